Context: an optimization exercise on an open-source flow, tuned for small area. The choices shown serve that exercise and are no tape-out recipe.
At most, simulation tests tie the RTL to the original design; equivalence was not proved.
Order is by start time. A run may have started before the one above it ended, and the first run may already hold edits.
Not every run is shown, and edits may drop behaviour that the tests do not exercise.
The RTL of runs 3 to 5 was laid out without a check of its function.
Power is estimated from default activity; no workload was simulated.

==> design/flow/config.mk <==
export PLATFORM = sky130hd
export DESIGN_NAME = Config
export DESIGN_NICKNAME = Config
export VERILOG_FILES = /design/flow/design.v
export SDC_FILE = /design/flow/constraint.sdc
export NUM_CORES = 4
export LEC_CHECK = 0
export CAP_MARGIN = 20
export CORE_MARGIN = 2
export CORE_UTILIZATION = 40
export SLEW_MARGIN = 20
==> design/flow/constraint.sdc <==
create_clock -name core_clock -period 10.0 [get_ports {CLK}]
set_input_delay 2.0000 -clock core_clock [delete_from_list [all_inputs] [get_ports {CLK}]]
set_output_delay 2.0000 -clock core_clock [all_outputs]
set_load 0.01 [all_outputs]
==> design/flow/design.v <==
module config_UART #(
	parameter Mode = 0,  
	parameter ComRate = 25  
) (
	input CLK,
	input RST,  
	input Rx,
	output reg [31:0] WriteData,
	output ComActive,
	output reg WriteStrobe,
	output [7:0] Command,
	output reg ReceiveLED
);
	localparam TimeToSendValue = 16777-1;  
	localparam TestFileChecksum = 20'h4FB00;
	function [4:0] ASCII2HEX;
	input [7:0] ASCII;
	begin
	case (ASCII)
		8'h30: ASCII2HEX = 5'b00000; 
		8'h31: ASCII2HEX = 5'b00001;
		8'h32: ASCII2HEX = 5'b00010;
		8'h33: ASCII2HEX = 5'b00011;
		8'h34: ASCII2HEX = 5'b00100;
		8'h35: ASCII2HEX = 5'b00101;
		8'h36: ASCII2HEX = 5'b00110;
		8'h37: ASCII2HEX = 5'b00111;
		8'h38: ASCII2HEX = 5'b01000;
		8'h39: ASCII2HEX = 5'b01001;
		8'h41: ASCII2HEX = 5'b01010;   
		8'h61: ASCII2HEX = 5'b01010;   
		8'h42: ASCII2HEX = 5'b01011;   
		8'h62: ASCII2HEX = 5'b01011;   
		8'h43: ASCII2HEX = 5'b01100;   
		8'h63: ASCII2HEX = 5'b01100;   
		8'h44: ASCII2HEX = 5'b01101;   
		8'h64: ASCII2HEX = 5'b01101;   
		8'h45: ASCII2HEX = 5'b01110;   
		8'h65: ASCII2HEX = 5'b01110;   
		8'h46: ASCII2HEX = 5'b01111;   
		8'h66: ASCII2HEX = 5'b01111;   
		default: ASCII2HEX = 5'b10000;    
	endcase
	end
	endfunction
	localparam HighNibble = 1, LowNibble = 0;
	reg ReceiveState;
	reg [3:0] HighReg;
	wire [4:0] HexValue;  
	reg [7:0] HexData;  
	reg HexWriteStrobe;  
	reg [11:0] ComCount;
	reg ComTick;
	localparam WaitForStartBit=0, DelayAfterStartBit=1, GetBit0=2, GetBit1=3, GetBit2=4, GetBit3=5, GetBit4=6, GetBit5=7, GetBit6=8, GetBit7=9, GetStopBit=10;
	reg [3:0] ComState;
	reg [7:0] ReceivedWord;
	reg RxLocal;
	reg [23:0] ID_Reg;
	reg [31:0] Start_Reg;
	reg [15:0] Size_Reg;
	reg [15:0] CRC_Reg;
	reg [7:0] Command_Reg;
	reg [7:0] Data_Reg;
	wire [7:0] ReceivedByte;
	reg TimeToSend;
	reg [14:0] TimeToSendCounter;
	localparam Idle=0, GetID_00=1, GetID_AA=2, GetID_FF=3, GetCommand=4, EvalCommand=5, GetData=6;
	reg [2:0] PresentState;
	localparam Word0=0, Word1=1, Word2=2, Word3=3;
	reg [1:0] GetWordState;
	reg LocalWriteStrobe;
	reg ByteWriteStrobe;
	reg [19:0] CRCReg,b_counter;
	reg [22:0] blink;
	always @ (posedge CLK)
	begin : P_sync
		if (RST) RxLocal <= 1'b1;
		else RxLocal <= Rx;
	end 
	always @ (posedge CLK)
	begin : P_com_en
		if (RST) begin
			ComCount <= 0;
			ComTick <= 1'b0;
		end else if (ComState == WaitForStartBit) begin
			ComCount <= ComRate/2; 
			ComTick <= 1'b0;
		end else if (ComCount==0) begin
			ComCount <= ComRate;
			ComTick <= 1'b1;
		end else begin
			ComCount <= ComCount - 1;
			ComTick <= 1'b0;
		end
	end
	always @ (posedge CLK)
	begin : P_COM
		if (RST) begin
			ComState <= WaitForStartBit;
			ReceivedWord <= 0;
			ID_Reg <= 0;
			Command_Reg <= 0;
			Data_Reg <= 0;
		end else begin
		case(ComState)
		WaitForStartBit: begin
			if (RxLocal==1'b0) begin
				ComState <= DelayAfterStartBit;
				ReceivedWord <= 0;
			end
		end
		DelayAfterStartBit: begin
			if (ComTick==1'b1) begin
				ComState <= GetBit0;
			end
		end
		GetBit0: begin
			if (ComTick==1'b1) begin
				ComState <= GetBit1;
				ReceivedWord[0] <= RxLocal;
			end
		end
		GetBit1: begin
			if (ComTick==1'b1) begin
				ComState <= GetBit2;
				ReceivedWord[1] <= RxLocal;
			end
		end
		GetBit2: begin
			if (ComTick==1'b1) begin
				ComState <= GetBit3;
				ReceivedWord[2] <= RxLocal;
			end
		end
		GetBit3: begin
			if (ComTick==1'b1) begin
				ComState <= GetBit4;
				ReceivedWord[3] <= RxLocal;
			end
		end
		GetBit4: begin
			if (ComTick==1'b1) begin
				ComState <= GetBit5;
				ReceivedWord[4] <= RxLocal;
			end
		end
		GetBit5: begin
			if (ComTick==1'b1) begin
				ComState <= GetBit6;
				ReceivedWord[5] <= RxLocal;
			end
		end
		GetBit6: begin
			if (ComTick==1'b1) begin
				ComState <= GetBit7;
				ReceivedWord[6] <= RxLocal;
			end
		end
		GetBit7: begin
			if (ComTick==1'b1) begin
				ComState <= GetStopBit;
				ReceivedWord[7] <= RxLocal;
			end
		end
		GetStopBit: begin
			if (ComTick==1'b1) begin
				ComState <= WaitForStartBit;
			end
		end
		endcase
		if (ComState==GetStopBit && ComTick==1'b1) begin
			case (PresentState)
				GetID_00: ID_Reg[23:16] <= ReceivedWord;
				GetID_AA: ID_Reg[15:8] <= ReceivedWord;
				GetID_FF: ID_Reg[7:0] <= ReceivedWord;
				GetCommand: Command_Reg <= ReceivedWord;
				GetData: Data_Reg <= ReceivedWord;
			endcase
		end
		end
	end 
	always @(posedge CLK)
	begin : P_FSM
		if (RST) begin
			PresentState <= Idle;
		end else begin
		case(PresentState)
		Idle: begin
			if (ComState==WaitForStartBit && RxLocal==1'b0) begin 
				PresentState <= GetID_00;
			end
		end
		GetID_00: begin
			if (TimeToSend==1'b1) begin 
				PresentState<=Idle;
			end else if (ComState==GetStopBit && ComTick==1'b1) begin
				PresentState <= GetID_AA;
			end
		end
		GetID_AA: begin
			if (TimeToSend==1'b1) begin
				PresentState<=Idle;
			end else if (ComState==GetStopBit && ComTick==1'b1) begin
				PresentState <= GetID_FF;
			end
		end
		GetID_FF: begin
			if (TimeToSend==1'b1) begin
				PresentState<=Idle;
			end else if (ComState==GetStopBit && ComTick==1'b1) begin 
				PresentState <= GetCommand;
			end
		end
		GetCommand: begin
			if (TimeToSend==1'b1) begin
				PresentState<=Idle;
			end else if (ComState==GetStopBit && ComTick==1'b1) begin 
				PresentState <= EvalCommand;
			end
		end
		EvalCommand: begin
			if (ID_Reg==24'h00AAFF && (Command_Reg[6:0]=={3'b000,4'h1} || Command_Reg[6:0]=={3'b000,4'h2})) begin
				PresentState <= GetData;
			end else begin
				PresentState <= Idle;
			end
		end
		GetData: begin
			if (TimeToSend==1'b1) begin 
				PresentState<=Idle; 
			end
		end
		endcase
		end
	end 
	assign Command = Command_Reg;
	if (Mode==0 || Mode==1) begin : L_hexmode 
		assign HexValue = ASCII2HEX(ReceivedWord);
		always @ (posedge CLK)
		begin
			if (RST) begin
				ReceiveState <= HighNibble;
				HighReg <= 0;
				HexData <= 0;
				HexWriteStrobe <= 1'b0;
			end else begin
			if (PresentState!=GetData) begin
				ReceiveState <= HighNibble;
			end else if (ComState==GetStopBit && ComTick==1'b1 && HexValue[4]==1'b0) begin
				if(ReceiveState==HighNibble) begin
					ReceiveState <= LowNibble;
				end
			end else begin
			  ReceiveState <= HighNibble;
			end
			if (ComState==GetStopBit && ComTick==1'b1 && HexValue[4]==1'b0) begin
				if(ReceiveState==HighNibble) begin
					HighReg <= HexValue[3:0];
					HexWriteStrobe <= 1'b0;
				end else begin 
					HexData <= {HighReg,HexValue[3:0]};
					HexWriteStrobe <= 1'b1;
				end
			end else begin
				HexWriteStrobe <= 1'b0;
			end
			end
		end 
	end
	always @(posedge CLK)
	begin : P_checksum
		if (RST) begin
			CRCReg <= TestFileChecksum;
			b_counter <= TestFileChecksum;
			ReceiveLED <= 1'b0;
			blink <= 0;
		end else begin
		if (PresentState==GetCommand) begin  
			CRCReg <= 0;
			b_counter <= 0;
		end else if (Mode==1 || (Mode==0 && Command_Reg[7]==1'b1)) begin  
			if (ComState==GetStopBit && ComTick==1'b1 && HexValue[4]==1'b0 && PresentState==GetData && ReceiveState==LowNibble) begin
				CRCReg <= CRCReg + {HighReg,HexValue[3:0]};
				b_counter <= b_counter+1;
			end
		end else begin 
			if (ComState==GetStopBit && ComTick==1'b1 && (PresentState==GetData)) begin
				CRCReg <= CRCReg + ReceivedWord;
				b_counter <= b_counter +1;
			end
		end 
		if (PresentState==GetData) begin
			ReceiveLED <= 1'b1;  
		end else if ((PresentState==Idle) && (CRCReg!=TestFileChecksum)) begin
			ReceiveLED <= blink[22];
		end else begin
			ReceiveLED <= 1'b0;  
		end
		blink <= blink-1;
		end
	end  
	always @(posedge CLK)
	begin : P_bus
		if (RST) begin
			LocalWriteStrobe <= 1'b0;
			ByteWriteStrobe <= 1'b0;
		end else begin
		if (PresentState==EvalCommand) begin
			LocalWriteStrobe <= 1'b0;
		end else if (PresentState==GetData && ComState==GetStopBit && ComTick==1'b1) begin
			LocalWriteStrobe <= 1'b1;
		end else begin
			LocalWriteStrobe <= 1'b0;
		end
		if (Mode==2 || (Mode==0 && Command_Reg[7]==1'b0)) begin  
			ByteWriteStrobe <= LocalWriteStrobe;  
		end else begin
			ByteWriteStrobe <= HexWriteStrobe;
		end
		end
	end 
	always @(posedge CLK)
	begin : P_WordMode
		if (RST) begin
			GetWordState <= Word0;
			WriteData <= 0;
			WriteStrobe <= 1'b0;
		end else begin
		if (PresentState==EvalCommand) begin
			GetWordState <= Word0;
			WriteData <= 0;
		end else begin
			case(GetWordState)
			Word0: begin
				if (ByteWriteStrobe==1'b1) begin
					WriteData[31:24] <= ReceivedByte;
					GetWordState <= Word1;
				end
			end
			Word1: begin
				if (ByteWriteStrobe==1'b1) begin
					WriteData[23:16] <= ReceivedByte;
					GetWordState <= Word2;
				end
			end
			Word2: begin
				if (ByteWriteStrobe==1'b1) begin
					WriteData[15:8] <= ReceivedByte;
					GetWordState <= Word3;
				end
			end
			Word3: begin
				if (ByteWriteStrobe==1'b1) begin
					WriteData[7:0] <= ReceivedByte;
					GetWordState <= Word0;
				end
			end
			endcase
		end
		if (ByteWriteStrobe==1'b1 && GetWordState==Word3) begin
			WriteStrobe <= 1'b1;
		end else begin
			WriteStrobe <= 1'b0;
		end
		end
	end 
	assign ReceivedByte = (Mode==2 || (Mode==0 && Command_Reg[7]==1'b0)) ? Data_Reg : HexData;  
	assign ComActive = (PresentState==GetData) ? 1'b1 : 1'b0;
	always @(posedge CLK)
	begin : P_TimeOut
		if (RST) begin
			TimeToSendCounter <= TimeToSendValue;
			TimeToSend <= 1'b0;
		end else if (PresentState==Idle || ComState==GetStopBit) begin
			TimeToSendCounter <= TimeToSendValue;
			TimeToSend <= 1'b0;
		end else if (TimeToSendCounter>0) begin
			TimeToSendCounter <= TimeToSendCounter - 1;
			TimeToSend <= 1'b0;
		end else begin
			TimeToSendCounter <= TimeToSendCounter;
			TimeToSend <= 1'b1;  
		end
	end 
endmodule
module bitbang (s_clk, s_data, strobe, data, active, clk, rst);
	localparam on_pattern = 16'hFAB1; 
	localparam off_pattern = 16'hFAB0; 
	input s_clk;
	input s_data;
	output reg strobe;
	output reg [31:0] data;
	output reg active;
	input clk; 
	input rst;
	reg [3:0] s_data_sample;
	reg [3:0] s_clk_sample;
	reg [31:0] serial_data;
	reg [15:0] serial_control;
	reg local_strobe;
	reg old_local_strobe;
	always @ (posedge clk)
	begin : p_input_sync
		if (rst) begin
			s_data_sample <= 4'b0;
			s_clk_sample  <= 4'b0;
		end else begin
		s_data_sample <= {s_data_sample[3-1:0],s_data};
		s_clk_sample  <= {s_clk_sample[3-1:0],s_clk};
		end
	end
	always @ (posedge clk)
	begin : p_in_shift
		if (rst) begin
			serial_data <= 32'b0;
			serial_control <= 16'b0;
		end else begin
		if ((s_clk_sample[3] == 1'b0) && (s_clk_sample[3-1] == 1'b1)) begin
			serial_data <= {serial_data[31-1:0],s_data_sample[3]};
		end
		if ((s_clk_sample[3] == 1'b1) && (s_clk_sample[3-1] == 1'b0)) begin
			serial_control <= {serial_control[15-1:0],s_data_sample[3]};  
		end
		end
	end
	always @ (posedge clk)
	begin : p_parallel_load
		if (rst) begin
			data <= 32'b0;
			local_strobe <= 1'b0;
			old_local_strobe <= 1'b0;
			strobe <= 1'b0;
		end else begin
		local_strobe <= 1'b0;  
		if (serial_control == on_pattern) begin 
			data <= serial_data;
			local_strobe <= 1'b1;
		end  
		old_local_strobe <= local_strobe;
		strobe <= local_strobe & ~old_local_strobe;  
		end
	end
	always @ (posedge clk)
	begin : active_FSM
		if (rst) begin
			active <= 1'b0;
		end else begin
		if (serial_control == on_pattern) begin 
			active <= 1'b1;
		end
		if (serial_control == off_pattern) begin 
			active <= 1'b0;
		end
		end
	end
endmodule
module ConfigFSM (CLK, RST, WriteData, WriteStrobe, Reset, FrameAddressRegister, LongFrameStrobe, RowSelect);
	parameter NumberOfRows = 12;
	parameter RowSelectWidth = 5;
	parameter FrameBitsPerRow = 32;
	parameter desync_flag = 20;
	input CLK; 
	input RST;
	input [31:0] WriteData;
	input WriteStrobe;
	input Reset;
	output reg [FrameBitsPerRow-1:0] FrameAddressRegister;
	output reg LongFrameStrobe;
	output reg [RowSelectWidth-1:0] RowSelect;
	reg FrameStrobe;
	reg [4:0] FrameShiftState;
	reg [1:0] state;
	reg old_reset;
	always @ (posedge CLK) begin : P_FSM
		if (RST) begin
		old_reset <= 1'b0;
		FrameStrobe <= 1'b0;
		state <= 0;
		FrameShiftState <= 0;
		FrameAddressRegister <= 0;
		end else begin
		old_reset <= Reset;
		FrameStrobe <= 1'b0;
		if ((old_reset == 1'b0) && (Reset == 1'b1)) begin  
			state <= 0;
			FrameShiftState <= 0;
		end else begin
			case(state)
				0: begin  
					if(WriteStrobe == 1'b1) begin  
						if (WriteData == 32'hFAB0_FAB1) begin  
							state <= 1;  
						end
					end
				end
				1: begin  
					if(WriteStrobe == 1'b1) begin 
						if(WriteData[desync_flag] == 1'b1) begin  
							state <= 0;  
						end else begin
							FrameAddressRegister <= WriteData;
							FrameShiftState <= NumberOfRows  ;
							state <= 2;  
						end
					end
				end
				2: begin
					if(WriteStrobe == 1'b1) begin 
						FrameShiftState <= FrameShiftState -1 ;
						if(FrameShiftState == 1) begin  
							FrameStrobe <= 1'b1;  
							state <= 1;  
						end
					end
				end
			endcase
		end
		end
	end
	always @ (*) begin
		if(WriteStrobe) begin  
			RowSelect = FrameShiftState;  
		end else begin
			RowSelect = {RowSelectWidth{1'b1}};  
		end
	end
	reg oldFrameStrobe;
	always @ (posedge CLK) begin : P_StrobeREG
		if (RST) begin
		oldFrameStrobe <= 1'b0;
		LongFrameStrobe <= 1'b0;
		end else begin
		oldFrameStrobe <= FrameStrobe;
		LongFrameStrobe <= (FrameStrobe || oldFrameStrobe);
		end
	end 
endmodule
module Config (CLK, RST, Rx, ComActive, ReceiveLED, s_clk, s_data, SelfWriteData, SelfWriteStrobe, ConfigWriteData, ConfigWriteStrobe, FrameAddressRegister, LongFrameStrobe, RowSelect);
	parameter RowSelectWidth = 5;
	parameter FrameBitsPerRow = 32;
	input CLK;
	input RST;  
	input Rx;
	output ComActive;
	output ReceiveLED;
	input s_clk;
	input s_data;
	input [32-1:0] SelfWriteData;  
	input SelfWriteStrobe;  
	output [32-1:0] ConfigWriteData;
	output ConfigWriteStrobe;
	output [FrameBitsPerRow-1:0] FrameAddressRegister;
	output LongFrameStrobe;
	output [RowSelectWidth-1:0] RowSelect;
	wire [7:0] Command;
	wire [31:0] UART_WriteData;
	wire UART_WriteStrobe;
	wire [31:0] UART_WriteData_Mux;
	wire UART_WriteStrobe_Mux;
	wire UART_ComActive;
	wire UART_LED;
	wire [31:0] BitBangWriteData;
	wire BitBangWriteStrobe;
	wire [31:0] BitBangWriteData_Mux;
	wire BitBangWriteStrobe_Mux;
	wire BitBangActive;
	wire Reset;
	config_UART INST_config_UART (
	.CLK(CLK),
	.RST(RST),
	.Rx(Rx),
	.WriteData(UART_WriteData),
	.ComActive(UART_ComActive),
	.WriteStrobe(UART_WriteStrobe),
	.Command(Command),
	.ReceiveLED(UART_LED)
	);
	bitbang Inst_bitbang (
	.s_clk(s_clk),
	.s_data(s_data),
	.strobe(BitBangWriteStrobe),
	.data(BitBangWriteData),
	.active(BitBangActive),
	.clk(CLK),
	.rst(RST)
	);
	assign BitBangWriteData_Mux = BitBangActive ? BitBangWriteData : SelfWriteData;
	assign BitBangWriteStrobe_Mux = BitBangActive ? BitBangWriteStrobe : SelfWriteStrobe;	
	assign UART_WriteData_Mux = UART_ComActive ? UART_WriteData : BitBangWriteData_Mux;
	assign UART_WriteStrobe_Mux = UART_ComActive ? UART_WriteStrobe : BitBangWriteStrobe_Mux;	
	assign ConfigWriteData = UART_WriteData_Mux;
	assign ConfigWriteStrobe = UART_WriteStrobe_Mux;
	assign Reset = UART_ComActive || BitBangActive;
	assign ComActive = UART_ComActive;
	assign ReceiveLED = UART_LED^BitBangWriteStrobe;   
	ConfigFSM ConfigFSM_inst (
	.CLK(CLK),
	.RST(RST),
	.WriteData(UART_WriteData_Mux),
	.WriteStrobe(UART_WriteStrobe_Mux),
	.Reset(Reset),
	.FrameAddressRegister(FrameAddressRegister),
	.LongFrameStrobe(LongFrameStrobe),
	.RowSelect(RowSelect)
	);
endmodule
==> design/flow/run.sh <==
#!/bin/bash
# synth_recipe.tcl (not shown) runs the flow's synth.tcl, then flattens the netlist and writes it again
# the make line also repeats each setting of config.mk as NAME=value (left out here)
make -C /OpenROAD-flow-scripts/flow DESIGN_CONFIG=/design/flow/config.mk WORK_HOME=/design/flow/orfs CLKGATE_MAP_FILE= SYNTH_SCRIPT=/design/flow/synth_recipe.tcl finish
==> flow_metrics.env, run 1 <==
export IMPL_postCtsHoldBufs=0
export IMPL_hold_violations=0
export IMPL_cts_sink_count=314
export IMPL_synth_area_leaders="dfxtp_1, mux2i_1, nand2_1"
export IMPL_area_delta_synth_final_pct=19.00
export IMPL_final_area_um2=16310
export IMPL_dp_slack_ns=4.065
export IMPL_fin_crit_ns=5.984
export IMPL_avgSynthCellArea_um2=8.556
export IMPL_yosysTopAreaCell="dfxtp_1"
export IMPL_top_layer="met4"
export IMPL_path_cells="clkdlybuf4s50_1 -> mux2_2 -> mux2i_1 -> inv_1 -> nand2_1 -> clkdlybuf4s50_1"
export IMPL_seq_area_frac_synth=0.4586
export IMPL_grt_pass1_vias=10700
export IMPL_clk_pin_slew_worst_paths_ns=0.06
export IMPL_fin_crit_sh=0.5984
export IMPL_io_pins=111
export IMPL_clock_path_buffers=3
export IMPL_holdWs_ns=0.3851
export IMPL_port_buffers=109
export IMPL_numCtsBuffers=37
export IMPL_cts_repair_resized=0
export IMPL_slew_limit_headroom=0.2779
export IMPL_synth_xor_area_frac=0.02939
export IMPL_detail_route_vias_per_cell=5.336
export IMPL_dp_hpwl_um=24420
export IMPL_wl_per_cell_um=16.58
export IMPL_grt_pass1_wl_um=57300
export IMPL_synth_main_ff_cell="dfxtp_1"
export IMPL_crit_slowest_cell="clkdlybuf4s50_1"
export IMPL_ff_latch_area_um2=6287
export IMPL_synthMuxAreaShare=0.09986
export IMPL_nNetsFinal=1711
export IMPL_worst_setup_path_end_kind="primary output"
export IMPL_antenna_found_initial=0
export IMPL_tns_ns=0
export IMPL_layout_commonest_cell="dfxtp_1"
export IMPL_setup_viol=0
export IMPL_synth_compound_area_share=0.1220
export IMPL_cpMostUsedCell="clkdlybuf4s50_1"
export IMPL_multiInputGateArea_um2=6939
export IMPL_ant_nets=0
export IMPL_start_util=0.4077
export IMPL_synth_edf_count=0
export IMPL_layout_common_cells="dfxtp_1, nand2_1, nor2_1, a21oi_1, mux2i_1"
export IMPL_synth_cells=1602
export IMPL_post_route_util=0.4852
export IMPL_synth_top_family_by_area="simple AND/OR/NAND/NOR gates"
export IMPL_place_area_um2=15020
export IMPL_grt_usage=0.1957
export IMPL_cap_violations=0
export IMPL_std_cell_rows=67
export IMPL_num_antenna_cells=0
export IMPL_die_w_um=189.1
export IMPL_cp_max_fo=7
export IMPL_vias=11360
export IMPL_ir_drop_mv=0.1101
export IMPL_htree_levels=2
export IMPL_timing_fmax_mhz=167.1
export IMPL_syn_area_um2=13710
export IMPL_drt_met1_wl_um=16230
export IMPL_drt_iter0_markers=635
export IMPL_synth_simple_area_share=0.2364
export IMPL_crit_buf_inv=3
export IMPL_critPathMaxStageDelay_ns=0.53
export IMPL_synth_seq_cells=314
export IMPL_wl_met2_um=16000
export IMPL_tightest_slew_ns=1.083
export IMPL_die_h_um=189.1
export IMPL_gp_congestion=0.8915
export IMPL_rsz0062_at_grt="no"
export IMPL_crit_arrival_ns=3.98
export IMPL_crit_family="buffers and inverters"
export IMPL_finClkSkew_ns=0.02347
export IMPL_ys_warn_count=3
export IMPL_grt_start_max_net_pins=108
export IMPL_cp_start_kind="primary input"
export IMPL_yosysTopAreaCellShare=0.4586
export IMPL_synthAdderAreaFrac=0.01771
export IMPL_clock_root_buffer="clkbuf_16"
export IMPL_hp_class="flop to flop"
export IMPL_critPathKind="primary input to primary output"
export IMPL_fillers=3268
export IMPL_synth_nets=1658
export IMPL_clk_latency_ns=0.53
export IMPL_wirelength_um=35310
export IMPL_cts_tree="built"
export IMPL_powerDensity_nw_per_um2=180.1
export IMPL_globalRouteOverflowTotal=0
export IMPL_die_area_um2=35760
export IMPL_drtPass1Iterations=7
export IMPL_status="timing/DRC/antenna clean"
export IMPL_synth_cell_types=71
export IMPL_slew_viol_final=0
export IMPL_final_layout_size_suffix_gt1_frac=0.06365
export IMPL_core_um2=33620
export IMPL_post_cts_setup_buffers=0
export IMPL_leakage_nw=6.110
export IMPL_drc=0
export IMPL_async_flop_share=0
export IMPL_critPathRequiredTime_ns=8.00
export IMPL_route_met3_wl_um=2089
export IMPL_fin_ws_ns=4.016
[logic make-up (layout without fill, tap and decap cells)]
logic type      Yosys count  in the layout
fa+ha+maj                19             19
other cells               1              1
simple gates            677            677
mux                     136            136
compound gates          283            283
buf+inv                 126            205
xor+xnor                 46             46
flops                   314            314
[worst reg2reg max path, stage by stage (launching register included)]
cell      delay, ns
dfxtp_1        0.65
or3b_4         0.47
nor3_1         0.15
a21oi_1        0.05
nand2b_1       0.23
a21oi_1        0.18
ha_1           0.22
fa_1           0.23
a21o_1         0.15
a31o_2         0.17
a21boi_0       0.22
or3_4          0.46
and3b_1        0.17
or3_1          0.33
[layer usage]
metal / up-vias / GRT usage
met1: 5308 / 0.2635
met2: 314 / 0.3185
met3: 58 / 0.03522
met5: - / 0
li1: 5681 / -
met4: 0 / 0.06070
[state kept, by name, indices dropped and copies added, names as in the netlist, 5 cells and up]
register                             count
INST_config_UART.WriteData              32
Inst_bitbang.data                       32
Inst_bitbang.serial_data                32
ConfigFSM_inst.FrameAddressRegister     31
INST_config_UART.ID_Reg                 24
INST_config_UART.blink                  23
INST_config_UART.CRCReg                 20
Inst_bitbang.serial_control             16
INST_config_UART.TimeToSendCounter      15
INST_config_UART.ComCount               12
INST_config_UART.Command_Reg             8
INST_config_UART.Data_Reg                8
INST_config_UART.HexData                 8
INST_config_UART.ReceivedWord            8
ConfigFSM_inst.FrameShiftState           5
[power breakdown]
part | switching [mW] | total, mW | internal (mW)
clock network | 0.519 | 1.41 | 0.888
registers | 0.0318 | 1.31 | 1.28
logic | 0.112 | 0.217 | 0.105
total | 0.662 | 2.94 | 2.27
[layout make-up]
class	instances	area share
multi-input combinational	1162	0.4254
tap	448	0.03437
clock inverter	9	0.009129
timing repair buffer	116	0.07019
sequential	314	0.3855
inverter	24	0.005523
clock buffer	56	0.06988
[path summary, 6_finish.rpt]
| check | startpoint | end | slack, ns | cells after the start |
|---|---|---|---|---|
| setup / recovery | SelfWriteStrobe | RowSelect[1] | 4.02 | 6 |
| hold / removal | Inst_bitbang.old_local_strobe$_SDFF_PP0_ | Inst_bitbang.strobe$_SDFF_PP0_ | 0.39 | 1 |
| setup reg to reg | INST_config_UART.ReceivedWord[6]$_SDFFE_PP0P_ | INST_config_UART.CRCReg[8]$_SDFFE_PP1P_ | 6.20 | 13 |
| hold reg to reg | Inst_bitbang.old_local_strobe$_SDFF_PP0_ | Inst_bitbang.strobe$_SDFF_PP0_ | 0.39 | 1 |
[cells in the mapped netlist (all sizes together), types with 18 or more instances]
library cell,number
inv,24
nor4,23
xor2,18
nor2,222
a211oi,42
nand2,231
dfxtp,314
buf,25
or3,20
nor3,37
xnor2,28
clkbuf,77
nor2b,18
a21oi,133
mux2i,130
o21ai,63
[metrics by stage]
stage | std cells | total power, mW
finish | 2129 | 2.937
global route | 2129 | 3.047
CTS | 2129 | 2.969
detailed placement | 2064 | 1.559
global placement | 2064 | 1.552
floorplan | 1602 | 1.492
==> inputs of run 2 (changes only) <==
==> design/flow/design.v (replaced) <==
module config_UART (
	input CLK,
	input RST,  
	input Rx,
	output reg [31:0] WriteData,  
	output ComActive,
	output WriteStrobe,
	output reg ReceiveLED
);
	localparam ComRate = 25;
	localparam TimeOutValue = 16777;
	localparam TestFileChecksum = 20'h4FB00;
	localparam WaitForStartBit=0, DelayAfterStartBit=1, GetBit0=2, GetBit7=9, GetStopBit=10;
	localparam Idle=0, GetID_00=1, GetID_AA=2, GetID_FF=3, GetCommand=4, EvalCommand=5, GetData=6;
	reg RxLocal;
	reg [4:0] ComCount;
	reg [3:0] ComState;
	reg [7:0] ReceivedWord;    
	reg [2:0] PresentState;
	reg HeaderOK;              
	reg HexMode;               
	reg [14:0] TimeOutCounter;
	reg [1:0] ByteStage;       
	reg [1:0] GetWordState;
	reg [19:0] CRCReg;
	reg [22:0] blink;
	wire ComTick = (ComCount == ComRate);    
	wire InWait = (ComState == WaitForStartBit);
	wire StopTick = (ComState == GetStopBit) & ComTick;
	wire TimeToSend = (TimeOutCounter == 15'd0);
	wire InData = (PresentState == GetData);
	wire ByteDone = StopTick & InData & ~HexMode;
	wire AddByte = ByteStage[0] & ~ByteStage[1];
	wire WriteByte = ByteStage[0] & ByteStage[1];
	assign ComActive = InData;
	assign WriteStrobe = ~ByteStage[0] & ByteStage[1] & (GetWordState == 2'd0);
	always @ (posedge CLK) begin
		RxLocal <= Rx | RST;
		if (InWait)
			ComCount <= ComRate / 2;
		else if (ComCount == 5'd0)
			ComCount <= ComRate;
		else
			ComCount <= ComCount - 5'd1;
		if (RST)
			ComState <= WaitForStartBit;
		else if (InWait) begin
			if (!RxLocal)
				ComState <= DelayAfterStartBit;
		end else if (ComTick) begin
			if (ComState == GetStopBit)
				ComState <= WaitForStartBit;
			else
				ComState <= ComState + 4'd1;
		end
		if (ComTick && ComState >= GetBit0 && ComState <= GetBit7)
			ReceivedWord <= {RxLocal, ReceivedWord[7:1]};
		if (StopTick) begin
			case (PresentState)
			GetID_00: HeaderOK <= (ReceivedWord == 8'h00);
			GetID_AA: HeaderOK <= HeaderOK & (ReceivedWord == 8'hAA);
			GetID_FF: HeaderOK <= HeaderOK & (ReceivedWord == 8'hFF);
			GetCommand: begin
				HeaderOK <= HeaderOK & (ReceivedWord[6:0] == 7'h01 || ReceivedWord[6:0] == 7'h02);
				HexMode <= ReceivedWord[7];
			end
			default: ;
			endcase
		end
		if (RST)
			PresentState <= Idle;
		else case (PresentState)
			Idle: if (InWait && !RxLocal) PresentState <= GetID_00;
			GetID_00, GetID_AA, GetID_FF, GetCommand:
				if (TimeToSend) PresentState <= Idle;
				else if (StopTick) PresentState <= PresentState + 3'd1;
			EvalCommand: PresentState <= HeaderOK ? GetData : Idle;
			GetData: if (TimeToSend) PresentState <= Idle;
			default: PresentState <= Idle;
		endcase
		if (PresentState == Idle || ComState == GetStopBit)
			TimeOutCounter <= TimeOutValue;
		else if (!TimeToSend)
			TimeOutCounter <= TimeOutCounter - 15'd1;
		if (RST)
			ByteStage <= 2'b00;
		else begin
			ByteStage[1] <= ByteStage[0];
			ByteStage[0] <= ByteDone | AddByte;
		end
		if (!InData)
			GetWordState <= 2'd0;
		else if (WriteByte)
			GetWordState <= GetWordState + 2'd1;
		if (RST || !InData || TimeToSend)
			WriteData <= 32'd0;
		else if (WriteByte) begin
			case (GetWordState)
			2'd0: WriteData[31:24] <= ReceivedWord;
			2'd1: WriteData[23:16] <= ReceivedWord;
			2'd2: WriteData[15:8] <= ReceivedWord;
			2'd3: WriteData[7:0] <= ReceivedWord;
			endcase
		end
		if (RST)
			CRCReg <= TestFileChecksum;
		else if (PresentState == GetCommand)
			CRCReg <= 20'd0;
		else if (AddByte)
			CRCReg <= CRCReg + {12'd0, ReceivedWord};
		if (RST)
			ReceiveLED <= 1'b0;
		else if (InData)
			ReceiveLED <= 1'b1;
		else if (PresentState == Idle && CRCReg != TestFileChecksum)
			ReceiveLED <= blink[22];
		else
			ReceiveLED <= 1'b0;
		if (RST)
			blink <= 23'd0;
		else
			blink <= blink - 23'd1;
	end
endmodule
module bitbang (s_clk, s_data, strobe, data, active, clk, rst);
	input s_clk;
	input s_data;
	output reg strobe;
	output reg [31:0] data;
	output reg active;
	input clk;
	input rst;
	reg [3:0] s_clk_sample;
	reg s_data_sample0;
	reg [2:0] s_data_delay;  
	reg [31:0] serial_data;
	reg [4:0] ctrl_state;
	reg local_strobe;
	reg old_local_strobe;
	function [4:0] kmp_next;
	input [4:0] s;
	input b;
	begin
		case (s)
		5'd0: kmp_next = b ? 5'd1 : 5'd0;
		5'd1: kmp_next = b ? 5'd2 : 5'd0;
		5'd2: kmp_next = b ? 5'd3 : 5'd0;
		5'd3: kmp_next = b ? 5'd4 : 5'd0;
		5'd4: kmp_next = b ? 5'd5 : 5'd0;
		5'd5: kmp_next = b ? 5'd5 : 5'd6;
		5'd6: kmp_next = b ? 5'd7 : 5'd0;
		5'd7: kmp_next = b ? 5'd2 : 5'd8;
		5'd8: kmp_next = b ? 5'd9 : 5'd0;
		5'd9: kmp_next = b ? 5'd2 : 5'd10;
		5'd10: kmp_next = b ? 5'd11 : 5'd0;
		5'd11: kmp_next = b ? 5'd12 : 5'd0;
		5'd12: kmp_next = b ? 5'd3 : 5'd13;
		5'd13: kmp_next = b ? 5'd1 : 5'd14;
		5'd14: kmp_next = b ? 5'd1 : 5'd15;
		5'd15: kmp_next = b ? 5'd17 : 5'd16;
		5'd16: kmp_next = b ? 5'd1 : 5'd0;
		5'd17: kmp_next = b ? 5'd2 : 5'd0;
		default: kmp_next = 5'd0;
		endcase
	end
	endfunction
	wire s_data3 = s_data_delay[2];
	wire rise = ~s_clk_sample[3] & s_clk_sample[2];
	wire fall = s_clk_sample[3] & ~s_clk_sample[2];
	wire on_match = (ctrl_state == 5'd17);
	wire off_match = (ctrl_state == 5'd16);
	always @ (posedge clk) begin
		s_data_delay <= {s_data_delay[1:0], s_data_sample0};
		if (rise)
			serial_data[31:16] <= serial_data[30:15];
		if (on_match)
			data <= serial_data;
		if (rst) begin
			s_clk_sample <= 4'b0;
			s_data_sample0 <= 1'b0;
			serial_data[15:0] <= 16'b0;
			ctrl_state <= 5'd0;
			local_strobe <= 1'b0;
			old_local_strobe <= 1'b0;
			strobe <= 1'b0;
			active <= 1'b0;
		end else begin
			s_clk_sample <= {s_clk_sample[2:0], s_clk};
			s_data_sample0 <= s_data;
			if (rise)
				serial_data[15:0] <= {serial_data[14:0], s_data3};
			if (fall)
				ctrl_state <= kmp_next(ctrl_state, s_data3);
			local_strobe <= on_match;
			old_local_strobe <= local_strobe;
			strobe <= local_strobe & ~old_local_strobe;
			if (on_match)
				active <= 1'b1;
			else if (off_match)
				active <= 1'b0;
		end
	end
endmodule
module ConfigFSM (CLK, RST, WriteData, WriteStrobe, Reset, FrameAddressRegister, LongFrameStrobe, RowSelect);
	input CLK;
	input RST;
	input [31:0] WriteData;
	input WriteStrobe;
	input Reset;
	output reg [31:0] FrameAddressRegister;
	output LongFrameStrobe;
	output [4:0] RowSelect;
	reg [3:0] FrameShiftState;
	reg synced;
	reg old_reset;
	reg [1:0] fs;
	wire restart = ~old_reset & Reset;
	wire last = WriteStrobe & (FrameShiftState == 4'd1);
	always @ (posedge CLK) begin
		old_reset <= Reset;
		if (RST) begin
			synced <= 1'b0;
			FrameShiftState <= 4'd0;
			FrameAddressRegister <= 32'd0;
			fs <= 2'b00;
		end else begin
			fs[1] <= fs[0];
			fs[0] <= (last & ~restart) | (fs[0] & ~fs[1]);
			if (restart) begin
				synced <= 1'b0;
				FrameShiftState <= 4'd0;
			end else if (WriteStrobe) begin
				if (FrameShiftState != 4'd0) begin
					FrameShiftState <= FrameShiftState - 4'd1;
				end else if (!synced) begin
					if (WriteData == 32'hFAB0_FAB1)
						synced <= 1'b1;
				end else if (WriteData[20]) begin
					synced <= 1'b0;
				end else begin
					FrameAddressRegister <= WriteData;
					FrameShiftState <= 4'd12;
				end
			end
		end
	end
	assign LongFrameStrobe = fs[1];
	assign RowSelect = WriteStrobe ? {1'b0, FrameShiftState} : 5'b11111;
endmodule
module Config (CLK, RST, Rx, ComActive, ReceiveLED, s_clk, s_data, SelfWriteData, SelfWriteStrobe, ConfigWriteData, ConfigWriteStrobe, FrameAddressRegister, LongFrameStrobe, RowSelect);
	parameter RowSelectWidth = 5;
	parameter FrameBitsPerRow = 32;
	input CLK;
	input RST;  
	input Rx;
	output ComActive;
	output ReceiveLED;
	input s_clk;
	input s_data;
	input [32-1:0] SelfWriteData;
	input SelfWriteStrobe;
	output [32-1:0] ConfigWriteData;
	output ConfigWriteStrobe;
	output [FrameBitsPerRow-1:0] FrameAddressRegister;
	output LongFrameStrobe;
	output [RowSelectWidth-1:0] RowSelect;
	wire [31:0] UART_WriteData;    
	wire UART_WriteStrobe;         
	wire UART_ComActive;
	wire UART_LED;
	wire [31:0] BitBangWriteData;
	wire BitBangWriteStrobe;
	wire BitBangActive;
	config_UART INST_config_UART (
	.CLK(CLK),
	.RST(RST),
	.Rx(Rx),
	.WriteData(UART_WriteData),
	.ComActive(UART_ComActive),
	.WriteStrobe(UART_WriteStrobe),
	.ReceiveLED(UART_LED)
	);
	bitbang Inst_bitbang (
	.s_clk(s_clk),
	.s_data(s_data),
	.strobe(BitBangWriteStrobe),
	.data(BitBangWriteData),
	.active(BitBangActive),
	.clk(CLK),
	.rst(RST)
	);
	wire [31:0] BitBangWriteData_Mux = BitBangActive ? BitBangWriteData : SelfWriteData;
	wire BitBangWriteStrobe_Mux = BitBangActive ? BitBangWriteStrobe : SelfWriteStrobe;
	assign ConfigWriteData = UART_WriteData | ({32{~UART_ComActive}} & BitBangWriteData_Mux);
	assign ConfigWriteStrobe = UART_WriteStrobe | (~UART_ComActive & BitBangWriteStrobe_Mux);
	assign ComActive = UART_ComActive;
	assign ReceiveLED = UART_LED ^ BitBangWriteStrobe;
	ConfigFSM ConfigFSM_inst (
	.CLK(CLK),
	.RST(RST),
	.WriteData(ConfigWriteData),
	.WriteStrobe(ConfigWriteStrobe),
	.Reset(UART_ComActive | BitBangActive),
	.FrameAddressRegister(FrameAddressRegister),
	.LongFrameStrobe(LongFrameStrobe),
	.RowSelect(RowSelect)
	);
endmodule
==> run 2 against run 1 <==
Effect of this change:
- total power fell by 22%
- setup slack improved by 0.30 ns
- wire length fell by 32%
- sequential power fell by 19%
- clock power fell by 31%
- first-iteration DRC count fell by 4.9%
- core utilization rose by 0.88 points
- largest cell class is now registers
- global-route usage fell by 1.9 points
==> flow_metrics.env, run 2 <==
export IMPL_status="timing/DRC/antenna clean"
export IMPL_powerDensity_nw_per_um2=183.5
export IMPL_yosysTopAreaCellShare=0.3518
export IMPL_start_util=0.4067
export IMPL_top_usage_layer="met1"
export IMPL_ant_nets=0
export IMPL_num_antenna_cells=0
export IMPL_fin_crit_ns=5.688
export IMPL_die_h_um=164.0
export IMPL_reg2reg_setup_slack_ns=6.44
export IMPL_hold_violations=0
export IMPL_drt_iter0_markers=604
export IMPL_hp_class="flop to flop"
export IMPL_clock_path_buffers=3
export IMPL_drc=0
export IMPL_postCtsHoldBufs=0
export IMPL_synth_seq_cells=238
export IMPL_clk_latency_ns=0.52
export IMPL_drtPass1Iterations=7
export IMPL_leakage_nw=4.518
export IMPL_nNetsFinal=1207
export IMPL_wirelength_um=24100
export IMPL_tns_ns=0
export IMPL_slew_limit_headroom=0.3269
export IMPL_final_layout_size_suffix_gt1_frac=0.06180
export IMPL_place_area_um2=11520
export IMPL_fin_crit_sh=0.5688
export IMPL_yosysTopAreaCell="dfxtp_1"
export IMPL_die_w_um=164.0
export IMPL_r2r_start="INST_config_UART.PresentState[0]$_SDFFE_PP0P_"
export IMPL_async_flop_share=0
export IMPL_finClkSkew_ns=0.01447
export IMPL_dp_hpwl_um=16840
export IMPL_detail_route_vias_per_cell=5.103
export IMPL_r2r_end="ConfigFSM_inst.FrameAddressRegister[16]$_SDFFE_PP0P_"
export IMPL_gr_usage_met1=0.2687
export IMPL_reg2reg_depth=10
export IMPL_rsz0062_at_grt="no"
export IMPL_syn_area_um2=10240
export IMPL_port_buffers=109
export IMPL_final_area_um2=12440
export IMPL_globalRouteOverflowTotal=0
export IMPL_hold_path_end="Inst_bitbang.s_data_delay[0]$_DFF_P_"
export IMPL_hold_start="Inst_bitbang.s_data_sample0$_SDFF_PP0_"
export IMPL_use_met3=0.02525
export IMPL_cp_start_kind="primary input"
export IMPL_tightest_slew_ns=1.010
export IMPL_layout_commonest_cell="dfxtp_1"
export IMPL_top_regs="INST_config_UART.WriteData (32), Inst_bitbang.data (32), Inst_bitbang.serial_data (32)"
export IMPL_setup_viol=0
export IMPL_antenna_found_initial=0
export IMPL_synth_cells=1059
export IMPL_htree_levels=1
export IMPL_core_um2=25180
export IMPL_std_cell_rows=58
export IMPL_synth_area_leaders="dfxtp_1, edfxtp_1, nor2_1"
export IMPL_slew_viol_final=0
export IMPL_grt_usage=0.1763
export IMPL_grt_pass1_vias=7146
export IMPL_post_synth_top_count_cell="dfxtp_1"
export IMPL_cp_max_fo=3
export IMPL_met2_usage=0.2641
export IMPL_worst_setup_path_end_kind="primary output"
export IMPL_ys_warn_count=3
export IMPL_clk_pin_slew_worst_paths_ns=0.05
export IMPL_synth_nets=1120
export IMPL_avgSynthCellArea_um2=9.672
export IMPL_cts_sink_count=238
export IMPL_crit_arrival_ns=3.69
export IMPL_layout_common_cells="dfxtp_1, nor2_1, clkdlybuf4s50_1, nand2_1, a21oi_1"
export IMPL_cts_tree="built"
export IMPL_ir_drop_mv=0.1411
export IMPL_wl_per_cell_um=16.12
export IMPL_seq_area_frac_synth=0.5219
export IMPL_area_delta_synth_final_pct=21.45
export IMPL_critPathKind="primary input to primary output"
export IMPL_synthTopCellsByCount="dfxtp_1, nor2_1, nand2_1, a21oi_1, edfxtp_1"
export IMPL_grt_pass1_wl_um=38050
export IMPL_timing_fmax_mhz=175.8
export IMPL_grt_start_max_net_pins=64
export IMPL_critPathRequiredTime_ns=8.00
export IMPL_post_cts_setup_buffers=0
export IMPL_cap_violations=0
export IMPL_io_pins=111
export IMPL_synth_main_ff_cell="dfxtp_1"
export IMPL_synth_edf_count=58
export IMPL_die_area_um2=26900
export IMPL_synth_cell_types=66
export IMPL_clock_root_buffer="clkbuf_16"
export IMPL_cts_repair_resized=0
export IMPL_vias=7629
export IMPL_holdPathStages=0
export IMPL_gp_congestion=0.8073
export IMPL_numCtsBuffers=26
-- run 2: cell types whose count changed after synthesis, moves of 33 or more --
cell,change
a21oi_1,-69
clkbuf_1,-41
dfxtp_1,-134
edfxtp_1,+58
mux2i_1,-79
nand2_1,-154
nor2_1,-66
o21ai_0,-33
-- run 2: through the flow --
stage	util	hold slack (ns)	power (mW)	instances	setup WS (ns)
2_1_floorplan	-	0.3096	1.252	1059	5.456
3_3_place_gp	0.4577	0.3130	1.327	1447	4.324
3_5_place_dp	0.4577	0.3121	1.330	1447	4.320
4_1_cts	0.4929	0.3347	2.308	1494	4.310
5_1_grt	0.4940	0.3534	2.387	1495	4.237
6_report	0.4940	0.3341	2.282	1495	4.312
-- run 2: critical path, stage by stage --
cell and delay [ns]:
clkdlybuf4s50_1 0.40, mux2_2 0.29, a21oi_1 0.41, inv_1 0.09
clkdlybuf4s50_1 0.49
-- run 2: worst max-delay path by stage --
stage / startpoint / to / cells past startpoint
final: SelfWriteData[20] / ConfigWriteData[20] / 5
after global routing: SelfWriteData[5] / ConfigWriteData[5] / 5
after CTS: SelfWriteData[20] / ConfigWriteData[20] / 5
after detailed placement: SelfWriteData[20] / ConfigWriteData[20] / 5
after global placement: SelfWriteData[0] / ConfigWriteData[0] / 5
after floorplan: SelfWriteData[23] / ConfigWriteData[23] / 3
-- run 2: cell families (layout without fill, tap and decap cells) --
logic type,count (synthesis),in the layout,synth area share
and+or+nand+nor,415,415,0.1962
AOI/OAI and AO/OA,184,184,0.1157
muxes,64,64,0.06413
other,1,1,0.0003661
adders and majority gates,23,23,0.02883
DFF,238,238,0.5219
buffers and inverters,94,200,0.03872
xor gates and xnor gates,40,40,0.03421
-- run 2: layout make-up --
| type | instances | area (um2) |
|---|---|---|
| flip-flops and latches | 238 | 5346 |
| inverters | 39 | 146.4 |
| well taps | 330 | 412.9 |
| repair buffers | 114 | 1144 |
| fillers | 2356 | 12740 |
| clock inverters | 6 | 90.09 |
| clock buffers | 41 | 798.3 |
| multi-input cells | 727 | 4502 |
-- run 2: per-layer routing --
layer / routed length (um) / part of all wire
met1: 12330 / 0.51
met2: 10370 / 0.43
met3: 1096 / 0.045
met4: 300 / 0.012
met5: 0 / 0
-- run 2: where the power goes --
group	internal [mW]	switching [mW]	total, mW
clock	0.597	0.374	0.971
combinational	0.116	0.136	0.252
sequential	1.02	0.0366	1.06
==> inputs of run 3 (changes only) <==
--- a/design/flow/design.v
+++ b/design/flow/design.v
@@ -8,7 +8,8 @@
 	output reg ReceiveLED
 );
 	localparam ComRate = 25;
-	localparam TimeOutValue = 16777;
+	localparam TimeOutLoad = 15'h7FFF;
+	localparam TimeOutEnd = 15'h5922;  
 	localparam TestFileChecksum = 20'h4FB00;
 	localparam WaitForStartBit=0, DelayAfterStartBit=1, GetBit0=2, GetBit7=9, GetStopBit=10;
 	localparam Idle=0, GetID_00=1, GetID_AA=2, GetID_FF=3, GetCommand=4, EvalCommand=5, GetData=6;
@@ -19,19 +20,23 @@
 	reg [2:0] PresentState;
 	reg HeaderOK;              
 	reg HexMode;               
-	reg [14:0] TimeOutCounter;
+	reg [14:0] TimeOutCounter;   
 	reg [1:0] ByteStage;       
 	reg [1:0] GetWordState;
 	reg [19:0] CRCReg;
-	reg [22:0] blink;
+	reg [21:0] blink;            
+	reg blink_bit;               
 	wire ComTick = (ComCount == ComRate);    
 	wire InWait = (ComState == WaitForStartBit);
 	wire StopTick = (ComState == GetStopBit) & ComTick;
-	wire TimeToSend = (TimeOutCounter == 15'd0);
+	wire TimeToSend = (TimeOutCounter == TimeOutEnd);
+	wire blink_zero = (blink[20:0] == 21'd0);
 	wire InData = (PresentState == GetData);
 	wire ByteDone = StopTick & InData & ~HexMode;
 	wire AddByte = ByteStage[0] & ~ByteStage[1];
 	wire WriteByte = ByteStage[0] & ByteStage[1];
+	wire ClearData = RST | ~InData | TimeToSend;
+	wire [7:0] LaneData = ReceivedWord & {8{~ClearData}};
 	assign ComActive = InData;
 	assign WriteStrobe = ~ByteStage[0] & ByteStage[1] & (GetWordState == 2'd0);
 	always @ (posedge CLK) begin
@@ -79,9 +84,9 @@
 			default: PresentState <= Idle;
 		endcase
 		if (PresentState == Idle || ComState == GetStopBit)
-			TimeOutCounter <= TimeOutValue;
-		else if (!TimeToSend)
-			TimeOutCounter <= TimeOutCounter - 15'd1;
+			TimeOutCounter <= TimeOutLoad;
+		else
+			TimeOutCounter <= {TimeOutCounter[13:0], TimeOutCounter[14] ^ TimeOutCounter[13]};
 		if (RST)
 			ByteStage <= 2'b00;
 		else begin
@@ -92,34 +97,31 @@
 			GetWordState <= 2'd0;
 		else if (WriteByte)
 			GetWordState <= GetWordState + 2'd1;
-		if (RST || !InData || TimeToSend)
-			WriteData <= 32'd0;
-		else if (WriteByte) begin
-			case (GetWordState)
-			2'd0: WriteData[31:24] <= ReceivedWord;
-			2'd1: WriteData[23:16] <= ReceivedWord;
-			2'd2: WriteData[15:8] <= ReceivedWord;
-			2'd3: WriteData[7:0] <= ReceivedWord;
-			endcase
-		end
+		if (ClearData || (WriteByte && GetWordState == 2'd0)) WriteData[31:24] <= LaneData;
+		if (ClearData || (WriteByte && GetWordState == 2'd1)) WriteData[23:16] <= LaneData;
+		if (ClearData || (WriteByte && GetWordState == 2'd2)) WriteData[15:8] <= LaneData;
+		if (ClearData || (WriteByte && GetWordState == 2'd3)) WriteData[7:0] <= LaneData;
 		if (RST)
 			CRCReg <= TestFileChecksum;
 		else if (PresentState == GetCommand)
 			CRCReg <= 20'd0;
-		else if (AddByte)
-			CRCReg <= CRCReg + {12'd0, ReceivedWord};
+		else
+			CRCReg <= CRCReg + {12'd0, ReceivedWord & {8{AddByte}}};
 		if (RST)
 			ReceiveLED <= 1'b0;
 		else if (InData)
 			ReceiveLED <= 1'b1;
 		else if (PresentState == Idle && CRCReg != TestFileChecksum)
-			ReceiveLED <= blink[22];
+			ReceiveLED <= blink_bit;
 		else
 			ReceiveLED <= 1'b0;
-		if (RST)
-			blink <= 23'd0;
-		else
-			blink <= blink - 23'd1;
+		if (RST) begin
+			blink <= 22'd0;
+			blink_bit <= 1'b0;
+		end else begin
+			blink <= {blink[20:0], blink[21] ^ blink[20] ^ blink_zero};
+			blink_bit <= blink_bit ^ (blink_zero & ~blink[21]);
+		end
 	end
 endmodule
 module bitbang (s_clk, s_data, strobe, data, active, clk, rst);
--- a/design/flow/config.mk
+++ b/design/flow/config.mk
@@ -7,5 +7,9 @@
 export LEC_CHECK = 0
 export CAP_MARGIN = 20
 export CORE_MARGIN = 2
-export CORE_UTILIZATION = 40
+export CORE_UTILIZATION = 65
+export CTS_BUF_LIST = sky130_fd_sc_hd__clkbuf_8
+export CTS_CLUSTER_DIAMETER = 60
+export CTS_CLUSTER_SIZE = 18
+export PLACE_DENSITY = 0.75
 export SLEW_MARGIN = 20
==> run 3 against run 2 <==
Effect of this change:
- still clean
- critical endpoint is now ConfigWriteData[14]
- highest routed layer unchanged
- hold slack improved by 0.0070 ns
- largest cell class unchanged
- largest power group unchanged
- clock power fell by 51%
- cell count fell by 21%
- design area fell by 11%
- core utilization rose by 27 points
- fmax rose by 0.72%
==> flow_metrics.env, run 3 <==
export IMPL_clock_path_buffers=3
export IMPL_wl_per_cell_um=17.43
export IMPL_post_cts_setup_buffers=0
export IMPL_detail_route_vias_per_cell=5.811
export IMPL_layout_common_cells="dfxtp_1, clkdlybuf4s50_1, nor2_1, edfxtp_1, nand2_1"
export IMPL_dp_cells=1149
export IMPL_tns_ns=0
export IMPL_critPathKind="primary input to primary output"
export IMPL_fin_ws_ns=4.353
export IMPL_post_route_util=0.7605
export IMPL_setup_viol=0
export IMPL_synth_edf_count=90
export IMPL_crit_arrival_ns=3.65
export IMPL_dp_hpwl_um=14650
export IMPL_tightest_slew_ns=1.075
export IMPL_synthAdderAreaFrac=0.02800
export IMPL_gp_congestion=0.8696
export IMPL_hp_class="flop to flop"
export IMPL_fin_crit_sh=0.5647
export IMPL_grt_start_max_net_pins=62
export IMPL_fin_crit_ns=5.647
export IMPL_die_w_um=125.9
export IMPL_htree_levels=1
export IMPL_synth_cell_types=64
export IMPL_slew_limit_headroom=0.2836
export IMPL_fillers=976
export IMPL_synth_area_leaders="dfxtp_1, edfxtp_1, nor2_1"
export IMPL_layout_commonest_cell="dfxtp_1"
export IMPL_area_delta_synth_final_pct=14.50
export IMPL_final_layout_size_suffix_gt1_frac=0.04733
export IMPL_cts_repair_resized=0
export IMPL_globalRouteOverflowTotal=0
export IMPL_drtPass1Iterations=5
export IMPL_hold_violations=0
export IMPL_synth_cells=899
export IMPL_vias=6840
export IMPL_finalPower_mw=1.652
export IMPL_syn_area_um2=9653
export IMPL_holdPathStages=0
export IMPL_leakage_nw=4.002
export IMPL_antenna_found_initial=0
export IMPL_io_pins=111
export IMPL_cp_start_kind="primary input"
export IMPL_timing_fmax_mhz=177.1
export IMPL_synth_simple_area_share=0.1909
export IMPL_yosysTopAreaCell="dfxtp_1"
export IMPL_cp_max_fo=3
export IMPL_core_um2=14530
export IMPL_ys_warn_count=3
export IMPL_layout_cells_non_filler=1177
export IMPL_numCtsBuffers=17
export IMPL_slew_viol_final=0
export IMPL_ir_drop_mv=0.1433
export IMPL_clk_latency_ns=0.49
export IMPL_grt_pass1_vias=6496
export IMPL_drc=0
export IMPL_nNetsFinal=1043
export IMPL_grt_pass1_wl_um=32870
export IMPL_grt_usage=0.2557
export IMPL_num_antenna_cells=0
export IMPL_rsz0062_at_grt="no"
export IMPL_finClkSkew_ns=0.01478
export IMPL_port_buffers=109
export IMPL_seq_area_frac_synth=0.5869
export IMPL_synth_compound_area_share=0.09449
export IMPL_place_area_um2=10750
export IMPL_powerDensity_nw_per_um2=149.4
export IMPL_dp_slack_ns=4.408
export IMPL_post_synth_top_count_cell="dfxtp_1"
export IMPL_synth_seq_cells=238
export IMPL_die_area_um2=15840
export IMPL_start_util=0.6642
export IMPL_avgSynthCellArea_um2=10.74
export IMPL_multiInputGateArea_um2=3608
export IMPL_cts_sink_count=238
export IMPL_clk_pin_slew_worst_paths_ns=0.11
export IMPL_synth_nets=958
export IMPL_async_flop_share=0
export IMPL_postCtsHoldBufs=0
export IMPL_synthTopCellsByCount="dfxtp_1, nor2_1, edfxtp_1, nand2_1, a21oi_1"
export IMPL_holdWs_ns=0.3410
export IMPL_die_h_um=125.9
export IMPL_reg2reg_depth=9
export IMPL_final_area_um2=11050
export IMPL_cts_tree="built"
export IMPL_synth_xor_area_frac=0.02268
export IMPL_critPathRequiredTime_ns=8.00
export IMPL_synth_main_ff_cell="dfxtp_1"
export IMPL_ant_nets=0
export IMPL_status="timing/DRC/antenna clean"
export IMPL_cap_violations=0
export IMPL_synthMuxAreaShare=0.03733
export IMPL_top_regs="INST_config_UART.WriteData (32), Inst_bitbang.data (32), Inst_bitbang.serial_data (32)"
export IMPL_yosysTopAreaCellShare=0.3069
export IMPL_worst_setup_path_end_kind="primary output"
export IMPL_ff_latch_area_um2=5667
export IMPL_clock_root_buffer="clkbuf_8"
export IMPL_std_cell_rows=44
export IMPL_drt_iter0_markers=518
export IMPL_synth_top_family_by_area="simple AND/OR/NAND/NOR gates"
export IMPL_wirelength_um=20520
-- run 3: cell types whose count changed in the layout (fill, tap and decap cells not counted), moves of 19 or more --
| cell | before | now |
|---|---|---|
| nor2b_1 | 20 | 39 |
| nor2_1 | 156 | 100 |
| dfxtp_1 | 179 | 147 |
| mux2i_1 | 51 | 21 |
| edfxtp_1 | 58 | 90 |
| clkbuf_16 | 28 | 0 |
-- run 3: per-layer routing --
metal / up-vias / routed length (um) / global-route usage
li1: 3313 / - / -
met1: 3247 / 8781 / 0.3477
met2: 245 / 9971 / 0.4353
met3: 35 / 1273 / 0.03653
met4: 0 / 492 / 0.06981
met5: - / 0 / 0
-- run 3: power by group --
group          internal, mW  leakage (nW)  total, mW  switching [mW]
logic                0.0650          1.69      0.150          0.0849
registers              1.01          2.12       1.03          0.0122
clock network         0.188         0.189      0.475           0.288
-- run 3: worst max-delay path, stage by stage --
cell and delay, ns:
clkdlybuf4s50_1 0.41, mux2_2 0.28, a21oi_1 0.40, inv_1 0.08
clkdlybuf4s50_1 0.49
-- run 3: final cells by class --
type | count | area share
tap | 184 | 0.02083
clock inverter | 11 | 0.006566
clock buffer | 17 | 0.02117
inverter | 34 | 0.01177
timing repair buffer | 112 | 0.1005
sequential | 238 | 0.5127
multi-input combinational | 581 | 0.3265
-- run 3: worst paths after layout --
check                                           startpoint                              endpoint  slack, ns
min                 Inst_bitbang.s_data_sample0$_SDFF_PP0_  Inst_bitbang.s_data_delay[0]$_DFF_P_       0.34
max                                      SelfWriteData[14]                   ConfigWriteData[14]       4.35
max reg2reg  INST_config_UART.PresentState[0]$_SDFFE_PP0P_    ConfigFSM_inst.synced$_SDFFE_PP0P_       6.75
min reg2reg         Inst_bitbang.s_data_sample0$_SDFF_PP0_  Inst_bitbang.s_data_delay[0]$_DFF_P_       0.34
-- run 3: logic make-up (layout without fill, tap and decap cells) --
group / after synthesis / count (layout)
AND/OR/NAND/NOR: 358 / 358
adder cells (fa/ha/maj): 21 / 21
AO/OA/AOI/OAI: 142 / 142
multiplexers: 34 / 34
flip-flops: 238 / 238
other: 1 / 1
buffers and inverters: 80 / 174
XOR/XNOR: 25 / 25
==> inputs of run 4 (changes only) <==
--- a/design/flow/config.mk
+++ b/design/flow/config.mk
@@ -8,8 +8,8 @@
 export CAP_MARGIN = 20
 export CORE_MARGIN = 2
 export CORE_UTILIZATION = 65
-export CTS_BUF_LIST = sky130_fd_sc_hd__clkbuf_8
-export CTS_CLUSTER_DIAMETER = 60
-export CTS_CLUSTER_SIZE = 18
+export CTS_BUF_LIST = sky130_fd_sc_hd__clkbuf_16
+export CTS_CLUSTER_DIAMETER = 80
+export CTS_CLUSTER_SIZE = 36
 export PLACE_DENSITY = 0.75
 export SLEW_MARGIN = 20
==> run 4 against run 3 <==
Effect of this change:
- hold slack better by 0.0026 ns
- non-clock buffer count up 1
- wire length about the same
- total power up 2.6%
- clock-buffer cell count down 6
- first-iteration DRC count down 18%
- critical endpoint is now ConfigWriteData[16]
- sequential cell count unchanged
- die area unchanged
- global-route usage about the same
- still clean
- register-to-register slack about the same
==> flow_metrics.env, run 4 <==
export IMPL_layout_cells_non_filler=1167
export IMPL_critPathKind="primary input to primary output"
export IMPL_cp_max_fo=3
export IMPL_hold_violations=0
export IMPL_synth_seq_cells=238
export IMPL_hold_path_end="Inst_bitbang.s_data_delay[1]$_DFF_P_"
export IMPL_synthTopCellsByCount="dfxtp_1, nor2_1, edfxtp_1, nand2_1, a21oi_1"
export IMPL_r2r_end="ConfigFSM_inst.synced$_SDFFE_PP0P_"
export IMPL_async_flop_share=0
export IMPL_tns_ns=0
export IMPL_num_antenna_cells=0
export IMPL_p_int_mw=1.297
export IMPL_gp_congestion=0.8696
export IMPL_wl_per_cell_um=17.60
export IMPL_vias=6807
export IMPL_cpMostUsedCell="clkdlybuf4s50_1"
export IMPL_dp_slack_ns=4.408
export IMPL_final_area_um2=11120
export IMPL_critPathMaxStageDelay_ns=0.64
export IMPL_grt_start_max_net_pins=62
export IMPL_ys_warn_count=3
export IMPL_hold_start="Inst_bitbang.s_data_delay[0]$_DFF_P_"
export IMPL_drtPass1Iterations=5
export IMPL_detail_route_vias_per_cell=5.833
export IMPL_critPathRequiredTime_ns=8.00
export IMPL_yosysTopAreaCellShare=0.3069
export IMPL_slew_viol_final=0
export IMPL_area_delta_synth_final_pct=15.15
export IMPL_synth_nets=958
export IMPL_powerDensity_nw_per_um2=152.5
export IMPL_synth_area_leaders="dfxtp_1, edfxtp_1, nor2_1"
export IMPL_power_share_switching=0.2350
export IMPL_p_comb_frac=0.089
export IMPL_nNetsFinal=1038
export IMPL_die_h_um=125.9
export IMPL_std_cell_rows=44
export IMPL_postCtsHoldBufs=0
export IMPL_dp_cells=1149
export IMPL_avgSynthCellArea_um2=10.74
export IMPL_cts_tree="built"
export IMPL_r2r_start="INST_config_UART.PresentState[0]$_SDFFE_PP0P_"
export IMPL_wirelength_um=20540
export IMPL_status="timing/DRC/antenna clean"
export IMPL_crit_buf_inv=2
export IMPL_start_util=0.6642
export IMPL_drt_iter0_markers=426
export IMPL_finClkSkew_ns=0.01939
export IMPL_crit_slowest_cell="clkdlybuf4s50_1"
export IMPL_clk_latency_ns=0.47
export IMPL_synth_edf_count=90
export IMPL_slew_limit_headroom=0.2770
export IMPL_globalRouteOverflowTotal=0
export IMPL_tightest_slew_ns=1.084
export IMPL_numCtsBuffers=11
export IMPL_rsz0062_at_grt="no"
export IMPL_synth_cells=899
export IMPL_seq_area_frac_synth=0.5869
export IMPL_die_area_um2=15840
export IMPL_cap_violations=0
export IMPL_dp_hpwl_um=14650
export IMPL_fin_ws_ns=4.324
export IMPL_top_usage_layer="met2"
export IMPL_cts_repair_resized=0
export IMPL_crit_arrival_ns=3.68
export IMPL_gr_usage_met1=0.3495
export IMPL_holdPathStages=0
export IMPL_met2_usage=0.4407
export IMPL_leakage_nw=3.995
export IMPL_setup_viol=0
export IMPL_drc=0
export IMPL_yosysTopAreaCell="dfxtp_1"
export IMPL_post_cts_setup_buffers=0
export IMPL_worst_setup_path_end_kind="primary output"
export IMPL_syn_area_um2=9653
export IMPL_layout_common_cells="dfxtp_1, clkdlybuf4s50_1, nor2_1, edfxtp_1, nand2_1"
export IMPL_grt_pass1_wl_um=32840
export IMPL_core_um2=14530
export IMPL_final_layout_size_suffix_gt1_frac=0.04578
export IMPL_clock_path_buffers=3
export IMPL_grt_pass1_vias=6442
export IMPL_ir_drop_mv=0.1495
export IMPL_top_regs="INST_config_UART.WriteData (32), Inst_bitbang.data (32), Inst_bitbang.serial_data (32)"
export IMPL_finalPower_mw=1.695
export IMPL_io_pins=111
export IMPL_fin_crit_sh=0.5676
export IMPL_clock_root_buffer="clkbuf_16"
export IMPL_place_area_um2=10750
export IMPL_synth_main_ff_cell="dfxtp_1"
export IMPL_grt_usage=0.2558
export IMPL_pwr_share_seq=0.606
export IMPL_p_switching_mw=0.3984
export IMPL_post_synth_top_count_cell="dfxtp_1"
export IMPL_clk_pin_slew_worst_paths_ns=0.11
export IMPL_port_buffers=109
export IMPL_reg2reg_setup_slack_ns=6.74
export IMPL_cp_start_kind="primary input"
export IMPL_p_clk_frac=0.305
export IMPL_htree_levels=1
export IMPL_fin_crit_ns=5.676
export IMPL_die_w_um=125.9
export IMPL_reg2reg_depth=9
export IMPL_holdWs_ns=0.3437
export IMPL_synth_cell_types=64
export IMPL_crit_family="buffers and inverters"
export IMPL_timing_fmax_mhz=176.2
export IMPL_use_met3=0.03016
export IMPL_hp_class="flop to flop"
export IMPL_fillers=971
export IMPL_layout_commonest_cell="dfxtp_1"
export IMPL_ant_nets=0
export IMPL_antenna_found_initial=0
export IMPL_post_route_util=0.7648
export IMPL_path_cells="clkdlybuf4s50_1 -> mux2i_1 -> o21bai_1 -> clkdlybuf4s50_1"
export IMPL_cts_sink_count=238
run 4: worst max path at each step:
stage	end	depth (start not counted)	slack [ns]	start
6_report	ConfigWriteData[16]	4	4.32	SelfWriteData[16]
4_1_cts	ConfigWriteData[16]	4	4.38	SelfWriteData[16]
5_1_grt	ConfigWriteData[14]	5	4.33	SelfWriteData[14]
2_1_floorplan	ConfigWriteData[23]	3	5.46	SelfWriteData[23]
3_3_place_gp	ConfigWriteData[9]	5	4.41	SelfWriteData[9]
3_5_place_dp	ConfigWriteData[14]	5	4.41	SelfWriteData[14]
run 4: metal layers:
| layer | vias to the layer above | wire length [um] |
|---|---|---|
| li1 | 3305 | - |
| met1 | 3218 | 8780 |
| met2 | 254 | 10070 |
| met3 | 30 | 1228 |
| met4 | 0 | 463 |
| met5 | - | 0 |
run 4: final cells by class:
class	instances	area, um2	area share
Clock buffer	11	275.3	0.02476
Multi-Input combinational cell	581	3608	0.3246
Tap cell	184	230.2	0.02071
Timing Repair Buffer	113	1139	0.1024
Inverter	34	130.1	0.01171
Clock inverter	6	66.31	0.005966
Sequential cell	238	5667	0.5098
run 4: power groups by stage:
stage | sequential, mW | combinational (mW) | clock [mW]
after floorplan | 1.04 | 0.0955 | 0
after global placement | 1.05 | 0.142 | 0
after detailed placement | 1.05 | 0.149 | 0
after CTS | 1.03 | 0.150 | 0.526
after global routing | 1.03 | 0.165 | 0.558
final | 1.03 | 0.151 | 0.517
run 4: kinds of logic after synthesis:
group / share of synthesized area
compound gates: 0.09449
xor+xnor: 0.02268
fa+ha+maj: 0.02800
buf+inv: 0.03927
flops: 0.5869
mux: 0.03733
other cells: 0.0003885
simple gates: 0.1909
run 4: worst register-to-register path, cell delays in order (launching register included):
cell and delay (ns):
dfxtp_1 0.35, inv_1 0.11, ha_1 0.30, nand2_4 0.22, inv_4 0.35, o21bai_1 0.26, or4_1 0.54, nor4_1 0.54
nand4_1 0.33, o21ai_1 0.20
==> inputs of run 5 (changes only) <==
==> design/flow/flow/run.sh (new file) <==
#!/bin/bash
# The standard layout (standard.sh: standard synthesis, floorplan, power grid,
# tap cells, placement, CTS, routing), with two changes to how cells are chosen:
#  - the port buffers that every input and output gets are sky130_fd_sc_hd__buf_1
#  - CTS uses clkbuf_8 leaf clusters of at most 18 sinks and inserts no dummy loads
# ORFS writes each step's full log under orfs/logs/; make's own output goes to flow_make.log.
set -euo pipefail
bash standard.sh \
  "BUFFER_PORTS_ARGS=-buffer_cell sky130_fd_sc_hd__buf_1" \
  "CTS_ARGS=-sink_clustering_enable -repair_clock_nets -dont_use_dummy_load -buf_list sky130_fd_sc_hd__clkbuf_8 -sink_clustering_size 18 -sink_clustering_max_diameter 60" \
  finish > flow_make.log 2>&1
==> design/flow/standard.sh (new file) <==
#!/bin/bash
# synth_recipe.tcl (not shown) runs the flow's synth.tcl, then flattens the netlist and writes it again
# the make line also repeats each setting of config.mk as NAME=value (left out here)
make -C /OpenROAD-flow-scripts/flow DESIGN_CONFIG=/design/flow/config.mk WORK_HOME=/design/flow/orfs CLKGATE_MAP_FILE= SYNTH_SCRIPT=/design/flow/synth_recipe.tcl "${@:-finish}"
--- a/design/flow/config.mk
+++ b/design/flow/config.mk
@@ -8,8 +8,8 @@
 export CAP_MARGIN = 20
 export CORE_MARGIN = 2
 export CORE_UTILIZATION = 65
-export CTS_BUF_LIST = sky130_fd_sc_hd__clkbuf_16
-export CTS_CLUSTER_DIAMETER = 80
-export CTS_CLUSTER_SIZE = 36
+export CTS_BUF_LIST = sky130_fd_sc_hd__clkbuf_8
+export CTS_CLUSTER_DIAMETER = 60
+export CTS_CLUSTER_SIZE = 18
 export PLACE_DENSITY = 0.75
 export SLEW_MARGIN = 20
removed: design/flow/run.sh
==> run 5 against run 4 <==
Effect of this change:
- setup slack better by 0.79 ns
- via count grew 0.51%
- sequential power barely moved
- sequential cell count unchanged
- non-clock buffer count down 1
- sequential share of layout area increased by 4.0 points
- die area unchanged
- design area is 7.3% lower
- register-to-register slack worse by 0.08 ns
==> flow_metrics.env, run 5 <==
export IMPL_crit_slowest_cell="a21oi_1"
export IMPL_synth_top_family_by_area="simple AND/OR/NAND/NOR gates"
export IMPL_powerDensity_nw_per_um2=154.0
export IMPL_core_um2=14530
export IMPL_io_pins=111
export IMPL_hold_violations=0
export IMPL_grt_usage=0.2529
export IMPL_synth_cells=899
export IMPL_layout_cells_non_filler=1166
export IMPL_synth_edf_count=90
export IMPL_synthAdderAreaFrac=0.02800
export IMPL_synth_compound_area_share=0.09449
export IMPL_syn_area_um2=9653
export IMPL_timing_fmax_mhz=204.5
export IMPL_post_cts_setup_buffers=0
export IMPL_p_switching_mw=0.3734
export IMPL_async_flop_share=0
export IMPL_power_share_switching=0.2352
export IMPL_layout_common_cells="dfxtp_1, buf_1, nor2_1, edfxtp_1, nand2_1"
export IMPL_tightest_slew_ns=1.036
export IMPL_clock_path_buffers=3
export IMPL_setup_viol=0
export IMPL_p_comb_frac=0.084
export IMPL_grt_start_max_net_pins=61
export IMPL_die_h_um=125.9
export IMPL_globalRouteOverflowTotal=0
export IMPL_seq_area_frac_synth=0.5869
export IMPL_rsz0062_at_grt="no"
export IMPL_synthMuxAreaShare=0.03733
export IMPL_start_util=0.6642
export IMPL_antenna_found_initial=0
export IMPL_cpMostUsedCell="buf_1"
export IMPL_drt_iter0_markers=474
export IMPL_ir_drop_mv=0.1211
export IMPL_cts_repair_resized=0
export IMPL_post_synth_top_count_cell="dfxtp_1"
export IMPL_gp_congestion=0.8617
export IMPL_cts_tree="built"
export IMPL_synth_area_leaders="dfxtp_1, edfxtp_1, nor2_1"
export IMPL_leakage_nw=3.658
export IMPL_wl_per_cell_um=17.53
export IMPL_grt_pass1_vias=6513
export IMPL_clock_root_buffer="clkbuf_8"
export IMPL_cp_start_kind="primary input"
export IMPL_wirelength_um=20440
export IMPL_synth_cell_types=64
export IMPL_synthTopCellsByCount="dfxtp_1, nor2_1, edfxtp_1, nand2_1, a21oi_1"
export IMPL_nNetsFinal=1043
export IMPL_path_cells="buf_1 -> mux2_2 -> a21oi_1 -> inv_1 -> buf_1"
export IMPL_p_int_mw=1.214
export IMPL_ys_warn_count=3
export IMPL_postCtsHoldBufs=0
export IMPL_detail_route_vias_per_cell=5.868
export IMPL_finClkSkew_ns=0.04553
export IMPL_yosysTopAreaCellShare=0.3069
export IMPL_top_regs="INST_config_UART.WriteData (32), Inst_bitbang.data (32), Inst_bitbang.serial_data (32)"
export IMPL_synth_simple_area_share=0.1909
export IMPL_htree_levels=1
export IMPL_grt_pass1_wl_um=32570
export IMPL_final_layout_size_suffix_gt1_frac=0.04582
export IMPL_numCtsBuffers=17
export IMPL_avgSynthCellArea_um2=10.74
export IMPL_cap_violations=0
export IMPL_die_w_um=125.9
export IMPL_clk_latency_ns=0.51
export IMPL_dp_cells=1149
export IMPL_slew_limit_headroom=0.3049
export IMPL_status="timing/DRC/antenna clean"
export IMPL_synth_seq_cells=238
export IMPL_critPathMaxStageDelay_ns=0.29
export IMPL_synth_xor_area_frac=0.02268
export IMPL_cp_max_fo=3
export IMPL_fin_crit_ns=4.889
export IMPL_pwr_share_seq=0.647
export IMPL_tns_ns=0
export IMPL_p_clk_frac=0.269
export IMPL_synth_main_ff_cell="dfxtp_1"
export IMPL_hp_class="flop to flop"
export IMPL_vias=6842
export IMPL_slew_viol_final=0
export IMPL_crit_arrival_ns=2.89
export IMPL_critPathRequiredTime_ns=8.00
export IMPL_yosysTopAreaCell="dfxtp_1"
export IMPL_die_area_um2=15840
export IMPL_critPathKind="primary input to primary output"
export IMPL_drtPass1Iterations=5
export IMPL_clk_pin_slew_worst_paths_ns=0.10
export IMPL_synth_nets=958
export IMPL_std_cell_rows=44
export IMPL_drc=0
export IMPL_area_delta_synth_final_pct=6.753
export IMPL_num_antenna_cells=0
export IMPL_layout_commonest_cell="dfxtp_1"
export IMPL_port_buffers=109
export IMPL_fin_crit_sh=0.4889
export IMPL_cts_sink_count=238
export IMPL_worst_setup_path_end_kind="primary output"
export IMPL_ant_nets=0
export IMPL_dp_hpwl_um=14520
## run 5: cell counts after synthesis
Identical to the previous run, type by type.
## run 5: layout make-up
cell class | count | area [um2]
Multi-Input combinational cell | 581 | 3608
Timing Repair Buffer | 112 | 435.4
Fill cell | 1086 | 4229
Tap cell | 184 | 230.2
Sequential cell | 238 | 5667
Clock buffer | 17 | 234.0
Inverter | 34 | 130.1
## run 5: path summary, 6_finish.rpt
| kind | start | to | slack, ns | depth (start not counted) |
|---|---|---|---|---|
| min reg2reg | Inst_bitbang.s_data_sample0$_SDFF_PP0_ | Inst_bitbang.s_data_delay[0]$_DFF_P_ | 0.34 | 0 |
| min | Inst_bitbang.s_data_sample0$_SDFF_PP0_ | Inst_bitbang.s_data_delay[0]$_DFF_P_ | 0.34 | 0 |
| max | SelfWriteData[9] | ConfigWriteData[9] | 5.11 | 5 |
| max reg2reg | INST_config_UART.ByteStage[0]$_SDFF_PP0_ | INST_config_UART.CRCReg[13]$_SDFF_PP1_ | 6.66 | 10 |
## run 5: per-stage QoR
step	worst slack, ns	instance area (um2)	total power [mW]	utilization	hold WS (ns)
floorplan	5.456	9653	1.139	-	0.3096
global placement	5.109	10070	1.170	0.6929	0.3103
detailed placement	5.124	10070	1.179	0.6929	0.3157
CTS	5.120	10300	1.593	0.7090	0.3398
global route	5.011	10300	1.643	0.7090	0.3458
finish	5.111	10300	1.587	0.7090	0.3368
## run 5: metal layers
layer	share of wire	wire, um	track usage	vias up
li1	-	-	-	3297
met4	0.018	368	0.05107	0
met2	0.50	10250	0.4576	254
met1	0.42	8638	0.3278	3257
met3	0.058	1183	0.03526	34
met5	0	0	0	-
## run 5: worst max-delay path: cells and delay by family
family	cells	cell delay [ns]
muxes	1	0.27
buffers and inverters	3	0.33
AOI/OAI and AO/OA	1	0.29
## run 5: logic make-up after synthesis
family,Yosys count
compound gates,142
xor+xnor,25
fa+ha+maj,21
buf+inv,80
flops,238
mux,34
other cells,1
simple gates,358
## run 5: power by group through the flow
stage / clock network [mW] / registers, mW / logic, mW
2_1_floorplan: 0 / 1.04 / 0.0955
3_3_place_gp: 0 / 1.05 / 0.123
3_5_place_dp: 0 / 1.05 / 0.131
4_1_cts: 0.436 / 1.03 / 0.131
5_1_grt: 0.466 / 1.03 / 0.148
6_report: 0.427 / 1.03 / 0.134
==> inputs of run 6 (changes only) <==
==> design/flow/design.v (replaced) <==
module Config (CLK, RST, Rx, ComActive, ReceiveLED, s_clk, s_data, SelfWriteData, SelfWriteStrobe, ConfigWriteData, ConfigWriteStrobe, FrameAddressRegister, LongFrameStrobe, RowSelect);
	input CLK;
	input RST;  
	input Rx;
	output ComActive;
	output ReceiveLED;
	input s_clk;
	input s_data;
	input [31:0] SelfWriteData;
	input SelfWriteStrobe;
	output [31:0] ConfigWriteData;
	output ConfigWriteStrobe;
	output reg [31:0] FrameAddressRegister;
	output LongFrameStrobe;
	output [4:0] RowSelect;
	localparam TimeOutLoad = 15'h7FFF;
	localparam TimeOutEnd = 15'h5922;  
	localparam TestFileChecksum = 20'h4FB00;
	localparam WaitForStartBit=0, DelayAfterStartBit=1, GetBit0=2, GetBit7=9, GetStopBit=10;
	localparam Idle=0, GetID_00=1, GetID_AA=2, GetID_FF=3, GetCommand=4, EvalCommand=5, GetData=6;
	reg RxLocal;
	reg [4:0] ComCount;
	reg [3:0] ComState;
	reg [7:0] ReceivedWord;      
	reg [2:0] PresentState;
	reg HeaderOK;                
	reg HexMode;                 
	reg [14:0] TimeOutCounter;   
	reg [1:0] ByteStage;         
	reg [1:0] GetWordState;
	reg [31:0] UART_WriteData;   
	reg [19:0] CRCReg;
	reg UART_LED;
	reg [21:0] blink;            
	reg blink_bit;               
	wire ComTick = ComCount[4] & ~ComCount[2] & ~ComCount[1] & ComCount[0];  
	wire InWait = (ComState == WaitForStartBit);
	wire StopTick = (ComState == GetStopBit) & ComTick;
	wire TimeToSend = (TimeOutCounter == TimeOutEnd);
	wire blink_zero = (blink[20:0] == 21'd0);
	wire InData = (PresentState == GetData);
	wire ByteDone = StopTick & InData & ~HexMode;
	wire AddByte = ByteStage[0] & ~ByteStage[1];
	wire WriteByte = ByteStage[0] & ByteStage[1];
	wire ClearData = RST | ~InData | TimeToSend;
	wire [7:0] LaneData = ReceivedWord & {8{~ClearData}};
	wire UART_ComActive = InData;
	wire UART_WriteStrobe = ~ByteStage[0] & ByteStage[1] & (GetWordState == 2'd0);  
	always @ (posedge CLK) begin
		RxLocal <= Rx | RST;
		if (InWait)
			ComCount <= 5'b00001;
		else
			ComCount <= {ComCount[3:0], ~(ComCount[4] ^ (ComCount[1] & ~ComCount[2]))};
		if (RST)
			ComState <= WaitForStartBit;
		else if (InWait) begin
			if (!RxLocal)
				ComState <= DelayAfterStartBit;
		end else if (ComTick) begin
			if (ComState == GetStopBit)
				ComState <= WaitForStartBit;
			else
				ComState <= ComState + 4'd1;
		end
		if (ComTick && ComState >= GetBit0 && ComState <= GetBit7)
			ReceivedWord <= {RxLocal, ReceivedWord[7:1]};
		if (StopTick) begin
			case (PresentState)
			GetID_00: HeaderOK <= (ReceivedWord == 8'h00);
			GetID_AA: HeaderOK <= HeaderOK & (ReceivedWord == 8'hAA);
			GetID_FF: HeaderOK <= HeaderOK & (ReceivedWord == 8'hFF);
			GetCommand: begin
				HeaderOK <= HeaderOK & (ReceivedWord[6:0] == 7'h01 || ReceivedWord[6:0] == 7'h02);
				HexMode <= ReceivedWord[7];
			end
			default: ;
			endcase
		end
		if (RST)
			PresentState <= Idle;
		else case (PresentState)
			Idle: if (InWait && !RxLocal) PresentState <= GetID_00;
			GetID_00, GetID_AA, GetID_FF, GetCommand:
				if (TimeToSend) PresentState <= Idle;
				else if (StopTick) PresentState <= PresentState + 3'd1;
			EvalCommand: PresentState <= HeaderOK ? GetData : Idle;
			GetData: if (TimeToSend) PresentState <= Idle;
			default: PresentState <= Idle;
		endcase
		if (PresentState == Idle || ComState == GetStopBit)
			TimeOutCounter <= TimeOutLoad;
		else
			TimeOutCounter <= {TimeOutCounter[13:0], TimeOutCounter[14] ^ TimeOutCounter[13]};
		if (RST)
			ByteStage <= 2'b00;
		else begin
			ByteStage[1] <= ByteStage[0];
			ByteStage[0] <= ByteDone | AddByte;
		end
		if (!InData)
			GetWordState <= 2'd0;
		else if (WriteByte)
			GetWordState <= GetWordState + 2'd1;
		if (ClearData || (WriteByte && GetWordState == 2'd0)) UART_WriteData[31:24] <= LaneData;
		if (ClearData || (WriteByte && GetWordState == 2'd1)) UART_WriteData[23:16] <= LaneData;
		if (ClearData || (WriteByte && GetWordState == 2'd2)) UART_WriteData[15:8] <= LaneData;
		if (ClearData || (WriteByte && GetWordState == 2'd3)) UART_WriteData[7:0] <= LaneData;
		if (RST)
			CRCReg <= TestFileChecksum;
		else if (PresentState == GetCommand)
			CRCReg <= 20'd0;
		else
			CRCReg <= CRCReg + {12'd0, ReceivedWord & {8{AddByte}}};
		if (RST)
			UART_LED <= 1'b0;
		else if (InData)
			UART_LED <= 1'b1;
		else if (PresentState == Idle && CRCReg != TestFileChecksum)
			UART_LED <= blink_bit;
		else
			UART_LED <= 1'b0;
		if (RST) begin
			blink <= 22'd0;
			blink_bit <= 1'b0;
		end else begin
			blink <= {blink[20:0], blink[21] ^ blink[20] ^ blink_zero};
			blink_bit <= blink_bit ^ (blink_zero & ~blink[21]);
		end
	end
	reg [3:0] s_clk_sample;
	reg s_data_sample0;
	reg [2:0] s_data_delay;      
	reg [31:0] serial_data;
	reg [4:0] ctrl_state;
	reg local_strobe;
	reg old_local_strobe;
	reg BitBangWriteStrobe;
	reg [31:0] BitBangWriteData;
	reg BitBangActive;
	function [4:0] kmp_next;
	input [4:0] s;
	input b;
	begin
		case (s)
		5'd0: kmp_next = b ? 5'd1 : 5'd0;
		5'd1: kmp_next = b ? 5'd2 : 5'd0;
		5'd2: kmp_next = b ? 5'd3 : 5'd0;
		5'd3: kmp_next = b ? 5'd4 : 5'd0;
		5'd4: kmp_next = b ? 5'd5 : 5'd0;
		5'd5: kmp_next = b ? 5'd5 : 5'd6;
		5'd6: kmp_next = b ? 5'd7 : 5'd0;
		5'd7: kmp_next = b ? 5'd2 : 5'd8;
		5'd8: kmp_next = b ? 5'd9 : 5'd0;
		5'd9: kmp_next = b ? 5'd2 : 5'd10;
		5'd10: kmp_next = b ? 5'd11 : 5'd0;
		5'd11: kmp_next = b ? 5'd12 : 5'd0;
		5'd12: kmp_next = b ? 5'd3 : 5'd13;
		5'd13: kmp_next = b ? 5'd1 : 5'd14;
		5'd14: kmp_next = b ? 5'd1 : 5'd15;
		5'd15: kmp_next = b ? 5'd17 : 5'd16;
		5'd16: kmp_next = b ? 5'd1 : 5'd0;
		5'd17: kmp_next = b ? 5'd2 : 5'd0;
		default: kmp_next = 5'd0;
		endcase
	end
	endfunction
	wire s_data3 = s_data_delay[2];
	wire bb_rise = ~s_clk_sample[3] & s_clk_sample[2];
	wire bb_fall = s_clk_sample[3] & ~s_clk_sample[2];
	wire on_match = (ctrl_state == 5'd17);
	wire off_match = (ctrl_state == 5'd16);
	always @ (posedge CLK) begin
		s_data_delay <= {s_data_delay[1:0], s_data_sample0};
		old_local_strobe <= local_strobe;  
		if (bb_rise)
			serial_data[31:16] <= serial_data[30:15];
		if (on_match)
			BitBangWriteData <= serial_data;
		if (RST) begin
			s_clk_sample <= 4'b0;
			s_data_sample0 <= 1'b0;
			serial_data[15:0] <= 16'b0;
			ctrl_state <= 5'd0;
			local_strobe <= 1'b0;
			BitBangWriteStrobe <= 1'b0;
			BitBangActive <= 1'b0;
		end else begin
			s_clk_sample <= {s_clk_sample[2:0], s_clk};
			s_data_sample0 <= s_data;
			if (bb_rise)
				serial_data[15:0] <= {serial_data[14:0], s_data3};
			if (bb_fall)
				ctrl_state <= kmp_next(ctrl_state, s_data3);
			local_strobe <= on_match;
			BitBangWriteStrobe <= local_strobe & ~old_local_strobe;
			if (on_match)
				BitBangActive <= 1'b1;
			else if (off_match)
				BitBangActive <= 1'b0;
		end
	end
	wire SelBitBang = ~UART_ComActive & BitBangActive;
	wire SelCPU = ~UART_ComActive & ~BitBangActive;
	genvar gi;
	generate for (gi = 0; gi < 32; gi = gi + 1) begin : g_data
		port_select u_sel (.a(UART_WriteData[gi]), .b(BitBangWriteData[gi]), .sb(SelBitBang), .c(SelfWriteData[gi]), .sc(SelCPU), .y(ConfigWriteData[gi]));
	end endgenerate
	port_select u_sel_strobe (.a(UART_WriteStrobe), .b(BitBangWriteStrobe), .sb(SelBitBang), .c(SelfWriteStrobe), .sc(SelCPU), .y(ConfigWriteStrobe));
	assign ComActive = UART_ComActive;
	assign ReceiveLED = UART_LED ^ BitBangWriteStrobe;
	reg [3:0] FrameShiftState;
	reg synced;
	reg old_reset;
	reg [1:0] frame_strobe;
	wire restart = ~old_reset & (UART_ComActive | BitBangActive);
	wire last_row = ConfigWriteStrobe & (FrameShiftState == 4'd1);
	always @ (posedge CLK) begin
		old_reset <= UART_ComActive | BitBangActive;
		if (RST) begin
			synced <= 1'b0;
			FrameShiftState <= 4'd0;
			FrameAddressRegister <= 32'd0;
			frame_strobe <= 2'b00;
		end else begin
			frame_strobe[1] <= frame_strobe[0];
			frame_strobe[0] <= (last_row & ~restart) | (frame_strobe[0] & ~frame_strobe[1]);
			if (restart) begin
				synced <= 1'b0;
				FrameShiftState <= 4'd0;
			end else if (ConfigWriteStrobe) begin
				if (FrameShiftState != 4'd0) begin
					FrameShiftState <= FrameShiftState - 4'd1;
				end else if (!synced) begin
					if (ConfigWriteData == 32'hFAB0_FAB1)
						synced <= 1'b1;
				end else if (ConfigWriteData[20]) begin
					synced <= 1'b0;
				end else begin
					FrameAddressRegister <= ConfigWriteData;
					FrameShiftState <= 4'd12;
				end
			end
		end
	end
	assign LongFrameStrobe = frame_strobe[1];
	assign RowSelect = ConfigWriteStrobe ? {1'b0, FrameShiftState} : 5'b11111;
endmodule
module port_select (input a, input b, input sb, input c, input sc, output y);
	assign y = a | (b & sb) | (c & sc);
endmodule
--- a/design/flow/config.mk
+++ b/design/flow/config.mk
@@ -8,8 +8,6 @@
 export CAP_MARGIN = 20
 export CORE_MARGIN = 2
 export CORE_UTILIZATION = 65
-export CTS_BUF_LIST = sky130_fd_sc_hd__clkbuf_8
-export CTS_CLUSTER_DIAMETER = 60
-export CTS_CLUSTER_SIZE = 18
 export PLACE_DENSITY = 0.75
 export SLEW_MARGIN = 20
+export SYNTH_HIERARCHICAL = 1
==> run 6 against run 5 <==
Effect of this change:
- via count down 2.8%
- cell count is 2.8% lower
- largest power group unchanged
- first-iteration DRC count is 13% higher
- global-route usage down 0.86 points
- largest cell class unchanged
- critical path depth shrank 1
==> flow_metrics.env, run 6 <==
export IMPL_fin_crit_sh=0.4822
export IMPL_critPathRequiredTime_ns=8.00
export IMPL_setup_viol=0
export IMPL_ant_nets=0
export IMPL_r2r_start="PresentState[0]$_SDFFE_PP0P_"
export IMPL_dp_cells=1115
export IMPL_layout_cells_non_filler=1133
export IMPL_cts_repair_resized=0
export IMPL_drc=0
export IMPL_grt_pass1_vias=5881
export IMPL_p_clk_frac=0.274
export IMPL_dp_hpwl_um=12840
export IMPL_synth_main_ff_cell="dfxtp_1"
export IMPL_slew_limit_headroom=0.2678
export IMPL_drtPass1Iterations=5
export IMPL_hp_class="flop to flop"
export IMPL_port_buffers=109
export IMPL_top_usage_layer="met2"
export IMPL_synth_area_leaders="dfxtp_1, edfxtp_1, nand2_1"
export IMPL_drt_iter0_markers=534
export IMPL_synth_cells=859
export IMPL_critPathLaunch="SelfWriteStrobe"
export IMPL_met2_usage=0.3942
export IMPL_yosysTopAreaCellShare=0.3186
export IMPL_postCtsHoldBufs=0
export IMPL_antenna_found_initial=0
export IMPL_critPathMaxStageDelay_ns=0.42
export IMPL_tightest_slew_ns=1.098
export IMPL_powerDensity_nw_per_um2=155.8
export IMPL_clock_root_buffer="clkbuf_8"
export IMPL_crit_slowest_cell="a221o_1"
export IMPL_syn_area_um2=9299
export IMPL_fillers=1017
export IMPL_wirelength_um=18560
export IMPL_ir_drop_mv=0.1317
export IMPL_cap_violations=0
export IMPL_crit_buf_inv=2
export IMPL_status="timing/DRC/antenna clean"
export IMPL_worst_setup_path_end_kind="primary output"
export IMPL_globalRouteOverflowTotal=0
export IMPL_p_int_mw=1.211
export IMPL_ff_latch_area_um2=5665
export IMPL_gr_usage_met1=0.3536
export IMPL_post_cts_setup_buffers=0
export IMPL_wl_per_cell_um=16.38
export IMPL_synth_seq_cells=238
export IMPL_top_regs="BitBangWriteData (32), UART_WriteData (32), serial_data (32)"
export IMPL_synth_nets=915
export IMPL_power_share_switching=0.2283
export IMPL_grt_usage=0.2442
export IMPL_cts_sink_count=238
export IMPL_synth_cell_types=65
export IMPL_synth_edf_count=90
export IMPL_use_met3=0.03205
export IMPL_final_layout_size_suffix_gt1_frac=0.03778
export IMPL_cpMostUsedCell="buf_1"
export IMPL_cp_max_fo=7
export IMPL_rsz0062_at_grt="no"
export IMPL_die_area_um2=15280
export IMPL_detail_route_vias_per_cell=5.868
export IMPL_nNetsFinal=1011
export IMPL_clock_path_buffers=3
export IMPL_seq_area_frac_synth=0.6093
export IMPL_core_um2=13930
export IMPL_leakage_nw=3.560
export IMPL_gp_congestion=0.8268
export IMPL_crit_arrival_ns=2.82
export IMPL_yosysTopAreaCell="dfxtp_1"
export IMPL_layout_commonest_cell="dfxtp_1"
export IMPL_numCtsBuffers=17
export IMPL_die_h_um=123.6
export IMPL_std_cell_rows=43
export IMPL_synthTopCellsByCount="dfxtp_1, nand2_1, edfxtp_1, a21oi_1, nor2_1"
export IMPL_path_cells="buf_1 -> a221o_1 -> nand2b_1 -> buf_1"
export IMPL_die_w_um=123.6
export IMPL_grt_start_max_net_pins=102
export IMPL_multiInputGateArea_um2=3426
export IMPL_crit_family="compound AO/OA/AOI/OAI gates"
export IMPL_io_pins=111
export IMPL_p_comb_frac=0.074
export IMPL_critPathKind="primary input to primary output"
export IMPL_clk_latency_ns=0.51
export IMPL_finClkSkew_ns=0.03016
export IMPL_post_synth_top_count_cell="dfxtp_1"
export IMPL_vias=6648
export IMPL_slew_viol_final=0
export IMPL_p_switching_mw=0.3584
export IMPL_grt_pass1_wl_um=29460
export IMPL_cts_tree="built"
export IMPL_tns_ns=0
export IMPL_hold_violations=0
export IMPL_start_util=0.6673
export IMPL_ys_warn_count=7
export IMPL_async_flop_share=0
export IMPL_avgSynthCellArea_um2=10.83
export IMPL_layout_common_cells="dfxtp_1, nand2_1, buf_1, edfxtp_1, a21oi_1"
export IMPL_timing_fmax_mhz=207.4
export IMPL_fin_crit_ns=4.822
export IMPL_htree_levels=1
export IMPL_cp_start_kind="primary input"
export IMPL_pwr_share_seq=0.652
export IMPL_clk_pin_slew_worst_paths_ns=0.10
export IMPL_num_antenna_cells=0
export IMPL_area_delta_synth_final_pct=8.316
export IMPL_hold_start="local_strobe$_SDFF_PP0_"
run 6: cells by family after synthesis:
family	after synthesis	share of synthesized area
multiplexers	2	0.002287
other	1	0.0004033
AND/OR/NAND/NOR	365	0.2051
AO/OA/AOI/OAI	162	0.1173
adder cells (fa/ha/maj)	18	0.02503
XOR/XNOR	19	0.01790
buffers and inverters	54	0.02274
flip-flops	238	0.6093
run 6: Yosys stat by module (local to each module, per instance):
module,cells,copies in the design,flops+latches
Config,826,1,238
port_select,1,33,0
run 6: layer usage:
metal,vias to the layer above,wire [um],share of wire
li1,3261,-,-
met1,3132,8543,0.46
met2,233,8537,0.46
met3,22,1211,0.065
met4,0,269,0.014
met5,-,0,0
run 6: path summary, 6_finish.rpt:
check                                         end  slack [ns]  cells past startpoint
min reg2reg              old_local_strobe$_DFF_P_        0.33                      0
max reg2reg  FrameAddressRegister[8]$_SDFFE_PP0P_        6.07                     11
max                                  RowSelect[0]        5.18                      4
min                      old_local_strobe$_DFF_P_        0.33                      0
run 6: final cells by class:
class,count,share of cell area
Sequential cell,238,0.5625
Multi-Input combinational cell,567,0.3401
Timing Repair Buffer,115,0.04584
Clock buffer,17,0.02323
Tap cell,180,0.02236
Inverter,16,0.005963
run 6: power groups by stage:
stage | sequential, mW | clock [mW] | combinational (mW)
floorplan | 1.04 | 0 | 0.0873
global placement | 1.04 | 0 | 0.113
detailed placement | 1.05 | 0 | 0.116
CTS | 1.02 | 0.441 | 0.116
global route | 1.03 | 0.474 | 0.131
finish | 1.02 | 0.430 | 0.116
run 6: per-stage QoR:
stage | hold WS (ns) | cell area [um2] | worst slack (ns) | utilization | power (mW)
2_1_floorplan | 0.3096 | 9299 | 5.338 | - | 1.128
3_3_place_gp | 0.3125 | 9827 | 5.219 | 0.7052 | 1.157
3_5_place_dp | 0.3193 | 9827 | 5.185 | 0.7052 | 1.161
4_1_cts | 0.3211 | 10060 | 5.184 | 0.7220 | 1.580
5_1_grt | 0.3398 | 10070 | 5.134 | 0.7228 | 1.630
6_report | 0.3289 | 10070 | 5.178 | 0.7228 | 1.570
==> inputs of run 7 (changes only) <==
--- a/design/flow/design.v
+++ b/design/flow/design.v
@@ -13,7 +13,6 @@
 	output reg [31:0] FrameAddressRegister;
 	output LongFrameStrobe;
 	output [4:0] RowSelect;
-	localparam TimeOutLoad = 15'h7FFF;
 	localparam TimeOutEnd = 15'h5922;  
 	localparam TestFileChecksum = 20'h4FB00;
 	localparam WaitForStartBit=0, DelayAfterStartBit=1, GetBit0=2, GetBit7=9, GetStopBit=10;
@@ -23,8 +22,7 @@
 	reg [3:0] ComState;
 	reg [7:0] ReceivedWord;      
 	reg [2:0] PresentState;
-	reg HeaderOK;                
-	reg HexMode;                 
+	reg HeaderOK_HexMode;
 	reg [14:0] TimeOutCounter;   
 	reg [1:0] ByteStage;         
 	reg [1:0] GetWordState;
@@ -36,12 +34,53 @@
 	wire ComTick = ComCount[4] & ~ComCount[2] & ~ComCount[1] & ComCount[0];  
 	wire InWait = (ComState == WaitForStartBit);
 	wire StopTick = (ComState == GetStopBit) & ComTick;
-	wire TimeToSend = (TimeOutCounter == TimeOutEnd);
-	wire blink_zero = (blink[20:0] == 21'd0);
+	wire [14:0] TimeOut = TimeOutCounter ^ 15'h2AAA;
+	wire [21:0] blink_s = blink ^ 22'h2AAAAA;
+	wire TimeToSend = (TimeOut == TimeOutEnd);
+	wire blink_zero = (blink_s[20:0] == 21'd0);
+	wire TimeOutReload = (PresentState == Idle) | (ComState == GetStopBit);
+	wire TimeOutKeep = ~TimeOutReload;
+	wire NotRST = ~RST;
+	wire [14:0] TimeOutNext;
+	wire [21:0] blink_next;
+	assign TimeOutNext[0] = TimeOutReload | (TimeOut[14] ^ TimeOut[13]);
+	assign blink_next[0] = NotRST & (blink_s[21] ^ blink_s[20] ^ blink_zero);
+	genvar gs;
+	generate
+		for (gs = 1; gs < 15; gs = gs + 1) begin : g_timeout
+			if (gs % 2) begin : g_odd    
+				nor2_cell u_g (.a(TimeOutReload), .b(TimeOutCounter[gs-1]), .y(TimeOutNext[gs]));
+			end else begin : g_even      
+				nand2_cell u_g (.a(TimeOutKeep), .b(TimeOutCounter[gs-1]), .y(TimeOutNext[gs]));
+			end
+		end
+		for (gs = 1; gs < 22; gs = gs + 1) begin : g_blink
+			if (gs % 2) begin : g_odd    
+				nand2_cell u_g (.a(NotRST), .b(blink[gs-1]), .y(blink_next[gs]));
+			end else begin : g_even      
+				nor2_cell u_g (.a(RST), .b(blink[gs-1]), .y(blink_next[gs]));
+			end
+		end
+	endgenerate
 	wire InData = (PresentState == GetData);
-	wire ByteDone = StopTick & InData & ~HexMode;
+	wire ByteDone = StopTick & InData & ~HeaderOK_HexMode;
 	wire AddByte = ByteStage[0] & ~ByteStage[1];
 	wire WriteByte = ByteStage[0] & ByteStage[1];
+	wire InBits = (ComState[3] & ~ComState[1]) | (~ComState[3] & (ComState[2] | ComState[1]));
+	wire [7:0] CRCAddend = ReceivedWord & {8{AddByte}};
+	wire [20:0] CRCCarry;
+	wire [19:0] CRCSum;
+	assign CRCCarry[0] = 1'b0;
+	genvar gc;
+	generate for (gc = 0; gc < 20; gc = gc + 1) begin : g_crc
+		if (gc < 8) begin : g_lo
+			assign CRCSum[gc] = CRCReg[gc] ^ CRCAddend[gc] ^ CRCCarry[gc];
+			assign CRCCarry[gc+1] = (CRCReg[gc] & CRCAddend[gc]) | (CRCCarry[gc] & (CRCReg[gc] ^ CRCAddend[gc]));
+		end else begin : g_hi
+			assign CRCSum[gc] = CRCReg[gc] ^ CRCCarry[gc];
+			assign CRCCarry[gc+1] = CRCReg[gc] & CRCCarry[gc];
+		end
+	end endgenerate
 	wire ClearData = RST | ~InData | TimeToSend;
 	wire [7:0] LaneData = ReceivedWord & {8{~ClearData}};
 	wire UART_ComActive = InData;
@@ -61,37 +100,33 @@
 			if (ComState == GetStopBit)
 				ComState <= WaitForStartBit;
 			else
-				ComState <= ComState + 4'd1;
-		end
-		if (ComTick && ComState >= GetBit0 && ComState <= GetBit7)
+				ComState <= {ComState[3] ^ (ComState[2] & ComState[1] & ComState[0]), ComState[2] ^ (ComState[1] & ComState[0]), ComState[1] ^ ComState[0], ~ComState[0]};
+		end
+		if (ComTick && InBits)
 			ReceivedWord <= {RxLocal, ReceivedWord[7:1]};
 		if (StopTick) begin
 			case (PresentState)
-			GetID_00: HeaderOK <= (ReceivedWord == 8'h00);
-			GetID_AA: HeaderOK <= HeaderOK & (ReceivedWord == 8'hAA);
-			GetID_FF: HeaderOK <= HeaderOK & (ReceivedWord == 8'hFF);
-			GetCommand: begin
-				HeaderOK <= HeaderOK & (ReceivedWord[6:0] == 7'h01 || ReceivedWord[6:0] == 7'h02);
-				HexMode <= ReceivedWord[7];
-			end
+			GetID_00: HeaderOK_HexMode <= (ReceivedWord == 8'h00);
+			GetID_AA: HeaderOK_HexMode <= HeaderOK_HexMode & (ReceivedWord == 8'hAA);
+			GetID_FF: HeaderOK_HexMode <= HeaderOK_HexMode & (ReceivedWord == 8'hFF);
+			GetCommand: HeaderOK_HexMode <= HeaderOK_HexMode & (ReceivedWord[6:0] == 7'h01 || ReceivedWord[6:0] == 7'h02);
 			default: ;
 			endcase
 		end
+		if (PresentState == EvalCommand)
+			HeaderOK_HexMode <= ReceivedWord[7];
 		if (RST)
 			PresentState <= Idle;
 		else case (PresentState)
 			Idle: if (InWait && !RxLocal) PresentState <= GetID_00;
 			GetID_00, GetID_AA, GetID_FF, GetCommand:
 				if (TimeToSend) PresentState <= Idle;
-				else if (StopTick) PresentState <= PresentState + 3'd1;
-			EvalCommand: PresentState <= HeaderOK ? GetData : Idle;
+				else if (StopTick) PresentState <= {PresentState[2] ^ (PresentState[1] & PresentState[0]), PresentState[1] ^ PresentState[0], ~PresentState[0]};
+			EvalCommand: PresentState <= HeaderOK_HexMode ? GetData : Idle;
 			GetData: if (TimeToSend) PresentState <= Idle;
 			default: PresentState <= Idle;
 		endcase
-		if (PresentState == Idle || ComState == GetStopBit)
-			TimeOutCounter <= TimeOutLoad;
-		else
-			TimeOutCounter <= {TimeOutCounter[13:0], TimeOutCounter[14] ^ TimeOutCounter[13]};
+		TimeOutCounter <= TimeOutNext;
 		if (RST)
 			ByteStage <= 2'b00;
 		else begin
@@ -101,7 +136,7 @@
 		if (!InData)
 			GetWordState <= 2'd0;
 		else if (WriteByte)
-			GetWordState <= GetWordState + 2'd1;
+			GetWordState <= {GetWordState[1] ^ GetWordState[0], ~GetWordState[0]};
 		if (ClearData || (WriteByte && GetWordState == 2'd0)) UART_WriteData[31:24] <= LaneData;
 		if (ClearData || (WriteByte && GetWordState == 2'd1)) UART_WriteData[23:16] <= LaneData;
 		if (ClearData || (WriteByte && GetWordState == 2'd2)) UART_WriteData[15:8] <= LaneData;
@@ -111,7 +146,7 @@
 		else if (PresentState == GetCommand)
 			CRCReg <= 20'd0;
 		else
-			CRCReg <= CRCReg + {12'd0, ReceivedWord & {8{AddByte}}};
+			CRCReg <= CRCSum;
 		if (RST)
 			UART_LED <= 1'b0;
 		else if (InData)
@@ -120,13 +155,11 @@
 			UART_LED <= blink_bit;
 		else
 			UART_LED <= 1'b0;
-		if (RST) begin
-			blink <= 22'd0;
+		blink <= blink_next;   
+		if (RST)
 			blink_bit <= 1'b0;
-		end else begin
-			blink <= {blink[20:0], blink[21] ^ blink[20] ^ blink_zero};
-			blink_bit <= blink_bit ^ (blink_zero & ~blink[21]);
-		end
+		else
+			blink_bit <= blink_bit ^ (blink_zero & ~blink_s[21]);
 	end
 	reg [3:0] s_clk_sample;
 	reg s_data_sample0;
@@ -170,8 +203,16 @@
 	wire bb_fall = s_clk_sample[3] & ~s_clk_sample[2];
 	wire on_match = (ctrl_state == 5'd17);
 	wire off_match = (ctrl_state == 5'd16);
+	wire sd_ld = ~RST & bb_rise;
+	wire sd_hd = ~RST & ~bb_rise;
+	wire [15:0] sd_next;
+	genvar gd;
+	generate for (gd = 0; gd < 16; gd = gd + 1) begin : g_sd
+		ao22_cell u_g (.a(sd_ld), .b(gd == 0 ? s_data3 : serial_data[gd-1]), .c(sd_hd), .d(serial_data[gd]), .y(sd_next[gd]));
+	end endgenerate
 	always @ (posedge CLK) begin
 		s_data_delay <= {s_data_delay[1:0], s_data_sample0};
+		serial_data[15:0] <= sd_next;   
 		old_local_strobe <= local_strobe;  
 		if (bb_rise)
 			serial_data[31:16] <= serial_data[30:15];
@@ -180,7 +221,6 @@
 		if (RST) begin
 			s_clk_sample <= 4'b0;
 			s_data_sample0 <= 1'b0;
-			serial_data[15:0] <= 16'b0;
 			ctrl_state <= 5'd0;
 			local_strobe <= 1'b0;
 			BitBangWriteStrobe <= 1'b0;
@@ -188,8 +228,6 @@
 		end else begin
 			s_clk_sample <= {s_clk_sample[2:0], s_clk};
 			s_data_sample0 <= s_data;
-			if (bb_rise)
-				serial_data[15:0] <= {serial_data[14:0], s_data3};
 			if (bb_fall)
 				ctrl_state <= kmp_next(ctrl_state, s_data3);
 			local_strobe <= on_match;
@@ -215,12 +253,20 @@
 	reg [1:0] frame_strobe;
 	wire restart = ~old_reset & (UART_ComActive | BitBangActive);
 	wire last_row = ConfigWriteStrobe & (FrameShiftState == 4'd1);
+	wire far_load = ~restart & ConfigWriteStrobe & (FrameShiftState == 4'd0) & synced & ~ConfigWriteData[20];
+	wire far_ld = ~RST & far_load;
+	wire far_hd = ~RST & ~far_load;
+	wire [31:0] far_next;
+	genvar gf;
+	generate for (gf = 0; gf < 32; gf = gf + 1) begin : g_far
+		ao22_cell u_g (.a(far_ld), .b(ConfigWriteData[gf]), .c(far_hd), .d(FrameAddressRegister[gf]), .y(far_next[gf]));
+	end endgenerate
 	always @ (posedge CLK) begin
 		old_reset <= UART_ComActive | BitBangActive;
+		FrameAddressRegister <= far_next;   
 		if (RST) begin
 			synced <= 1'b0;
 			FrameShiftState <= 4'd0;
-			FrameAddressRegister <= 32'd0;
 			frame_strobe <= 2'b00;
 		end else begin
 			frame_strobe[1] <= frame_strobe[0];
@@ -230,14 +276,13 @@
 				FrameShiftState <= 4'd0;
 			end else if (ConfigWriteStrobe) begin
 				if (FrameShiftState != 4'd0) begin
-					FrameShiftState <= FrameShiftState - 4'd1;
+					FrameShiftState <= {FrameShiftState[3] ^ ~(FrameShiftState[2] | FrameShiftState[1] | FrameShiftState[0]), FrameShiftState[2] ^ ~(FrameShiftState[1] | FrameShiftState[0]), FrameShiftState[1] ^ ~FrameShiftState[0], ~FrameShiftState[0]};
 				end else if (!synced) begin
 					if (ConfigWriteData == 32'hFAB0_FAB1)
 						synced <= 1'b1;
 				end else if (ConfigWriteData[20]) begin
 					synced <= 1'b0;
 				end else begin
-					FrameAddressRegister <= ConfigWriteData;
 					FrameShiftState <= 4'd12;
 				end
 			end
@@ -249,3 +294,12 @@
 module port_select (input a, input b, input sb, input c, input sc, output y);
 	assign y = a | (b & sb) | (c & sc);
 endmodule
+module nor2_cell (input a, input b, output y);
+	assign y = ~(a | b);
+endmodule
+module nand2_cell (input a, input b, output y);
+	assign y = ~(a & b);
+endmodule
+module ao22_cell (input a, input b, input c, input d, output y);
+	assign y = (a & b) | (c & d);
+endmodule
==> run 7 against run 6 <==
Effect of this change:
- still clean on timing, DRC and antenna
- sequential cell count unchanged
- synthesized area down 5.2%
- synthesized cell count down 18%
- design area down 4.1%
- cell count down 12%
- hold slack better by 0.0096 ns
- fmax down 18%
- clock power about the same
- setup slack worse by 1.1 ns
- sequential share of layout area up 2.3 points
- critical path type is now flop to flop
- critical endpoint is now CRCReg[18]$_SDFF_PP1_
- largest power group unchanged
==> flow_metrics.env, run 7 <==
export IMPL_io_pins=111
export IMPL_ys_warn_count=7
export IMPL_numCtsBuffers=17
export IMPL_tightest_slew_ns=1.053
export IMPL_layout_common_cells="dfxtp_1, buf_1, edfxtp_1, nand2_1, nor2_1"
export IMPL_wl_met2_um=8867
export IMPL_reg2reg_depth=27
export IMPL_hold_path_end="s_data_delay[1]$_DFF_P_"
export IMPL_fin_crit_sh=0.5897
export IMPL_hold_violations=0
export IMPL_fin_crit_ns=5.897
export IMPL_cap_violations=0
export IMPL_detail_route_vias_per_cell=6.026
export IMPL_slew_limit_headroom=0.2956
export IMPL_clk_pin_slew_worst_paths_ns=0.11
export IMPL_globalRouteOverflowTotal=0
export IMPL_start_util=0.6659
export IMPL_r2r_end="CRCReg[18]$_SDFF_PP1_"
export IMPL_num_antenna_cells=0
export IMPL_crit_arrival_ns=6.24
export IMPL_powerDensity_nw_per_um2=179.5
export IMPL_fin_ws_ns=4.103
export IMPL_drtPass1Iterations=5
export IMPL_hp_class="flop to flop"
export IMPL_synth_cells=706
export IMPL_rsz0062_at_grt="no"
export IMPL_layout_commonest_cell="dfxtp_1"
export IMPL_dp_slack_ns=4.191
export IMPL_top_layer="met4"
export IMPL_final_layout_size_suffix_gt1_frac=0.04385
export IMPL_synth_seq_cells=238
export IMPL_syn_area_um2=8818
export IMPL_postCtsHoldBufs=0
export IMPL_clock_root_buffer="clkbuf_8"
export IMPL_grt_pass1_wl_um=29200
export IMPL_die_area_um2=14510
export IMPL_wirelength_um=18090
export IMPL_synth_edf_count=89
export IMPL_status="timing/DRC/antenna clean"
export IMPL_ir_drop_mv=0.1355
export IMPL_wl_per_cell_um=18.15
export IMPL_grt_pass1_vias=5807
export IMPL_slew_viol_final=0
export IMPL_drt_iter0_markers=414
export IMPL_clock_path_buffers=3
export IMPL_yosysTopAreaCell="dfxtp_1"
export IMPL_post_cts_setup_buffers=0
export IMPL_htree_levels=1
export IMPL_avgSynthCellArea_um2=12.49
export IMPL_post_synth_top_count_cell="dfxtp_1"
export IMPL_synth_area_leaders="dfxtp_1, edfxtp_1, a22o_1"
export IMPL_gp_congestion=0.8632
export IMPL_timing_fmax_mhz=169.6
export IMPL_tns_ns=0
export IMPL_die_h_um=120.5
export IMPL_synth_cell_types=56
export IMPL_antenna_found_initial=0
export IMPL_clk_latency_ns=0.51
export IMPL_async_flop_share=0
export IMPL_fillers=943
export IMPL_ff_latch_area_um2=5655
export IMPL_setup_viol=0
export IMPL_std_cell_rows=42
export IMPL_seq_area_frac_synth=0.6413
export IMPL_ant_nets=0
export IMPL_dp_hpwl_um=12910
export IMPL_core_um2=13240
export IMPL_grt_usage=0.2510
export IMPL_cp_start_kind="flop"
export IMPL_cp_max_fo=9
export IMPL_cts_tree="built"
export IMPL_yosysTopAreaCellShare=0.3383
export IMPL_synth_main_ff_cell="dfxtp_1"
export IMPL_critPathKind="flop to flop"
export IMPL_holdPathStages=0
export IMPL_die_w_um=120.5
export IMPL_hold_start="s_data_delay[0]$_DFF_P_"
export IMPL_worst_setup_path_end_kind="flop"
export IMPL_critPathRequiredTime_ns=10.34
export IMPL_r2r_start="ByteStage[1]$_SDFF_PP0_"
export IMPL_cts_repair_resized=0
export IMPL_multiInputGateArea_um2=3002
export IMPL_synthTopCellsByCount="dfxtp_1, edfxtp_1, nand2_1, nor2_1, a22o_1"
export IMPL_vias=6008
export IMPL_grt_start_max_net_pins=43
export IMPL_synth_nets=775
export IMPL_leakage_nw=3.634
export IMPL_finClkSkew_ns=0.03827
export IMPL_drc=0
export IMPL_cts_sink_count=238
export IMPL_port_buffers=110
export IMPL_drt_met1_wl_um=7753
export IMPL_route_met3_wl_um=1211
export IMPL_reg2reg_setup_slack_ns=4.10
export IMPL_nNetsFinal=892
export IMPL_area_delta_synth_final_pct=9.520
## run 7: changes by cell type after synthesis, moves of 21 or more
cell | before | now
nand2_1 | 135 | 66
or3_1 | 23 | 2
clkbuf_1 | 32 | 8
a22o_1 | 0 | 49
nor2b_1 | 36 | 13
a21oi_1 | 71 | 23
## run 7: metrics by stage
stage	utilization	hold WS [ns]	area (um2)	instances	power (mW)
after global placement	0.7105	0.3150	9409	979	1.318
after CTS	0.7286	0.3400	9648	997	1.742
final	0.7293	0.3385	9658	997	1.734
after detailed placement	0.7109	0.3158	9414	980	1.328
after global routing	0.7293	0.3527	9658	997	1.810
after floorplan	-	0.3096	8818	706	1.253
## run 7: how the worst max path moves through the flow
stage               cells after the start  slack, ns                    start                     to
global placement                       27       4.43  ByteStage[0]$_SDFF_PP0_  CRCReg[18]$_SDFF_PP1_
detailed placement                     27       4.19  ByteStage[1]$_SDFF_PP0_  CRCReg[19]$_SDFF_PP0_
floorplan                              29       4.38  ByteStage[0]$_SDFF_PP0_  CRCReg[18]$_SDFF_PP1_
CTS                                    27       4.14  ByteStage[1]$_SDFF_PP0_  CRCReg[18]$_SDFF_PP1_
finish                                 27       4.10  ByteStage[1]$_SDFF_PP0_  CRCReg[18]$_SDFF_PP1_
global route                           27       3.80  ByteStage[1]$_SDFF_PP0_  CRCReg[18]$_SDFF_PP1_
## run 7: kinds of logic after synthesis
family	share of synthesized area
AO/OA/AOI/OAI	0.1280
XOR/XNOR	0.007945
adder cells (fa/ha/maj)	0.04994
buffers and inverters	0.02043
flip-flops	0.6413
multiplexers	0.002270
AND/OR/NAND/NOR	0.1501
## run 7: layout make-up
cell class,count,share of cell area
clock buffers,17,0.02423
inverters,24,0.009328
multi-input cells,426,0.3108
flip-flops and latches,238,0.5856
well taps,176,0.02280
repair buffers,116,0.04729
## run 7: metal layers
metal | global-route usage | vias to the layer above
met1 | 0.3390 | 2935
met3 | 0.03396 | 22
met2 | 0.4350 | 222
met4 | 0.05741 | 0
met5 | 0 | -
li1 | - | 2829
## run 7: worst max-delay path, cell delays in order, from the launching register on
cell	delay, ns
dfxtp_1	0.46
nor2b_1	0.18
and2_1	0.20
ha_1	0.17
inv_1	0.07
fa_1	0.19
fa_1	0.17
inv_1	0.06
fa_1	0.44
fa_1	0.44
fa_1	0.43
fa_1	0.41
inv_1	0.09
fa_1	0.16
inv_1	0.04
ha_1	0.17
ha_1	0.18
ha_1	0.18
ha_1	0.18
ha_1	0.18
ha_1	0.18
ha_1	0.18
ha_1	0.18
ha_1	0.19
ha_1	0.19
ha_1	0.27
nand2_1	0.06
nand2_1	0.06
## run 7: where the power goes
group	internal (mW)	switching, mW
logic	0.0889	0.158
clock network	0.154	0.273
registers	1.04	0.0242
total	1.28	0.455
## run 7: Yosys stat by module, one instance, submodules excluded
| module | cell area (um2) | flip-flops and latches | copies in the design | cells inside |
|---|---|---|---|---|
| nand2_cell | 3.754 | 0 | 18 | 1 |
| nor2_cell | 3.754 | 0 | 17 | 1 |
| Config | 7936 | 238 | 1 | 590 |
| port_select | 10.01 | 0 | 33 | 1 |
| ao22_cell | 8.758 | 0 | 48 | 1 |
==> inputs of run 8 (changes only) <==
--- a/design/flow/design.v
+++ b/design/flow/design.v
@@ -15,8 +15,8 @@
 	output [4:0] RowSelect;
 	localparam TimeOutEnd = 15'h5922;  
 	localparam TestFileChecksum = 20'h4FB00;
-	localparam WaitForStartBit=0, DelayAfterStartBit=1, GetBit0=2, GetBit7=9, GetStopBit=10;
-	localparam Idle=0, GetID_00=1, GetID_AA=2, GetID_FF=3, GetCommand=4, EvalCommand=5, GetData=6;
+	localparam WaitForStartBit=4'b0000, DelayAfterStartBit=4'b0001, GetBit0=4'b1000, GetStopBit=4'b0010;
+	localparam Idle=3'b000, GetID_00=3'b001, GetID_AA=3'b011, GetID_FF=3'b010, GetCommand=3'b110, EvalCommand=3'b111, GetData=3'b101;
 	reg RxLocal;
 	reg [4:0] ComCount;
 	reg [3:0] ComState;
@@ -32,13 +32,14 @@
 	reg [21:0] blink;            
 	reg blink_bit;               
 	wire ComTick = ComCount[4] & ~ComCount[2] & ~ComCount[1] & ComCount[0];  
-	wire InWait = (ComState == WaitForStartBit);
-	wire StopTick = (ComState == GetStopBit) & ComTick;
+	wire InWait = ~ComState[3] & ~ComState[1] & ~ComState[0];
+	wire InStop = ~ComState[3] & ComState[1];
+	wire StopTick = InStop & ComTick;
 	wire [14:0] TimeOut = TimeOutCounter ^ 15'h2AAA;
 	wire [21:0] blink_s = blink ^ 22'h2AAAAA;
 	wire TimeToSend = (TimeOut == TimeOutEnd);
 	wire blink_zero = (blink_s[20:0] == 21'd0);
-	wire TimeOutReload = (PresentState == Idle) | (ComState == GetStopBit);
+	wire TimeOutReload = (PresentState == Idle) | InStop;
 	wire TimeOutKeep = ~TimeOutReload;
 	wire NotRST = ~RST;
 	wire [14:0] TimeOutNext;
@@ -62,11 +63,11 @@
 			end
 		end
 	endgenerate
-	wire InData = (PresentState == GetData);
+	wire InData = PresentState[2] & ~PresentState[1];    
 	wire ByteDone = StopTick & InData & ~HeaderOK_HexMode;
 	wire AddByte = ByteStage[0] & ~ByteStage[1];
 	wire WriteByte = ByteStage[0] & ByteStage[1];
-	wire InBits = (ComState[3] & ~ComState[1]) | (~ComState[3] & (ComState[2] | ComState[1]));
+	wire InBits = ComState[3];
 	wire [7:0] CRCAddend = ReceivedWord & {8{AddByte}};
 	wire [20:0] CRCCarry;
 	wire [19:0] CRCSum;
@@ -97,10 +98,14 @@
 			if (!RxLocal)
 				ComState <= DelayAfterStartBit;
 		end else if (ComTick) begin
-			if (ComState == GetStopBit)
+			if (InStop)
 				ComState <= WaitForStartBit;
+			else if (!InBits)
+				ComState <= GetBit0;
+			else if (ComState[2:0] == 3'b111)
+				ComState <= GetStopBit;
 			else
-				ComState <= {ComState[3] ^ (ComState[2] & ComState[1] & ComState[0]), ComState[2] ^ (ComState[1] & ComState[0]), ComState[1] ^ ComState[0], ~ComState[0]};
+				ComState <= {1'b1, ComState[2] ^ (ComState[1] & ComState[0]), ComState[1] ^ ComState[0], ~ComState[0]};
 		end
 		if (ComTick && InBits)
 			ReceivedWord <= {RxLocal, ReceivedWord[7:1]};
@@ -119,9 +124,10 @@
 			PresentState <= Idle;
 		else case (PresentState)
 			Idle: if (InWait && !RxLocal) PresentState <= GetID_00;
-			GetID_00, GetID_AA, GetID_FF, GetCommand:
-				if (TimeToSend) PresentState <= Idle;
-				else if (StopTick) PresentState <= {PresentState[2] ^ (PresentState[1] & PresentState[0]), PresentState[1] ^ PresentState[0], ~PresentState[0]};
+			GetID_00: if (TimeToSend) PresentState <= Idle; else if (StopTick) PresentState <= GetID_AA;
+			GetID_AA: if (TimeToSend) PresentState <= Idle; else if (StopTick) PresentState <= GetID_FF;
+			GetID_FF: if (TimeToSend) PresentState <= Idle; else if (StopTick) PresentState <= GetCommand;
+			GetCommand: if (TimeToSend) PresentState <= Idle; else if (StopTick) PresentState <= EvalCommand;
 			EvalCommand: PresentState <= HeaderOK_HexMode ? GetData : Idle;
 			GetData: if (TimeToSend) PresentState <= Idle;
 			default: PresentState <= Idle;
@@ -201,8 +207,8 @@
 	wire s_data3 = s_data_delay[2];
 	wire bb_rise = ~s_clk_sample[3] & s_clk_sample[2];
 	wire bb_fall = s_clk_sample[3] & ~s_clk_sample[2];
-	wire on_match = (ctrl_state == 5'd17);
-	wire off_match = (ctrl_state == 5'd16);
+	wire on_match = ctrl_state[4] & ctrl_state[0];
+	wire off_match = ctrl_state[4] & ~ctrl_state[0];
 	wire sd_ld = ~RST & bb_rise;
 	wire sd_hd = ~RST & ~bb_rise;
 	wire [15:0] sd_next;
==> run 8 against run 7 <==
Effect of this change:
- sequential share of layout area up 0.94 points
- synthesized area down 2.1%
- die area down 2.1%
- combinational power down 63%
- design area down 1.6%
- core utilization down 0.29 points
- synthesized cell count down 2.3%
- hold slack worse by 0.0030 ns
- clock skew up 0.015 ns
- clock-buffer cell count unchanged
- total power down 11%
- critical path type unchanged
- critical endpoint unchanged
- largest power group unchanged
==> flow_metrics.env, run 8 <==
export IMPL_wirelength_um=17190
export IMPL_num_antenna_cells=0
export IMPL_std_cell_rows=42
export IMPL_port_buffers=110
export IMPL_r2r_end="CRCReg[18]$_SDFF_PP1_"
export IMPL_synth_area_leaders="dfxtp_1, edfxtp_1, a22o_1"
export IMPL_ir_drop_mv=0.1479
export IMPL_ant_nets=0
export IMPL_drtPass1Iterations=5
export IMPL_clock_root_buffer="clkbuf_8"
export IMPL_die_h_um=119.2
export IMPL_finClkSkew_ns=0.05311
export IMPL_globalRouteOverflowTotal=0
export IMPL_synth_edf_count=89
export IMPL_hp_class="flop to flop"
export IMPL_clk_pin_slew_worst_paths_ns=0.11
export IMPL_r2r_start="ByteStage[0]$_SDFF_PP0_"
export IMPL_rsz0062_at_grt="no"
export IMPL_powerDensity_nw_per_um2=162.3
export IMPL_clk_latency_ns=0.51
export IMPL_nNetsFinal=872
export IMPL_cap_violations=0
export IMPL_synth_main_ff_cell="dfxtp_1"
export IMPL_numCtsBuffers=17
export IMPL_antenna_found_initial=0
export IMPL_post_synth_top_count_cell="dfxtp_1"
export IMPL_cts_tree="built"
export IMPL_fin_crit_sh=0.5850
export IMPL_met2_usage=0.4256
export IMPL_use_met3=0.03161
export IMPL_synth_cell_types=51
export IMPL_slew_limit_headroom=0.3233
export IMPL_async_flop_share=0
export IMPL_postCtsHoldBufs=0
export IMPL_hold_violations=0
export IMPL_hold_path_end="s_data_delay[2]$_DFF_P_"
export IMPL_grt_usage=0.2438
export IMPL_timing_fmax_mhz=171.0
export IMPL_holdWs_ns=0.3356
export IMPL_cpMostUsedCell="ha_1"
export IMPL_avgSynthCellArea_um2=12.51
export IMPL_gp_congestion=0.8415
export IMPL_status="timing/DRC/antenna clean"
export IMPL_post_cts_setup_buffers=0
export IMPL_holdPathStages=0
export IMPL_clock_path_buffers=3
export IMPL_tightest_slew_ns=1.007
export IMPL_seq_area_frac_synth=0.6554
export IMPL_critPathKind="flop to flop"
export IMPL_yosysTopAreaCell="dfxtp_1"
export IMPL_setup_viol=0
export IMPL_area_delta_synth_final_pct=10.15
export IMPL_cp_start_kind="flop"
export IMPL_yosysTopAreaCellShare=0.3457
export IMPL_final_layout_size_suffix_gt1_frac=0.04089
export IMPL_hold_start="s_data_delay[1]$_DFF_P_"
export IMPL_slew_viol_final=0
export IMPL_cp_max_fo=9
export IMPL_critPathRequiredTime_ns=10.40
export IMPL_layout_common_cells="dfxtp_1, buf_1, edfxtp_1, nand2_1, nor2_1"
export IMPL_cts_repair_resized=0
export IMPL_vias=5799
export IMPL_synth_seq_cells=238
export IMPL_grt_pass1_wl_um=27800
export IMPL_die_area_um2=14210
export IMPL_io_pins=111
export IMPL_synthTopCellsByCount="dfxtp_1, edfxtp_1, nand2_1, nor2_1, a22o_1"
export IMPL_fin_crit_ns=5.850
export IMPL_detail_route_vias_per_cell=5.899
export IMPL_fillers=919
export IMPL_tns_ns=0
export IMPL_layout_commonest_cell="dfxtp_1"
export IMPL_top_usage_layer="met2"
export IMPL_dp_hpwl_um=12000
export IMPL_critPathMaxStageDelay_ns=0.44
export IMPL_gr_usage_met1=0.3235
export IMPL_crit_slowest_cell="fa_1"
export IMPL_drc=0
export IMPL_synth_cells=690
export IMPL_reg2reg_depth=27
export IMPL_die_w_um=119.2
export IMPL_core_um2=13090
export IMPL_crit_arrival_ns=6.25
export IMPL_drt_iter0_markers=483
export IMPL_leakage_nw=3.573
export IMPL_wl_per_cell_um=17.49
export IMPL_reg2reg_setup_slack_ns=4.15
export IMPL_ys_warn_count=7
export IMPL_worst_setup_path_end_kind="flop"
export IMPL_synth_nets=753
export IMPL_htree_levels=1
export IMPL_grt_start_max_net_pins=38
export IMPL_grt_pass1_vias=5552
export IMPL_start_util=0.6595
export IMPL_syn_area_um2=8630
export IMPL_cts_sink_count=238
[run 8: changes by cell type after synthesis, sizes merged, moves of 6 or more]
cell	delta
buf	-8
ha	-6
clkbuf	+9
a211oi	-6
and2	-7
o21ai	+7
and3	+8
[run 8: kinds of logic (layout without fill, tap and decap cells)]
logic type / after synthesis / count (layout) / synth area share
flops: 238 / 238 / 0.6554
fa+ha+maj: 25 / 25 / 0.04234
xor+xnor: 8 / 8 / 0.008120
simple gates: 242 / 242 / 0.1502
compound gates: 138 / 138 / 0.1261
mux: 1 / 1 / 0.001160
buf+inv: 38 / 155 / 0.01667
[run 8: through the flow]
step,setup WS [ns],utilization,power (mW),std cells,instance area [um2]
final,4.150,0.7264,1.543,983,9505
after global routing,3.821,0.7264,1.593,983,9505
after CTS,4.125,0.7254,1.552,982,9492
after detailed placement,4.117,0.7075,1.143,965,9258
after global placement,4.439,0.7075,1.140,965,9258
after floorplan,4.384,-,1.112,690,8630
[run 8: per-module statistics from Yosys (local to each module, per instance)]
module,cells,cell area (um2),flip-flops and latches,copies in the design
Config,574,7747,238,1
ao22_cell,1,8.758,0,48
nand2_cell,1,3.754,0,18
nor2_cell,1,3.754,0,17
port_select,1,10.01,0,33
[run 8: cell type report]
type,count,area [um2],share of cell area
well taps,176,220.2,0.02317
repair buffers,119,480.5,0.05055
flip-flops and latches,238,5655,0.5950
multi-input cells,414,2844,0.2992
inverters,19,71.32,0.007503
clock buffers,17,234.0,0.02461
[run 8: how the worst max path moves through the flow]
stage,from,end,slack (ns),cells past startpoint
global route,ByteStage[1]$_SDFF_PP0_,CRCReg[18]$_SDFF_PP1_,3.82,27
finish,ByteStage[0]$_SDFF_PP0_,CRCReg[18]$_SDFF_PP1_,4.15,27
CTS,ByteStage[1]$_SDFF_PP0_,CRCReg[18]$_SDFF_PP1_,4.12,27
detailed placement,ByteStage[1]$_SDFF_PP0_,CRCReg[18]$_SDFF_PP1_,4.12,27
global placement,ByteStage[0]$_SDFF_PP0_,CRCReg[18]$_SDFF_PP1_,4.44,27
floorplan,ByteStage[0]$_SDFF_PP0_,CRCReg[18]$_SDFF_PP1_,4.38,29
[run 8: power by group]
part | internal (mW) | switching, mW | total (mW)
clock | 0.154 | 0.267 | 0.421
combinational | 0.0358 | 0.0561 | 0.0920
sequential | 1.01 | 0.0183 | 1.03
total | 1.20 | 0.341 | 1.54
[run 8: worst max-delay path, delay by kind of cell (launching register included)]
family / cells / cell delay (ns)
flops: 1 / 0.40
simple gates: 4 / 0.57
buf+inv: 4 / 0.25
fa+ha+maj: 19 / 4.51
[run 8: routing by layer]
| metal | up-vias | part of all wire |
|---|---|---|
| li1 | 2783 | - |
| met1 | 2782 | 0.43 |
| met2 | 206 | 0.49 |
| met3 | 28 | 0.061 |
| met4 | 0 | 0.018 |
| met5 | - | 0 |
==> inputs of run 9 (changes only) <==
--- a/design/flow/design.v
+++ b/design/flow/design.v
@@ -84,6 +84,24 @@
 	end endgenerate
 	wire ClearData = RST | ~InData | TimeToSend;
 	wire [7:0] LaneData = ReceivedWord & {8{~ClearData}};
+	wire rw_shift = ComTick & InBits;
+	wire rw_hold = ~rw_shift;
+	wire [7:0] rw_next;
+	wire [3:0] wd_load, wd_hold;
+	wire [31:0] wd_next;
+	genvar gw;
+	generate
+		for (gw = 0; gw < 8; gw = gw + 1) begin : g_rw
+			ao22_cell u_g (.a(rw_shift), .b(gw == 7 ? RxLocal : ReceivedWord[gw+1]), .c(rw_hold), .d(ReceivedWord[gw]), .y(rw_next[gw]));
+		end
+		for (gw = 0; gw < 4; gw = gw + 1) begin : g_lane
+			assign wd_load[gw] = ClearData | (WriteByte & (GetWordState == gw));
+			assign wd_hold[gw] = ~wd_load[gw];
+		end
+		for (gw = 0; gw < 32; gw = gw + 1) begin : g_wd
+			ao22_cell u_g (.a(wd_load[3 - gw / 8]), .b(LaneData[gw % 8]), .c(wd_hold[3 - gw / 8]), .d(UART_WriteData[gw]), .y(wd_next[gw]));
+		end
+	endgenerate
 	wire UART_ComActive = InData;
 	wire UART_WriteStrobe = ~ByteStage[0] & ByteStage[1] & (GetWordState == 2'd0);  
 	always @ (posedge CLK) begin
@@ -107,8 +125,7 @@
 			else
 				ComState <= {1'b1, ComState[2] ^ (ComState[1] & ComState[0]), ComState[1] ^ ComState[0], ~ComState[0]};
 		end
-		if (ComTick && InBits)
-			ReceivedWord <= {RxLocal, ReceivedWord[7:1]};
+		ReceivedWord <= rw_next;   
 		if (StopTick) begin
 			case (PresentState)
 			GetID_00: HeaderOK_HexMode <= (ReceivedWord == 8'h00);
@@ -143,10 +160,7 @@
 			GetWordState <= 2'd0;
 		else if (WriteByte)
 			GetWordState <= {GetWordState[1] ^ GetWordState[0], ~GetWordState[0]};
-		if (ClearData || (WriteByte && GetWordState == 2'd0)) UART_WriteData[31:24] <= LaneData;
-		if (ClearData || (WriteByte && GetWordState == 2'd1)) UART_WriteData[23:16] <= LaneData;
-		if (ClearData || (WriteByte && GetWordState == 2'd2)) UART_WriteData[15:8] <= LaneData;
-		if (ClearData || (WriteByte && GetWordState == 2'd3)) UART_WriteData[7:0] <= LaneData;
+		UART_WriteData <= wd_next;   
 		if (RST)
 			CRCReg <= TestFileChecksum;
 		else if (PresentState == GetCommand)
@@ -171,44 +185,55 @@
 	reg s_data_sample0;
 	reg [2:0] s_data_delay;      
 	reg [31:0] serial_data;
-	reg [4:0] ctrl_state;
+	reg [3:0] ctrl_state;
+	reg ctrl_full;
 	reg local_strobe;
 	reg old_local_strobe;
 	reg BitBangWriteStrobe;
 	reg [31:0] BitBangWriteData;
 	reg BitBangActive;
-	function [4:0] kmp_next;
-	input [4:0] s;
+	function [3:0] kmp_next;
+	input [3:0] st;
 	input b;
 	begin
-		case (s)
-		5'd0: kmp_next = b ? 5'd1 : 5'd0;
-		5'd1: kmp_next = b ? 5'd2 : 5'd0;
-		5'd2: kmp_next = b ? 5'd3 : 5'd0;
-		5'd3: kmp_next = b ? 5'd4 : 5'd0;
-		5'd4: kmp_next = b ? 5'd5 : 5'd0;
-		5'd5: kmp_next = b ? 5'd5 : 5'd6;
-		5'd6: kmp_next = b ? 5'd7 : 5'd0;
-		5'd7: kmp_next = b ? 5'd2 : 5'd8;
-		5'd8: kmp_next = b ? 5'd9 : 5'd0;
-		5'd9: kmp_next = b ? 5'd2 : 5'd10;
-		5'd10: kmp_next = b ? 5'd11 : 5'd0;
-		5'd11: kmp_next = b ? 5'd12 : 5'd0;
-		5'd12: kmp_next = b ? 5'd3 : 5'd13;
-		5'd13: kmp_next = b ? 5'd1 : 5'd14;
-		5'd14: kmp_next = b ? 5'd1 : 5'd15;
-		5'd15: kmp_next = b ? 5'd17 : 5'd16;
-		5'd16: kmp_next = b ? 5'd1 : 5'd0;
-		5'd17: kmp_next = b ? 5'd2 : 5'd0;
-		default: kmp_next = 5'd0;
+		case (st)
+		4'd0: kmp_next = b ? 4'd1 : 4'd0;
+		4'd1: kmp_next = b ? 4'd2 : 4'd0;
+		4'd2: kmp_next = b ? 4'd3 : 4'd0;
+		4'd3: kmp_next = b ? 4'd4 : 4'd0;
+		4'd4: kmp_next = b ? 4'd5 : 4'd0;
+		4'd5: kmp_next = b ? 4'd5 : 4'd6;
+		4'd6: kmp_next = b ? 4'd7 : 4'd0;
+		4'd7: kmp_next = b ? 4'd2 : 4'd8;
+		4'd8: kmp_next = b ? 4'd9 : 4'd0;
+		4'd9: kmp_next = b ? 4'd2 : 4'd10;
+		4'd10: kmp_next = b ? 4'd11 : 4'd0;
+		4'd11: kmp_next = b ? 4'd12 : 4'd0;
+		4'd12: kmp_next = b ? 4'd3 : 4'd13;
+		4'd13: kmp_next = b ? 4'd1 : 4'd14;
+		4'd14: kmp_next = b ? 4'd1 : 4'd15;
+		default: kmp_next = b ? 4'd1 : 4'd0;    
 		endcase
 	end
 	endfunction
 	wire s_data3 = s_data_delay[2];
 	wire bb_rise = ~s_clk_sample[3] & s_clk_sample[2];
 	wire bb_fall = s_clk_sample[3] & ~s_clk_sample[2];
-	wire on_match = ctrl_state[4] & ctrl_state[0];
-	wire off_match = ctrl_state[4] & ~ctrl_state[0];
+	wire on_match = ctrl_full & ctrl_state[0];
+	wire off_match = ctrl_full & ~ctrl_state[0];
+	wire bb_hold = ~bb_rise;
+	wire bbd_hold = ~on_match;
+	wire [31:16] sd_hi_next;
+	wire [31:0] bbd_next;
+	genvar gh;
+	generate
+		for (gh = 16; gh < 32; gh = gh + 1) begin : g_sdhi
+			ao22_cell u_g (.a(bb_rise), .b(serial_data[gh-1]), .c(bb_hold), .d(serial_data[gh]), .y(sd_hi_next[gh]));
+		end
+		for (gh = 0; gh < 32; gh = gh + 1) begin : g_bbd
+			ao22_cell u_g (.a(on_match), .b(serial_data[gh]), .c(bbd_hold), .d(BitBangWriteData[gh]), .y(bbd_next[gh]));
+		end
+	endgenerate
 	wire sd_ld = ~RST & bb_rise;
 	wire sd_hd = ~RST & ~bb_rise;
 	wire [15:0] sd_next;
@@ -220,22 +245,23 @@
 		s_data_delay <= {s_data_delay[1:0], s_data_sample0};
 		serial_data[15:0] <= sd_next;   
 		old_local_strobe <= local_strobe;  
-		if (bb_rise)
-			serial_data[31:16] <= serial_data[30:15];
-		if (on_match)
-			BitBangWriteData <= serial_data;
+		serial_data[31:16] <= sd_hi_next;
+		BitBangWriteData <= bbd_next;   
 		if (RST) begin
 			s_clk_sample <= 4'b0;
 			s_data_sample0 <= 1'b0;
-			ctrl_state <= 5'd0;
+			ctrl_state <= 4'd0;
+			ctrl_full <= 1'b0;
 			local_strobe <= 1'b0;
 			BitBangWriteStrobe <= 1'b0;
 			BitBangActive <= 1'b0;
 		end else begin
 			s_clk_sample <= {s_clk_sample[2:0], s_clk};
 			s_data_sample0 <= s_data;
-			if (bb_fall)
+			if (bb_fall) begin
 				ctrl_state <= kmp_next(ctrl_state, s_data3);
+				ctrl_full <= (ctrl_state == 4'd15);
+			end
 			local_strobe <= on_match;
 			BitBangWriteStrobe <= local_strobe & ~old_local_strobe;
 			if (on_match)
==> run 9 against run 8 <==
Effect of this change:
- total power shrank 6.5%
- hold slack is essentially flat
- fmax grew 3.8%
- critical path type unchanged
==> flow_metrics.env, run 9 <==
export IMPL_status="timing/DRC/antenna clean"
export IMPL_postCtsHoldBufs=0
export IMPL_async_flop_share=0
export IMPL_clock_path_buffers=3
export IMPL_std_cell_rows=41
export IMPL_cap_violations=0
export IMPL_hold_violations=0
export IMPL_rsz0062_at_grt="no"
export IMPL_synth_main_ff_cell="dfxtp_1"
export IMPL_vias=6456
export IMPL_cp_start_kind="flop"
export IMPL_dp_cells=1037
export IMPL_wirelength_um=18930
export IMPL_htree_levels=1
export IMPL_layout_commonest_cell="dfxtp_1"
export IMPL_grt_pass1_wl_um=30950
export IMPL_synthTopCellsByCount="dfxtp_1, a22o_1, nand2_1, nor2_1, a221o_1"
export IMPL_clk_latency_ns=0.50
export IMPL_crit_arrival_ns=6.03
export IMPL_cp_max_fo=9
export IMPL_synth_seq_cells=238
export IMPL_leakage_nw=3.701
export IMPL_synth_nets=830
export IMPL_start_util=0.6685
export IMPL_grt_usage=0.2638
export IMPL_top_usage_layer="met2"
export IMPL_critical_path_depth=27
export IMPL_critPathKind="flop to flop"
export IMPL_synth_edf_count=1
export IMPL_layout_common_cells="dfxtp_1, a22o_1, buf_1, nand2_1, nor2_1"
export IMPL_yosysTopAreaCellShare=0.5579
export IMPL_drt_iter0_markers=483
export IMPL_tightest_slew_ns=1.100
export IMPL_ir_drop_mv=0.1517
export IMPL_avgSynthCellArea_um2=11.09
export IMPL_die_area_um2=14020
export IMPL_hp_class="flop to flop"
export IMPL_io_pins=111
export IMPL_synth_area_leaders="dfxtp_1, a22o_1, a221o_1"
export IMPL_cts_sink_count=238
export IMPL_holdPathStages=0
export IMPL_area_delta_synth_final_pct=10.23
export IMPL_finClkSkew_ns=0.02951
export IMPL_dp_hpwl_um=13100
export IMPL_die_h_um=118.4
export IMPL_clock_root_buffer="clkbuf_8"
export IMPL_grt_start_max_net_pins=40
export IMPL_wl_per_cell_um=17.94
export IMPL_worst_setup_path_end_kind="flop"
export IMPL_globalRouteOverflowTotal=0
export IMPL_nNetsFinal=948
export IMPL_drc=0
export IMPL_fillers=964
export IMPL_gp_congestion=0.8078
export IMPL_cts_tree="built"
export IMPL_post_cts_setup_buffers=0
export IMPL_fin_crit_ns=5.638
export IMPL_synth_cell_types=56
export IMPL_crit_family="adder cells"
export IMPL_detail_route_vias_per_cell=6.119
export IMPL_grt_pass1_vias=6301
export IMPL_setup_viol=0
export IMPL_ys_warn_count=7
export IMPL_gr_usage_met1=0.3462
export IMPL_ant_nets=0
export IMPL_syn_area_um2=8504
export IMPL_critPathRequiredTime_ns=10.39
export IMPL_crit_buf_inv=4
export IMPL_use_met3=0.03330
export IMPL_critPathMaxStageDelay_ns=0.43
export IMPL_reg2reg_depth=27
export IMPL_fin_ws_ns=4.362
export IMPL_cts_repair_resized=0
export IMPL_final_layout_size_suffix_gt1_frac=0.03624
export IMPL_met2_usage=0.4650
export IMPL_core_um2=12720
export IMPL_crit_slowest_cell="fa_1"
export IMPL_dp_slack_ns=4.329
export IMPL_synth_cells=767
export IMPL_tns_ns=0
export IMPL_slew_viol_final=0
export IMPL_drtPass1Iterations=5
export IMPL_antenna_found_initial=0
export IMPL_cpMostUsedCell="ha_1"
export IMPL_port_buffers=110
export IMPL_seq_area_frac_synth=0.5614
export IMPL_clk_pin_slew_worst_paths_ns=0.11
export IMPL_layout_cells_non_filler=1055
export IMPL_timing_fmax_mhz=177.4
export IMPL_powerDensity_nw_per_um2=154.0
export IMPL_die_w_um=118.4
export IMPL_slew_limit_headroom=0.2641
export IMPL_fin_crit_sh=0.5638
export IMPL_num_antenna_cells=0
export IMPL_post_synth_top_count_cell="dfxtp_1"
export IMPL_numCtsBuffers=17
export IMPL_yosysTopAreaCell="dfxtp_1"
run 9: final cells by class:
class / instances / area (um2) / area share
Timing Repair Buffer: 117 / 473.0 / 0.05045
Inverter: 22 / 82.58 / 0.008809
Multi-Input combinational cell: 489 / 3595 / 0.3835
Sequential cell: 238 / 4775 / 0.5093
Clock buffer: 17 / 234.0 / 0.02496
Tap cell: 172 / 215.2 / 0.02296
run 9: worst paths after layout:
kind | from | end | slack [ns]
hold reg to reg | s_data_delay[1]$_DFF_P_ | s_data_delay[2]$_DFF_P_ | 0.34
setup / recovery | ByteStage[0]$_SDFF_PP0_ | CRCReg[18]$_SDFF_PP1_ | 4.36
hold / removal | s_data_delay[1]$_DFF_P_ | s_data_delay[2]$_DFF_P_ | 0.34
setup reg to reg | ByteStage[0]$_SDFF_PP0_ | CRCReg[18]$_SDFF_PP1_ | 4.36
run 9: logic make-up after synthesis:
family                   share of synthesized area
adder cells (fa/ha/maj)                    0.04296
buffers and inverters                      0.01765
multiplexers                              0.005002
flip-flops                                  0.5614
AO/OA/AOI/OAI                               0.2214
AND/OR/NAND/NOR                             0.1443
XOR/XNOR                                  0.007209
run 9: per-module statistics from Yosys (local to each module, per instance):
module	cells inside	times used	cell area, um2
Config	563	1	6852
port_select	1	33	10.01
ao22_cell	1	136	8.758
nand2_cell	1	18	3.754
nor2_cell	1	17	3.754
run 9: where the power goes:
group          switching [mW]  internal (mW)
registers             0.00473          0.953
clock network           0.275          0.154
logic                  0.0346         0.0216
run 9: stage by stage:
| step | hold slack [ns] | cell area, um2 | total power [mW] | util |
|---|---|---|---|---|
| final | 0.3359 | 9374 | 1.443 | 0.7368 |
| after global routing | 0.3499 | 9374 | 1.489 | 0.7368 |
| after CTS | 0.3376 | 9349 | 1.450 | 0.7349 |
| after detailed placement | 0.3147 | 9115 | 1.036 | 0.7165 |
| after global placement | 0.3110 | 9115 | 1.034 | 0.7165 |
| after floorplan | 0.3096 | 8504 | 1.014 | - |
run 9: routing by layer:
layer  wire, um  vias to the layer above  part of all wire
li1           -                     3114                 -
met1       8216                     3114              0.43
met2       9236                      197              0.49
met3       1065                       31             0.056
met4        409                        0             0.022
met5          0                        -                 0
==> inputs of run 10 (changes only) <==
--- a/design/flow/design.v
+++ b/design/flow/design.v
@@ -83,7 +83,6 @@
 		end
 	end endgenerate
 	wire ClearData = RST | ~InData | TimeToSend;
-	wire [7:0] LaneData = ReceivedWord & {8{~ClearData}};
 	wire rw_shift = ComTick & InBits;
 	wire rw_hold = ~rw_shift;
 	wire [7:0] rw_next;
@@ -95,11 +94,11 @@
 			ao22_cell u_g (.a(rw_shift), .b(gw == 7 ? RxLocal : ReceivedWord[gw+1]), .c(rw_hold), .d(ReceivedWord[gw]), .y(rw_next[gw]));
 		end
 		for (gw = 0; gw < 4; gw = gw + 1) begin : g_lane
-			assign wd_load[gw] = ClearData | (WriteByte & (GetWordState == gw));
-			assign wd_hold[gw] = ~wd_load[gw];
+			assign wd_load[gw] = ~ClearData & WriteByte & (GetWordState == gw);
+			assign wd_hold[gw] = ~ClearData & ~(WriteByte & (GetWordState == gw));
 		end
 		for (gw = 0; gw < 32; gw = gw + 1) begin : g_wd
-			ao22_cell u_g (.a(wd_load[3 - gw / 8]), .b(LaneData[gw % 8]), .c(wd_hold[3 - gw / 8]), .d(UART_WriteData[gw]), .y(wd_next[gw]));
+			ao22_cell u_g (.a(wd_load[3 - gw / 8]), .b(ReceivedWord[gw % 8]), .c(wd_hold[3 - gw / 8]), .d(UART_WriteData[gw]), .y(wd_next[gw]));
 		end
 	endgenerate
 	wire UART_ComActive = InData;
==> run 10 against run 9 <==
Effect of this change:
- still clean on timing, DRC and antenna
- non-clock buffer count is 1 lower
- critical path depth stayed put
- first-iteration DRC count is 9.1% lower
- largest power group unchanged
==> flow_metrics.env, run 10 <==
export IMPL_numCtsBuffers=17
export IMPL_yosysTopAreaCell="dfxtp_1"
export IMPL_synth_nets=826
export IMPL_synth_seq_cells=238
export IMPL_synth_cells=763
export IMPL_fin_ws_ns=4.258
export IMPL_layout_commonest_cell="dfxtp_1"
export IMPL_globalRouteOverflowTotal=0
export IMPL_gp_congestion=0.8507
export IMPL_port_buffers=110
export IMPL_antenna_found_initial=0
export IMPL_postCtsHoldBufs=0
export IMPL_cp_start_kind="flop"
export IMPL_powerDensity_nw_per_um2=154.0
export IMPL_die_h_um=118.2
export IMPL_critPathRequiredTime_ns=10.34
export IMPL_fin_crit_ns=5.742
export IMPL_synth_cell_types=58
export IMPL_clock_path_buffers=3
export IMPL_status="timing/DRC/antenna clean"
export IMPL_grt_start_max_net_pins=44
export IMPL_hold_path_end="s_data_delay[0]$_DFF_P_"
export IMPL_wl_per_cell_um=17.65
export IMPL_finClkSkew_ns=0.05807
export IMPL_post_cts_setup_buffers=0
export IMPL_drt_iter0_markers=439
export IMPL_cpMostUsedCell="ha_1"
export IMPL_synthMuxAreaShare=0.006197
export IMPL_yosysTopAreaCellShare=0.5595
export IMPL_die_w_um=118.2
export IMPL_fin_crit_sh=0.5742
export IMPL_clock_root_buffer="clkbuf_8"
export IMPL_r2r_end="CRCReg[18]$_SDFF_PP1_"
export IMPL_detail_route_vias_per_cell=6.152
export IMPL_cts_tree="built"
export IMPL_seq_area_frac_synth=0.5630
export IMPL_leakage_nw=3.633
export IMPL_drc=0
export IMPL_reg2reg_depth=27
export IMPL_synthTopCellsByCount="dfxtp_1, a22o_1, nor2_1, nand2_1, a221o_1"
export IMPL_cap_violations=0
export IMPL_hp_class="flop to flop"
export IMPL_cp_max_fo=9
export IMPL_core_um2=12670
export IMPL_dp_hpwl_um=12700
export IMPL_ant_nets=0
export IMPL_drtPass1Iterations=5
export IMPL_synth_edf_count=1
export IMPL_num_antenna_cells=0
export IMPL_cts_repair_resized=0
export IMPL_layout_common_cells="dfxtp_1, a22o_1, buf_1, nand2_1, nor2_1"
export IMPL_tightest_slew_ns=1.100
export IMPL_critPathMaxStageDelay_ns=0.45
export IMPL_vias=6460
export IMPL_nNetsFinal=943
export IMPL_rsz0062_at_grt="no"
export IMPL_synth_top_family_by_area="compound AO/OA/AOI/OAI gates"
export IMPL_syn_area_um2=8481
export IMPL_synthAdderAreaFrac=0.04308
export IMPL_htree_levels=1
export IMPL_cts_sink_count=238
export IMPL_grt_pass1_wl_um=30260
export IMPL_dp_slack_ns=4.290
export IMPL_synth_simple_area_share=0.1400
export IMPL_io_pins=111
export IMPL_hold_violations=0
export IMPL_setup_viol=0
export IMPL_clk_pin_slew_worst_paths_ns=0.10
export IMPL_post_synth_top_count_cell="dfxtp_1"
export IMPL_slew_viol_final=0
export IMPL_timing_fmax_mhz=174.2
export IMPL_worst_setup_path_end_kind="flop"
export IMPL_wirelength_um=18530
export IMPL_r2r_start="ByteStage[0]$_SDFF_PP0_"
export IMPL_tns_ns=0
export IMPL_area_delta_synth_final_pct=10.11
export IMPL_async_flop_share=0
export IMPL_final_layout_size_suffix_gt1_frac=0.03759
export IMPL_synth_xor_area_frac=0.007229
export IMPL_synth_main_ff_cell="dfxtp_1"
export IMPL_std_cell_rows=41
export IMPL_crit_slowest_cell="fa_1"
export IMPL_grt_pass1_vias=6180
export IMPL_start_util=0.6693
export IMPL_clk_latency_ns=0.52
export IMPL_synth_compound_area_share=0.2228
export IMPL_reg2reg_setup_slack_ns=4.26
export IMPL_post_route_util=0.7369
export IMPL_synth_area_leaders="dfxtp_1, a22o_1, a221o_1"
export IMPL_slew_limit_headroom=0.2641
export IMPL_ys_warn_count=7
export IMPL_avgSynthCellArea_um2=11.11
export IMPL_hold_start="s_data_sample0$_SDFF_PP0_"
export IMPL_ir_drop_mv=0.1258
export IMPL_holdPathStages=0
export IMPL_crit_arrival_ns=6.08
export IMPL_critPathKind="flop to flop"
export IMPL_grt_usage=0.2576
export IMPL_die_area_um2=13980
-- run 10: changes by cell type in the layout (fill, tap and decap cells not counted), sizes merged, moves of 5 or more --
cell    change
and3       -10
nand2       -5
nand2b      +5
nor2        +8
o21ai       -6
-- run 10: layout make-up --
cell class / instances / area (um2)
clock buffers: 17 / 234.0
multi-input cells: 485 / 3572
well taps: 172 / 215.2
repair buffers: 116 / 459.2
fillers: 971 / 3333
inverters: 22 / 82.58
flip-flops and latches: 238 / 4775
-- run 10: worst max-delay path by stage --
stage,startpoint,to,slack (ns),depth (start not counted)
2_1_floorplan,SelfWriteStrobe,FrameAddressRegister[0]$_DFF_P_,4.47,5
3_3_place_gp,ByteStage[0]$_SDFF_PP0_,CRCReg[18]$_SDFF_PP1_,4.49,27
3_5_place_dp,ByteStage[0]$_SDFF_PP0_,CRCReg[19]$_SDFF_PP0_,4.29,27
4_1_cts,ByteStage[0]$_SDFF_PP0_,CRCReg[18]$_SDFF_PP1_,4.26,27
5_1_grt,ByteStage[0]$_SDFF_PP0_,CRCReg[18]$_SDFF_PP1_,3.96,27
6_report,ByteStage[0]$_SDFF_PP0_,CRCReg[18]$_SDFF_PP1_,4.26,27
-- run 10: metrics by stage --
stage / std cells / power [mW] / hold WS, ns / area, um2
after global placement: 1032 / 1.034 / 0.3161 / 9089
after CTS: 1049 / 1.448 / 0.2852 / 9323
after floorplan: 763 / 1.015 / 0.3096 / 8481
after detailed placement: 1032 / 1.036 / 0.3150 / 9089
after global routing: 1050 / 1.486 / 0.2855 / 9338
final: 1050 / 1.438 / 0.2824 / 9338
-- run 10: report_power, final --
group	switching [mW]	total, mW	internal (mW)
combinational	0.0341	0.0560	0.0219
sequential	0.00468	0.958	0.954
clock	0.270	0.424	0.154
-- run 10: cell families after synthesis --
logic type / count (synthesis)
muxes: 5
xor gates and xnor gates: 7
DFF: 238
buffers and inverters: 40
AOI/OAI and AO/OA: 225
adders and majority gates: 25
and+or+nand+nor: 223
-- run 10: per-module statistics from Yosys, one instance, submodules excluded --
module | cells | area [um2] | times used | flip-flops and latches
nor2_cell | 1 | 3.754 | 17 | 0
Config | 559 | 6828 | 1 | 238
port_select | 1 | 10.01 | 33 | 0
ao22_cell | 1 | 8.758 | 136 | 0
nand2_cell | 1 | 3.754 | 18 | 0
-- run 10: routing by layer --
metal,global-route usage,share of wire
met5,0,0
met3,0.03378,0.055
met1,0.3374,0.44
met4,0.06627,0.019
met2,0.4501,0.49
-- run 10: worst max-delay path, delay by kind of cell, from the launching register on --
family | cells | cell delay [ns]
AND/OR/NAND/NOR | 4 | 0.52
adder cells (fa/ha/maj) | 19 | 4.52
flip-flops | 1 | 0.33
buffers and inverters | 4 | 0.25
==> inputs of run 11 (changes only) <==
==> design/flow/flow/run.sh (replaced) <==
#!/bin/bash
# The standard layout (standard.sh: standard synthesis, floorplan, power grid,
# tap cells, placement, CTS, routing), with two changes to how cells are chosen:
#  - the port buffers that every input and output gets are sky130_fd_sc_hd__buf_1
#  - CTS uses clkbuf_16 leaf clusters of at most 30 sinks and inserts no dummy loads
# ORFS writes each step's full log under orfs/logs/; make's own output goes to flow_make.log.
set -euo pipefail
bash standard.sh \
  "BUFFER_PORTS_ARGS=-buffer_cell sky130_fd_sc_hd__buf_1" \
  "CTS_ARGS=-sink_clustering_enable -repair_clock_nets -dont_use_dummy_load -buf_list sky130_fd_sc_hd__clkbuf_16 -sink_clustering_size 30 -sink_clustering_max_diameter 60" \
  finish > flow_make.log 2>&1
==> run 11 against run 10 <==
Effect of this change:
- still clean on timing, DRC and antenna
- hold slack improved by 0.045 ns
- setup slack got worse by 0.020 ns
- sequential power barely moved
- fmax fell by 0.34%
- wire length rose by 1.7%
- clock power rose by 25%
- via count rose by 0.48%
- design area rose by 1.3%
- largest cell class unchanged
==> flow_metrics.env, run 11 <==
export IMPL_fin_crit_ns=5.761
export IMPL_reg2reg_setup_slack_ns=4.24
export IMPL_crit_family="adder cells"
export IMPL_hold_start="s_data_delay[1]$_DFF_P_"
export IMPL_ff_latch_area_um2=4775
export IMPL_worst_setup_path_end_kind="flop"
export IMPL_drtPass1Iterations=6
export IMPL_avgSynthCellArea_um2=11.11
export IMPL_nNetsFinal=940
export IMPL_hold_path_end="s_data_delay[2]$_DFF_P_"
export IMPL_ys_warn_count=7
export IMPL_cts_repair_resized=0
export IMPL_drt_met1_wl_um=8292
export IMPL_die_w_um=118.2
export IMPL_status="timing/DRC/antenna clean"
export IMPL_globalRouteOverflowTotal=0
export IMPL_synth_seq_cells=238
export IMPL_die_area_um2=13980
export IMPL_vias=6491
export IMPL_leakage_nw=3.682
export IMPL_critPathMaxStageDelay_ns=0.44
export IMPL_synth_cells=763
export IMPL_fillers=941
export IMPL_post_route_util=0.7463
export IMPL_post_synth_top_count_cell="dfxtp_1"
export IMPL_num_antenna_cells=0
export IMPL_post_cts_setup_buffers=0
export IMPL_syn_area_um2=8481
export IMPL_start_util=0.6693
export IMPL_cts_sink_count=238
export IMPL_antenna_found_initial=0
export IMPL_wirelength_um=18850
export IMPL_holdWs_ns=0.3275
export IMPL_clock_path_buffers=3
export IMPL_yosysTopAreaCellShare=0.5595
export IMPL_powerDensity_nw_per_um2=163.3
export IMPL_layout_commonest_cell="dfxtp_1"
export IMPL_crit_arrival_ns=6.07
export IMPL_reg2reg_depth=27
export IMPL_final_layout_size_suffix_gt1_frac=0.03543
export IMPL_cp_max_fo=9
export IMPL_dp_hpwl_um=12700
export IMPL_detail_route_vias_per_cell=6.200
export IMPL_numCtsBuffers=14
export IMPL_clock_root_buffer="clkbuf_16"
export IMPL_grt_pass1_vias=6234
export IMPL_finClkSkew_ns=0.05444
export IMPL_async_flop_share=0
export IMPL_synth_nets=826
export IMPL_io_pins=111
export IMPL_synth_edf_count=1
export IMPL_synth_main_ff_cell="dfxtp_1"
export IMPL_holdPathStages=0
export IMPL_fin_crit_sh=0.5761
export IMPL_postCtsHoldBufs=0
export IMPL_top_layer="met4"
export IMPL_area_delta_synth_final_pct=11.51
export IMPL_yosysTopAreaCell="dfxtp_1"
export IMPL_tns_ns=0
export IMPL_r2r_start="ByteStage[0]$_SDFF_PP0_"
export IMPL_drt_iter0_markers=453
export IMPL_grt_start_max_net_pins=44
export IMPL_critPathKind="flop to flop"
export IMPL_slew_limit_headroom=0.3328
export IMPL_hold_violations=0
export IMPL_cpMostUsedCell="ha_1"
export IMPL_port_buffers=110
export IMPL_tightest_slew_ns=0.9947
export IMPL_route_met3_wl_um=811
export IMPL_slew_viol_final=0
export IMPL_synth_cell_types=58
export IMPL_synth_area_leaders="dfxtp_1, a22o_1, a221o_1"
export IMPL_ant_nets=0
export IMPL_clk_latency_ns=0.48
export IMPL_seq_area_frac_synth=0.5630
export IMPL_wl_met2_um=9336
export IMPL_grt_usage=0.2631
export IMPL_crit_buf_inv=4
export IMPL_cap_violations=0
export IMPL_crit_slowest_cell="fa_1"
export IMPL_multiInputGateArea_um2=3575
export IMPL_cts_tree="built"
export IMPL_grt_pass1_wl_um=30930
export IMPL_place_area_um2=9089
export IMPL_die_h_um=118.2
export IMPL_drc=0
export IMPL_core_um2=12670
export IMPL_rsz0062_at_grt="no"
export IMPL_synthTopCellsByCount="dfxtp_1, a22o_1, nor2_1, nand2_1, a221o_1"
export IMPL_cp_start_kind="flop"
export IMPL_final_area_um2=9457
export IMPL_critPathRequiredTime_ns=10.31
export IMPL_hp_class="flop to flop"
export IMPL_clk_pin_slew_worst_paths_ns=0.07
export IMPL_gp_congestion=0.8507
export IMPL_htree_levels=1
export IMPL_timing_fmax_mhz=173.6
export IMPL_setup_viol=0
export IMPL_std_cell_rows=41
export IMPL_ir_drop_mv=0.1712
export IMPL_wl_per_cell_um=18.00
export IMPL_r2r_end="CRCReg[18]$_SDFF_PP1_"
export IMPL_layout_common_cells="dfxtp_1, a22o_1, buf_1, nand2_1, nor2_1"
==> run 11: area by class of cell <==
type | instances | area share
Clock buffer | 14 | 0.03705
Inverter | 22 | 0.008732
Tap cell | 172 | 0.02276
Multi-Input combinational cell | 485 | 0.3780
Sequential cell | 238 | 0.5049
Timing Repair Buffer | 116 | 0.04856
==> run 11: where the power goes <==
part           switching [mW]  internal (mW)  leakage (nW)
sequential            0.00482          0.953          1.92
combinational          0.0343         0.0221          1.59
clock                   0.279          0.251         0.173
total                   0.318           1.23          3.68
==> run 11: per-stage QoR <==
stage | power, mW | instances | worst slack [ns]
after floorplan | 1.015 | 763 | 4.468
after global placement | 1.034 | 1032 | 4.490
after detailed placement | 1.036 | 1032 | 4.290
after CTS | 1.554 | 1046 | 4.229
after global routing | 1.594 | 1047 | 3.923
final | 1.544 | 1047 | 4.239
==> run 11: logic make-up (layout without fill, tap and decap cells) <==
| kind of cell | count (synthesis) | after routing | synth area share |
|---|---|---|---|
| XOR/XNOR | 7 | 7 | 0.007229 |
| adder cells (fa/ha/maj) | 25 | 25 | 0.04308 |
| AND/OR/NAND/NOR | 223 | 223 | 0.1400 |
| buffers and inverters | 40 | 152 | 0.01770 |
| multiplexers | 5 | 5 | 0.006196 |
| AO/OA/AOI/OAI | 225 | 225 | 0.2228 |
| flip-flops | 238 | 238 | 0.5630 |
==> run 11: routing by layer <==
metal	global-route usage	vias to the layer above
met4	0.06627	0
met3	0.03282	30
met5	0	-
met2	0.4610	184
met1	0.3450	3185
li1	-	3092
==> run 11: per-module statistics from Yosys (local to each module, per instance) <==
module       area [um2]  flip-flops and latches
nor2_cell         3.754                       0
nand2_cell        3.754                       0
port_select       10.01                       0
Config             6828                     238
ao22_cell         8.758                       0
==> run 11: how the worst max path moves through the flow <==
stage | from | to | slack [ns] | cells after the start
2_1_floorplan | SelfWriteStrobe | FrameAddressRegister[0]$_DFF_P_ | 4.47 | 5
3_3_place_gp | ByteStage[0]$_SDFF_PP0_ | CRCReg[18]$_SDFF_PP1_ | 4.49 | 27
3_5_place_dp | ByteStage[0]$_SDFF_PP0_ | CRCReg[19]$_SDFF_PP0_ | 4.29 | 27
4_1_cts | ByteStage[0]$_SDFF_PP0_ | CRCReg[18]$_SDFF_PP1_ | 4.23 | 27
5_1_grt | ByteStage[0]$_SDFF_PP0_ | CRCReg[18]$_SDFF_PP1_ | 3.92 | 27
6_report | ByteStage[0]$_SDFF_PP0_ | CRCReg[18]$_SDFF_PP1_ | 4.24 | 27
==> inputs of run 12 (changes only) <==
==> design/flow/flow/run.sh (replaced) <==
#!/bin/bash
# The standard layout (standard.sh: standard synthesis, floorplan, power grid,
# tap cells, placement, CTS, routing), with two changes to how cells are chosen:
#  - the port buffers that every input and output gets are sky130_fd_sc_hd__buf_1
#  - CTS uses clkbuf_4 leaf clusters of at most 10 sinks and inserts no dummy loads
# ORFS writes each step's full log under orfs/logs/; make's own output goes to flow_make.log.
set -euo pipefail
bash standard.sh \
  "BUFFER_PORTS_ARGS=-buffer_cell sky130_fd_sc_hd__buf_1" \
  "CTS_ARGS=-sink_clustering_enable -repair_clock_nets -dont_use_dummy_load -buf_list sky130_fd_sc_hd__clkbuf_4 -sink_clustering_size 10 -sink_clustering_max_diameter 60" \
  finish > flow_make.log 2>&1
==> run 12 against run 11 <==
Effect of this change:
- largest cell class unchanged
- via count is 0.29% higher
- combinational power is essentially flat
- synthesized area is the same
- total power is 8.5% lower
- sequential cell count stayed put
- sequential share of layout area up 0.80 points
- clock power fell by 25%
- clock skew fell by 0.020 ns
- non-clock buffer count unchanged
- design area fell by 1.6%
- still clean
- hold slack improved by 0.0037 ns
==> flow_metrics.env, run 12 <==
export IMPL_status="timing/DRC/antenna clean"
export IMPL_avgSynthCellArea_um2=11.11
export IMPL_die_h_um=118.2
export IMPL_drt_iter0_markers=470
export IMPL_fin_ws_ns=4.292
export IMPL_grt_start_max_net_pins=44
export IMPL_crit_arrival_ns=6.21
export IMPL_synth_edf_count=1
export IMPL_synth_area_leaders="dfxtp_1, a22o_1, a221o_1"
export IMPL_ys_warn_count=7
export IMPL_synth_cell_types=58
export IMPL_globalRouteOverflowTotal=0
export IMPL_slew_limit_headroom=0.3332
export IMPL_synth_cells=763
export IMPL_tns_ns=0
export IMPL_hold_violations=0
export IMPL_layout_common_cells="dfxtp_1, a22o_1, buf_1, nand2_1, nor2_1"
export IMPL_post_cts_setup_buffers=0
export IMPL_cap_violations=0
export IMPL_cts_sink_count=238
export IMPL_seq_area_frac_synth=0.5630
export IMPL_hold_start="s_data_delay[1]$_DFF_P_"
export IMPL_synthTopCellsByCount="dfxtp_1, a22o_1, nor2_1, nand2_1, a221o_1"
export IMPL_area_delta_synth_final_pct=9.767
export IMPL_r2r_end="CRCReg[18]$_SDFF_PP1_"
export IMPL_holdPathStages=0
export IMPL_grt_usage=0.2604
export IMPL_numCtsBuffers=27
export IMPL_synth_nets=826
export IMPL_r2r_start="ByteStage[0]$_SDFF_PP0_"
export IMPL_fin_crit_ns=5.708
export IMPL_critPathKind="flop to flop"
export IMPL_drc=0
export IMPL_powerDensity_nw_per_um2=151.7
export IMPL_std_cell_rows=41
export IMPL_final_area_um2=9309
export IMPL_reg2reg_setup_slack_ns=4.29
export IMPL_yosysTopAreaCellShare=0.5595
export IMPL_postCtsHoldBufs=0
export IMPL_die_w_um=118.2
export IMPL_die_area_um2=13980
export IMPL_power_share_switching=0.2212
export IMPL_cts_repair_resized=0
export IMPL_layout_cells_non_filler=1060
export IMPL_cp_max_fo=9
export IMPL_start_util=0.6693
export IMPL_clock_root_buffer="clkbuf_4"
export IMPL_core_um2=12670
export IMPL_grt_pass1_vias=6255
export IMPL_worst_setup_path_end_kind="flop"
export IMPL_place_area_um2=9089
export IMPL_hp_class="flop to flop"
export IMPL_ant_nets=0
export IMPL_post_synth_top_count_cell="dfxtp_1"
export IMPL_p_int_mw=1.100
export IMPL_htree_levels=1
export IMPL_syn_area_um2=8481
export IMPL_p_clk_frac=0.282
export IMPL_p_comb_frac=0.040
export IMPL_antenna_found_initial=0
export IMPL_dp_hpwl_um=12700
export IMPL_port_buffers=110
export IMPL_layout_commonest_cell="dfxtp_1"
export IMPL_critPathRequiredTime_ns=10.50
export IMPL_final_layout_size_suffix_gt1_frac=0.04955
export IMPL_clk_latency_ns=0.65
export IMPL_timing_fmax_mhz=175.2
export IMPL_rsz0062_at_grt="no"
export IMPL_setup_viol=0
export IMPL_leakage_nw=3.634
export IMPL_pwr_share_seq=0.678
export IMPL_tightest_slew_ns=0.9941
export IMPL_vias=6510
export IMPL_dp_slack_ns=4.290
export IMPL_yosysTopAreaCell="dfxtp_1"
export IMPL_grt_pass1_wl_um=30550
export IMPL_ir_drop_mv=0.1324
export IMPL_slew_viol_final=0
export IMPL_num_antenna_cells=0
export IMPL_dp_cells=1032
export IMPL_synth_main_ff_cell="dfxtp_1"
export IMPL_clk_pin_slew_worst_paths_ns=0.10
export IMPL_io_pins=111
export IMPL_clock_path_buffers=3
export IMPL_p_switching_mw=0.3124
export IMPL_nNetsFinal=953
export IMPL_synth_seq_cells=238
export IMPL_detail_route_vias_per_cell=6.142
export IMPL_cp_start_kind="flop"
export IMPL_gp_congestion=0.8507
export IMPL_wl_per_cell_um=17.50
export IMPL_hold_path_end="s_data_delay[2]$_DFF_P_"
export IMPL_holdWs_ns=0.3312
export IMPL_cts_tree="built"
export IMPL_async_flop_share=0
export IMPL_finClkSkew_ns=0.03412
export IMPL_drtPass1Iterations=5
export IMPL_wirelength_um=18550
export IMPL_fin_crit_sh=0.5708
export IMPL_reg2reg_depth=27
## run 12: cell counts after synthesis
Identical to the previous run, type by type.
## run 12: power groups by stage
stage	Combinational, mW	Sequential (mW)	Clock (mW)
floorplan	0.0372	0.978	0
global placement	0.0545	0.979	0
detailed placement	0.0560	0.980	0
CTS	0.0561	0.958	0.410
global route	0.0618	0.959	0.447
finish	0.0564	0.958	0.398
## run 12: cell type report
cell class	instances	area, um2
Multi-Input combinational cell	485	3575
Clock buffer	27	202.7
Timing Repair Buffer	116	459.2
Tap cell	172	215.2
Fill cell	996	3362
Inverter	22	82.58
Sequential cell	238	4775
## run 12: logic make-up after synthesis
logic type                 synth area share
adders and majority gates           0.04308
xor gates and xnor gates           0.007229
DFF                                  0.5630
AOI/OAI and AO/OA                    0.2228
muxes                              0.006196
buffers and inverters               0.01770
and+or+nand+nor                      0.1400
## run 12: worst max-delay path by stage
stage	start	end	slack (ns)
finish	ByteStage[0]$_SDFF_PP0_	CRCReg[18]$_SDFF_PP1_	4.29
global route	ByteStage[0]$_SDFF_PP0_	CRCReg[18]$_SDFF_PP1_	3.95
CTS	ByteStage[0]$_SDFF_PP0_	CRCReg[18]$_SDFF_PP1_	4.27
detailed placement	ByteStage[0]$_SDFF_PP0_	CRCReg[19]$_SDFF_PP0_	4.29
global placement	ByteStage[0]$_SDFF_PP0_	CRCReg[18]$_SDFF_PP1_	4.49
floorplan	SelfWriteStrobe	FrameAddressRegister[0]$_DFF_P_	4.47
## run 12: critical path: stages (launching register included)
cell and delay (ns):
dfxtp_1 0.34, nor2b_1 0.22, and2_1 0.19, ha_1 0.18, inv_1 0.07, fa_1 0.20, fa_1 0.17, inv_1 0.05
fa_1 0.42, fa_1 0.44, fa_1 0.43, fa_1 0.39, inv_1 0.08, fa_1 0.17, inv_1 0.05, ha_1 0.18
ha_1 0.18, ha_1 0.18, ha_1 0.18, ha_1 0.18, ha_1 0.18, ha_1 0.18, ha_1 0.18, ha_1 0.18
ha_1 0.19, ha_1 0.27, nand2_1 0.06, nand2_1 0.05
## run 12: per-module statistics from Yosys (local to each module, per instance)
| module | area, um2 | flip-flops and latches | times used |
|---|---|---|---|
| nor2_cell | 3.754 | 0 | 17 |
| port_select | 10.01 | 0 | 33 |
| ao22_cell | 8.758 | 0 | 136 |
| Config | 6828 | 238 | 1 |
| nand2_cell | 3.754 | 0 | 18 |
## run 12: layer usage
layer  part of all wire  wire length [um]  up-vias  GRT usage
li1                   -                 -     3110          -
met1               0.44              8218     3172     0.3402
met2               0.48              8981      194     0.4473
met3              0.051               949       34    0.04392
met4              0.021               395        0    0.07003
met5                  0                 0        -          0
## run 12: stage by stage
stage,util,total power [mW]
3_5_place_dp,0.7173,1.036
3_3_place_gp,0.7173,1.034
5_1_grt,0.7347,1.468
4_1_cts,0.7333,1.424
2_1_floorplan,-,1.015
6_report,0.7347,1.412
==> inputs of run 13 (changes only) <==
==> design/flow/flow/run.sh (replaced) <==
#!/bin/bash
# The standard layout (standard.sh: standard synthesis, floorplan, power grid,
# tap cells, placement, CTS, routing), with two changes to how cells are chosen:
#  - the port buffers that every input and output gets are sky130_fd_sc_hd__buf_1
#  - CTS uses clkbuf_8 leaf clusters of at most 16 sinks within 40 um and inserts no dummy loads
# ORFS writes each step's full log under orfs/logs/; make's own output goes to flow_make.log.
set -euo pipefail
bash standard.sh \
  "BUFFER_PORTS_ARGS=-buffer_cell sky130_fd_sc_hd__buf_1" \
  "CTS_ARGS=-sink_clustering_enable -repair_clock_nets -dont_use_dummy_load -buf_list sky130_fd_sc_hd__clkbuf_8 -sink_clustering_size 16 -sink_clustering_max_diameter 40" \
  finish > flow_make.log 2>&1
==> run 13 against run 12 <==
Effect of this change:
- still clean
- total power increased by 9.2%
- global-route usage increased by 0.081 points
- design area increased by 1.8%
- sequential share of layout area decreased by 0.91 points
- hold slack got worse by 0.0052 ns
- critical path depth unchanged
- synthesized cell count unchanged
- critical path type unchanged
- critical endpoint unchanged
- highest routed layer unchanged
==> flow_metrics.env, run 13 <==
export IMPL_leakage_nw=3.704
export IMPL_grt_usage=0.2612
export IMPL_port_buffers=110
export IMPL_die_w_um=118.2
export IMPL_seq_area_frac_synth=0.5630
export IMPL_grt_pass1_wl_um=30780
export IMPL_dp_cells=1032
export IMPL_finalPower_mw=1.542
export IMPL_tightest_slew_ns=0.9576
export IMPL_ant_nets=0
export IMPL_hold_violations=0
export IMPL_clock_path_buffers=3
export IMPL_setup_viol=0
export IMPL_synth_cells=763
export IMPL_synth_nets=826
export IMPL_fin_ws_ns=4.260
export IMPL_clk_latency_ns=0.54
export IMPL_layout_commonest_cell="dfxtp_1"
export IMPL_cap_violations=0
export IMPL_tns_ns=0
export IMPL_status="timing/DRC/antenna clean"
export IMPL_final_area_um2=9478
export IMPL_slew_viol_final=0
export IMPL_globalRouteOverflowTotal=0
export IMPL_holdWs_ns=0.3260
export IMPL_htree_levels=1
export IMPL_avgSynthCellArea_um2=11.11
export IMPL_yosysTopAreaCellShare=0.5595
export IMPL_p_comb_frac=0.036
export IMPL_crit_arrival_ns=6.12
export IMPL_async_flop_share=0
export IMPL_die_h_um=118.2
export IMPL_p_int_mw=1.215
export IMPL_wirelength_um=18480
export IMPL_grt_pass1_vias=6281
export IMPL_start_util=0.6693
export IMPL_die_area_um2=13980
export IMPL_drtPass1Iterations=5
export IMPL_cts_repair_resized=0
export IMPL_hp_class="flop to flop"
export IMPL_layout_common_cells="dfxtp_1, a22o_1, buf_1, nand2_1, nor2_1"
export IMPL_synth_edf_count=1
export IMPL_cts_sink_count=238
export IMPL_synthTopCellsByCount="dfxtp_1, a22o_1, nor2_1, nand2_1, a221o_1"
export IMPL_post_cts_setup_buffers=0
export IMPL_synth_area_leaders="dfxtp_1, a22o_1, a221o_1"
export IMPL_post_route_util=0.7480
export IMPL_p_switching_mw=0.3272
export IMPL_drt_iter0_markers=379
export IMPL_grt_start_max_net_pins=44
export IMPL_std_cell_rows=41
export IMPL_clk_pin_slew_worst_paths_ns=0.06
export IMPL_area_delta_synth_final_pct=11.76
export IMPL_crit_slowest_cell="fa_1"
export IMPL_pwr_share_seq=0.622
export IMPL_slew_limit_headroom=0.3577
export IMPL_vias=6468
export IMPL_cpMostUsedCell="ha_1"
export IMPL_powerDensity_nw_per_um2=162.7
export IMPL_fin_crit_sh=0.5740
export IMPL_syn_area_um2=8481
export IMPL_io_pins=111
export IMPL_power_share_switching=0.2122
export IMPL_timing_fmax_mhz=174.2
export IMPL_yosysTopAreaCell="dfxtp_1"
export IMPL_worst_setup_path_end_kind="flop"
export IMPL_critPathMaxStageDelay_ns=0.44
export IMPL_cts_tree="built"
export IMPL_core_um2=12670
export IMPL_post_synth_top_count_cell="dfxtp_1"
export IMPL_synth_cell_types=58
export IMPL_critPathRequiredTime_ns=10.38
export IMPL_crit_family="adder cells"
export IMPL_num_antenna_cells=0
export IMPL_clock_root_buffer="clkbuf_8"
export IMPL_synth_main_ff_cell="dfxtp_1"
export IMPL_dp_slack_ns=4.290
export IMPL_cp_max_fo=9
export IMPL_ir_drop_mv=0.1300
export IMPL_critPathKind="flop to flop"
export IMPL_dp_hpwl_um=12700
export IMPL_gp_congestion=0.8507
export IMPL_fin_crit_ns=5.740
export IMPL_wl_per_cell_um=17.44
export IMPL_rsz0062_at_grt="no"
export IMPL_ys_warn_count=7
export IMPL_postCtsHoldBufs=0
export IMPL_layout_cells_non_filler=1060
export IMPL_p_clk_frac=0.342
export IMPL_numCtsBuffers=27
export IMPL_crit_buf_inv=4
export IMPL_antenna_found_initial=0
export IMPL_detail_route_vias_per_cell=6.102
export IMPL_cp_start_kind="flop"
export IMPL_place_area_um2=9089
export IMPL_nNetsFinal=953
export IMPL_synth_seq_cells=238
export IMPL_final_layout_size_suffix_gt1_frac=0.04955
export IMPL_drc=0
export IMPL_finClkSkew_ns=0.05967
-- run 13: cell count changes in the layout (fill, tap and decap cells not counted) --
cell / previous run / this run
clkbuf_4: 27 / 0
clkbuf_8: 0 / 27
-- run 13: final timing paths --
check                                             start                      end  slack [ns]  cells after the start
worst max register to register  ByteStage[0]$_SDFF_PP0_    CRCReg[18]$_SDFF_PP1_        4.26                     27
worst min-delay path            s_data_delay[1]$_DFF_P_  s_data_delay[2]$_DFF_P_        0.33                      0
worst min register to register  s_data_delay[1]$_DFF_P_  s_data_delay[2]$_DFF_P_        0.33                      0
worst max-delay path            ByteStage[0]$_SDFF_PP0_    CRCReg[18]$_SDFF_PP1_        4.26                     27
-- run 13: routing by layer --
metal,up-vias,GRT usage,wire (um)
met4,0,0.07003,424
met2,201,0.4451,8891
met1,3117,0.3484,8205
met3,38,0.03813,963
met5,-,0,0
li1,3112,-,-
-- run 13: modules after synthesis (local to each module, per instance) --
| module | flops+latches | cells | times used |
|---|---|---|---|
| nand2_cell | 0 | 1 | 18 |
| ao22_cell | 0 | 1 | 136 |
| Config | 238 | 559 | 1 |
| port_select | 0 | 1 | 33 |
| nor2_cell | 0 | 1 | 17 |
-- run 13: logic make-up (layout without fill, tap and decap cells) --
kind of cell	after synthesis	in the layout	synth area share
buffers and inverters	40	165	0.01770
XOR/XNOR	7	7	0.007229
AO/OA/AOI/OAI	225	225	0.2228
AND/OR/NAND/NOR	223	223	0.1400
multiplexers	5	5	0.006196
adder cells (fa/ha/maj)	25	25	0.04308
flip-flops	238	238	0.5630
-- run 13: layout make-up --
type,count,area (um2)
Sequential cell,238,4775
Multi-Input combinational cell,485,3575
Fill cell,954,3193
Timing Repair Buffer,116,459.2
Clock buffer,27,371.6
Tap cell,172,215.2
Inverter,22,82.58
-- run 13: power by group through the flow --
stage          combinational [mW]  clock, mW  sequential (mW)
2_1_floorplan              0.0372          0            0.978
3_3_place_gp               0.0545          0            0.979
3_5_place_dp               0.0560          0            0.980
4_1_cts                    0.0559      0.535            0.959
5_1_grt                    0.0617      0.577            0.959
6_report                   0.0562      0.527            0.959
==> inputs of run 14 (changes only) <==
==> design/flow/flow/run.sh (replaced) <==
#!/bin/bash
# The standard layout (standard.sh: standard synthesis, floorplan, power grid,
# tap cells, placement, CTS, routing), with two changes to how cells are chosen:
#  - the port buffers that every input and output gets are sky130_fd_sc_hd__buf_1
#  - CTS uses clkbuf_4 leaf clusters of at most 8 sinks and inserts no dummy loads
# ORFS writes each step's full log under orfs/logs/; make's own output goes to flow_make.log.
set -euo pipefail
bash standard.sh \
  "BUFFER_PORTS_ARGS=-buffer_cell sky130_fd_sc_hd__buf_1" \
  "CTS_ARGS=-sink_clustering_enable -repair_clock_nets -dont_use_dummy_load -buf_list sky130_fd_sc_hd__clkbuf_4 -sink_clustering_size 8 -sink_clustering_max_diameter 60" \
  finish > flow_make.log 2>&1
==> run 14 against run 13 <==
Effect of this change:
- via count grew 0.54%
- still clean on timing, DRC and antenna
- cell count increased by 0.75%
- design area decreased by 1.1%
- synthesized area unchanged
- combinational power is essentially flat
- synthesized cell count stayed put
- core utilization decreased by 0.86 points
- fmax up 0.76%
- clock power shrank 15%
- clock-buffer cell count is 8 higher
==> flow_metrics.env, run 14 <==
export IMPL_p_clk_frac=0.306
export IMPL_critPathRequiredTime_ns=10.45
export IMPL_pwr_share_seq=0.655
export IMPL_antenna_found_initial=0
export IMPL_clk_pin_slew_worst_paths_ns=0.09
export IMPL_grt_pass1_vias=6364
export IMPL_power_share_switching=0.2219
export IMPL_htree_levels=2
export IMPL_ys_warn_count=7
export IMPL_detail_route_vias_per_cell=6.089
export IMPL_clk_latency_ns=0.60
export IMPL_core_um2=12670
export IMPL_synth_cells=763
export IMPL_layout_cells_non_filler=1068
export IMPL_reg2reg_depth=27
export IMPL_drc=0
export IMPL_status="timing/DRC/antenna clean"
export IMPL_area_delta_synth_final_pct=10.48
export IMPL_final_layout_size_suffix_gt1_frac=0.05804
export IMPL_io_pins=111
export IMPL_tns_ns=0
export IMPL_die_w_um=118.2
export IMPL_cp_start_kind="flop"
export IMPL_clock_path_buffers=3
export IMPL_p_switching_mw=0.3244
export IMPL_nNetsFinal=961
export IMPL_slew_limit_headroom=0.3551
export IMPL_synth_area_leaders="dfxtp_1, a22o_1, a221o_1"
export IMPL_wirelength_um=18700
export IMPL_powerDensity_nw_per_um2=156.0
export IMPL_fin_crit_ns=5.697
export IMPL_postCtsHoldBufs=0
export IMPL_drt_iter0_markers=438
export IMPL_gp_congestion=0.8507
export IMPL_syn_area_um2=8481
export IMPL_grt_pass1_wl_um=30730
export IMPL_port_buffers=110
export IMPL_globalRouteOverflowTotal=0
export IMPL_layout_commonest_cell="dfxtp_1"
export IMPL_synth_seq_cells=238
export IMPL_seq_area_frac_synth=0.5630
export IMPL_critPathKind="flop to flop"
export IMPL_synth_cell_types=58
export IMPL_std_cell_rows=41
export IMPL_slew_viol_final=0
export IMPL_numCtsBuffers=35
export IMPL_r2r_end="CRCReg[18]$_SDFF_PP1_"
export IMPL_post_cts_setup_buffers=0
export IMPL_holdPathStages=0
export IMPL_wl_per_cell_um=17.51
export IMPL_finClkSkew_ns=0.03739
export IMPL_yosysTopAreaCellShare=0.5595
export IMPL_leakage_nw=3.671
export IMPL_rsz0062_at_grt="no"
export IMPL_timing_fmax_mhz=175.5
export IMPL_async_flop_share=0
export IMPL_p_comb_frac=0.038
export IMPL_ir_drop_mv=0.1511
export IMPL_post_route_util=0.7394
export IMPL_synthTopCellsByCount="dfxtp_1, a22o_1, nor2_1, nand2_1, a221o_1"
export IMPL_cap_violations=0
export IMPL_grt_start_max_net_pins=44
export IMPL_vias=6503
export IMPL_reg2reg_setup_slack_ns=4.30
export IMPL_die_area_um2=13980
export IMPL_synth_edf_count=1
export IMPL_worst_setup_path_end_kind="flop"
export IMPL_dp_hpwl_um=12700
export IMPL_drtPass1Iterations=5
export IMPL_cts_sink_count=238
export IMPL_r2r_start="ByteStage[0]$_SDFF_PP0_"
export IMPL_yosysTopAreaCell="dfxtp_1"
export IMPL_die_h_um=118.2
export IMPL_synth_nets=826
export IMPL_cts_tree="built"
export IMPL_cp_max_fo=9
export IMPL_avgSynthCellArea_um2=11.11
export IMPL_setup_viol=0
export IMPL_fin_crit_sh=0.5697
export IMPL_hold_start="s_data_delay[1]$_DFF_P_"
export IMPL_clock_root_buffer="clkbuf_4"
export IMPL_synth_main_ff_cell="dfxtp_1"
export IMPL_layout_common_cells="dfxtp_1, a22o_1, buf_1, nand2_1, nor2_1"
export IMPL_dp_cells=1032
export IMPL_hp_class="flop to flop"
export IMPL_hold_path_end="s_data_delay[2]$_DFF_P_"
export IMPL_tightest_slew_ns=0.9614
export IMPL_holdWs_ns=0.3267
export IMPL_num_antenna_cells=0
export IMPL_grt_usage=0.2659
export IMPL_finalPower_mw=1.462
export IMPL_start_util=0.6693
export IMPL_cts_repair_resized=0
export IMPL_p_int_mw=1.137
export IMPL_hold_violations=0
export IMPL_post_synth_top_count_cell="dfxtp_1"
export IMPL_ant_nets=0
export IMPL_crit_arrival_ns=6.15
-- run 14: stage by stage --
step / setup WS, ns / cell area [um2]
finish: 4.303 / 9369
global route: 3.949 / 9369
global placement: 4.490 / 9089
detailed placement: 4.290 / 9089
CTS: 4.278 / 9351
floorplan: 4.468 / 8481
-- run 14: cells by family (layout without fill, tap and decap cells) --
family,Yosys count,count (layout),share of synthesized area
buf+inv,40,173,0.01770
flops,238,238,0.5630
fa+ha+maj,25,25,0.04308
compound gates,225,225,0.2228
xor+xnor,7,7,0.007229
simple gates,223,223,0.1400
mux,5,5,0.006196
-- run 14: area by class of cell --
| type | count | area, um2 |
|---|---|---|
| clock buffers | 35 | 262.8 |
| well taps | 172 | 215.2 |
| multi-input cells | 485 | 3575 |
| repair buffers | 116 | 459.2 |
| flip-flops and latches | 238 | 4775 |
| inverters | 22 | 82.58 |
| fillers | 992 | 3302 |
-- run 14: how the worst max path moves through the flow --
stage,start,endpoint,cells after the start
final,ByteStage[0]$_SDFF_PP0_,CRCReg[18]$_SDFF_PP1_,27
after global routing,ByteStage[0]$_SDFF_PP0_,CRCReg[18]$_SDFF_PP1_,27
after CTS,ByteStage[0]$_SDFF_PP0_,CRCReg[18]$_SDFF_PP1_,27
after detailed placement,ByteStage[0]$_SDFF_PP0_,CRCReg[19]$_SDFF_PP0_,27
after global placement,ByteStage[0]$_SDFF_PP0_,CRCReg[18]$_SDFF_PP1_,27
after floorplan,SelfWriteStrobe,FrameAddressRegister[0]$_DFF_P_,5
-- run 14: power by group through the flow --
stage	combinational [mW]	sequential [mW]	clock (mW)
floorplan	0.0372	0.978	0
detailed placement	0.0560	0.980	0
global placement	0.0545	0.979	0
global route	0.0618	0.959	0.501
CTS	0.0561	0.957	0.458
finish	0.0562	0.958	0.448
-- run 14: per-layer routing --
layer	track usage	part of all wire
met4	0.1039	0.026
met5	0	0
met2	0.4433	0.48
met1	0.3414	0.44
met3	0.05116	0.054
-- run 14: per-module statistics from Yosys, one instance, submodules excluded --
module / cells / flip-flops and latches / times used / cell area, um2
Config: 559 / 238 / 1 / 6828
ao22_cell: 1 / 0 / 136 / 8.758
nand2_cell: 1 / 0 / 18 / 3.754
nor2_cell: 1 / 0 / 17 / 3.754
port_select: 1 / 0 / 33 / 10.01
-- run 14: worst max-delay path: stages, from the launching register on --
cell	delay, ns
dfxtp_1	0.33
nor2b_1	0.22
and2_1	0.19
ha_1	0.17
inv_1	0.07
fa_1	0.20
fa_1	0.17
inv_1	0.05
fa_1	0.42
fa_1	0.44
fa_1	0.43
fa_1	0.39
inv_1	0.08
fa_1	0.17
inv_1	0.04
ha_1	0.18
ha_1	0.18
ha_1	0.18
ha_1	0.18
ha_1	0.18
ha_1	0.18
ha_1	0.18
ha_1	0.18
ha_1	0.18
ha_1	0.19
ha_1	0.27
nand2_1	0.06
nand2_1	0.05
==> inputs of run 15 (changes only) <==
==> design/flow/flow/run.sh (replaced) <==
#!/bin/bash
# The standard layout (standard.sh: standard synthesis, floorplan, power grid,
# tap cells, placement, CTS, routing), with two changes to how cells are chosen:
#  - the port buffers that every input and output gets are sky130_fd_sc_hd__buf_1
#  - CTS uses clkbuf_4 leaf clusters of at most 9 sinks under a clkbuf_8 root and inserts no dummy loads
# ORFS writes each step's full log under orfs/logs/; make's own output goes to flow_make.log.
set -euo pipefail
bash standard.sh \
  "BUFFER_PORTS_ARGS=-buffer_cell sky130_fd_sc_hd__buf_1" \
  "CTS_ARGS=-sink_clustering_enable -repair_clock_nets -dont_use_dummy_load -buf_list sky130_fd_sc_hd__clkbuf_4 -root_buf sky130_fd_sc_hd__clkbuf_8 -sink_clustering_size 9 -sink_clustering_max_diameter 60" \
  finish > flow_make.log 2>&1
==> run 15 against run 14 <==
Effect of this change:
- non-clock buffer count decreased by 1
- sequential cell count unchanged
- fmax decreased by 0.17%
- sequential share of layout area increased by 0.13 points
- critical endpoint unchanged
- largest power group unchanged
==> flow_metrics.env, run 15 <==
export IMPL_die_w_um=118.2
export IMPL_wirelength_um=18450
export IMPL_synth_area_leaders="dfxtp_1, a22o_1, a221o_1"
export IMPL_powerDensity_nw_per_um2=154.6
export IMPL_dp_hpwl_um=12700
export IMPL_critPathKind="flop to flop"
export IMPL_hold_violations=0
export IMPL_drc=0
export IMPL_fin_crit_sh=0.5707
export IMPL_reg2reg_depth=27
export IMPL_clock_path_buffers=3
export IMPL_ant_nets=0
export IMPL_area_delta_synth_final_pct=10.19
export IMPL_die_h_um=118.2
export IMPL_fin_crit_ns=5.707
export IMPL_synth_cells=763
export IMPL_p_switching_mw=0.3177
export IMPL_drt_iter0_markers=481
export IMPL_slew_limit_headroom=0.3561
export IMPL_grt_usage=0.2603
export IMPL_cts_sink_count=238
export IMPL_slew_viol_final=0
export IMPL_cp_start_kind="flop"
export IMPL_port_buffers=110
export IMPL_synth_seq_cells=238
export IMPL_p_clk_frac=0.299
export IMPL_setup_viol=0
export IMPL_pwr_share_seq=0.663
export IMPL_htree_levels=1
export IMPL_seq_area_frac_synth=0.5630
export IMPL_holdPathStages=0
export IMPL_synth_nets=826
export IMPL_power_share_switching=0.2198
export IMPL_cap_violations=0
export IMPL_p_int_mw=1.127
export IMPL_async_flop_share=0
export IMPL_yosysTopAreaCellShare=0.5595
export IMPL_hp_class="flop to flop"
export IMPL_avgSynthCellArea_um2=11.11
export IMPL_io_pins=111
export IMPL_tightest_slew_ns=0.9600
export IMPL_final_layout_size_suffix_gt1_frac=0.05281
export IMPL_clock_root_buffer="clkbuf_8"
export IMPL_clk_pin_slew_worst_paths_ns=0.10
export IMPL_crit_slowest_cell="fa_1"
export IMPL_globalRouteOverflowTotal=0
export IMPL_p_comb_frac=0.039
export IMPL_numCtsBuffers=30
export IMPL_detail_route_vias_per_cell=6.129
export IMPL_tns_ns=0
export IMPL_multiInputGateArea_um2=3577
export IMPL_vias=6509
export IMPL_ff_latch_area_um2=4775
export IMPL_cts_repair_resized=0
export IMPL_synthTopCellsByCount="dfxtp_1, a22o_1, nor2_1, nand2_1, a221o_1"
export IMPL_post_cts_setup_buffers=0
export IMPL_start_util=0.6693
export IMPL_num_antenna_cells=0
export IMPL_post_route_util=0.7375
export IMPL_rsz0062_at_grt="no"
export IMPL_synth_cell_types=58
export IMPL_leakage_nw=3.651
export IMPL_die_area_um2=13980
export IMPL_grt_pass1_vias=6290
export IMPL_gp_congestion=0.8507
export IMPL_grt_pass1_wl_um=30460
export IMPL_core_um2=12670
export IMPL_finalPower_mw=1.445
export IMPL_status="timing/DRC/antenna clean"
export IMPL_std_cell_rows=41
export IMPL_drtPass1Iterations=5
export IMPL_cp_max_fo=9
export IMPL_post_synth_top_count_cell="dfxtp_1"
export IMPL_layout_common_cells="dfxtp_1, a22o_1, buf_1, nand2_1, nor2_1"
export IMPL_synth_edf_count=1
export IMPL_syn_area_um2=8481
export IMPL_ir_drop_mv=0.1276
export IMPL_critPathRequiredTime_ns=10.39
export IMPL_finClkSkew_ns=0.03356
export IMPL_yosysTopAreaCell="dfxtp_1"
export IMPL_cts_tree="built"
export IMPL_ys_warn_count=7
export IMPL_holdWs_ns=0.3364
export IMPL_postCtsHoldBufs=0
export IMPL_crit_arrival_ns=6.10
export IMPL_worst_setup_path_end_kind="flop"
export IMPL_synth_main_ff_cell="dfxtp_1"
export IMPL_layout_commonest_cell="dfxtp_1"
export IMPL_nNetsFinal=955
export IMPL_antenna_found_initial=0
export IMPL_grt_start_max_net_pins=44
export IMPL_critPathMaxStageDelay_ns=0.44
export IMPL_clk_latency_ns=0.52
export IMPL_wl_per_cell_um=17.37
export IMPL_fillers=988
export IMPL_cpMostUsedCell="ha_1"
export IMPL_timing_fmax_mhz=175.2
==> run 15: changes by cell type in the layout (fill, tap and decap cells not counted), sizes merged <==
| cell | delta |
|---|---|
| clkbuf | -5 |
| buf | -1 |
==> run 15: kinds of logic after synthesis <==
logic type               synth area share
flip-flops                         0.5630
AO/OA/AOI/OAI                      0.2228
adder cells (fa/ha/maj)           0.04308
multiplexers                     0.006196
buffers and inverters             0.01770
AND/OR/NAND/NOR                    0.1400
XOR/XNOR                         0.007229
==> run 15: worst max-delay path, delay by kind of cell, from the launching register on <==
kind | cells | cell delay, ns
fa+ha+maj | 19 | 4.48
buf+inv | 4 | 0.25
flops | 1 | 0.33
simple gates | 4 | 0.52
==> run 15: final cells by class <==
type | count | share of cell area
Sequential cell | 238 | 0.5109
Timing Repair Buffer | 115 | 0.04833
Tap cell | 172 | 0.02303
Inverter | 22 | 0.008837
Multi-Input combinational cell | 485 | 0.3828
Clock buffer | 30 | 0.02611
==> run 15: per-layer routing <==
| metal | track usage | vias up | wire length, um |
|---|---|---|---|
| met2 | 0.4451 | 207 | 8898 |
| met1 | 0.3376 | 3134 | 8138 |
| met3 | 0.03813 | 41 | 959 |
| li1 | - | 3127 | - |
| met4 | 0.08886 | 0 | 457 |
| met5 | 0 | - | 0 |
==> run 15: path summary, 6_finish.rpt <==
kind	end	slack, ns	start
min	s_data_delay[0]$_DFF_P_	0.34	s_data_sample0$_SDFF_PP0_
max reg2reg	CRCReg[18]$_SDFF_PP1_	4.29	ByteStage[0]$_SDFF_PP0_
max	CRCReg[18]$_SDFF_PP1_	4.29	ByteStage[0]$_SDFF_PP0_
min reg2reg	s_data_delay[0]$_DFF_P_	0.34	s_data_sample0$_SDFF_PP0_
==> run 15: power by group through the flow <==
stage	registers (mW)	clock network, mW	logic [mW]
final	0.958	0.432	0.0558
after floorplan	0.978	0	0.0372
after CTS	0.958	0.442	0.0560
after detailed placement	0.980	0	0.0560
after global routing	0.959	0.481	0.0613
after global placement	0.979	0	0.0545
==> run 15: modules after synthesis, one instance, submodules excluded <==
module	area, um2	flops+latches
Config	6828	238
port_select	10.01	0
ao22_cell	8.758	0
nand2_cell	3.754	0
nor2_cell	3.754	0
==> run 15: stage by stage <==
step | std cells | worst slack (ns) | cell area (um2)
floorplan | 763 | 4.468 | 8481
global placement | 1032 | 4.490 | 9089
detailed placement | 1032 | 4.290 | 9089
CTS | 1062 | 4.282 | 9333
global route | 1062 | 3.953 | 9345
finish | 1062 | 4.293 | 9345
==> inputs of run 16 (changes only) <==
==> design/flow/flow/run.sh (replaced) <==
#!/bin/bash
# The standard layout (standard.sh: standard synthesis, floorplan, power grid,
# tap cells, placement, CTS, routing), with two changes to how cells are chosen:
#  - the port buffers that every input and output gets are sky130_fd_sc_hd__buf_1
#  - CTS builds the clock tree from clkbuf_4 with leaf clusters of at most 10 sinks,
#    and inserts no dummy loads
# ORFS writes each step's full log under orfs/logs/; make's own output goes to flow_make.log.
set -euo pipefail
bash standard.sh \
  "BUFFER_PORTS_ARGS=-buffer_cell sky130_fd_sc_hd__buf_1" \
  "CTS_ARGS=-sink_clustering_enable -repair_clock_nets -dont_use_dummy_load -buf_list sky130_fd_sc_hd__clkbuf_4 -sink_clustering_size 10 -sink_clustering_max_diameter 60" \
  finish > flow_make.log 2>&1
==> run 16 against run 15 <==
Effect of this change:
- clock power shrank 7.9%
- highest routed layer unchanged
- design area shrank 0.39%
- die area is the same
==> flow_metrics.env, run 16 <==
export IMPL_cts_repair_resized=0
export IMPL_tns_ns=0
export IMPL_worst_setup_path_end_kind="flop"
export IMPL_grt_pass1_wl_um=30550
export IMPL_seq_area_frac_synth=0.5630
export IMPL_slew_limit_headroom=0.3332
export IMPL_clk_latency_ns=0.65
export IMPL_detail_route_vias_per_cell=6.142
export IMPL_grt_pass1_vias=6255
export IMPL_powerDensity_nw_per_um2=151.7
export IMPL_fin_ws_ns=4.292
export IMPL_avgSynthCellArea_um2=11.11
export IMPL_rsz0062_at_grt="no"
export IMPL_clock_path_buffers=3
export IMPL_cts_sink_count=238
export IMPL_layout_common_cells="dfxtp_1, a22o_1, buf_1, nand2_1, nor2_1"
export IMPL_yosysTopAreaCellShare=0.5595
export IMPL_tightest_slew_ns=0.9941
export IMPL_port_buffers=110
export IMPL_finalPower_mw=1.412
export IMPL_post_synth_top_count_cell="dfxtp_1"
export IMPL_num_antenna_cells=0
export IMPL_fin_crit_ns=5.708
export IMPL_finClkSkew_ns=0.03412
export IMPL_die_h_um=118.2
export IMPL_core_um2=12670
export IMPL_post_route_util=0.7347
export IMPL_critPathRequiredTime_ns=10.50
export IMPL_reg2reg_depth=27
export IMPL_leakage_nw=3.634
export IMPL_syn_area_um2=8481
export IMPL_hold_path_end="s_data_delay[2]$_DFF_P_"
export IMPL_wirelength_um=18550
export IMPL_grt_start_max_net_pins=44
export IMPL_synth_edf_count=1
export IMPL_r2r_start="ByteStage[0]$_SDFF_PP0_"
export IMPL_synth_area_leaders="dfxtp_1, a22o_1, a221o_1"
export IMPL_r2r_end="CRCReg[18]$_SDFF_PP1_"
export IMPL_wl_per_cell_um=17.50
export IMPL_async_flop_share=0
export IMPL_std_cell_rows=41
export IMPL_critPathKind="flop to flop"
export IMPL_drtPass1Iterations=5
export IMPL_status="timing/DRC/antenna clean"
export IMPL_synthTopCellsByCount="dfxtp_1, a22o_1, nor2_1, nand2_1, a221o_1"
export IMPL_cts_tree="built"
export IMPL_numCtsBuffers=27
export IMPL_gp_congestion=0.8507
export IMPL_timing_fmax_mhz=175.2
export IMPL_io_pins=111
export IMPL_synth_nets=826
export IMPL_hp_class="flop to flop"
export IMPL_hold_violations=0
export IMPL_ys_warn_count=7
export IMPL_drc=0
export IMPL_start_util=0.6693
export IMPL_cap_violations=0
export IMPL_ant_nets=0
export IMPL_crit_arrival_ns=6.21
export IMPL_layout_commonest_cell="dfxtp_1"
export IMPL_synth_cell_types=58
export IMPL_setup_viol=0
export IMPL_globalRouteOverflowTotal=0
export IMPL_cp_max_fo=9
export IMPL_post_cts_setup_buffers=0
export IMPL_dp_slack_ns=4.290
export IMPL_synth_cells=763
export IMPL_ir_drop_mv=0.1324
export IMPL_hold_start="s_data_delay[1]$_DFF_P_"
export IMPL_area_delta_synth_final_pct=9.767
export IMPL_clock_root_buffer="clkbuf_4"
export IMPL_synth_seq_cells=238
export IMPL_nNetsFinal=953
export IMPL_antenna_found_initial=0
export IMPL_dp_hpwl_um=12700
export IMPL_cp_start_kind="flop"
export IMPL_postCtsHoldBufs=0
export IMPL_yosysTopAreaCell="dfxtp_1"
export IMPL_holdWs_ns=0.3312
export IMPL_drt_iter0_markers=470
export IMPL_fin_crit_sh=0.5708
export IMPL_holdPathStages=0
export IMPL_reg2reg_setup_slack_ns=4.29
export IMPL_htree_levels=1
export IMPL_slew_viol_final=0
export IMPL_grt_usage=0.2604
export IMPL_vias=6510
export IMPL_clk_pin_slew_worst_paths_ns=0.10
export IMPL_final_layout_size_suffix_gt1_frac=0.04955
export IMPL_die_area_um2=13980
export IMPL_synth_main_ff_cell="dfxtp_1"
export IMPL_die_w_um=118.2
==> run 16: worst max-delay path: stages, from the launching register on <==
cell	delay, ns
dfxtp_1	0.34
nor2b_1	0.22
and2_1	0.19
ha_1	0.18
inv_1	0.07
fa_1	0.20
fa_1	0.17
inv_1	0.05
fa_1	0.42
fa_1	0.44
fa_1	0.43
fa_1	0.39
inv_1	0.08
fa_1	0.17
inv_1	0.05
ha_1	0.18
ha_1	0.18
ha_1	0.18
ha_1	0.18
ha_1	0.18
ha_1	0.18
ha_1	0.18
ha_1	0.18
ha_1	0.18
ha_1	0.19
ha_1	0.27
nand2_1	0.06
nand2_1	0.05
==> run 16: how the worst max path moves through the flow <==
stage                                  startpoint                              end  slack (ns)  depth (start not counted)
after CTS                 ByteStage[0]$_SDFF_PP0_            CRCReg[18]$_SDFF_PP1_        4.27                         27
after global placement    ByteStage[0]$_SDFF_PP0_            CRCReg[18]$_SDFF_PP1_        4.49                         27
after detailed placement  ByteStage[0]$_SDFF_PP0_            CRCReg[19]$_SDFF_PP0_        4.29                         27
after floorplan                   SelfWriteStrobe  FrameAddressRegister[0]$_DFF_P_        4.47                          5
after global routing      ByteStage[0]$_SDFF_PP0_            CRCReg[18]$_SDFF_PP1_        3.95                         27
final                     ByteStage[0]$_SDFF_PP0_            CRCReg[18]$_SDFF_PP1_        4.29                         27
==> run 16: routing by layer <==
metal	share of wire	routed length, um	up-vias	global-route usage
li1	-	-	3110	-
met1	0.44	8218	3172	0.3402
met2	0.48	8981	194	0.4473
met3	0.051	949	34	0.04392
met4	0.021	395	0	0.07003
met5	0	0	-	0
==> run 16: per-stage QoR <==
step           area, um2  std cells
2_1_floorplan       8481        763
6_report            9309       1060
4_1_cts             9291       1059
5_1_grt             9309       1060
3_5_place_dp        9089       1032
3_3_place_gp        9089       1032
==> run 16: area by class of cell <==
class / instances / area [um2]
fillers: 996 / 3362
clock buffers: 27 / 202.7
multi-input cells: 485 / 3575
inverters: 22 / 82.58
repair buffers: 116 / 459.2
flip-flops and latches: 238 / 4775
well taps: 172 / 215.2
==> run 16: where the power goes <==
group	switching [mW]	leakage, nW	internal, mW	total, mW
sequential	0.00469	1.92	0.953	0.958
clock	0.273	0.124	0.124	0.398
combinational	0.0343	1.59	0.0221	0.0564
==> run 16: cell families after synthesis <==
group / after synthesis / share of synthesized area
adders and majority gates: 25 / 0.04308
xor gates and xnor gates: 7 / 0.007229
and+or+nand+nor: 223 / 0.1400
muxes: 5 / 0.006196
DFF: 238 / 0.5630
buffers and inverters: 40 / 0.01770
AOI/OAI and AO/OA: 225 / 0.2228
==> run 16: modules after synthesis (local to each module, per instance) <==
| module | copies in the design | cells inside | area [um2] | flops+latches |
|---|---|---|---|---|
| nor2_cell | 17 | 1 | 3.754 | 0 |
| port_select | 33 | 1 | 10.01 | 0 |
| nand2_cell | 18 | 1 | 3.754 | 0 |
| Config | 1 | 559 | 6828 | 238 |
| ao22_cell | 136 | 1 | 8.758 | 0 |
==> inputs of run 17 (changes only) <==
==> design/flow/flow/run.sh (replaced) <==
#!/bin/bash
# The standard layout (standard.sh: standard synthesis, floorplan, power grid,
# tap cells, placement, CTS, routing), with two changes to how cells are chosen:
#  - the port buffers that every input and output gets are sky130_fd_sc_hd__buf_1
#  - CTS builds the clock tree from clkbuf_4 leaf clusters of at most 9 sinks under a clkbuf_8 root,
#    and inserts no dummy loads
# ORFS writes each step's full log under orfs/logs/; make's own output goes to flow_make.log.
set -euo pipefail
bash standard.sh \
  "BUFFER_PORTS_ARGS=-buffer_cell sky130_fd_sc_hd__buf_1" \
  "CTS_ARGS=-sink_clustering_enable -repair_clock_nets -dont_use_dummy_load -buf_list sky130_fd_sc_hd__clkbuf_4 -root_buf sky130_fd_sc_hd__clkbuf_8 -sink_clustering_size 9 -sink_clustering_max_diameter 60" \
  finish > flow_make.log 2>&1
==> run 17 against run 16 <==
Effect of this change:
- sequential cell count did not move
- via count about the same
- critical path depth unchanged
==> flow_metrics.env, run 17 <==
export IMPL_fin_crit_ns=5.707
export IMPL_dp_slack_ns=4.290
export IMPL_clock_path_buffers=3
export IMPL_postCtsHoldBufs=0
export IMPL_port_buffers=110
export IMPL_numCtsBuffers=30
export IMPL_finalPower_mw=1.445
export IMPL_yosysTopAreaCellShare=0.5595
export IMPL_r2r_end="CRCReg[18]$_SDFF_PP1_"
export IMPL_drtPass1Iterations=5
export IMPL_std_cell_rows=41
export IMPL_num_antenna_cells=0
export IMPL_drc=0
export IMPL_synthTopCellsByCount="dfxtp_1, a22o_1, nor2_1, nand2_1, a221o_1"
export IMPL_antenna_found_initial=0
export IMPL_core_um2=12670
export IMPL_synth_area_leaders="dfxtp_1, a22o_1, a221o_1"
export IMPL_crit_buf_inv=4
export IMPL_cts_tree="built"
export IMPL_post_route_util=0.7375
export IMPL_multiInputGateArea_um2=3577
export IMPL_hp_class="flop to flop"
export IMPL_synth_cells=763
export IMPL_io_pins=111
export IMPL_cp_start_kind="flop"
export IMPL_cp_max_fo=9
export IMPL_crit_slowest_cell="fa_1"
export IMPL_clk_pin_slew_worst_paths_ns=0.10
export IMPL_ys_warn_count=7
export IMPL_wl_per_cell_um=17.37
export IMPL_gp_congestion=0.8507
export IMPL_layout_commonest_cell="dfxtp_1"
export IMPL_reg2reg_depth=27
export IMPL_final_layout_size_suffix_gt1_frac=0.05281
export IMPL_area_delta_synth_final_pct=10.19
export IMPL_critPathLaunch="ByteStage[0]$_SDFF_PP0_"
export IMPL_r2r_start="ByteStage[0]$_SDFF_PP0_"
export IMPL_post_synth_top_count_cell="dfxtp_1"
export IMPL_grt_start_max_net_pins=44
export IMPL_layout_common_cells="dfxtp_1, a22o_1, buf_1, nand2_1, nor2_1"
export IMPL_drt_iter0_markers=481
export IMPL_setup_viol=0
export IMPL_ir_drop_mv=0.1276
export IMPL_grt_usage=0.2603
export IMPL_synth_seq_cells=238
export IMPL_slew_viol_final=0
export IMPL_seq_area_frac_synth=0.5630
export IMPL_cpMostUsedCell="ha_1"
export IMPL_fin_crit_sh=0.5707
export IMPL_ant_nets=0
export IMPL_clock_root_buffer="clkbuf_8"
export IMPL_nNetsFinal=955
export IMPL_die_area_um2=13980
export IMPL_yosysTopAreaCell="dfxtp_1"
export IMPL_critical_path_depth=27
export IMPL_cts_repair_resized=0
export IMPL_htree_levels=1
export IMPL_die_h_um=118.2
export IMPL_synth_nets=826
export IMPL_timing_fmax_mhz=175.2
export IMPL_syn_area_um2=8481
export IMPL_vias=6509
export IMPL_reg2reg_setup_slack_ns=4.29
export IMPL_status="timing/DRC/antenna clean"
export IMPL_hold_violations=0
export IMPL_fin_ws_ns=4.293
export IMPL_cts_sink_count=238
export IMPL_leakage_nw=3.651
export IMPL_crit_arrival_ns=6.10
export IMPL_slew_limit_headroom=0.3561
export IMPL_post_cts_setup_buffers=0
export IMPL_avgSynthCellArea_um2=11.11
export IMPL_dp_hpwl_um=12700
export IMPL_critPathKind="flop to flop"
export IMPL_critPathRequiredTime_ns=10.39
export IMPL_synth_main_ff_cell="dfxtp_1"
export IMPL_start_util=0.6693
export IMPL_rsz0062_at_grt="no"
export IMPL_critPathMaxStageDelay_ns=0.44
export IMPL_critPathCapture="CRCReg[18]$_SDFF_PP1_"
export IMPL_synth_edf_count=1
export IMPL_tns_ns=0
export IMPL_worst_setup_path_end_kind="flop"
export IMPL_crit_family="adder cells"
export IMPL_wirelength_um=18450
export IMPL_async_flop_share=0
export IMPL_cap_violations=0
export IMPL_powerDensity_nw_per_um2=154.6
export IMPL_clk_latency_ns=0.52
export IMPL_detail_route_vias_per_cell=6.129
export IMPL_grt_pass1_vias=6290
export IMPL_globalRouteOverflowTotal=0
export IMPL_finClkSkew_ns=0.03356
export IMPL_tightest_slew_ns=0.9600
export IMPL_grt_pass1_wl_um=30460
export IMPL_synth_cell_types=58
export IMPL_die_w_um=118.2
export IMPL_fillers=988
export IMPL_ff_latch_area_um2=4775
==> run 17: cell count changes in the layout (fill, tap and decap cells not counted), sizes merged <==
cell,previous run,this run
buf,115,114
clkbuf,28,31
==> run 17: through the flow <==
step / hold slack, ns / cell area, um2 / std cells
2_1_floorplan: 0.3096 / 8481 / 763
3_3_place_gp: 0.3161 / 9089 / 1032
3_5_place_dp: 0.3150 / 9089 / 1032
4_1_cts: 0.3418 / 9333 / 1062
5_1_grt: 0.3491 / 9345 / 1062
6_report: 0.3364 / 9345 / 1062
==> run 17: power breakdown <==
part | total [mW] | internal (mW) | switching [mW]
Combinational | 0.0558 | 0.0219 | 0.0339
Clock | 0.432 | 0.152 | 0.279
Sequential | 0.958 | 0.953 | 0.00463
Total | 1.45 | 1.13 | 0.318
==> run 17: final cells by class <==
type | instances | area share
Sequential cell | 238 | 0.5109
Multi-Input combinational cell | 485 | 0.3828
Clock buffer | 30 | 0.02611
Tap cell | 172 | 0.02303
Inverter | 22 | 0.008837
Timing Repair Buffer | 115 | 0.04833
==> run 17: Yosys stat by module, one instance, submodules excluded <==
module | times used | flip-flops and latches
ao22_cell | 136 | 0
Config | 1 | 238
nor2_cell | 17 | 0
port_select | 33 | 0
nand2_cell | 18 | 0
==> run 17: cell families after synthesis <==
| logic type | count (synthesis) | share of synthesized area |
|---|---|---|
| XOR/XNOR | 7 | 0.007229 |
| AND/OR/NAND/NOR | 223 | 0.1400 |
| adder cells (fa/ha/maj) | 25 | 0.04308 |
| AO/OA/AOI/OAI | 225 | 0.2228 |
| flip-flops | 238 | 0.5630 |
| buffers and inverters | 40 | 0.01770 |
| multiplexers | 5 | 0.006196 |
==> run 17: worst min-delay path by stage <==
stage | start | end | slack, ns | cells after the start
2_1_floorplan | s_data_sample0$_SDFF_PP0_ | s_data_delay[0]$_DFF_P_ | 0.31 | 0
3_3_place_gp | s_data_delay[1]$_DFF_P_ | s_data_delay[2]$_DFF_P_ | 0.32 | 0
3_5_place_dp | s_data_sample0$_SDFF_PP0_ | s_data_delay[0]$_DFF_P_ | 0.32 | 0
4_1_cts | s_data_sample0$_SDFF_PP0_ | s_data_delay[0]$_DFF_P_ | 0.34 | 0
5_1_grt | s_data_sample0$_SDFF_PP0_ | s_data_delay[0]$_DFF_P_ | 0.35 | 0
6_report | s_data_sample0$_SDFF_PP0_ | s_data_delay[0]$_DFF_P_ | 0.34 | 0
==> run 17: layer usage <==
metal | global-route usage | wire length (um) | vias up | part of all wire
met1 | 0.3376 | 8138 | 3134 | 0.44
met3 | 0.03813 | 959 | 41 | 0.052
met5 | 0 | 0 | - | 0
met2 | 0.4451 | 8898 | 207 | 0.48
li1 | - | - | 3127 | -
met4 | 0.08886 | 457 | 0 | 0.025
==> inputs of run 18 (changes only) <==
==> design/flow/flow/run.sh (replaced) <==
#!/bin/bash
# The standard layout (standard.sh: standard synthesis, floorplan, power grid,
# tap cells, placement, CTS, routing), with two changes to how cells are chosen:
#  - the port buffers that every input and output gets are sky130_fd_sc_hd__buf_1
#  - CTS builds the clock tree from clkbuf_4 with leaf clusters of at most 10 sinks,
#    and inserts no dummy loads
# ORFS writes each step's full log under orfs/logs/; make's own output goes to flow_make.log.
set -euo pipefail
bash standard.sh \
  "BUFFER_PORTS_ARGS=-buffer_cell sky130_fd_sc_hd__buf_1" \
  "CTS_ARGS=-sink_clustering_enable -repair_clock_nets -dont_use_dummy_load -buf_list sky130_fd_sc_hd__clkbuf_4 -sink_clustering_size 10 -sink_clustering_max_diameter 60" \
  finish > flow_make.log 2>&1
--- a/design/flow/config.mk
+++ b/design/flow/config.mk
@@ -5,9 +5,9 @@
 export SDC_FILE = /design/flow/constraint.sdc
 export NUM_CORES = 4
 export LEC_CHECK = 0
-export CAP_MARGIN = 20
+export CAP_MARGIN = 0
 export CORE_MARGIN = 2
 export CORE_UTILIZATION = 65
 export PLACE_DENSITY = 0.75
-export SLEW_MARGIN = 20
+export SLEW_MARGIN = 0
 export SYNTH_HIERARCHICAL = 1
==> run 18 against run 17 <==
Effect of this change:
- cell count decreased by 0.28%
- combinational power about the same
- sequential power is essentially flat
- synthesized area did not move
- global-route usage about the same
- hold slack worse by 0.0052 ns
- sequential cell count did not move
==> flow_metrics.env, run 18 <==
export IMPL_wirelength_um=18490
export IMPL_grt_start_max_net_pins=44
export IMPL_synth_seq_cells=238
export IMPL_die_w_um=118.2
export IMPL_reg2reg_setup_slack_ns=4.28
export IMPL_finalPower_mw=1.411
export IMPL_rsz0062_at_grt="no"
export IMPL_ir_drop_mv=0.1328
export IMPL_port_buffers=110
export IMPL_synth_top_family_by_area="compound AO/OA/AOI/OAI gates"
export IMPL_synthTopCellsByCount="dfxtp_1, a22o_1, nor2_1, nand2_1, a221o_1"
export IMPL_detail_route_vias_per_cell=6.155
export IMPL_layout_cells_non_filler=1059
export IMPL_cpMostUsedCell="ha_1"
export IMPL_drt_iter0_markers=456
export IMPL_crit_slowest_cell="fa_1"
export IMPL_post_route_util=0.7333
export IMPL_synth_xor_area_frac=0.007229
export IMPL_grt_pass1_wl_um=30550
export IMPL_ant_nets=0
export IMPL_drc=0
export IMPL_clock_root_buffer="clkbuf_4"
export IMPL_r2r_end="CRCReg[18]$_SDFF_PP1_"
export IMPL_drtPass1Iterations=7
export IMPL_synth_edf_count=1
export IMPL_critPathMaxStageDelay_ns=0.44
export IMPL_synth_simple_area_share=0.1400
export IMPL_synthAdderAreaFrac=0.04308
export IMPL_fin_crit_sh=0.5715
export IMPL_reg2reg_depth=27
export IMPL_syn_area_um2=8481
export IMPL_cap_violations=0
export IMPL_tightest_slew_ns=1.264
export IMPL_avgSynthCellArea_um2=11.11
export IMPL_synth_main_ff_cell="dfxtp_1"
export IMPL_final_layout_size_suffix_gt1_frac=0.04510
export IMPL_post_cts_setup_buffers=0
export IMPL_cts_tree="built"
export IMPL_critPathCapture="CRCReg[18]$_SDFF_PP1_"
export IMPL_die_h_um=118.2
export IMPL_cp_start_kind="flop"
export IMPL_timing_fmax_mhz=175.0
export IMPL_synth_area_leaders="dfxtp_1, a22o_1, a221o_1"
export IMPL_synth_compound_area_share=0.2228
export IMPL_slew_limit_headroom=0.1577
export IMPL_crit_arrival_ns=6.22
export IMPL_hp_class="flop to flop"
export IMPL_yosysTopAreaCellShare=0.5595
export IMPL_num_antenna_cells=0
export IMPL_synthMuxAreaShare=0.006197
export IMPL_cts_sink_count=238
export IMPL_ys_warn_count=7
export IMPL_layout_common_cells="dfxtp_1, a22o_1, buf_1, nand2_1, nor2_1"
export IMPL_slew_viol_final=0
export IMPL_critPathKind="flop to flop"
export IMPL_layout_commonest_cell="dfxtp_1"
export IMPL_worst_setup_path_end_kind="flop"
export IMPL_htree_levels=1
export IMPL_critical_path_depth=27
export IMPL_tns_ns=0
export IMPL_vias=6518
export IMPL_async_flop_share=0
export IMPL_grt_pass1_vias=6255
export IMPL_globalRouteOverflowTotal=0
export IMPL_area_delta_synth_final_pct=9.560
export IMPL_crit_family="adder cells"
export IMPL_setup_viol=0
export IMPL_status="timing/DRC/antenna clean"
export IMPL_powerDensity_nw_per_um2=151.8
export IMPL_antenna_found_initial=0
export IMPL_clock_path_buffers=3
export IMPL_finClkSkew_ns=0.03240
export IMPL_io_pins=111
export IMPL_die_area_um2=13980
export IMPL_postCtsHoldBufs=0
export IMPL_critPathRequiredTime_ns=10.50
export IMPL_synth_cell_types=58
export IMPL_start_util=0.6693
export IMPL_synth_nets=826
export IMPL_post_synth_top_count_cell="dfxtp_1"
export IMPL_core_um2=12670
export IMPL_fin_crit_ns=5.715
export IMPL_seq_area_frac_synth=0.5630
export IMPL_gp_congestion=0.8507
export IMPL_grt_usage=0.2604
export IMPL_r2r_start="ByteStage[0]$_SDFF_PP0_"
export IMPL_cp_max_fo=9
export IMPL_leakage_nw=3.635
export IMPL_dp_hpwl_um=12700
export IMPL_nNetsFinal=952
export IMPL_synth_cells=763
export IMPL_critPathLaunch="ByteStage[0]$_SDFF_PP0_"
export IMPL_cts_repair_resized=0
export IMPL_hold_violations=0
export IMPL_numCtsBuffers=27
export IMPL_clk_latency_ns=0.65
export IMPL_clk_pin_slew_worst_paths_ns=0.10
export IMPL_dp_cells=1032
export IMPL_wl_per_cell_um=17.46
export IMPL_crit_buf_inv=4
export IMPL_std_cell_rows=41
export IMPL_yosysTopAreaCell="dfxtp_1"
[run 18: cell types whose count changed in the layout (fill, tap and decap cells not counted), sizes merged]
cell    before  now
inv         21   22
clkbuf      31   28
clkinv       1    0
[run 18: kinds of logic after synthesis]
| kind of cell | Yosys count |
|---|---|
| muxes | 5 |
| xor gates and xnor gates | 7 |
| AOI/OAI and AO/OA | 225 |
| adders and majority gates | 25 |
| DFF | 238 |
| and+or+nand+nor | 223 |
| buffers and inverters | 40 |
[run 18: area by class of cell]
type	count	area, um2
fill	994	3379
timing repair buffer	115	451.7
tap	172	215.2
multi-input combinational	485	3565
sequential	238	4775
inverter	22	82.58
clock buffer	27	202.7
[run 18: stage by stage]
| step | worst slack (ns) | hold slack (ns) | area (um2) |
|---|---|---|---|
| final | 4.285 | 0.3312 | 9291 |
| after global routing | 3.948 | 0.3477 | 9291 |
| after CTS | 4.274 | 0.3357 | 9291 |
| after detailed placement | 4.290 | 0.3150 | 9089 |
| after global placement | 4.490 | 0.3161 | 9089 |
| after floorplan | 4.468 | 0.3096 | 8481 |
[run 18: worst min-delay path by stage]
stage	from	depth (start not counted)	slack, ns	end
after floorplan	s_data_sample0$_SDFF_PP0_	0	0.31	s_data_delay[0]$_DFF_P_
after global placement	s_data_delay[1]$_DFF_P_	0	0.32	s_data_delay[2]$_DFF_P_
after detailed placement	s_data_sample0$_SDFF_PP0_	0	0.32	s_data_delay[0]$_DFF_P_
after CTS	s_data_delay[1]$_DFF_P_	0	0.34	s_data_delay[2]$_DFF_P_
after global routing	s_data_sample0$_SDFF_PP0_	0	0.35	s_data_delay[0]$_DFF_P_
final	s_data_delay[1]$_DFF_P_	0	0.33	s_data_delay[2]$_DFF_P_
[run 18: power breakdown]
part	switching, mW	internal [mW]	total, mW
logic	0.0341	0.0217	0.0558
clock network	0.273	0.124	0.397
registers	0.00460	0.953	0.958
[run 18: layer usage]
layer,vias to the layer above,share of wire,global-route usage
met5,-,0,0
li1,3118,-,-
met2,167,0.49,0.4473
met1,3193,0.45,0.3402
met3,40,0.045,0.04392
met4,0,0.020,0.07003
[run 18: Yosys stat by module, one instance, submodules excluded]
module / copies in the design / cell area (um2) / flip-flops and latches / cells inside
nor2_cell: 17 / 3.754 / 0 / 1
nand2_cell: 18 / 3.754 / 0 / 1
Config: 1 / 6828 / 238 / 559
ao22_cell: 136 / 8.758 / 0 / 1
port_select: 33 / 10.01 / 0 / 1

[separate check: timing with driven ports]
The results above use ideal ports. As a check the final layouts listed here were re-extracted and re-timed, cells and wires unchanged.
Step 1 assumes that a clkbuf_16 drives the clock port and a buf_2 every other input.
Step 2 moves the port delays by t, midway between the first and last clock arrival at a register: inputs arrive t later, outputs are due t later. That takes back most of the time a late clock gives input paths.
Slacks: ideal / step 1 / step 2; pairs: ideal / step 1.
run	shift t [ns]	setup WS [ns]	latest minus earliest clock arrival (ns)	worst data-port slew with drivers (ns)
run 1	0.564	4.016 / 3.986 / 3.986	0.024 / 0.023	0.07
run 2	0.561	4.312 / 4.292 / 4.292	0.016 / 0.016	0.06
run 3	0.520	4.353 / 4.312 / 4.312	0.015 / 0.015	0.05
run 4	0.500	4.324 / 4.289 / 4.289	0.021 / 0.020	0.05
run 5	0.520	5.111 / 5.090 / 5.090	0.046 / 0.045	0.04
run 6	0.532	5.178 / 5.155 / 5.155	0.031 / 0.031	0.04
run 7	0.526	4.103 / 4.103 / 4.103	0.039 / 0.038	0.04
run 8	0.523	4.150 / 4.150 / 4.150	0.054 / 0.054	0.04
run 9	0.524	4.362 / 4.362 / 4.362	0.029 / 0.029	0.04
run 10	0.531	4.258 / 4.258 / 4.258	0.062 / 0.062	0.04
run 11	0.495	4.239 / 4.239 / 4.239	0.055 / 0.056	0.04
run 12	0.665	4.292 / 4.292 / 4.292	0.034 / 0.034	0.04
run 13	0.548	4.260 / 4.260 / 4.260	0.060 / 0.060	0.04
run 14	0.615	4.303 / 4.303 / 4.303	0.037 / 0.038	0.04
run 15	0.552	4.293 / 4.293 / 4.293	0.060 / 0.061	0.04
run 16	0.665	4.292 / 4.292 / 4.292	0.034 / 0.034	0.04
run 17	0.552	4.293 / 4.293 / 4.293	0.060 / 0.061	0.04
run 18	0.667	4.285 / 4.285 / 4.285	0.033 / 0.033	0.04
After both steps every run listed still meets setup and hold. For run 3, which loses most, drivers alone change the setup slack by -0.041 ns; drivers and shift together by -0.041 ns.
